Background: an optimization exercise with open tools, aiming at small area and a short achievable clock period. Do not read the settings as production practice. Only simulation tests tie the RTL to the original design; equivalence was not proved. Order is by start time. A run may have started before the one above it ended, and the first run may already hold edits. Some runs may be left out. An edit can pass the tests and still lose a function that they never use. Power figures rest on the tool's default switching activity, not on a simulated workload.

==> flow/design.v <==
module full_adder (
    input a,
    input b,
    input cin, 
    output sum,
    output cout
); 
assign sum = a ^ b ^ cin;
assign cout = (a&b) | ((a^b) & cin);
endmodule 
module adder (
    input  [31:0] op_a,
    input  [31:0] op_b,
    input         cin ,
    output        cout,
    output [31:0] sum
);
logic [31:0]  cout_tmp; 
full_adder fa_0 (
    .a(op_a[0]), 
    .b(op_b[0]),
    .cin(cin),
    .cout(cout_tmp[0]),
    .sum(sum[0])
); 
genvar i; 
generate 
  for (i = 1; i < 32; i++) begin : fa
    full_adder fa_i (
        .a(op_a[i]), 
        .b(op_b[i]),
        .cin(cout_tmp[i-1]),
        .cout(cout_tmp[i]),
        .sum(sum[i])
    ); 
  end 
endgenerate 
assign cout = cout_tmp[31]; 
endmodule 
module shifter_left (
    input [31:0] a_in,
    input [4:0] shamt,
    output [31:0] a_out
); 
logic [31:0] a_left_1b; 
logic [31:0] a_left_2b; 
logic [31:0] a_left_4b; 
logic [31:0] a_left_8b; 
logic [31:0] a_left_16b;
assign a_left_1b = shamt[0] ? {a_in[30:0], 1'b0} : a_in;
assign a_left_2b = shamt[1] ? {a_left_1b[29:0], 2'b0} : a_left_1b;
assign a_left_4b = shamt[2] ? {a_left_2b[27:0], 4'b0} : a_left_2b;
assign a_left_8b = shamt[3] ? {a_left_4b[23:0], 8'b0} : a_left_4b;
assign a_left_16b = shamt[4] ? {a_left_8b[15:0], 16'b0} : a_left_8b;
assign a_out = a_left_16b;
endmodule 
module shifter_right_arth (
    input [31:0] a_in,
    input [4:0] shamt,
    output [31:0] a_out
); 
logic [31:0] a_right_1b; 
logic [31:0] a_right_2b; 
logic [31:0] a_right_4b; 
logic [31:0] a_right_8b; 
logic [31:0] a_right_16b;
assign a_right_1b = shamt[0] ? {a_in[31],a_in[31:1]} : a_in;
assign a_right_2b = shamt[1] ? {{2{a_right_1b[31]}}, a_right_1b[31:2]} : a_right_1b;
assign a_right_4b = shamt[2] ? {{4{a_right_2b[31]}}, a_right_2b[31:4]} : a_right_2b;
assign a_right_8b = shamt[3] ? {{8{a_right_4b[31]}}, a_right_4b[31:8]} : a_right_4b;
assign a_right_16b = shamt[4] ? {{16{a_right_8b[31]}}, a_right_8b[31:16]} : a_right_8b;
assign a_out = a_right_16b;
endmodule 
module shifter_right_logic (
    input [31:0] a_in,
    input [4:0] shamt,
    output [31:0] a_out
); 
logic [31:0] a_right_1b; 
logic [31:0] a_right_2b; 
logic [31:0] a_right_4b; 
logic [31:0] a_right_8b; 
logic [31:0] a_right_16b;
assign a_right_1b = shamt[0] ? {1'b0,a_in[31:1]} : a_in;
assign a_right_2b = shamt[1] ? {2'b0, a_right_1b[31:2]} : a_right_1b;
assign a_right_4b = shamt[2] ? {4'b0, a_right_2b[31:4]} : a_right_2b;
assign a_right_8b = shamt[3] ? {8'b0, a_right_4b[31:8]} : a_right_4b;
assign a_right_16b = shamt[4] ? {16'b0, a_right_8b[31:16]} : a_right_8b;
assign a_out = a_right_16b;
endmodule 
module alu (
    input  logic [31:0] i_operand_a,  
    input  logic [31:0] i_operand_b,  
    input  logic [3:0]  i_alu_op,     
    output logic [31:0] o_alu_data    
);
localparam logic [3:0] ADD  = 4'b0000;
localparam logic [3:0] SUB  = 4'b0001;
localparam logic [3:0] SLT  = 4'b0010;
localparam logic [3:0] SLTU = 4'b0011;
localparam logic [3:0] XOR  = 4'b0100;
localparam logic [3:0] OR   = 4'b0101;
localparam logic [3:0] AND  = 4'b0110;
localparam logic [3:0] SLL  = 4'b0111;
localparam logic [3:0] SRL  = 4'b1000;
localparam logic [3:0] SRA  = 4'b1001;
logic [31:0] b_path; 
logic  cin_path; 
logic [31:0] b_path_4op; 
logic cin_path_4op; 
logic [31:0] sum_path; 
logic [31:0] shrl_path; 
logic [31:0] shll_path; 
logic [31:0] shra_path; 
logic cout_path; 
logic sel_path; 
logic signA, signB, signDiff, overflow, res;
assign sel_path = (~i_alu_op[3]) & (~i_alu_op[2]) & (i_alu_op[1] | i_alu_op[0]);  
assign b_path     = sel_path ? (~i_operand_b) : i_operand_b; 
assign cin_path   = sel_path; 
adder adder_0 (
    .op_a(i_operand_a),
    .op_b(b_path),
    .cin(cin_path),
    .sum(sum_path),
    .cout(cout_path)
);
shifter_right_logic shrl0 (
    .a_in(i_operand_a),
    .shamt(i_operand_b[4:0]),
    .a_out(shrl_path)
);
shifter_left shll0 (
    .a_in(i_operand_a),
    .shamt(i_operand_b[4:0]),
    .a_out(shll_path)
);
shifter_right_arth shra0 (
    .a_in(i_operand_a),
    .shamt(i_operand_b[4:0]),
    .a_out(shra_path)
);
always_comb begin
    signA =0; 
	 signB=0; 
	 signDiff = 0;
	 overflow = 0; 
	 res = 0;
    case (i_alu_op)
    ADD: begin
        o_alu_data = sum_path[31:0];
    end
    SUB: begin
        o_alu_data = sum_path[31:0];
    end
    SLT: begin
    signA = i_operand_a[31]; 
    signB = i_operand_b[31];
    signDiff = sum_path[31]; 
    overflow = (signA ^ signB) & (signDiff ^ signA);  
    res = signDiff ^ overflow;
    o_alu_data = {31'h0, res};
    end
    SLTU: begin
    o_alu_data = {31'b0, ~cout_path};
    end
    XOR: begin
        o_alu_data = i_operand_a ^ i_operand_b;
    end
    OR: begin
        o_alu_data = i_operand_a | i_operand_b;
    end
    AND: begin
        o_alu_data = i_operand_a & i_operand_b;
    end
    SLL: begin
        o_alu_data = shll_path;
    end
    SRL: begin
        o_alu_data = shrl_path;
    end
    SRA: begin
        o_alu_data = shra_path;
    end
    default: begin
        o_alu_data = sum_path[31:0];
    end
    endcase
end
endmodule
module aludecode(
     input logic [2:0]      i_funct3, 
     input logic            i_funct7,
     input logic  [6:0]     i_opcode, 
     output logic [3:0]     o_alu_op     
);
    localparam logic [3:0] ADD  = 4'b0000;
    localparam logic [3:0] SUB  = 4'b0001;
    localparam logic [3:0] SLT  = 4'b0010;
    localparam logic [3:0] SLTU = 4'b0011;
    localparam logic [3:0] XOR  = 4'b0100;
    localparam logic [3:0] OR   = 4'b0101;
    localparam logic [3:0] AND  = 4'b0110;
    localparam logic [3:0] SLL  = 4'b0111;
    localparam logic [3:0] SRL  = 4'b1000;
    localparam logic [3:0] SRA  = 4'b1001;
    localparam R_TYPE           =   7'b0110011; 
    logic [3:0] sr; 
    assign sr = (i_funct7) ? SRA : SRL; 
    always_comb begin 
        if (i_opcode == R_TYPE) begin 
            o_alu_op = ADD;
            case({i_funct7, i_funct3})
                4'b0000: o_alu_op = ADD;
                4'b1000: o_alu_op = SUB; 
                4'b0001: o_alu_op = SLL; 
                4'b0010: o_alu_op = SLT; 
                4'b0011: o_alu_op = SLTU; 
                4'b0100: o_alu_op = XOR;
                4'b0101: o_alu_op = SRL; 
                4'b1101: o_alu_op = SRA;
                4'b0110: o_alu_op = OR;
                4'b0111: o_alu_op = AND;
                default: o_alu_op = ADD; 
            endcase
        end
        else begin 
            o_alu_op = ADD;
            case(i_funct3) 
                3'b000: o_alu_op = ADD;
                3'b001: o_alu_op = SLL; 
                3'b010: o_alu_op = SLT; 
                3'b011: o_alu_op = SLTU;  
                3'b100: o_alu_op = XOR; 
                3'b101: o_alu_op = sr;  
                3'b110: o_alu_op = OR; 
                3'b111: o_alu_op = AND; 
            endcase
        end
    end
endmodule
module brc (
    input  logic [31:0] i_rs1_data,  
    input  logic [31:0] i_rs2_data,  
    input logic  i_br_un,     
    output logic  o_br_less,    
    output logic  o_br_equal    
);
assign o_br_equal = ~|(i_rs1_data ^ i_rs2_data);
logic cout_path; 
logic [31:0] sum_path; 
logic signA, signB, signDiff, overflow;
adder adder_0 (
    .op_a(i_rs1_data),
    .op_b(~i_rs2_data),
    .cin(1'b1),
    .sum(sum_path),
    .cout(cout_path)
);
always_comb begin
	 signA=0;
	 signB=0;
	 signDiff=0;
	 overflow=0;
    case (i_br_un)
    1'b1: begin 
        signA = i_rs1_data[31]; 
        signB = i_rs2_data[31];
        signDiff = sum_path[31]; 
        overflow = (signA ^ signB) & (signDiff ^ signA);  
        o_br_less = signDiff ^ overflow;
    end
    1'b0: begin 
        o_br_less = ~cout_path;
    end
    default: begin 
        o_br_less = ~cout_path;
    end 
    endcase 
end 
endmodule
module imm_gen(
    input logic     [31:7]  i_inst, 
    input logic     [2:0]   i_imm_sel,
    output logic    [31:0]  o_imm
);
    localparam IMM_I_TYPE       =   3'b000; 
    localparam IMM_S_TYPE       =   3'b001; 
    localparam IMM_B_TYPE       =   3'b010; 
    localparam IMM_J_TYPE       =   3'b011; 
    localparam IMM_U_TYPE       =   3'b100;
    always_comb begin 
        case(i_imm_sel) 
            IMM_I_TYPE: o_imm = {{20{i_inst[31]}}, i_inst[31:20]}; 
            IMM_S_TYPE: o_imm = {{20{i_inst[31]}} ,i_inst[31:25], i_inst[11:7]};
            IMM_B_TYPE: o_imm = {{20{i_inst[31]}} ,i_inst[7], i_inst[30:25], i_inst[11:8], 1'b0};
            IMM_J_TYPE: o_imm = { {11{i_inst[31]}},i_inst[31], i_inst[19:12], i_inst[20], i_inst[30:25], i_inst[24:21], 1'b0};
            IMM_U_TYPE: o_imm = {i_inst[31:12], 12'd0};
            default: o_imm = 32'd0;
        endcase
    end 
endmodule
module controller(
    input            [31:0]    i_inst,
    output logic     [3:0]     o_alu_op, 
    output logic               o_reg_wen,
    output logic     [1:0]     o_alu_a_sel,
    output logic               o_alu_b_sel, 
    output logic     [2:0]     o_imm_sel,  
    output logic     [1:0]     o_wb_sel,
    output logic               o_dmem_we, 
    output logic               o_pc_sel, 
    output logic               o_insn_vld,
    output logic               o_lsu_signed,
    output logic     [1:0]     o_lsu_size   
);
    localparam IMM_I_TYPE       =   3'b000; 
    localparam IMM_S_TYPE       =   3'b001;
    localparam IMM_B_TYPE       =   3'b010; 
    localparam IMM_J_TYPE       =   3'b011; 
    localparam IMM_U_TYPE       =   3'b100;
    localparam  ADD  =   4'b0000;
    typedef enum logic [6:0] { R_TYPE           =   7'b0110011, 
                               R_TYPE_IMM       =   7'b0010011,
                               I_TYPE           =   7'b0000011, 
                               S_TYPE           =   7'b0100011,
                               B_TYPE           =   7'b1100011, 
                               J_TYPE           =   7'b1101111, 
                               JALR_TYPE        =   7'b1100111, 
                               LUI_TYPE         =   7'b0110111, 
                               AUIPC_TYPE       =   7'b0010111} inst_type; 
    inst_type opcode ;
    logic [3:0] alu_op; 
    always_comb begin
        opcode = inst_type'(i_inst[6:0]);
    end
    always_comb begin 
        case(opcode) 
            R_TYPE: begin 
                o_alu_op        =       alu_op;  
                o_reg_wen       =       1'b1;
                o_alu_a_sel     =       2'b00;
                o_alu_b_sel     =       1'b0; 
                o_imm_sel       =       3'b00;
                o_wb_sel        =       2'b01; 
                o_dmem_we       =       1'b0; 
                o_pc_sel        =       1'b0; 
                o_insn_vld      =       1'b1;  
            end 
            R_TYPE_IMM: begin
                 o_alu_op       =       alu_op; 
                 o_reg_wen      =       1'b1;
                 o_alu_a_sel    =       2'b00;
                 o_alu_b_sel    =       1'b1; 
                 o_imm_sel      =       IMM_I_TYPE; 
                 o_wb_sel       =       2'b01; 
                 o_dmem_we      =       1'b0; 
                 o_pc_sel        =      1'b0; 
                 o_insn_vld     =       1'b1;
            end 
            I_TYPE: begin  
                o_alu_op        =       ADD;  
                o_reg_wen       =       1'b1;
                o_alu_a_sel     =       2'b00;
                o_alu_b_sel     =       1'b1; 
                o_imm_sel       =       IMM_I_TYPE;
                o_wb_sel        =       2'b00; 
                o_dmem_we       =       1'b0; 
                o_pc_sel        =       1'b0; 
                o_insn_vld      =       1'b1;  
            end 
            S_TYPE: begin   
                o_alu_op        =       ADD;  
                o_reg_wen       =       1'b0;
                o_alu_a_sel     =       2'b00;
                o_alu_b_sel     =       1'b1; 
                o_imm_sel       =       IMM_S_TYPE;
                o_wb_sel        =       2'b0; 
                o_dmem_we       =       1'b1; 
                o_pc_sel        =       1'b0; 
                o_insn_vld      =       1'b1;  
            end 
            B_TYPE: begin  
                 o_alu_op        =      ADD;
                 o_reg_wen       =      1'b0;
                 o_alu_a_sel     =      2'b01;
                 o_alu_b_sel     =      1'b1;
                 o_imm_sel       =      IMM_B_TYPE;
                 o_wb_sel        =      2'b00;
                 o_dmem_we       =      1'b0;
                 o_pc_sel        =      1'b0; 
                 o_insn_vld      =      1'b1;
            end
            J_TYPE: begin 
                 o_alu_op        =      ADD;
                 o_reg_wen       =      1'b1;
                 o_alu_a_sel     =      2'b01;
                 o_alu_b_sel     =      1'b1;
                 o_imm_sel       =      IMM_J_TYPE;
                 o_wb_sel        =      2'b10;
                 o_dmem_we       =      1'b0;
                 o_pc_sel        =      1'b1; 
                 o_insn_vld      =      1'b1;
            end 
            JALR_TYPE: begin 
                 o_alu_op        =      ADD;
                 o_reg_wen       =      1'b1;
                 o_alu_a_sel     =      2'b00; 
                 o_alu_b_sel     =      1'b1;
                 o_imm_sel       =      IMM_I_TYPE;
                 o_wb_sel        =      2'b10;
                 o_dmem_we       =      1'b0;
                 o_pc_sel        =      1'b1; 
                 o_insn_vld      =      1'b1;
            end 
            LUI_TYPE: begin
                 o_alu_op        =      ADD;
                 o_reg_wen       =      1'b1;
                 o_alu_a_sel     =      2'b10; 
                 o_alu_b_sel     =      1'b1;
                 o_imm_sel       =      IMM_U_TYPE;
                 o_wb_sel        =      2'b01;
                 o_dmem_we       =      1'b0;
                 o_pc_sel        =      1'b0; 
                 o_insn_vld      =      1'b1;
            end
            AUIPC_TYPE: begin 
                 o_alu_op        =      ADD;
                 o_reg_wen       =      1'b1;
                 o_alu_a_sel     =      2'b01; 
                 o_alu_b_sel     =      1'b1;
                 o_imm_sel       =      IMM_U_TYPE;
                 o_wb_sel        =      2'b01;
                 o_dmem_we       =      1'b1;
                 o_pc_sel        =      1'b0; 
                 o_insn_vld      =      1'b1;
            end 
            default: begin 
                o_alu_op        =       4'd0; 
                o_reg_wen       =       1'b0;
                o_alu_a_sel     =       2'b00;
                o_alu_b_sel     =       1'b0; 
                o_imm_sel       =       3'b000; 
                o_wb_sel        =       2'b00; 
                o_dmem_we       =       1'b0; 
                o_pc_sel        =       1'b0; 
                o_insn_vld      =       1'b0; 
            end 
        endcase
    end 
     logic [2:0] funct3; 
     assign  funct3 = i_inst[14:12]; 
    always_comb begin 
        case(opcode)
        S_TYPE: begin
            o_lsu_signed = 1'b0; 
            o_lsu_size   = funct3[1:0]; 
        end 
        I_TYPE: begin 
            o_lsu_signed = funct3[2]; 
            o_lsu_size   = funct3[1:0];
        end
        default: begin
            o_lsu_signed = 1'b0; 
            o_lsu_size   = 2'b0;
        end 
        endcase 
    end 
    aludecode aludecode_inst(
        .i_opcode       (opcode), 
        .i_funct3       (i_inst[14:12]),   
        .i_funct7       (i_inst[30]),   
        .o_alu_op       (alu_op)
    );
endmodule
module regfile (
    input                       i_clk, 
    input                       i_reset,
    input         [4:0]         i_rs1_addr, 
    input         [4:0]         i_rs2_addr, 
    output logic  [31:0]        o_rs1_data, 
    output logic  [31:0]        o_rs2_data, 
    input         [4:0]         i_rd_addr, 
    input         [31:0]        i_rd_data,
    input                       i_rd_wren
);
    logic [31:0]  reg_mem [0:31]; 
    always_ff @(posedge i_clk, posedge i_reset)begin 
        if (i_reset) begin 
            for (int i=0; i<32; i++) begin 
                reg_mem[i] <= 32'd0;
            end
        end 
        else begin 
            if (i_rd_wren) begin 
                reg_mem[i_rd_addr] <= i_rd_data;
            end 
        end 
    end 
     always_comb begin 
        if (i_rd_wren && (i_rs1_addr==i_rd_addr) && (i_rs1_addr!=0)) begin
            o_rs1_data = i_rd_data;
        end 
        else begin 
            o_rs1_data = (i_rs1_addr == 5'd0) ? 32'd0 : reg_mem[i_rs1_addr];
        end 
     end
    always_comb begin 
        if (i_rd_wren && (i_rs2_addr==i_rd_addr) && (i_rs2_addr!=0)) begin
            o_rs2_data = i_rd_data;
        end 
        else begin 
            o_rs2_data = (i_rs2_addr == 5'd0) ? 32'd0 : reg_mem[i_rs2_addr];
        end 
     end
endmodule
module SimpleFIFO #(
    parameter DATA_WIDTH = 32,
    parameter DEPTH      = 2
) (
    input  logic                 clk,
    input  logic                 reset,
    input  logic                 purge,     
    input  logic                 wr_en,
    input  logic                 rd_en,
    input  logic [DATA_WIDTH-1:0] din,
    output logic [DATA_WIDTH-1:0] dout,
    output logic                 full,
    output logic                 empty
);
    localparam PTR_WIDTH = $clog2(DEPTH);
    logic [DATA_WIDTH-1:0] mem [0:DEPTH-1];
    logic [PTR_WIDTH-1:0]  wr_ptr, rd_ptr;
    logic [PTR_WIDTH:0]    count;
    always_ff @(posedge clk or posedge reset) begin
        if (reset) begin
            wr_ptr <= '0;
            rd_ptr <= '0;
            count  <= '0;
        end else if (purge) begin
            wr_ptr <= '0;
            rd_ptr <= '0;
            count  <= '0;
        end else begin
            if (wr_en && !full) begin
                mem[wr_ptr] <= din;
                wr_ptr <= wr_ptr + 1;
            end
            if (rd_en && !empty) begin
                rd_ptr <= rd_ptr + 1;
            end
            count <= count + (wr_en && !full ? 1 : 0) - (rd_en && !empty ? 1 : 0);
        end
    end
    assign dout = mem[rd_ptr];
    assign full  = (count == DEPTH);
    assign empty = (count == 0);
endmodule
module prefetch_buffer #(
    parameter ADDR_WIDTH = 32,
    parameter DATA_WIDTH = 32,
    parameter DEPTH      = 4
) (
    input  logic                   clk,
    input  logic                   reset,
    input  logic [ADDR_WIDTH-1:0]  pc_current,
    input  logic                   pc_stall,
    input  logic                   branch_flush,
    input  logic [ADDR_WIDTH-1:0]  branch_target,
    output logic [ADDR_WIDTH-1:0]  sram_addr,
    output logic                   sram_req,
    input  logic                   sram_valid,
    input  logic [DATA_WIDTH-1:0]  sram_data,
    output logic [DATA_WIDTH-1:0]  inst_out,
    output logic                   inst_valid
);
    typedef enum logic [1:0] {START, PREFILL, STEADY, FLUSH } state_t;
    state_t state, next_state;
    logic [ADDR_WIDTH-1:0] next_addr;
    logic fifo_full, fifo_empty;
    logic fifo_wr_en, fifo_rd_en;
    SimpleFIFO #(
        .DATA_WIDTH(DATA_WIDTH),
        .DEPTH(DEPTH)
    ) fifo_inst (
        .clk   (clk),
        .reset (reset),
        .purge (branch_flush),
        .wr_en (fifo_wr_en),
        .rd_en (fifo_rd_en),
        .din   (sram_data),
        .dout  (inst_out),
        .full  (fifo_full),
        .empty (fifo_empty)
    );
    always_ff @(posedge clk or posedge reset) begin
        if (reset) begin
            state     <= PREFILL;
            next_addr <= 0;
        end else begin
            state <= next_state;
            if (branch_flush) begin
                next_addr <= branch_target;
            end else if (sram_req) begin
                next_addr <= next_addr + 4;
            end
        end
    end
    assign sram_req     = (state == PREFILL) ? (pre_fill_counter <= DEPTH-1) : ((state == STEADY) && !fifo_full);
    assign sram_addr    = next_addr;
    assign inst_valid   = (state == STEADY);
    assign fifo_rd_en   = (state == STEADY) && !fifo_empty && !pc_stall;   
    assign fifo_wr_en   =  (state == PREFILL) ?  pre_fill_counter>=1 : ((state == STEADY) && !fifo_full); 
    logic [2:0] pre_fill_counter; 
    always_ff @(posedge clk or posedge reset) begin
        if (reset) begin
            pre_fill_counter <= 0;
        end 
        else if (state == PREFILL) begin
            pre_fill_counter <= pre_fill_counter + 1;
        end 
        else begin
            pre_fill_counter <= 0;
        end
    end
    always_comb begin
        next_state   = state;
        case (state)
            START: begin
                next_state = PREFILL;
            end
            PREFILL: begin
                if (pre_fill_counter == DEPTH-1) begin
                    next_state = STEADY;
                end
            end
            STEADY: begin
                if (branch_flush) begin
                    next_state = FLUSH;
                end
            end
            FLUSH: begin
                next_state = PREFILL;
            end
            default: next_state = PREFILL;
        endcase
    end
endmodule
module hazard_unit_always_non_taken (
    input  logic       i_clk, i_reset,
    input  logic [6:0] opcodeIF,  
    input  logic [6:0] opcodeEX,
    input  logic [4:0] rs1E, rs2E, 
    input  logic [4:0] rs1D, rs2D,         
    input  logic [4:0] ex_rd, mem_rd, wb_rd,    
    input  logic       ex_regwrite, mem_regwrite, wb_regwrite,
    input  logic [1:0] wb_sel,    
    input  logic       pc_sel_ex,  
    output logic       stallF,
    output logic       stallD,
    output logic       flushD,           
    output logic       flushE,       
    output logic       flushMEM, 
    output logic [1:0] forward_a, forward_b     
);
    always_comb begin
        forward_a = 2'b00;  
        forward_b = 2'b00;
        if (mem_regwrite && (mem_rd != 0) && (mem_rd == rs1E))
            forward_a = 2'b10;
        else if (wb_regwrite && (wb_rd != 0) && (wb_rd == rs1E))
            forward_a = 2'b01;
        if (mem_regwrite && (mem_rd != 0) && (mem_rd == rs2E))
            forward_b = 2'b10;
        else if (wb_regwrite && (wb_rd != 0) && (wb_rd == rs2E))
            forward_b = 2'b01;
    end
    wire lwStall = (wb_sel==2'b00) && ((ex_rd == rs1D) || (ex_rd == rs2D)) && (ex_rd != 0);
    wire branchFlush = pc_sel_ex; 
    assign stallD = lwStall;  
    assign stallF = lwStall;
    assign flushD = branchFlush;
    assign flushE = lwStall | branchFlush;
    assign flushMEM = 0 ;
endmodule
module lsu (
    input logic         i_clk,
    input logic         i_reset,
    input logic [31:0]  i_lsu_addr,
    input logic [31:0]  i_st_data,
    input logic [1:0]   i_lsu_size,   
    input logic         i_lsu_wren,
    input logic         i_lsu_signed,
    output logic [31:0] o_ld_data,
    output logic [31:0] o_io_ledr,
    output logic [31:0] o_io_ledg,
    output logic [6:0]  o_io_hex0, o_io_hex1, o_io_hex2, o_io_hex3,  
    output logic [6:0]  o_io_hex4, o_io_hex5, o_io_hex6, o_io_hex7,  
    output logic [31:0] o_io_lcd,
    input  logic [31:0] i_io_sw,
    output logic [31:0] o_dmem_addr_a,
    output logic [31:0] o_dmem_addr_b,
    output logic [31:0] o_dmem_wdata_a,
    output logic [31:0] o_dmem_wdata_b,
    output logic [3:0]  o_dmem_bmask_a,
    output logic [3:0]  o_dmem_bmask_b,
    output logic        o_dmem_wren_a,
    output logic        o_dmem_wren_b,
    input  logic [31:0] i_dmem_rdata_a,
    input  logic [31:0] i_dmem_rdata_b
);
    logic [31:0] aligned_addr;
    logic [1:0]  byte_offset;
    logic [31:0] mem_addr;
    logic [31:0] mem_addr_a;
    logic [31:0] mem_addr_b;
    logic        misalign; 
    logic [31:0] i_st_data_a; 
    logic [31:0] i_st_data_b; 
    logic [31:0] i_st_data_temp;
    logic        i_lsu_wren_a;
    logic        i_lsu_wren_b; 
    logic [31:0] r_data;
    logic [31:0] r_data_a;
    logic [31:0] r_data_b;
    logic [3:0]  mem_bmask; 
    logic [3:0]  mem_bmask_a;
    logic [3:0]  mem_bmask_b;
    logic [31:0] r_switch; 
    logic [31:0] r_seven_seg_0; 
    logic [31:0] r_seven_seg_1;
    logic [31:0] r_ledr; 
    logic [31:0] r_ledg;
    logic [31:0] r_lcd ; 
    assign o_dmem_addr_a  = mem_addr_a;
    assign o_dmem_addr_b  = mem_addr_b;
    assign o_dmem_wdata_a = i_st_data_a;
    assign o_dmem_wdata_b = i_st_data_b;
    assign o_dmem_bmask_a = mem_bmask_a;
    assign o_dmem_bmask_b = mem_bmask_b;
    assign o_dmem_wren_a  = i_lsu_wren_a;
    assign o_dmem_wren_b  = i_lsu_wren_b;
    assign r_data_a       = i_dmem_rdata_a;
    assign r_data_b       = i_dmem_rdata_b;
    assign misalign = ((i_lsu_size == 2'b10) && (byte_offset != 2'b00)) ? 1'b1 : 
                      ((i_lsu_size == 2'b01) && (byte_offset[0])) ? 1'b1 : 1'b0;
    always_comb begin 
        if (!misalign) begin
            mem_bmask_a = mem_bmask; 
            mem_bmask_b = 4'b0; 
            i_st_data_a = i_st_data_temp;  
            i_st_data_b = 32'b0;
            mem_addr_a = mem_addr; 
            mem_addr_b = 32'b0; 
            r_data = r_data_a; 
            i_lsu_wren_a = i_lsu_wren; 
            i_lsu_wren_b = 1'b0; 
        end else begin  
            mem_addr_a = mem_addr; 
            mem_addr_b = mem_addr + 1'b1;  
            i_lsu_wren_a = i_lsu_wren; 
            i_lsu_wren_b = i_lsu_wren; 
            if (i_lsu_size == 2'b10) begin 
                case (byte_offset)
                2'b01: begin
                    i_st_data_a = {i_st_data[23:0],8'b0};  
                    i_st_data_b = {24'b0,i_st_data[31:24]}; 
                    mem_bmask_a = 4'b1110; 
                    mem_bmask_b = 4'b0001;
                    r_data = {r_data_b[7:0],r_data_a[31:8]};
                end 
                2'b10: begin
                    i_st_data_a = {i_st_data[15:0],16'b0};  
                    i_st_data_b = {16'b0,i_st_data[31:16]}; 
                    mem_bmask_a = 4'b1100; 
                    mem_bmask_b = 4'b0011;
                    r_data = {r_data_b[15:0],r_data_a[31:16]};
                end 
                2'b11: begin 
                    i_st_data_a = {i_st_data[7:0],24'b0};  
                    i_st_data_b = {8'b0,i_st_data[31:8]}; 
                    mem_bmask_a = 4'b1000; 
                    mem_bmask_b = 4'b0111;
                    r_data = {r_data_b[23:0],r_data_a[31:24]};
                end 
                default: begin
                    i_st_data_a = {i_st_data[23:0],8'b0};  
                    i_st_data_b = {24'b0,i_st_data[31:24]}; 
                    mem_bmask_a = 4'b1110; 
                    mem_bmask_b = 4'b0001;
                    r_data = {r_data_b[7:0],r_data_a[31:8]};
                end 
                endcase 
            end else begin
                case(byte_offset)
                2'b01: begin
                    i_st_data_a = {8'b0,i_st_data[15:0],8'b0};  
                    i_st_data_b = 32'b0; 
                    mem_bmask_a = 4'b0110; 
                    mem_bmask_b = 4'b0000;
                    r_data = {16'b0,r_data_a[23:8]};
                end 
                2'b11: begin
                    i_st_data_a = {i_st_data[7:0],24'b0};  
                    i_st_data_b = {24'b0,i_st_data[15:8]}; 
                    i_st_data_a = {i_st_data[23:0],8'b0};  
                    i_st_data_b = {24'b0,i_st_data[31:24]};
                    mem_bmask_a = 4'b1000; 
                    mem_bmask_b = 4'b0001;
                    r_data = {16'b0,r_data_b[7:0],r_data_a[31:24]};
                end 
                default: begin
						  i_st_data_a = {8'b0,i_st_data[15:0],8'b0};  
                    i_st_data_b = 32'b0; 
                    mem_bmask_a = 4'b0110; 
                    mem_bmask_b = 4'b0000;
                    r_data = {16'b0,r_data_a[23:8]};
                end 
                endcase 
            end
        end 
    end 
    assign aligned_addr = {i_lsu_addr[31:2], 2'b00};
    assign byte_offset  = i_lsu_addr[1:0];
     assign mem_addr = {2'b0, i_lsu_addr[31:2]}; 
    always_comb begin 
        if (i_lsu_addr <= 32'h0000_7FFF) begin
            i_st_data_temp = i_st_data;
            case (i_lsu_size)
                2'b00: begin  
                i_st_data_temp = (byte_offset == 2'b00) ? {24'b0,i_st_data[7:0]} : 
                                 (byte_offset == 2'b01) ? {16'b0,i_st_data[7:0],8'b0} : 
                                 (byte_offset == 2'b10) ? {8'b0,i_st_data[7:0],16'b0} :
                                 (byte_offset == 2'b11) ? {i_st_data[7:0],24'b0} : {24'b0,i_st_data[7:0]};
                mem_bmask = (byte_offset == 2'b00) ? (4'b0001) : 
                            (byte_offset == 2'b01) ? (4'b0010) : 
                            (byte_offset == 2'b10) ? (4'b0100) :
                            (byte_offset == 2'b11) ? (4'b1000) : (4'b0001); 
                end
                2'b01: begin  
                mem_bmask = (byte_offset[1] == 1'b0) ? (4'b0011) : 
                            (byte_offset[1] == 1'b1) ? (4'b1100) : (4'b0011);
                i_st_data_temp = (byte_offset[1] == 1'b0) ? {16'b0,i_st_data[15:0]} : 
                                 (byte_offset[1] == 1'b1) ? {i_st_data[15:0], 16'b0} : {16'b0,i_st_data[15:0]};
                end
                default: begin 
                mem_bmask = 4'b1111;
					 i_st_data_temp = i_st_data; 
                end 
            endcase
        end else begin 
            mem_bmask = 4'b0000;
			   i_st_data_temp = i_st_data;	
        end 
    end
  always_ff @(posedge i_clk or posedge i_reset) begin
        if (i_reset) begin
            r_ledr <= 0;
            r_ledg <= 0;
            r_lcd  <= 0;
            r_seven_seg_0 <= 0;
            r_seven_seg_1 <= 0;
        end else begin 
	 if (i_lsu_wren) begin
            case (i_lsu_addr)
                32'h1000_0000: r_ledr <= i_st_data;
                32'h1000_1000: r_ledg <= i_st_data;
                32'h1000_2000: r_seven_seg_0 <= i_st_data;
                32'h1000_3000: r_seven_seg_1 <= i_st_data;
                32'h1000_4000: r_lcd   <= i_st_data;
            endcase
         end
      end 
    end
    assign r_switch = i_io_sw;
    assign o_io_lcd = {r_lcd[31],20'b0,r_lcd[10:0]};
    assign o_io_ledg = {24'b0,r_ledg[7:0]}; 
    assign o_io_ledr = {15'b0,r_ledr[16:0]};
    assign o_io_hex0 = r_seven_seg_0[6:0];
    assign o_io_hex1 = r_seven_seg_0[14:8];
    assign o_io_hex2 = r_seven_seg_0[22:16];
    assign o_io_hex3 = r_seven_seg_0[30:24];
    assign o_io_hex4 = r_seven_seg_1[6:0];
    assign o_io_hex5 = r_seven_seg_1[14:8];
    assign o_io_hex6 = r_seven_seg_1[22:16];
    assign o_io_hex7 = r_seven_seg_1[30:24];
    always_comb begin
        o_ld_data = 32'd0;
          if (i_lsu_addr <= 32'h0000_7FFF) begin
            case (i_lsu_size)
                2'b00: begin  
                    o_ld_data = (byte_offset == 2'b00) ? {{24{i_lsu_signed & r_data[7]}}, r_data[7:0]} :
                                (byte_offset == 2'b01) ? {{24{i_lsu_signed & r_data[15]}}, r_data[15:8]} :
                                (byte_offset == 2'b10) ? {{24{i_lsu_signed & r_data[23]}}, r_data[23:16]} :
                                                         {{24{i_lsu_signed & r_data[31]}}, r_data[31:24]};
                end
                2'b01: begin  
                    o_ld_data = (byte_offset[1] == 1'b1) ? {{16{i_lsu_signed&r_data[31]}},r_data[31:16]} : {{16{i_lsu_signed&r_data[15]}},r_data[15:0]}; 
                end
                2'b10: begin  
                    o_ld_data = r_data;
                end
                default: begin 
                    o_ld_data = r_data;
                end 
            endcase
    end else begin 
            case (i_lsu_addr)
                32'h1000_0000: o_ld_data = r_ledr;
                32'h1000_1000: o_ld_data = r_ledg;
                32'h1000_2000: o_ld_data = r_seven_seg_0;
                32'h1000_3000: o_ld_data = r_seven_seg_1;
                32'h1000_4000: o_ld_data = r_lcd;
                32'h1001_0000: o_ld_data = r_switch;
		default o_ld_data = r_data; 
            endcase
    end  
    end
endmodule
module pipelined(
    input  logic            i_clk, 
    input  logic            i_reset, 
    output logic [31:0]     o_pc_debug,
    output logic            o_ctrl, 
    output logic            o_mispred,
    output logic            o_insn_vld, 
    output logic [31:0]     o_io_ledr, 
    output logic [31:0]     o_io_ledg, 
    output logic [6:0]      o_io_hex0,
    output logic [6:0]      o_io_hex1,
    output logic [6:0]      o_io_hex2,
    output logic [6:0]      o_io_hex3,
    output logic [6:0]      o_io_hex4,
    output logic [6:0]      o_io_hex5,
    output logic [6:0]      o_io_hex6,
    output logic [6:0]      o_io_hex7,
    output logic [31:0]     o_io_lcd, 
    input  logic [31:0]     i_io_sw,
    output logic [31:0]     o_imem_addr,
    output logic            o_imem_req,
    input  logic [31:0]     i_imem_rdata,
    output logic [31:0]     o_dmem_addr_a,
    output logic [31:0]     o_dmem_addr_b,
    output logic [31:0]     o_dmem_wdata_a,
    output logic [31:0]     o_dmem_wdata_b,
    output logic [3:0]      o_dmem_bmask_a,
    output logic [3:0]      o_dmem_bmask_b,
    output logic            o_dmem_wren_a,
    output logic            o_dmem_wren_b,
    input  logic [31:0]     i_dmem_rdata_a,
    input  logic [31:0]     i_dmem_rdata_b
);
    logic [31:0]    pc, pc_next, pc_plus_4; 
    logic [31:0]    inst;
    logic [31:0]    alu_out, write_back_data; 
    logic [31:0]    rs1_data, rs2_data; 
    logic [31:0]    alu_opa, alu_opb;
    logic [31:0]    imm;
    logic [31:0]    dmem_rdata, dmem_wdata; 
    logic [1:0]     alu_a_sel; 
    logic           alu_b_sel; 
    logic [2:0]     imm_sel; 
    logic [3:0]     alu_op; 
    logic           reg_wen;
    logic [1:0]     wb_sel;
    logic           dmem_we; 
    logic           br_un; 
    logic           br_less, br_equal; 
    logic           pc_sel;
    logic           lsu_signed;
    logic [1:0]     lsu_size;
    logic [31:0]    imem_data_out;
    logic [31:0]    inst_if, pc_if; 
    localparam  BEQ        =   3'b000;
    localparam  BNE        =   3'b001;
    localparam  BLT        =   3'b100;
    localparam  BGE        =   3'b101;
    localparam  BLTU       =   3'b110;
    localparam  BGEU       =   3'b111;
    logic     stall_IF;
    logic     stall_ID;
    logic     flush_ID; 
    logic     flush_EX; 
    logic     flush_MEM; 
    typedef enum logic [6:0] { R_TYPE           =   7'b0110011, 
                               R_TYPE_IMM       =   7'b0010011,
                               I_TYPE           =   7'b0000011, 
                               S_TYPE           =   7'b0100011,
                               B_TYPE           =   7'b1100011, 
                               J_TYPE           =   7'b1101111, 
                               JALR_TYPE        =   7'b1100111, 
                               LUI_TYPE         =   7'b0110111, 
                               AUIPC_TYPE       =   7'b0010111} inst_type; 
    assign o_ctrl = 1; 
    assign o_mispred = 1; 
    logic [31:0] sram_addr; 
    logic        sram_addr_valid;
    assign o_imem_addr   = {2'd0, sram_addr[31:2]};
    assign o_imem_req    = sram_addr_valid;
    assign imem_data_out = i_imem_rdata;
    logic pc_sel_if; 
    logic inst_valid_if;
    logic [31:0] pc_if_delay;
    prefetch_buffer #(
        .ADDR_WIDTH(32), 
        .DATA_WIDTH(32),
        .DEPTH(2)
    ) prefetch_buffer_inst (
        .clk               (i_clk),
        .reset             (i_reset),
        .pc_current        (pc_if),
        .pc_stall          (stall_IF),
        .branch_flush      (flush_ID),
        .branch_target     (pc_next),
        .sram_addr         (sram_addr),
        .sram_valid        (1'b1), 
        .sram_req          (sram_addr_valid),
        .sram_data         (imem_data_out),
        .inst_out          (inst_if),
        .inst_valid        (inst_valid_if) 
    );
    always_ff @(posedge i_clk, posedge i_reset) begin 
        if (i_reset) begin 
            pc_if <= 0; 
        end 
        else if (~stall_IF && inst_valid_if) begin 
            pc_if <= pc_next; 
        end 
    end
    assign pc_plus_4 = pc_if + 32'd4;
    assign pc_next = pc_sel_if ? alu_out : pc_plus_4; 
    assign pc_sel_if = pc_sel;
    inst_type opcode_if;
    always_comb begin 
        opcode_if = inst_type'(inst_if[6:0]); 
    end
    typedef struct packed {
        logic [31:0] pc; 
        logic [31:0] inst; 
    } IF_ID_t;
    IF_ID_t reg_IF_ID;
    always_ff @(posedge i_clk, posedge i_reset) begin
        if (i_reset) begin 
            reg_IF_ID <= 0;
        end 
        else if (flush_ID) begin 
            reg_IF_ID <= 0; 
        end 
        else if (~stall_ID && inst_valid_if) begin 
            reg_IF_ID.pc <= pc_if;
            reg_IF_ID.inst <= inst_if; 
        end
    end 
    wire [31:0] inst_id = reg_IF_ID.inst;
    wire [31:0] pc_id   = reg_IF_ID.pc;
    logic [2:0] imm_sel_id; 
    logic       reg_wen_id;
    logic       pc_sel_id;
    logic       dmem_we_id;
    logic [1:0] alu_a_sel_id;
    logic       alu_b_sel_id; 
    logic [3:0]  alu_op_id;
    logic [1:0]  wb_sel_id; 
    logic [1:0]  lsu_size_id;
    logic        insn_vld_id;
    logic        lsu_signed_id;
    regfile regfile_inst(
        .i_clk          (i_clk),                
        .i_reset        (i_reset),              
        .i_rs1_addr     (inst_id[19:15]),           
        .i_rs2_addr     (inst_id[24:20]),           
        .o_rs1_data     (rs1_data),           
        .o_rs2_data     (rs2_data), 
        .i_rd_addr      (inst_wb[11:7]),            
        .i_rd_data      (write_back_data),            
        .i_rd_wren      (reg_wen_wb)      
    );
    imm_gen imm_gen_inst (
         .i_inst         (inst_id[31:7]),                     
         .i_imm_sel      (imm_sel_id),                
         .o_imm          (imm)          
    );
    controller controller_inst(
        .i_inst          (inst_id),
        .o_imm_sel       (imm_sel_id),
        .o_reg_wen       (reg_wen_id),
        .o_alu_op        (alu_op_id),
        .o_alu_a_sel     (alu_a_sel_id), 
        .o_alu_b_sel     (alu_b_sel_id),  
        .o_dmem_we       (dmem_we_id), 
        .o_pc_sel        (pc_sel_id),
        .o_insn_vld      (insn_vld_id),
        .o_lsu_signed    (lsu_signed_id),
        .o_lsu_size      (lsu_size_id),
        .o_wb_sel        (wb_sel_id) 
    );
    inst_type opcode_id;
    always_comb begin 
        opcode_id = inst_type'(inst_id[6:0]); 
    end
    typedef struct packed {
        logic [31:0] pc;
        logic [31:0] rs1_data;
        logic [31:0] rs2_data;
        logic [31:0] imm;
        logic [31:0] inst;
        logic [3:0]  alu_op;
        logic [1:0]  alu_a_sel;
        logic        alu_b_sel;
        logic        dmem_we;
        logic [1:0]  wb_sel;
        logic        lsu_signed;
        logic [1:0]  lsu_size;
        logic        insn_vld;
        logic        reg_wen;
        logic        pc_sel;
    } id_ex_reg_t;
    id_ex_reg_t reg_ID_EX;
    always_ff @(posedge i_clk, posedge i_reset) begin
        if (i_reset) begin 
            reg_ID_EX <= 0;
        end 
        else if (flush_EX) begin
            reg_ID_EX <= 0; 
        end 
        else begin 
            reg_ID_EX.pc <= pc_id;
            reg_ID_EX.rs1_data <= rs1_data;
            reg_ID_EX.rs2_data <= rs2_data;
            reg_ID_EX.imm <= imm;
            reg_ID_EX.inst <= inst_id;
            reg_ID_EX.alu_op <= alu_op_id;
            reg_ID_EX.alu_a_sel <= alu_a_sel_id;
            reg_ID_EX.alu_b_sel <= alu_b_sel_id;
            reg_ID_EX.dmem_we <= dmem_we_id;
            reg_ID_EX.wb_sel <= wb_sel_id;
            reg_ID_EX.lsu_signed <= lsu_signed_id;
            reg_ID_EX.lsu_size <= lsu_size_id;
            reg_ID_EX.insn_vld <= insn_vld_id;
            reg_ID_EX.reg_wen <= reg_wen_id;
            reg_ID_EX.pc_sel <= pc_sel_id;
        end
    end 
    wire [3:0]  alu_op_ex     = reg_ID_EX.alu_op;  
    wire [1:0]  alu_a_sel_ex  = reg_ID_EX.alu_a_sel;  
    wire        alu_b_sel_ex  = reg_ID_EX.alu_b_sel;  
    wire        dmem_we_ex    = reg_ID_EX.dmem_we;
    wire [1:0]  wb_sel_ex     = reg_ID_EX.wb_sel;
    wire        lsu_signed_ex = reg_ID_EX.lsu_signed;
    wire [1:0]  lsu_size_ex   = reg_ID_EX.lsu_size;
    wire        insn_vld_ex   = reg_ID_EX.insn_vld;
    wire        reg_wen_ex    = reg_ID_EX.reg_wen;
    wire        pc_sel_ex_id  = reg_ID_EX.pc_sel;  
    wire [31:0] rs1_data_ex  = reg_ID_EX.rs1_data;
    wire [31:0] rs2_data_ex  = reg_ID_EX.rs2_data;
    wire [31:0] imm_ex       = reg_ID_EX.imm;
    wire [31:0] inst_ex      = reg_ID_EX.inst;
    wire [31:0] pc_ex        = reg_ID_EX.pc;
    logic [2:0] funct3; 
    logic [6:0] opcode; 
    logic       pc_sel_ex;
    logic       reg_wen_wb;
    assign  opcode = inst_ex[6:0];
    assign  funct3 = inst_ex[14:12]; 
    assign pc_sel = (opcode == B_TYPE) ? pc_sel_ex : pc_sel_ex_id;
    always_comb begin   
        case(funct3)
            BEQ: begin 
                pc_sel_ex = br_equal; 
            end 
            BNE: begin 
                pc_sel_ex = ~br_equal; 
            end 
            BLT: begin 
                pc_sel_ex = br_less; 
            end 
            BGE: begin 
                pc_sel_ex = br_equal | ~br_less; 
            end
            BLTU: begin
                pc_sel_ex = br_less; 
            end
            BGEU: begin 
                pc_sel_ex = br_equal | ~br_less; 
            end
            default: begin
                pc_sel_ex = 1'b0;
            end
        endcase
    end 
    always_comb begin   
        case(funct3)
            BEQ: begin 
                br_un = 1'b0; 
            end 
            BNE: begin 
                br_un = 1'b0; 
            end 
            BLT: begin 
                br_un = 1'b1; 
            end 
            BGE: begin 
                br_un = 1'b1;     
            end
            BLTU: begin
                br_un = 1'b0; 
            end
            BGEU: begin 
                br_un = 1'b0; 
            end
            default: begin
                br_un = 1'b0;
            end
        endcase
    end 
    logic [1:0] forward_a, forward_b;
    alu alu_inst (
        .i_operand_a    (alu_opa),
        .i_operand_b    (alu_opb),
        .i_alu_op       (alu_op_ex),   
        .o_alu_data     (alu_out) 
    );
    always_comb begin 
        alu_opa = 0; 
        casez({forward_a, alu_a_sel_ex})
            {2'b00,2'b00}: alu_opa = rs1_data_ex; 
            {2'b00,2'b01}: alu_opa = pc_ex; 
            {2'b00,2'b10}: alu_opa = 0;
            {2'b10,2'b??}: alu_opa = alu_out_mem;
            {2'b01,2'b??}: alu_opa = write_back_data; 
            default: alu_opa = rs1_data_ex; 
        endcase
    end 
    always_comb begin
        alu_opb = 0; 
        casez({forward_b, alu_b_sel_ex})
            {2'b00,1'b0}: alu_opb = rs2_data_ex; 
            {2'b00,1'b1}: alu_opb = imm_ex; 
            {2'b10,1'b?}: alu_opb = alu_out_mem;
            {2'b01,1'b?}: alu_opb = alu_out_wb; 
            default: alu_opb = rs2_data_ex; 
        endcase
    end
    brc brc_inst (
        .i_rs1_data     (rs1_data_ex),
        .i_rs2_data     (rs2_data_ex),
        .i_br_un        (br_un), 
        .o_br_less      (br_less), 
        .o_br_equal     (br_equal)
    );
    inst_type opcode_ex;
    always_comb begin 
        opcode_ex = inst_type'(inst_ex[6:0]); 
    end
    typedef struct packed  {
        logic [31:0] pc;
        logic [31:0] alu_out;
        logic [31:0] rs2_data;
        logic [31:0] inst;
        logic        dmem_we;   
        logic [1:0]  wb_sel;    
        logic        lsu_signed;
        logic [1:0]  lsu_size;  
        logic        insn_vld;  
        logic        reg_wen;   
    } ex_mem_reg_t;
    ex_mem_reg_t reg_EX_MEM;
    always_ff @(posedge i_clk, posedge i_reset) begin
        if (i_reset) begin 
            reg_EX_MEM <= '0;
        end 
        else if (flush_MEM) begin 
            reg_EX_MEM <= '0; 
        end 
        else begin 
            reg_EX_MEM.pc <= pc_ex;
            reg_EX_MEM.alu_out <= alu_out;
            reg_EX_MEM.rs2_data <= rs2_data_ex;
            reg_EX_MEM.inst <= inst_ex;
            reg_EX_MEM.dmem_we <= dmem_we_ex;
            reg_EX_MEM.wb_sel <= wb_sel_ex;
            reg_EX_MEM.lsu_signed <= lsu_signed_ex;
            reg_EX_MEM.lsu_size <= lsu_size_ex;
            reg_EX_MEM.insn_vld <= insn_vld_ex;
            reg_EX_MEM.reg_wen <= reg_wen_ex; 
        end
    end 
    wire [31:0] pc_mem         =       reg_EX_MEM.pc;
    wire [31:0] alu_out_mem    =       reg_EX_MEM.alu_out;
    wire [31:0] rs2_data_mem   =       reg_EX_MEM.rs2_data;
    wire [31:0] inst_mem       =       reg_EX_MEM.inst;
    wire        dmem_we_mem    =       reg_EX_MEM.dmem_we;    
    wire [1:0]  wb_sel_mem     =       reg_EX_MEM.wb_sel;    
    wire        lsu_signed_mem =       reg_EX_MEM.lsu_signed;  
    wire [1:0]  lsu_size_mem   =       reg_EX_MEM.lsu_size;    
    wire        insn_vld_mem   =       reg_EX_MEM.insn_vld;  
    wire        reg_wen_mem    =       reg_EX_MEM.reg_wen;   
    logic [31:0]     io_ledr_mem;
    logic [31:0]     io_ledg_mem;
    logic [31:0]     io_lcd_mem;
    logic [6:0]     io_hex0_mem;
    logic [6:0]     io_hex1_mem;
    logic [6:0]     io_hex2_mem;
    logic [6:0]     io_hex3_mem;
    logic [6:0]     io_hex4_mem;
    logic [6:0]     io_hex5_mem;
    logic [6:0]     io_hex6_mem;
    logic [6:0]     io_hex7_mem;
    lsu lsu_inst (
          .i_clk        (i_clk),
          .i_reset      (i_reset),
          .i_lsu_addr   (alu_out_mem),
          .i_st_data    (dmem_wdata),
          .i_lsu_size    (lsu_size_mem),  
          .i_lsu_signed  (~lsu_signed_mem), 
          .i_lsu_wren   (dmem_we_mem),
          .o_ld_data    (dmem_rdata),
          .o_io_ledr    (io_ledr_mem),
          .o_io_ledg    (io_ledg_mem),
          .o_io_hex0    (io_hex0_mem),
          .o_io_hex1    (io_hex1_mem),
          .o_io_hex2    (io_hex2_mem),
          .o_io_hex3    (io_hex3_mem),
          .o_io_hex4    (io_hex4_mem),
          .o_io_hex5    (io_hex5_mem),
          .o_io_hex6    (io_hex6_mem),
          .o_io_hex7    (io_hex7_mem),
          .o_io_lcd     (io_lcd_mem),
          .i_io_sw      (i_io_sw),
          .o_dmem_addr_a  (o_dmem_addr_a),
          .o_dmem_addr_b  (o_dmem_addr_b),
          .o_dmem_wdata_a (o_dmem_wdata_a),
          .o_dmem_wdata_b (o_dmem_wdata_b),
          .o_dmem_bmask_a (o_dmem_bmask_a),
          .o_dmem_bmask_b (o_dmem_bmask_b),
          .o_dmem_wren_a  (o_dmem_wren_a),
          .o_dmem_wren_b  (o_dmem_wren_b),
          .i_dmem_rdata_a (i_dmem_rdata_a),
          .i_dmem_rdata_b (i_dmem_rdata_b)
    );
    assign dmem_wdata       = rs2_data_mem;
    wire [31:0] pc_plus_4_mem = pc_mem + 32'd4;
    inst_type opcode_mem;
    always_comb begin 
        opcode_mem = inst_type'(inst_mem[6:0]); 
    end
    typedef struct packed {
        logic [31:0]    pc;
        logic [31:0]    pc_plus_4;
        logic [31:0]    alu_out;
        logic [31:0]    dmem_rdata;
        logic [31:0]    inst; 
        logic [31:0]    io_ledr;
        logic [31:0]    io_ledg;
        logic [31:0]    io_lcd;
        logic [6:0]     io_hex0;
        logic [6:0]     io_hex1;
        logic [6:0]     io_hex2;
        logic [6:0]     io_hex3;
        logic [6:0]     io_hex4;
        logic [6:0]     io_hex5;
        logic [6:0]     io_hex6;
        logic [6:0]     io_hex7;
        logic           reg_wen;
        logic [1:0]     wb_sel; 
        logic           insn_vld;
    } mem_wb_reg_t;
    mem_wb_reg_t reg_MEM_WB;
    always_ff @(posedge i_clk, posedge i_reset) begin
        if (i_reset) begin 
            reg_MEM_WB <= 0;
        end 
        else begin 
            reg_MEM_WB.pc <= pc_mem;
            reg_MEM_WB.pc_plus_4 <= pc_plus_4_mem;
            reg_MEM_WB.alu_out <= alu_out_mem;
            reg_MEM_WB.dmem_rdata <= dmem_rdata;
            reg_MEM_WB.inst <= inst_mem;
            reg_MEM_WB.io_ledr <= io_ledr_mem;
            reg_MEM_WB.io_ledg <= io_ledg_mem;
            reg_MEM_WB.io_lcd <= io_lcd_mem;
            reg_MEM_WB.io_hex0 <= io_hex0_mem;
            reg_MEM_WB.io_hex1 <= io_hex1_mem;
            reg_MEM_WB.io_hex2 <= io_hex2_mem;
            reg_MEM_WB.io_hex3 <= io_hex3_mem;
            reg_MEM_WB.io_hex4 <= io_hex4_mem;
            reg_MEM_WB.io_hex5 <= io_hex5_mem;
            reg_MEM_WB.io_hex6 <= io_hex6_mem;
            reg_MEM_WB.io_hex7 <= io_hex7_mem;
            reg_MEM_WB.reg_wen <= reg_wen_mem;
            reg_MEM_WB.wb_sel <= wb_sel_mem;
            reg_MEM_WB.insn_vld <= insn_vld_mem;
        end
    end 
    wire [31:0]    pc_wb = reg_MEM_WB.pc;
    wire [31:0]    pc_plus_4_wb = reg_MEM_WB.pc_plus_4;
    wire [31:0]    alu_out_wb = reg_MEM_WB.alu_out;
    wire [31:0]    inst_wb = reg_MEM_WB.inst; 
    wire [31:0]    io_ledr_wb = reg_MEM_WB.io_ledr;
    wire [31:0]    io_ledg_wb = reg_MEM_WB.io_ledg;
    wire [31:0]    io_lcd_wb = reg_MEM_WB.io_lcd;
    wire [6:0]     io_hex0_wb = reg_MEM_WB.io_hex0;
    wire [6:0]     io_hex1_wb = reg_MEM_WB.io_hex1;
    wire [6:0]     io_hex2_wb = reg_MEM_WB.io_hex2;
    wire [6:0]     io_hex3_wb = reg_MEM_WB.io_hex3;
    wire [6:0]     io_hex4_wb = reg_MEM_WB.io_hex4;
    wire [6:0]     io_hex5_wb = reg_MEM_WB.io_hex5;
    wire [6:0]     io_hex6_wb = reg_MEM_WB.io_hex6;
    wire [6:0]     io_hex7_wb = reg_MEM_WB.io_hex7;
    wire [1:0]     wb_sel_wb = reg_MEM_WB.wb_sel; 
    wire           insn_vld_wb = reg_MEM_WB.insn_vld;
    assign         reg_wen_wb = reg_MEM_WB.reg_wen;
    always_comb begin
        write_back_data = dmem_rdata;
        case(wb_sel_wb)
            2'b00: write_back_data = dmem_rdata; 
            2'b01: write_back_data = alu_out_wb; 
            2'b10: write_back_data = pc_plus_4_wb;
	    default:write_back_data = dmem_rdata; 
        endcase
    end 
    inst_type opcode_wb;
    always_comb begin 
        opcode_wb = inst_type'(inst_wb[6:0]); 
    end
    assign o_io_ledr = io_ledr_wb; 
    assign o_io_ledg = io_ledg_wb; 
    assign o_io_lcd  = io_lcd_wb; 
    assign o_io_hex0 = io_hex0_wb;
    assign o_io_hex1 = io_hex1_wb;
    assign o_io_hex2 = io_hex2_wb;
    assign o_io_hex3 = io_hex3_wb;
    assign o_io_hex4 = io_hex4_wb;
    assign o_io_hex5 = io_hex5_wb;
    assign o_io_hex6 = io_hex6_wb;
    assign o_io_hex7 = io_hex7_wb;
    assign o_insn_vld = insn_vld_wb;
    assign o_pc_debug = pc_wb;
    hazard_unit_always_non_taken hazard_unit_inst (
        .i_clk         (i_clk),
        .i_reset       (i_reset),
        .opcodeIF      (inst_if[6:0]),  
        .opcodeEX      (inst_ex[6:0]),  
        .rs1E          (inst_ex[19:15]),  
        .rs2E          (inst_ex[24:20]),  
        .rs1D          (inst_id[19:15]),  
        .rs2D          (inst_id[24:20]),  
        .ex_rd         (inst_ex[11:7]),   
        .mem_rd        (inst_mem[11:7]),  
        .wb_rd         (inst_wb[11:7]),   
        .ex_regwrite   (reg_wen_ex), 
        .mem_regwrite  (reg_wen_mem), 
        .wb_regwrite   (reg_wen_wb), 
        .wb_sel        (wb_sel_ex), 
        .pc_sel_ex     (pc_sel),
        .stallF        (stall_IF), 
        .stallD        (stall_ID), 
        .flushE        (flush_EX), 
        .flushD        (flush_ID),
        .flushMEM      (flush_MEM),
        .forward_a     (forward_a), 
        .forward_b     (forward_b) 
    );
endmodule 
==> flow/run.sh <==
#!/bin/bash
# synth_recipe.tcl (not shown) runs the flow's synth.tcl, then flattens the netlist and writes it again
# the make line also repeats each setting of config.mk as NAME=value (left out here)
make -C /OpenROAD-flow-scripts/flow DESIGN_CONFIG=/design/flow/config.mk WORK_HOME=/design/flow/orfs CLKGATE_MAP_FILE= SYNTH_SCRIPT=/design/flow/synth_recipe.tcl finish
==> flow/config.mk <==
export PLATFORM = sky130hd
export DESIGN_NAME = pipelined
export DESIGN_NICKNAME = pipelined
export VERILOG_FILES = /design/flow/design.v
export SDC_FILE = /design/flow/constraint.sdc
export NUM_CORES = 4
export LEC_CHECK = 0
export CAP_MARGIN = 20
export CORE_MARGIN = 2
export CORE_UTILIZATION = 30
export SLEW_MARGIN = 20
==> flow/constraint.sdc <==
create_clock -name core_clock -period 18.5 [get_ports {i_clk}]
set_input_delay 3.7000 -clock core_clock [delete_from_list [all_inputs] [get_ports {i_clk}]]
set_output_delay 3.7000 -clock core_clock [all_outputs]
set_load 0.01 [all_outputs]
==> summary.md, run 1 <==
| Metric | Value |
|---|---|
| Result of the run | no timing/DRC/antenna violations |
| Number of H-tree branching levels | 4 |
| TritonCTS clock tree | built |
| Setup Skew | 0.134 ns |
| Maximum number of pins on one net before global-route repair | about 170 |
| Overall track demand over capacity in global routing | 31.4% |
| Type of the worst setup path | input pin to flop |
| Routed WL per cell | approximately 36 um |
| Synthesized instance count | 10,232 |
| Total vias in the final route | ~90,000 |
| Worst Setup Start Kind | input pin |
| Post-DP HPWL | ~350 mm |
| Clock latency on the worst-skew pair | 0.98 ns |
| Most used flip-flop cell after synthesis | sky130_fd_sc_hd__dfrtp_1 |
| Slew at the pin closest to its max-slew limit | around 1.4 ns |
| Root Buffer Master | sky130_fd_sc_hd__clkbuf_16 |
| Share of flip-flops with an asynchronous set or reset | 96.5% |
| Crit path capture type | flop |
| Number of sinks handled by clock tree synthesis | 1,825 |
| Crit share post-route | between 90% and 100% |
| Total of warnings raised by yosys | 13 |
| Vias in the first global route | 85,216 |
| Worst max-slew margin expressed relative to the limit | 6.70% |
| Share of layout cells above drive strength 1 | 13.0% |
| Final setup margin | 0.304 ns |
| Flop and latch count out of synthesis | 1,825 |
| Number of input and output port buffers inserted | 404 |
| Final cell count without fillers | between 10,000 and 15,000 |
| Ratio of total power to cell area | 218 nW/um2 |
| Worst slack at placement | -3.21 ns |
| Max Buffers Root-to-Sink | 4 |
| Layout filler cell count | 32,352 |
| Achievable frequency | 0.0550 GHz |
| Wire length of the first global-routing pass | 718 mm |
| Peak supply drop | 0.162 mV |
| Number of antenna violations at the first check in global routing | 59 |
| Startpoint of the lowest-slack hold path | reg_ID_EX[8] |
| Final GP Congestion | ~1.1 |
| Initial Util | 30.2% |
| Antenna violation net count after detailed routing | 0 |
| Area growth from synthesis to layout | 17.2% |
| Initial DRT Pass Iterations | 14 |
| Cell with the largest stage delay on the worst path | sky130_fd_sc_hd__or4b_2 |
| Launching element of the worst setup path | i_dmem_rdata_a[18] |
| Sequential element share of the synthesized area | 47.9% |
| Average cell area after synthesis | 9.38 um2 |
| Crit path DAT | 18.95 ns |
| Most common cell after layout, fill and taps aside | sky130_fd_sc_hd__dfrtp_1 |
| Yosys cell types | around 120 |
| Post-layout minimum cycle time | 18.20 ns |
| Final hold violation count | 0 |
| Cell Count Post-Placement | ~14,000 |
| Required time of the worst setup path | 19.26 ns |
| Number of top-level pins | approximately 500 |
| Horizontal die dimension | approximately 570 um |
| Largest stage delay on the critical path | 0.64 ns |
| Placement Rows | 207 |
| DIE HEIGHT | 570 um |
| Hold crit path type | flop to flop |
| Post-synthesis instance area | 96,000 um2 |
| NumNets Final | 10,570 |
| Critical register-to-register path startpoint | reg_EX_MEM[3] |
| Detailed router's first-iteration violation count | about 16,000 |
| Most frequent cells in the layout | sky130_fd_sc_hd__dfrtp_1 (1,751), sky130_fd_sc_hd__nand2_1 (1,362), sky130_fd_sc_hd__o21ai_0 (1,204) |
| Worst-case hold slack | 0.350 ns |
| Unrepaired setup endpoints after global routing | no |
| Reported max-cap violation count | 0 |
| Grt ovf | 0 |
| Die footprint | 325,000 um2 |
| Cell mode on critical path | sky130_fd_sc_hd__fa_2 |
| Wirelength, routed | between 500 and 600 mm |
| Clock buffers created by TritonCTS | 203 |
| Number of enable flip-flop cells after synthesis | 64 |
| Clock input transition at the sequential cells of the worst setup and hold paths | around 0.06 ns |
| Via-to-Cell Ratio | 6.29 |
| Final max-slew violation count | 0 |
| Total core area | between 300,000 and 400,000 um2 |
| Peak fanout along the critical path | 3 |
| Drt drc | 0 |
| Total of endpoints with negative setup slack in the final report | 0 |
| Static leakage | between 0.04 and 0.05 uW |
| # hold bufs at CTS | 0 |
## final timing paths
path,end,slack [ns],depth (start not counted)
max in group asynchronous,regfile_inst.reg_mem[13][26],11.54,6
max,pc_if[31],0.30,45
min reg2reg,reg_EX_MEM[7],0.35,0
min,reg_EX_MEM[7],0.35,0
max reg2reg,pc_if[31],2.49,46
min in group asynchronous,reg_IF_ID[1],3.30,2
## where the power goes
part	internal, uW	switching (uW)
logic	4030	9140
clock network	2480	1810
registers	5350	1670
total	11900	12600
## sequential cells by signal, indices dropped and copies added, names as in the netlist, named ones only
| signal | flops |
|---|---|
| regfile_inst.reg_mem | 992 |
| reg_MEM_WB | 196 |
| reg_ID_EX | 169 |
| reg_EX_MEM | 109 |
| prefetch_buffer_inst.fifo_inst.mem | 64 |
| reg_IF_ID | 64 |
| lsu_inst.r_lcd | 32 |
| lsu_inst.r_ledg | 32 |
| lsu_inst.r_ledr | 32 |
| lsu_inst.r_seven_seg_0 | 32 |
| lsu_inst.r_seven_seg_1 | 32 |
| pc_if | 30 |
| prefetch_buffer_inst.next_addr | 30 |
| prefetch_buffer_inst.pre_fill_counter | 3 |
| prefetch_buffer_inst.fifo_inst.count | 2 |
| prefetch_buffer_inst.state | 2 |
| prefetch_buffer_inst.fifo_inst.rd_ptr | 1 |
| prefetch_buffer_inst.fifo_inst.wr_ptr | 1 |
## critical path: cells and delay by family
family / cells / cell delay, ns
compound gates: 9 / 1.88
fa+ha+maj: 30 / 11.88
buf+inv: 3 / 0.54
simple gates: 3 / 0.95
## synthesized netlist by cell type, drive strengths merged (43+ instances only)
cell    number  area (um2)
a211oi     101         768
a21oi      497        2510
a221oi     300        2660
a222oi      77         771
a22o       274        2400
a22oi      402        3020
a31oi       48         388
and3       134         838
buf        400        2530
clkbuf     744        2790
dfrtp     1760       44000
edfxtp      64        1920
ha         111        1390
inv        191         717
mux2       178        2010
mux2i      184        1840
nand2     1388        5220
nand3      211        1060
nand3b      46         358
nand4      171        1070
nor2       518        1950
nor3       208        1070
nor4        43         337
o211ai      59         473
o21ai     1230        6200
o221ai      53         470
o22ai      104         663
xnor2      120        1050
## what timing repair did
action | CTS | global route
endpoints found under the hold margin | 0 | 0
pin swaps | 16 | 27
setup endpoints to repair | 14 | 5
setup buffers | 3 | 0
gates resized for setup | 50 | 8
## per-layer routing
metal / share of wire (%) / global-route usage, %
met1: 37 / 39.3
met2: 42 / 45.7
met5: 0.096 / 0.312
met4: 8.3 / 21.1
met3: 12 / 10.3
## layout make-up
class                           count  area (um2)  share of cell area [%]
Sequential cell                  1825       46000                    40.9
Multi-Input combinational cell   7142       45400                    40.4
Inverter                          194         732                   0.651
Clock buffer                      281        5790                    5.14
Antenna cell                       28        70.1                  0.0623
Tap cell                         4180        5230                    4.65
Clock inverter                     83        1120                    1.00
Timing Repair Buffer              930        8120                    7.22
## kinds of logic (layout without fill, tap and decap cells)
| logic type | count (synthesis) | after routing | share of synthesized area [%] |
|---|---|---|---|
| fa+ha+maj | 145 | 145 | 2.15 |
| simple gates | 2944 | 2944 | 14.1 |
| buf+inv | 1338 | 1488 | 6.30 |
| mux | 363 | 363 | 4.03 |
| other cells | 2 | 103 | 0.00782 |
| flops | 1825 | 1825 | 47.9 |
| xor+xnor | 160 | 160 | 1.46 |
| compound gates | 3455 | 3455 | 24.1 |
## through the flow
stage / setup TNS, ns / power (uW) / cell area (um2) / util, %
2_1_floorplan: - / 12700 / 96300 / -
3_3_place_gp: -36.07 / 19300 / 105000 / 33.0
3_5_place_dp: -34.72 / 19300 / 105000 / 33.0
4_1_cts: 0 / 23700 / 112000 / 35.3
5_1_grt: 0 / 25100 / 112000 / 35.3
6_report: 0 / 24500 / 112000 / 35.3
==> run 2, diff against run 1 <==
==> flow/design.v (replaced) <==
module alu (
    input  logic [31:0] i_operand_a,
    input  logic [31:0] i_operand_b,
    input  logic [3:0]  i_alu_op,
    output logic [31:0] o_alu_data
);
    wire sub = (i_alu_op == 4'd1) | (i_alu_op == 4'd2) | (i_alu_op == 4'd3);
    wire [31:0] bx = i_operand_b ^ {32{sub}};
    wire [33:0] s  = {1'b0, i_operand_a, 1'b1} + {1'b0, bx, sub};
    wire [31:0] sum  = s[32:1];
    wire        cout = s[33];
    wire slt  = (i_operand_a[31] ^ i_operand_b[31]) ? i_operand_a[31] : sum[31];
    wire sltu = ~cout;
    wire        left  = (i_alu_op == 4'd7);
    wire        arith = (i_alu_op == 4'd9);
    logic [31:0] a_rev, sr_rev;
    always_comb for (int i = 0; i < 32; i++) a_rev[i] = i_operand_a[31-i];
    wire [31:0] sh_in = left ? a_rev : i_operand_a;
    wire [63:0] sh_x  = {{32{arith & i_operand_a[31]}}, sh_in};
    wire [63:0] sr    = sh_x >> i_operand_b[4:0];
    always_comb for (int i = 0; i < 32; i++) sr_rev[i] = sr[31-i];
    wire [31:0] shout = left ? sr_rev : sr[31:0];
    always_comb begin
        case (i_alu_op)
            4'd2:    o_alu_data = {31'd0, slt};
            4'd3:    o_alu_data = {31'd0, sltu};
            4'd4:    o_alu_data = i_operand_a ^ i_operand_b;
            4'd5:    o_alu_data = i_operand_a | i_operand_b;
            4'd6:    o_alu_data = i_operand_a & i_operand_b;
            4'd7, 4'd8, 4'd9: o_alu_data = shout;
            default: o_alu_data = sum;
        endcase
    end
endmodule
module regfile (input i_clk, input i_reset, input [4:0] i_rs1_addr, input [4:0] i_rs2_addr,
 output logic [31:0] o_rs1_data, output logic [31:0] o_rs2_data, input [4:0] i_rd_addr, input [31:0] i_rd_data, input i_rd_wren);
    logic [31:0]  reg_mem [0:31];
    logic [31:0]  reg_vld;
    always_ff @(posedge i_clk) if (i_rd_wren && (i_rd_addr != 5'd0)) reg_mem[i_rd_addr] <= i_rd_data;
    always_ff @(posedge i_clk, posedge i_reset) if (i_reset) reg_vld <= '0; else if (i_rd_wren && (i_rd_addr != 5'd0)) reg_vld[i_rd_addr] <= 1'b1;
    logic [31:0] rd1, rd2;
    wire byp1 = i_rd_wren && (i_rs1_addr == i_rd_addr) && (i_rs1_addr != 5'd0);
    wire byp2 = i_rd_wren && (i_rs2_addr == i_rd_addr) && (i_rs2_addr != 5'd0);
    assign o_rs1_data = byp1 ? i_rd_data : rd1;
    assign o_rs2_data = byp2 ? i_rd_data : rd2;
    logic [31:0] s1, s2;
    always_comb begin
      for (int i=0;i<32;i++) begin
        s1[i] = (i_rs1_addr[4:2]==i[4:2]) && (i_rs1_addr[1:0]==i[1:0]) && reg_vld[i] && i!=0;
        s2[i] = (i_rs2_addr[4:2]==i[4:2]) && (i_rs2_addr[1:0]==i[1:0]) && reg_vld[i] && i!=0;
      end
      rd1 = 0; rd2 = 0;
      for (int i=1;i<32;i++) begin rd1 = rd1 | ({32{s1[i]}} & reg_mem[i]); rd2 = rd2 | ({32{s2[i]}} & reg_mem[i]); end
    end
endmodule
module ldfmt #(parameter int LDS_N = 27) (
    input  logic [LDS_N-1:0] s,
    input  logic [31:0]      ra,
    input  logic [31:0]      rb,
    input  logic [31:0]      p,
    input  logic [159:0]     c,       
    input  logic [31:0]      sw,
    output logic [31:0]      y
);
    localparam int LS_RA  = 0;
    localparam int LS_W1  = 1;
    localparam int LS_W2  = 2;
    localparam int LS_W3  = 3;
    localparam int LS_H3  = 4;
    localparam int LS_H1  = 5;
    localparam int LS_B0  = 6;    
    localparam int LS_BS0 = 10;   
    localparam int LS_HL  = 14;
    localparam int LS_HLS = 15;
    localparam int LS_HH  = 16;
    localparam int LS_HHS = 17;
    localparam int LS_HM  = 18;
    localparam int LS_HMS = 19;
    localparam int LS_C0  = 20;   
    localparam int LS_P   = 25;
    localparam int LS_SW  = 26;
    function automatic [31:0] rep(input logic b);
        rep = {32{b}};
    endfunction
    always_comb begin
        y = (rep(s[LS_RA]) & ra)
          | (rep(s[LS_W1]) & {rb[7:0],  ra[31:8]})
          | (rep(s[LS_W2]) & {rb[15:0], ra[31:16]})
          | (rep(s[LS_W3]) & {rb[23:0], ra[31:24]})
          | (rep(s[LS_H3]) & {16'd0, rb[7:0], ra[31:24]})
          | (rep(s[LS_H1]) & {16'd0, ra[23:8]})
          | (rep(s[LS_B0+0]) & {24'd0, ra[7:0]})
          | (rep(s[LS_B0+1]) & {24'd0, ra[15:8]})
          | (rep(s[LS_B0+2]) & {24'd0, ra[23:16]})
          | (rep(s[LS_B0+3]) & {24'd0, ra[31:24]})
          | {{24{s[LS_BS0+0] & ra[7]}},  8'd0}
          | {{24{s[LS_BS0+1] & ra[15]}}, 8'd0}
          | {{24{s[LS_BS0+2] & ra[23]}}, 8'd0}
          | {{24{s[LS_BS0+3] & ra[31]}}, 8'd0}
          | (rep(s[LS_HL]) & {16'd0, ra[15:0]})
          | {{16{s[LS_HLS] & ra[15]}}, 16'd0}
          | (rep(s[LS_HH]) & {16'd0, ra[31:16]})
          | {{16{s[LS_HHS] & ra[31]}}, 16'd0}
          | (rep(s[LS_HM]) & {16'd0, ra[23:8]})
          | {{16{s[LS_HMS] & ra[23]}}, 16'd0}
          | (rep(s[LS_C0+0]) & c[0 +: 32])
          | (rep(s[LS_C0+1]) & c[32 +: 32])
          | (rep(s[LS_C0+2]) & c[64 +: 32])
          | (rep(s[LS_C0+3]) & c[96 +: 32])
          | (rep(s[LS_C0+4]) & c[128 +: 32])
          | (rep(s[LS_P]) & p)
          | (rep(s[LS_SW]) & sw);
    end
endmodule
module lsu #(parameter int LDS_N = 27) (
    input  logic        i_clk,
    input  logic        i_reset,
    input  logic [31:0] i_lsu_addr,
    input  logic [31:0] i_st_data,
    input  logic [1:0]  i_lsu_size,    
    input  logic        i_lsu_wren,
    input  logic        i_lsu_sext,    
    output logic [LDS_N-1:0] o_ld_sel,      
    output logic [31:0] o_io_p,
    output logic [159:0] o_io_r,
    output logic [31:0] o_io_ledr,
    output logic [31:0] o_io_ledg,
    output logic [31:0] o_io_seg0,
    output logic [31:0] o_io_seg1,
    output logic [31:0] o_io_lcd,
    input  logic [31:0] i_io_sw,
    output logic [31:0] o_dmem_addr_a,
    output logic [31:0] o_dmem_addr_b,
    output logic [31:0] o_dmem_wdata_a,
    output logic [31:0] o_dmem_wdata_b,
    output logic [3:0]  o_dmem_bmask_a,
    output logic [3:0]  o_dmem_bmask_b,
    output logic        o_dmem_wren_a,
    output logic        o_dmem_wren_b,
    input  logic [31:0] i_dmem_rdata_a,
    input  logic [31:0] i_dmem_rdata_b
);
    localparam int LS_RA  = 0;
    localparam int LS_W1  = 1;
    localparam int LS_W2  = 2;
    localparam int LS_W3  = 3;
    localparam int LS_H3  = 4;
    localparam int LS_H1  = 5;
    localparam int LS_B0  = 6;    
    localparam int LS_BS0 = 10;   
    localparam int LS_HL  = 14;
    localparam int LS_HLS = 15;
    localparam int LS_HH  = 16;
    localparam int LS_HHS = 17;
    localparam int LS_HM  = 18;
    localparam int LS_HMS = 19;
    localparam int LS_C0  = 20;   
    localparam int LS_P   = 25;
    localparam int LS_SW  = 26;
    wire [1:0]  off    = i_lsu_addr[1:0];
    wire        is_w   = i_lsu_size[1];
    wire        is_h   = (i_lsu_size == 2'b01);
    wire        is_b   = (i_lsu_size == 2'b00);
    wire        mis    = (i_lsu_size == 2'b10 && off != 2'b00) || (is_h && off[0]);
    wire        in_mem = (i_lsu_addr[31:15] == 17'd0);
    wire [29:0] waddr  = i_lsu_addr[31:2];
    assign o_dmem_addr_a = {2'b00, waddr};
    assign o_dmem_addr_b = mis ? {1'b0, {1'b0, waddr} + 31'd1} : 32'd0;
    assign o_dmem_wren_a = i_lsu_wren;
    assign o_dmem_wren_b = i_lsu_wren & mis;
    wire [31:0] st = i_st_data;
    always_comb begin
        o_dmem_wdata_b = 32'd0;
        o_dmem_bmask_b = 4'b0000;
        if (!mis) begin
            if (!in_mem) begin
                o_dmem_bmask_a = 4'b0000;
                o_dmem_wdata_a = st;
            end else if (is_b) begin
                o_dmem_bmask_a = 4'b0001 << off;
                o_dmem_wdata_a = {24'd0, st[7:0]} << {off, 3'b000};
            end else if (is_h) begin
                o_dmem_bmask_a = off[1] ? 4'b1100 : 4'b0011;
                o_dmem_wdata_a = off[1] ? {st[15:0], 16'd0} : {16'd0, st[15:0]};
            end else begin
                o_dmem_bmask_a = 4'b1111;
                o_dmem_wdata_a = st;
            end
        end else if (is_w) begin
            case (off)
                2'b10: begin
                    o_dmem_wdata_a = {st[15:0], 16'd0}; o_dmem_bmask_a = 4'b1100;
                    o_dmem_wdata_b = {16'd0, st[31:16]}; o_dmem_bmask_b = 4'b0011;
                end
                2'b11: begin
                    o_dmem_wdata_a = {st[7:0], 24'd0};  o_dmem_bmask_a = 4'b1000;
                    o_dmem_wdata_b = {8'd0, st[31:8]};  o_dmem_bmask_b = 4'b0111;
                end
                default: begin
                    o_dmem_wdata_a = {st[23:0], 8'd0};  o_dmem_bmask_a = 4'b1110;
                    o_dmem_wdata_b = {24'd0, st[31:24]}; o_dmem_bmask_b = 4'b0001;
                end
            endcase
        end else if (off[1]) begin    
            o_dmem_wdata_a = {st[23:0], 8'd0};  o_dmem_bmask_a = 4'b1000;
            o_dmem_wdata_b = {24'd0, st[31:24]}; o_dmem_bmask_b = 4'b0001;
        end else begin                
            o_dmem_wdata_a = {8'd0, st[15:0], 8'd0}; o_dmem_bmask_a = 4'b0110;
        end
    end
    logic [31:0] io_cledr, io_cledg, io_cseg0, io_cseg1, io_clcd;
    logic [31:0] io_p;
    logic [2:0]  io_pend;    
    wire io_hit = (i_lsu_addr[31:15] == 17'h02000) && (i_lsu_addr[11:0] == 12'd0)
                  && (i_lsu_addr[14:12] <= 3'd4);
    always_ff @(posedge i_clk or posedge i_reset) begin
        if (i_reset) begin
            io_cledr <= 0; io_cledg <= 0; io_cseg0 <= 0; io_cseg1 <= 0; io_clcd <= 0;
            io_pend <= 3'd0;
        end else begin
            if (io_pend == 3'd1) io_cledr <= io_p;
            if (io_pend == 3'd2) io_cledg <= io_p;
            if (io_pend == 3'd3) io_cseg0 <= io_p;
            if (io_pend == 3'd4) io_cseg1 <= io_p;
            if (io_pend == 3'd5) io_clcd  <= io_p;
            io_pend <= (i_lsu_wren && io_hit) ? i_lsu_addr[14:12] + 3'd1 : 3'd0;
        end
    end
    always_ff @(posedge i_clk) io_p <= st;
    assign o_io_ledr = io_cledr;
    assign o_io_ledg = io_cledg;
    assign o_io_seg0 = io_cseg0;
    assign o_io_seg1 = io_cseg1;
    assign o_io_lcd  = io_clcd;
    wire io_rd  = (i_lsu_addr[31:15] == 17'h02000) && (i_lsu_addr[11:0] == 12'd0);
    wire io_any = io_rd && (i_lsu_addr[14:12] <= 3'd4);
    wire sw_sel = (i_lsu_addr == 32'h1001_0000);
    wire dflt   = !in_mem && !io_any && !sw_sel;
    wire sel_r  = (in_mem && is_w) || dflt;
    wire sx     = i_lsu_sext;
    logic [4:0] io_k, pend_k;
    always_comb begin
        for (int k = 0; k < 5; k++) begin
            io_k[k]   = io_rd && (i_lsu_addr[14:12] == k[2:0]);
            pend_k[k] = (io_pend == k[2:0] + 3'd1);
        end
    end
    always_comb begin
        o_ld_sel = '0;
        o_ld_sel[LS_RA] = sel_r && !mis;
        o_ld_sel[LS_W1] = sel_r && mis && is_w && off == 2'b01;
        o_ld_sel[LS_W2] = sel_r && mis && is_w && off == 2'b10;
        o_ld_sel[LS_W3] = sel_r && mis && is_w && off == 2'b11;
        o_ld_sel[LS_H3] = sel_r && mis && !is_w && off[1];
        o_ld_sel[LS_H1] = sel_r && mis && !is_w && !off[1];
        for (int k = 0; k < 4; k++) begin
            o_ld_sel[LS_B0 + k]  = in_mem && is_b && off == k[1:0];
            o_ld_sel[LS_BS0 + k] = in_mem && is_b && off == k[1:0] && sx;
        end
        o_ld_sel[LS_HL]  = in_mem && is_h && off == 2'b00;
        o_ld_sel[LS_HLS] = in_mem && is_h && off == 2'b00 && sx;
        o_ld_sel[LS_HH]  = in_mem && is_h && off == 2'b10;
        o_ld_sel[LS_HHS] = in_mem && is_h && off == 2'b10 && sx;
        o_ld_sel[LS_HM]  = in_mem && is_h && off == 2'b01;
        o_ld_sel[LS_HMS] = in_mem && is_h && off == 2'b01 && sx;
        for (int k = 0; k < 5; k++) o_ld_sel[LS_C0 + k] = io_k[k] && !pend_k[k];
        o_ld_sel[LS_P]  = |(io_k & pend_k);
        o_ld_sel[LS_SW] = sw_sel;
    end
    assign o_io_p    = io_p;
    assign o_io_r[0 +: 32] = io_cledr;
    assign o_io_r[32 +: 32] = io_cledg;
    assign o_io_r[64 +: 32] = io_cseg0;
    assign o_io_r[96 +: 32] = io_cseg1;
    assign o_io_r[128 +: 32] = io_clcd;
endmodule
module pipelined(
    input  logic            i_clk,
    input  logic            i_reset,
    output logic [31:0]     o_pc_debug,
    output logic            o_ctrl,
    output logic            o_mispred,
    output logic            o_insn_vld,
    output logic [31:0]     o_io_ledr,
    output logic [31:0]     o_io_ledg,
    output logic [6:0]      o_io_hex0,
    output logic [6:0]      o_io_hex1,
    output logic [6:0]      o_io_hex2,
    output logic [6:0]      o_io_hex3,
    output logic [6:0]      o_io_hex4,
    output logic [6:0]      o_io_hex5,
    output logic [6:0]      o_io_hex6,
    output logic [6:0]      o_io_hex7,
    output logic [31:0]     o_io_lcd,
    input  logic [31:0]     i_io_sw,
    output logic [31:0]     o_imem_addr,
    output logic            o_imem_req,
    input  logic [31:0]     i_imem_rdata,
    output logic [31:0]     o_dmem_addr_a,
    output logic [31:0]     o_dmem_addr_b,
    output logic [31:0]     o_dmem_wdata_a,
    output logic [31:0]     o_dmem_wdata_b,
    output logic [3:0]      o_dmem_bmask_a,
    output logic [3:0]      o_dmem_bmask_b,
    output logic            o_dmem_wren_a,
    output logic            o_dmem_wren_b,
    input  logic [31:0]     i_dmem_rdata_a,
    input  logic [31:0]     i_dmem_rdata_b
);
    localparam int LDS_N = 27;
    assign o_ctrl    = 1'b1;
    assign o_mispred = 1'b1;
    logic        stall;       
    logic        pc_sel;      
    logic [31:0] alu_out;
    logic [31:0] wb_data;
    logic [1:0]  pf_state;
    logic [31:2] fetch_addr;
    logic [31:0] fifo_mem0, fifo_mem1;
    logic        fifo_wp, fifo_rp;
    logic [1:0]  fifo_cnt;
    wire steady     = (pf_state == 2'd2);
    wire fifo_full  = (fifo_cnt == 2'd2);
    wire fifo_empty = (fifo_cnt == 2'd0);
    wire fetch_req  = (pf_state == 2'd0) | (pf_state == 2'd1) | (steady & ~fifo_full);
    wire fifo_wr    = ((pf_state == 2'd1) | steady) & ~fifo_full;
    wire fifo_rd    = steady & ~fifo_empty & ~stall;
    wire [31:0] inst_if = fifo_rp ? fifo_mem1 : fifo_mem0;
    assign o_imem_addr = {2'b00, fetch_addr};
    assign o_imem_req  = fetch_req;
    always_ff @(posedge i_clk or posedge i_reset) begin
        if (i_reset) begin
            pf_state   <= 2'd0;
            fetch_addr <= '0;
            fifo_wp    <= 1'b0;
            fifo_rp    <= 1'b0;
            fifo_cnt   <= 2'd0;
        end else begin
            case (pf_state)
                2'd0:    pf_state <= 2'd1;
                2'd1:    pf_state <= 2'd2;
                2'd2:    if (pc_sel) pf_state <= 2'd3;
                default: pf_state <= 2'd0;
            endcase
            if (pc_sel)         fetch_addr <= alu_out[31:2];
            else if (fetch_req) fetch_addr <= fetch_addr + 30'd1;
            if (pc_sel) begin
                fifo_wp  <= 1'b0;
                fifo_rp  <= 1'b0;
                fifo_cnt <= 2'd0;
            end else begin
                if (fifo_wr) fifo_wp <= ~fifo_wp;
                if (fifo_rd) fifo_rp <= ~fifo_rp;
                fifo_cnt <= fifo_cnt + {1'b0, fifo_wr} - {1'b0, fifo_rd};
            end
        end
    end
    always_ff @(posedge i_clk) begin
        if (fifo_wr & ~pc_sel & ~fifo_wp) fifo_mem0 <= i_imem_rdata;
        if (fifo_wr & ~pc_sel &  fifo_wp) fifo_mem1 <= i_imem_rdata;
    end
    logic [31:0] pc_if;
    wire if_adv = steady & ~stall;
    always_ff @(posedge i_clk or posedge i_reset) begin
        if (i_reset)     pc_if <= '0;
        else if (if_adv) pc_if <= pc_sel ? alu_out : pc_if + 32'd4;
    end
    logic [31:0] id_pc, id_inst;
    always_ff @(posedge i_clk or posedge i_reset) begin
        if (i_reset) begin
            id_pc <= '0; id_inst <= '0;
        end else if (pc_sel) begin
            id_pc <= '0; id_inst <= '0;
        end else if (if_adv) begin
            id_pc <= pc_if; id_inst <= inst_if;
        end
    end
    wire [6:0] opc = id_inst[6:0];
    wire [2:0] f3  = id_inst[14:12];
    wire [4:0] id_rs1 = id_inst[19:15];
    wire [4:0] id_rs2 = id_inst[24:20];
    wire [4:0] id_rd  = id_inst[11:7];
    wire op_r     = (opc == 7'b0110011);
    wire op_i     = (opc == 7'b0010011);
    wire op_l     = (opc == 7'b0000011);
    wire op_s     = (opc == 7'b0100011);
    wire op_b     = (opc == 7'b1100011);
    wire op_jal   = (opc == 7'b1101111);
    wire op_jalr  = (opc == 7'b1100111);
    wire op_lui   = (opc == 7'b0110111);
    wire op_auipc = (opc == 7'b0010111);
    wire       d_vld     = op_r | op_i | op_l | op_s | op_b | op_jal | op_jalr | op_lui | op_auipc;
    wire       d_reg_wen = op_r | op_i | op_l | op_jal | op_jalr | op_lui | op_auipc;
    wire [1:0] d_a_sel   = (op_b | op_jal | op_auipc) ? 2'b01 : op_lui ? 2'b10 : 2'b00;
    wire       d_b_sel   = d_vld & ~op_r;
    wire [1:0] d_wb_sel  = (op_r | op_i | op_lui | op_auipc) ? 2'b01 : (op_jal | op_jalr) ? 2'b10 : 2'b00;
    wire       d_dmem_we = op_s | op_auipc;
    wire       d_jump    = op_jal | op_jalr;
    wire       d_lsu_signed = op_l & f3[2];
    wire [1:0] d_lsu_size   = (op_l | op_s) ? f3[1:0] : 2'b00;
    logic [3:0] d_alu_op;
    always_comb begin
        d_alu_op = 4'd0;
        if (op_r) begin
            case ({id_inst[30], f3})
                4'b1000: d_alu_op = 4'd1;
                4'b0001: d_alu_op = 4'd7;
                4'b0010: d_alu_op = 4'd2;
                4'b0011: d_alu_op = 4'd3;
                4'b0100: d_alu_op = 4'd4;
                4'b0101: d_alu_op = 4'd8;
                4'b1101: d_alu_op = 4'd9;
                4'b0110: d_alu_op = 4'd5;
                4'b0111: d_alu_op = 4'd6;
                default: d_alu_op = 4'd0;
            endcase
        end else if (op_i) begin
            case (f3)
                3'b001:  d_alu_op = 4'd7;
                3'b010:  d_alu_op = 4'd2;
                3'b011:  d_alu_op = 4'd3;
                3'b100:  d_alu_op = 4'd4;
                3'b101:  d_alu_op = id_inst[30] ? 4'd9 : 4'd8;
                3'b110:  d_alu_op = 4'd5;
                3'b111:  d_alu_op = 4'd6;
                default: d_alu_op = 4'd0;
            endcase
        end
    end
    logic [31:0] d_imm;
    always_comb begin
        if (op_s)
            d_imm = {{20{id_inst[31]}}, id_inst[31:25], id_inst[11:7]};
        else if (op_b)
            d_imm = {{20{id_inst[31]}}, id_inst[7], id_inst[30:25], id_inst[11:8], 1'b0};
        else if (op_jal)
            d_imm = {{12{id_inst[31]}}, id_inst[19:12], id_inst[20], id_inst[30:21], 1'b0};
        else if (op_lui | op_auipc)
            d_imm = {id_inst[31:12], 12'd0};
        else
            d_imm = {{20{id_inst[31]}}, id_inst[31:20]};
    end
    logic        wb_reg_wen;
    logic [4:0]  wb_rd;
    logic [31:0] rs1_data, rs2_data;
    regfile regfile_inst (
        .i_clk      (i_clk),
        .i_reset    (i_reset),
        .i_rs1_addr (id_rs1),
        .i_rs2_addr (id_rs2),
        .o_rs1_data (rs1_data),
        .o_rs2_data (rs2_data),
        .i_rd_addr  (wb_rd),
        .i_rd_data  (wb_data),
        .i_rd_wren  (wb_reg_wen)
    );
    logic [31:0] ex_pc, ex_rs1, ex_rs2, ex_imm;
    logic [4:0]  ex_rd;
    logic [2:0]  ex_f3;
    logic        ex_isb, ex_jump;
    logic [3:0]  ex_alu_op;
    logic [1:0]  ex_a_sel;
    logic        ex_b_sel;
    logic        ex_dmem_we;
    logic [1:0]  ex_wb_sel;
    logic        ex_lsu_signed;
    logic [1:0]  ex_lsu_size;
    logic        ex_vld;
    logic        ex_reg_wen;
    logic [1:0]  ex_fa, ex_fb;    
    logic        mem_reg_wen;
    logic [4:0]  mem_rd;
    assign stall = (ex_wb_sel == 2'b00) && (ex_rd != 5'd0) && ((ex_rd == id_rs1) || (ex_rd == id_rs2));
    wire fa_mem = ex_reg_wen  && (ex_rd  != 5'd0) && (ex_rd  == id_rs1);
    wire fa_wb  = mem_reg_wen && (mem_rd != 5'd0) && (mem_rd == id_rs1);
    wire fb_mem = ex_reg_wen  && (ex_rd  != 5'd0) && (ex_rd  == id_rs2);
    wire fb_wb  = mem_reg_wen && (mem_rd != 5'd0) && (mem_rd == id_rs2);
    always_ff @(posedge i_clk or posedge i_reset) begin
        if (i_reset) begin
            ex_pc <= '0; ex_rs1 <= '0; ex_rs2 <= '0; ex_imm <= '0;
            ex_rd <= '0; ex_f3 <= '0; ex_isb <= 1'b0; ex_jump <= 1'b0;
            ex_alu_op <= '0; ex_a_sel <= '0; ex_b_sel <= 1'b0; ex_dmem_we <= 1'b0;
            ex_wb_sel <= '0; ex_lsu_signed <= 1'b0; ex_lsu_size <= '0; ex_vld <= 1'b0;
            ex_reg_wen <= 1'b0; ex_fa <= '0; ex_fb <= '0;
        end else if (stall | pc_sel) begin
            ex_pc <= '0; ex_rs1 <= '0; ex_rs2 <= '0; ex_imm <= '0;
            ex_rd <= '0; ex_f3 <= '0; ex_isb <= 1'b0; ex_jump <= 1'b0;
            ex_alu_op <= '0; ex_a_sel <= '0; ex_b_sel <= 1'b0; ex_dmem_we <= 1'b0;
            ex_wb_sel <= '0; ex_lsu_signed <= 1'b0; ex_lsu_size <= '0; ex_vld <= 1'b0;
            ex_reg_wen <= 1'b0; ex_fa <= '0; ex_fb <= '0;
        end else begin
            ex_pc <= id_pc; ex_rs1 <= rs1_data; ex_rs2 <= rs2_data; ex_imm <= d_imm;
            ex_rd <= id_rd; ex_f3 <= f3; ex_isb <= op_b; ex_jump <= d_jump;
            ex_alu_op <= d_alu_op; ex_a_sel <= d_a_sel; ex_b_sel <= d_b_sel; ex_dmem_we <= d_dmem_we;
            ex_wb_sel <= d_wb_sel; ex_lsu_signed <= d_lsu_signed; ex_lsu_size <= d_lsu_size; ex_vld <= d_vld;
            ex_reg_wen <= d_reg_wen;
            ex_fa <= {fa_mem, fa_wb & ~fa_mem};
            ex_fb <= {fb_mem, fb_wb & ~fb_mem};
        end
    end
    logic [31:0] mem_alu, wb_alu;
    logic [31:0] wb_pc;
    logic [1:0]  wb_sel;
    logic [LDS_N-1:0] ld_sel;
    logic [31:0] io_p;
    logic [159:0] io_r;
    wire [31:0] wb_pc4   = wb_pc + 32'd4;
    wire        wsel_ld  = (wb_sel == 2'b00) | (wb_sel == 2'b11);
    wire        wsel_alu = (wb_sel == 2'b01);
    wire        wsel_pc4 = (wb_sel == 2'b10);
    logic [31:0] opa, opb;
    logic [31:0] opa_ld, opa_base;
    wire ex_fa_wb = ex_fa[0] & ~ex_fa[1];
    ldfmt ldfmt_opa (
        .s (ld_sel & {LDS_N{wsel_ld & ex_fa_wb}}), .ra (i_dmem_rdata_a), .rb (i_dmem_rdata_b),
        .p (io_p), .c (io_r), .sw (i_io_sw), .y (opa_ld)
    );
    always_comb begin
        if (ex_a_sel == 2'b01)      opa_base = ex_pc;
        else if (ex_a_sel == 2'b10) opa_base = 32'd0;
        else                        opa_base = ex_rs1;
    end
    assign opa = opa_ld
               | ({32{ex_fa_wb & wsel_alu}} & wb_alu)
               | ({32{ex_fa_wb & wsel_pc4}} & wb_pc4)
               | ({32{ex_fa[1]}} & mem_alu)
               | ({32{ex_fa == 2'b00}} & opa_base);
    always_comb begin
        if (ex_fb[1])      opb = mem_alu;
        else if (ex_fb[0]) opb = wb_alu;
        else if (ex_b_sel) opb = ex_imm;
        else               opb = ex_rs2;
    end
    alu alu_inst (
        .i_operand_a (opa),
        .i_operand_b (opb),
        .i_alu_op    (ex_alu_op),
        .o_alu_data  (alu_out)
    );
    wire br_eq  = (ex_rs1 == ex_rs2);
    wire br_ltu = (ex_rs1 < ex_rs2);
    wire br_lt  = (ex_rs1[31] ^ ex_rs2[31]) ? ex_rs1[31] : br_ltu;
    logic br_taken;
    always_comb begin
        case (ex_f3)
            3'b000:  br_taken = br_eq;
            3'b001:  br_taken = ~br_eq;
            3'b100:  br_taken = br_lt;
            3'b101:  br_taken = ~br_lt;
            3'b110:  br_taken = br_ltu;
            3'b111:  br_taken = ~br_ltu;
            default: br_taken = 1'b0;
        endcase
    end
    assign pc_sel = ex_isb ? br_taken : ex_jump;
    logic [31:0] mem_pc, mem_rs2;
    logic        mem_dmem_we;
    logic [1:0]  mem_wb_sel;
    logic        mem_lsu_signed;
    logic [1:0]  mem_lsu_size;
    logic        mem_vld;
    always_ff @(posedge i_clk or posedge i_reset) begin
        if (i_reset) begin
            mem_pc <= '0; mem_alu <= '0; mem_rs2 <= '0; mem_rd <= '0;
            mem_dmem_we <= 1'b0; mem_wb_sel <= '0; mem_lsu_signed <= 1'b0; mem_lsu_size <= '0;
            mem_vld <= 1'b0; mem_reg_wen <= 1'b0;
        end else begin
            mem_pc <= ex_pc; mem_alu <= alu_out; mem_rs2 <= ex_rs2; mem_rd <= ex_rd;
            mem_dmem_we <= ex_dmem_we; mem_wb_sel <= ex_wb_sel; mem_lsu_signed <= ex_lsu_signed;
            mem_lsu_size <= ex_lsu_size; mem_vld <= ex_vld; mem_reg_wen <= ex_reg_wen;
        end
    end
    logic [31:0] io_ledr, io_ledg, io_seg0, io_seg1, io_lcd;
    lsu lsu_inst (
        .i_clk          (i_clk),
        .i_reset        (i_reset),
        .i_lsu_addr     (mem_alu),
        .i_st_data      (mem_rs2),
        .i_lsu_size     (mem_lsu_size),
        .i_lsu_wren     (mem_dmem_we),
        .i_lsu_sext     (~mem_lsu_signed),
        .o_ld_sel       (ld_sel),
        .o_io_p         (io_p),
        .o_io_r         (io_r),
        .o_io_ledr      (io_ledr),
        .o_io_ledg      (io_ledg),
        .o_io_seg0      (io_seg0),
        .o_io_seg1      (io_seg1),
        .o_io_lcd       (io_lcd),
        .i_io_sw        (i_io_sw),
        .o_dmem_addr_a  (o_dmem_addr_a),
        .o_dmem_addr_b  (o_dmem_addr_b),
        .o_dmem_wdata_a (o_dmem_wdata_a),
        .o_dmem_wdata_b (o_dmem_wdata_b),
        .o_dmem_bmask_a (o_dmem_bmask_a),
        .o_dmem_bmask_b (o_dmem_bmask_b),
        .o_dmem_wren_a  (o_dmem_wren_a),
        .o_dmem_wren_b  (o_dmem_wren_b),
        .i_dmem_rdata_a (i_dmem_rdata_a),
        .i_dmem_rdata_b (i_dmem_rdata_b)
    );
    logic        wb_vld;
    always_ff @(posedge i_clk or posedge i_reset) begin
        if (i_reset) begin
            wb_pc <= '0; wb_alu <= '0; wb_rd <= '0; wb_reg_wen <= 1'b0; wb_sel <= '0; wb_vld <= 1'b0;
        end else begin
            wb_pc <= mem_pc; wb_alu <= mem_alu; wb_rd <= mem_rd; wb_reg_wen <= mem_reg_wen;
            wb_sel <= mem_wb_sel; wb_vld <= mem_vld;
        end
    end
    logic [31:0] wb_ld;
    ldfmt ldfmt_wb (
        .s (ld_sel & {LDS_N{wsel_ld}}), .ra (i_dmem_rdata_a), .rb (i_dmem_rdata_b),
        .p (io_p), .c (io_r), .sw (i_io_sw), .y (wb_ld)
    );
    assign wb_data = wb_ld | ({32{wsel_alu}} & wb_alu) | ({32{wsel_pc4}} & wb_pc4);
    assign o_pc_debug = wb_pc;
    assign o_insn_vld = wb_vld;
    assign o_io_ledr  = {15'd0, io_ledr[16:0]};
    assign o_io_ledg  = {24'd0, io_ledg[7:0]};
    assign o_io_lcd   = {io_lcd[31], 20'd0, io_lcd[10:0]};
    assign o_io_hex0  = io_seg0[6:0];
    assign o_io_hex1  = io_seg0[14:8];
    assign o_io_hex2  = io_seg0[22:16];
    assign o_io_hex3  = io_seg0[30:24];
    assign o_io_hex4  = io_seg1[6:0];
    assign o_io_hex5  = io_seg1[14:8];
    assign o_io_hex6  = io_seg1[22:16];
    assign o_io_hex7  = io_seg1[30:24];
endmodule
==> run 2 against run 1 <==
  * Die area shrank 9.1%
  * First-iteration DRC count grew 5.8%
  * Still clean on timing, DRC and antenna
  * Combinational power shrank 52%
  * Cell area shrank 9.4%
  * Synthesized cell count shrank 23%
  * Sequential power shrank 15%
  * Fmax grew 69%
  * Setup slack gained 7.5 ns
==> summary.md, run 2 <==
| Metric | Value |
|---|---|
| Result of the run | no timing/DRC/antenna violations |
| Number of input and output port buffers inserted | 404 (unchanged) |
| Dominant cell type by area after synthesis | sky130_fd_sc_hd__edfxtp_1 |
| Most frequent cells in the layout | sky130_fd_sc_hd__edfxtp_1 (1,056), sky130_fd_sc_hd__nand2_1 (790), sky130_fd_sc_hd__dfrtp_1 (659) |
| Final cell utilization of the core | 35.3% (about the same) |
| P_sw | 7080 uW (-44%) |
| # hold bufs at CTS | 0 (unchanged) |
| Worst slack at placement | 7.40 ns (+10.61 ns) |
| Part of the total power dissipated in the clock network | 24.0% (+6.5 points) |
| Required time of the worst setup path | 19.21 ns (-0.05 ns) |
| Total core area | 289,000 um2 (-9.3%) |
| Unrepaired setup endpoints after global routing | no |
| Clock latency on the worst-skew pair | 0.90 ns (-0.08 ns) |
| Yosys cell types | 107 (-10%) |
| NumNets Final | 8,316 (-21%) |
| Ratio of total power to cell area | 159 nW/um2 (-27%) |
| TritonCTS clock tree | built |
| Leading post-synthesis cells by instance count | sky130_fd_sc_hd__edfxtp_1 (1,056), sky130_fd_sc_hd__nand2_1 (792), sky130_fd_sc_hd__dfrtp_1 (665) |
| Share of total power in combinational logic | 39.0% (-15 points) |
| Final max-slew violation count | 0 (unchanged) |
| Clock buffers created by TritonCTS | 184 (-9.4%) |
| Leading post-synthesis cells by cell area | sky130_fd_sc_hd__edfxtp_1 (36%), sky130_fd_sc_hd__dfrtp_1 (19%), sky130_fd_sc_hd__a221oi_1 (3.5%), sky130_fd_sc_hd__nand2_1 (3.4%), sky130_fd_sc_hd__a22oi_1 (3.3%) |
| Layout filler cell count | 28,299 (-13%) |
| Grt ovf | 0 (unchanged) |
| Horizontal die dimension | 543 um (-4.6%) |
| Via-to-Cell Ratio | 6.54 (+4.0%) |
| Max Buffers Root-to-Sink | 3 (-1) |
| Slew at the pin closest to its max-slew limit | 1.29 ns (-0.102 ns) |
| Largest reg by FF count | regfile_inst.reg_mem |
| Flop and latch count out of synthesis | 1,753 (-3.9%) |
| Fin Setup TNS | 0 ns (unchanged) |
| Most common cell in the synthesized netlist | sky130_fd_sc_hd__edfxtp_1 |
| Switching fraction of total power | 43.6% (-7.9 points) |
| Achievable frequency | 0.0931 GHz (+69%) |
| Wire length of the first global-routing pass | 625 mm (-13%) |
| Total of endpoints with negative setup slack in the final report | 0 (unchanged) |
| Antenna violation net count after detailed routing | 0 (unchanged) |
| Placement Rows | 197 (-4.8%) |
| Area growth from synthesis to layout | 16.8% |
| Number of sinks handled by clock tree synthesis | 1,753 (-3.9%) |
| Worst-case hold slack | 0.345 ns (-0.00531 ns) |
| Hold crit path type | flop to flop |
| Post-layout minimum cycle time | 10.74 ns (-7.45 ns) |
| Post-synthesis instance area | 87,200 um2 (-9.1%) |
| # Post-CTS Setup Buffers | 0 (-3) |
| Post-DP HPWL | 309 mm (-13%) |
| Crit path capture type | flop |
| Setup Skew | 0.0914 ns (-0.0428 ns) |
| Number of cells traversed by the worst register-to-register path | 27 (-41%) |
| Synth top area share | 36.4% (-9.5 points) |
| DIE HEIGHT | 543 um (-4.6%) |
| Initial DRT Pass Iterations | 10 (-4) |
| Static leakage | 0.0376 uW (-22%) |
| Synthesized instance count | 7,898 (-23%) |
| Total of warnings raised by yosys | 5 (-8) |
| Drt drc | 0 (unchanged) |
| Sequential element share of the synthesized area | 56.2% (+8.3 points) |
| Clock input transition at the sequential cells of the worst setup and hold paths | 0.07 ns (about the same) |
| Crit share post-route | 58.1% (-40 points) |
| Most common cell after layout, fill and taps aside | sky130_fd_sc_hd__edfxtp_1 |
| Root Buffer Master | sky130_fd_sc_hd__clkbuf_16 |
| Overall track demand over capacity in global routing | 30.5% (-0.87 points) |
| Share of layout cells above drive strength 1 | 9.89% (-3.1 points) |
| Number of enable flip-flop cells after synthesis | 1,056 (+1600%) |
| Number of antenna violations at the first check in global routing | 48 (-19%) |
| Peak supply drop | 0.134 mV (-17%) |
| Cell area after layout | 102,000 um2 (-9.4%) |
| Worst max-slew margin expressed relative to the limit | 13.4% (+6.7 points) |
| Total vias in the final route | 79,180 (-14%) |
| Share of flip-flops with an asynchronous set or reset | 37.9% (-59 points) |
| Worst Setup Start Kind | input pin |
| Final setup margin | 7.76 ns (+7.45 ns) |
| Hold Crit Depth | 0 (unchanged) |
| Maximum number of pins on one net before global-route repair | 158 (-5.4%) |
| Routed WL per cell | 38.8 um (+7.8%) |
| Final GP Congestion | 1.04 (-1.9%) |
| Power share of the sequential group | 37.0% (+8.3 points) |
| Detailed router's first-iteration violation count | 16,592 (+5.8%) |
| Number of H-tree branching levels | 4 (unchanged) |
| Cell-internal power | 9140 uW (-23%) |
| Vias in the first global route | 73,490 (-14%) |
| Type of the worst setup path | input pin to flop |
| Most used flip-flop cell after synthesis | sky130_fd_sc_hd__edfxtp_1 |
| Peak fanout along the critical path | 12 (+9) |
| Final hold violation count | 0 (unchanged) |
| Initial Util | 30.2% (+0.061 points) |
| Crit path DAT | 11.45 ns (-7.50 ns) |
| Wirelength, routed | 470 mm (-11%) |
| Die footprint | 295,000 um2 (-9.1%) |
| Placed instance area | 95,400 um2 (-9.3%) |
| Post-cts resize count | 0 (-100%) |
| Max FFs per register | 992 (unchanged) |
| Reported max-cap violation count | 0 (unchanged) |
| Number of top-level pins | 488 (unchanged) |
| Average cell area after synthesis | 11.0 um2 (+18%) |
## run 2: cell type report
cell class	count	area, um2	area share, %
clock inverters	107	1300	1.27
flip-flops and latches	1753	49000	48.1
inverters	170	642	0.630
clock buffers	234	5000	4.91
multi-input cells	5253	34900	34.3
diodes	40	100	0.0982
repair buffers	673	6090	5.97
well taps	3880	4850	4.76
## run 2: cells by family after synthesis
logic type	count (synthesis)	share of synthesized area (%)
other	2	0.00861
adder cells (fa/ha/maj)	151	2.17
buffers and inverters	965	5.06
multiplexers	135	1.67
AND/OR/NAND/NOR	2424	13.3
flip-flops	1753	56.2
XOR/XNOR	174	1.75
AO/OA/AOI/OAI	2294	19.9
## run 2: path summary, 6_finish.rpt
path                                    endpoint               start  slack [ns]
max                               fetch_addr[16]  i_dmem_rdata_a[15]        7.76
min                                    wb_pc[22]          mem_pc[22]        0.34
max reg2reg                       fetch_addr[30]          mem_alu[1]        8.80
min reg2reg                            wb_pc[22]          mem_pc[22]        0.34
max in group asynchronous             ex_rs2[27]             i_reset       12.09
min in group asynchronous  lsu_inst.io_cseg0[26]             i_reset        3.28
## run 2: per-layer routing
| metal | global-route usage, % | part of all wire, % | vias to the layer above |
|---|---|---|---|
| met5 | 0.146 | 0.054 | - |
| met1 | 37.0 | 35 | 38708 |
| met4 | 20.8 | 8.5 | 28 |
| met3 | 10.7 | 14 | 2104 |
| met2 | 45.4 | 42 | 7722 |
| li1 | - | - | 30618 |
## run 2: stage by stage
step | power, uW | instances
global route | 16600 | 12092
CTS | 15900 | 12070
detailed placement | 12100 | 11729
floorplan | 8910 | 7971
finish | 16200 | 12110
global placement | 12100 | 11728
## run 2: worst max-delay path, cell delays in order
cell and delay, ns:
sky130_fd_sc_hd__clkdlybuf4s50_1 0.83, sky130_fd_sc_hd__mux2_2 0.50, sky130_fd_sc_hd__nand3_1 0.21, sky130_fd_sc_hd__a211oi_1 0.16, sky130_fd_sc_hd__o21bai_2 0.51, sky130_fd_sc_hd__nand2_1 0.57, sky130_fd_sc_hd__nor4_1 1.14, sky130_fd_sc_hd__nor2_1 0.12
sky130_fd_sc_hd__buf_4 0.22, sky130_fd_sc_hd__o21ai_1 0.59, sky130_fd_sc_hd__a221oi_1 0.30, sky130_fd_sc_hd__a31oi_1 0.83, sky130_fd_sc_hd__a221oi_1 0.23, sky130_fd_sc_hd__a211oi_1 0.99, sky130_fd_sc_hd__nor2_1 0.19, sky130_fd_sc_hd__mux2_2 0.32
## run 2: power groups by stage
stage	combinational, uW	clock, uW	sequential (uW)
final	6330	3890	5990
after global routing	6540	4060	6010
after CTS	6070	3910	5970
after detailed placement	6040	0	6040
after global placement	6020	0	6030
after floorplan	3350	0	5570
==> run 3, diff against run 2 <==
--- a/flow/config.mk
+++ b/flow/config.mk
@@ -9,3 +9,3 @@
 export CORE_MARGIN = 2
-export CORE_UTILIZATION = 30
+export CORE_UTILIZATION = 55
 export SLEW_MARGIN = 20
==> run 3 against run 2 <==
  * Still clean
  * Wire length shrank 8.9%
  * Combinational power decreased by 3%
  * Sequential cell count stayed put
  * Fmax is 2.5% higher
  * Die area is 45% lower
  * Sequential share of layout area up 1.4 points
  * First-iteration DRC count grew 7.8%
  * Core utilization is 27 points higher
  * Critical path type unchanged
  * Largest power group unchanged
==> summary.md, run 3 <==
| Metric | Value |
|---|---|
| Result of the run | no timing/DRC/antenna violations |
| Fin Setup TNS | 0 ns (unchanged) |
| Final max-slew violation count | 0 (unchanged) |
| Placement Rows | 146 (-26%) |
| Critical register-to-register path startpoint | mem_alu[14] |
| Dominant cell type by area after synthesis | sky130_fd_sc_hd__edfxtp_1 |
| Worst-case hold slack | 0.345 ns (+0.000723 ns) |
| TritonCTS clock tree | built |
| # hold bufs at CTS | 0 (unchanged) |
| Final GP Congestion | 1.07 (+3.6%) |
| Crit path capture type | flop |
| Post-synthesis instance area | 87,200 um2 (unchanged) |
| Share of flip-flops with an asynchronous set or reset | 37.9% (unchanged) |
| Most frequent cells in the layout | sky130_fd_sc_hd__edfxtp_1 (1,056), sky130_fd_sc_hd__nand2_1 (790), sky130_fd_sc_hd__dfrtp_1 (660) |
| # Post-CTS Setup Buffers | 0 (unchanged) |
| Average cell area after synthesis | 11.0 um2 (unchanged) |
| Hold Crit Depth | 0 (unchanged) |
| Dominant combinational cell family by area after synthesis | compound AO/OA/AOI/OAI gates |
| DIE HEIGHT | 402 um (-26%) |
| Number of input and output port buffers inserted | 404 (unchanged) |
| Root Buffer Master | sky130_fd_sc_hd__clkbuf_16 |
| Post-synthesis compound-gate area fraction | 19.9% (unchanged) |
| Hold crit path type | flop to flop |
| Number of cells traversed by the worst register-to-register path | 26 (-3.7%) |
| Crit path DAT | 11.14 ns (-0.31 ns) |
| Total of warnings raised by yosys | 5 (unchanged) |
| Leading post-synthesis cells by instance count | sky130_fd_sc_hd__edfxtp_1 (1,056), sky130_fd_sc_hd__nand2_1 (792), sky130_fd_sc_hd__dfrtp_1 (665) |
| Area growth from synthesis to layout | 13.5% |
| Post-DP HPWL | 272 mm (-12%) |
| Arithmetic-cell share of the synthesized area counting full adders, half adders and majority gates | 2.17% (unchanged) |
| Layout filler cell count | 12,627 (-55%) |
| Horizontal die dimension | 402 um (-26%) |
| Final hold violation count | 0 (unchanged) |
| Via-to-Cell Ratio | 7.80 (+19%) |
| Number of top-level pins | 488 (unchanged) |
| Overall track demand over capacity in global routing | 51.5% (+21 points) |
| Setup slack of the most critical reg-to-reg path | 8.82 ns (+0.02 ns) |
| Area share of and/or/nand/nor cells after synthesis | 13.3% (unchanged) |
| Most common cell after layout, fill and taps aside | sky130_fd_sc_hd__edfxtp_1 |
| Static leakage | 0.0376 uW (-0.19%) |
| Worst max-slew margin expressed relative to the limit | 11.4% (-2.0 points) |
| Antenna violation net count after detailed routing | 0 (unchanged) |
| Sequential element share of the synthesized area | 56.2% (unchanged) |
| Clock latency on the worst-skew pair | 0.88 ns (-0.02 ns) |
| Max FFs per register | 992 (unchanged) |
| Peak fanout along the critical path | 11 (-1) |
| Startpoint of the lowest-slack hold path | mem_pc[29] |
| XOR/XNOR share of the synthesized area | 1.75% (unchanged) |
| Type of the worst setup path | input pin to flop |
| Multiplexer fraction of the synthesized cell area | 1.67% (unchanged) |
| Unrepaired setup endpoints after global routing | no |
| Reported max-cap violation count | 0 (unchanged) |
| Setup Skew | 0.0800 ns (-0.0115 ns) |
| Number of antenna violations at the first check in global routing | 22 (-54%) |
| Post-cts resize count | 0 (unchanged) |
| Total vias in the final route | 80,048 (+1.1%) |
| Detailed router's first-iteration violation count | 17,881 (+7.8%) |
| Total of endpoints with negative setup slack in the final report | 0 (unchanged) |
| Worst Setup Start Kind | input pin |
| Clock input transition at the sequential cells of the worst setup and hold paths | 0.06 ns (about the same) |
| Yosys cell types | 107 (unchanged) |
| Die footprint | 162,000 um2 (-45%) |
| Max Buffers Root-to-Sink | 3 (unchanged) |
| Number of enable flip-flop cells after synthesis | 1,056 (unchanged) |
| Clock buffers created by TritonCTS | 179 (-2.7%) |
| Achievable frequency | 0.0954 GHz (+2.5%) |
| Maximum number of pins on one net before global-route repair | 168 (+6.3%) |
| NumNets Final | 8,302 (-0.17%) |
| Ratio of total power to cell area | 160 nW/um2 (+0.82%) |
| Most used flip-flop cell after synthesis | sky130_fd_sc_hd__edfxtp_1 |
| Number of H-tree branching levels | 4 (unchanged) |
| Hold worst-path end | wb_pc[29] |
| Required time of the worst setup path | 19.15 ns (-0.06 ns) |
| Synthesized instance count | 7,898 (unchanged) |
| Flop and latch count out of synthesis | 1,753 (unchanged) |
| Wirelength, routed | 428 mm (-8.9%) |
| Initial DRT Pass Iterations | 13 (+3) |
| Crit share post-route | 56.7% (-1.4 points) |
| Post-layout minimum cycle time | 10.49 ns (-0.258 ns) |
| Grt ovf | 0 (unchanged) |
| Most common cell in the synthesized netlist | sky130_fd_sc_hd__edfxtp_1 |
| Launching element of the worst setup path | i_dmem_rdata_a[7] |
| Slew at the pin closest to its max-slew limit | 1.32 ns (+0.0292 ns) |
| Initial Util | 55.2% (+25 points) |
| Total core area | 158,000 um2 (-45%) |
| Peak supply drop | 0.121 mV (-10%) |
| Wire length of the first global-routing pass | 582 mm (-6.8%) |
| Drt drc | 0 (unchanged) |
| Share of layout cells above drive strength 1 | 9.47% (-0.42 points) |
| Number of sinks handled by clock tree synthesis | 1,753 (unchanged) |
| Crit Reg-Reg Endpoint | pc_if[28] |
| Leading post-synthesis cells by cell area | sky130_fd_sc_hd__edfxtp_1 (36%), sky130_fd_sc_hd__dfrtp_1 (19%), sky130_fd_sc_hd__a221oi_1 (3.5%), sky130_fd_sc_hd__nand2_1 (3.4%), sky130_fd_sc_hd__a22oi_1 (3.3%) |
| Routed WL per cell | 41.7 um (+7.4%) |
| Synth top area share | 36.4% (unchanged) |
| Largest reg by FF count | regfile_inst.reg_mem |
| Vias in the first global route | 73,765 (+0.37%) |
## run 3: cell types whose count changed in the layout (fill, tap and decap cells not counted), sizes merged
cell and delta:
bufinv -5, clkinv -3, buf -9, clkinvlp -2
diode -19, inv -8, clkbuf +9
## run 3: report_power, final
group          internal [uW]  switching, uW  total (uW)
clock network           2110           1640        3760
registers               5150            845        6000
logic                   1780           4360        6140
total                   9040           6850       15900
## run 3: area by class of cell
| class | count | area, um2 | share of cell area (%) |
|---|---|---|---|
| Sequential cell | 1753 | 49000 | 49.5 |
| Multi-Input combinational cell | 5253 | 34600 | 35.0 |
| Timing Repair Buffer | 664 | 6010 | 6.07 |
| Clock buffer | 243 | 5040 | 5.09 |
| Tap cell | 2072 | 2590 | 2.62 |
| Clock inverter | 89 | 1080 | 1.09 |
| Inverter | 170 | 642 | 0.648 |
| Antenna cell | 21 | 52.6 | 0.0531 |
## run 3: worst max path at each step
stage / end / slack, ns
after floorplan: ex_a_sel[0] / 5.71
after global placement: pc_if[28] / 7.74
after detailed placement: pc_if[28] / 7.71
after CTS: pc_if[28] / 8.53
after global routing: fetch_addr[30] / 8.05
final: pc_if[28] / 8.01
## run 3: critical path, cell delays in order
cell	delay (ns)
sky130_fd_sc_hd__clkdlybuf4s50_1	0.58
sky130_fd_sc_hd__mux2_2	0.35
sky130_fd_sc_hd__a32oi_1	0.30
sky130_fd_sc_hd__or3_1	0.15
sky130_fd_sc_hd__a21o_1	0.50
sky130_fd_sc_hd__nand2_1	0.35
sky130_fd_sc_hd__nor3_1	0.88
sky130_fd_sc_hd__nor2_1	0.11
sky130_fd_sc_hd__buf_4	0.23
sky130_fd_sc_hd__ha_1	0.24
sky130_fd_sc_hd__a2111oi_0	0.53
sky130_fd_sc_hd__nand2_1	0.12
sky130_fd_sc_hd__or4_1	0.48
sky130_fd_sc_hd__o21a_1	0.24
sky130_fd_sc_hd__o21ai_0	0.19
sky130_fd_sc_hd__buf_4	0.17
sky130_fd_sc_hd__o211ai_1	0.16
sky130_fd_sc_hd__a31o_2	0.27
sky130_fd_sc_hd__a211oi_1	0.24
sky130_fd_sc_hd__nor3_1	0.09
sky130_fd_sc_hd__nor4bb_1	0.98
sky130_fd_sc_hd__a221oi_1	0.23
## run 3: cells by family (layout without fill, tap and decap cells)
logic type | Yosys count | in the layout
simple gates | 2424 | 2424
flops | 1753 | 1753
fa+ha+maj | 151 | 151
compound gates | 2294 | 2294
mux | 135 | 135
buf+inv | 965 | 1166
other cells | 2 | 96
xor+xnor | 174 | 174
## run 3: per-stage QoR
step	total power (uW)	utilization [%]	instances	area (um2)	worst slack, ns
2_1_floorplan	8910	-	7971	87500	5.71
3_3_place_gp	11700	58.8	9912	92800	7.74
3_5_place_dp	11800	58.8	9912	92800	7.71
4_1_cts	15500	62.6	10244	99000	8.53
5_1_grt	16200	62.6	10247	99000	8.05
6_report	15900	62.7	10265	99000	8.01
## run 3: per-layer routing
layer / vias to the layer above / track usage [%] / share of wire (%)
met3: 2568 / 20.0 / 16
met4: 16 / 38.6 / 10
met2: 8529 / 73.0 / 41
li1: 30570 / - / -
met5: - / 0.268 / 0.030
met1: 38365 / 63.7 / 33
==> run 4, diff against run 3 <==
--- a/flow/design.v
+++ b/flow/design.v
@@ -6,15 +6,26 @@
 );
-    wire sub = (i_alu_op == 4'd1) | (i_alu_op == 4'd2) | (i_alu_op == 4'd3);
+    wire [3:0] op = i_alu_op;
+    wire sub    = (op == 4'd1) | (op == 4'd2) | (op == 4'd3);
+    wire s_sum  = (op == 4'd0) | (op == 4'd1) | (op >= 4'd10);
+    wire s_slt  = (op == 4'd2);
+    wire s_sltu = (op == 4'd3);
+    wire s_xor  = (op == 4'd4);
+    wire s_or   = (op == 4'd5);
+    wire s_and  = (op == 4'd6);
+    wire s_sh   = (op == 4'd7) | (op == 4'd8) | (op == 4'd9);
+    wire [31:0] a  = i_operand_a;
     wire [31:0] bx = i_operand_b ^ {32{sub}};
-    wire [33:0] s  = {1'b0, i_operand_a, 1'b1} + {1'b0, bx, sub};
+    wire [31:0] p  = a ^ bx;
+    wire [31:0] g  = a & bx;
+    wire [33:0] s  = {1'b0, a, 1'b1} + {1'b0, bx, sub};
     wire [31:0] sum  = s[32:1];
     wire        cout = s[33];
-    wire slt  = (i_operand_a[31] ^ i_operand_b[31]) ? i_operand_a[31] : sum[31];
+    wire slt  = (a[31] ^ i_operand_b[31]) ? a[31] : sum[31];
     wire sltu = ~cout;
-    wire        left  = (i_alu_op == 4'd7);
-    wire        arith = (i_alu_op == 4'd9);
+    wire        left  = (op == 4'd7);
+    wire        arith = (op == 4'd9);
     logic [31:0] a_rev, sr_rev;
-    always_comb for (int i = 0; i < 32; i++) a_rev[i] = i_operand_a[31-i];
-    wire [31:0] sh_in = left ? a_rev : i_operand_a;
-    wire [63:0] sh_x  = {{32{arith & i_operand_a[31]}}, sh_in};
+    always_comb for (int i = 0; i < 32; i++) a_rev[i] = a[31-i];
+    wire [31:0] sh_in = left ? a_rev : a;
+    wire [63:0] sh_x  = {{32{arith & a[31]}}, sh_in};
     wire [63:0] sr    = sh_x >> i_operand_b[4:0];
@@ -22,13 +33,8 @@
     wire [31:0] shout = left ? sr_rev : sr[31:0];
-    always_comb begin
-        case (i_alu_op)
-            4'd2:    o_alu_data = {31'd0, slt};
-            4'd3:    o_alu_data = {31'd0, sltu};
-            4'd4:    o_alu_data = i_operand_a ^ i_operand_b;
-            4'd5:    o_alu_data = i_operand_a | i_operand_b;
-            4'd6:    o_alu_data = i_operand_a & i_operand_b;
-            4'd7, 4'd8, 4'd9: o_alu_data = shout;
-            default: o_alu_data = sum;
-        endcase
-    end
+    assign o_alu_data = ({32{s_sum}} & sum)
+                      | {31'd0, (s_slt & slt) | (s_sltu & sltu)}
+                      | ({32{s_xor}} & (a ^ i_operand_b))
+                      | ({32{s_or}} & (a | i_operand_b))
+                      | ({32{s_and}} & (a & i_operand_b))
+                      | ({32{s_sh}}  & shout);
 endmodule
@@ -367,10 +373,13 @@
     end
-    logic [31:0] id_pc, id_inst;
+    logic [31:0] id_inst;
+    logic        id_vld;
+    wire  [31:0] id_pc = pc_if - 32'd4;
     always_ff @(posedge i_clk or posedge i_reset) begin
-        if (i_reset) begin
-            id_pc <= '0; id_inst <= '0;
-        end else if (pc_sel) begin
-            id_pc <= '0; id_inst <= '0;
-        end else if (if_adv) begin
-            id_pc <= pc_if; id_inst <= inst_if;
+        if (i_reset)     id_vld <= 1'b0;
+        else if (pc_sel) id_vld <= 1'b0;
+        else if (if_adv) id_vld <= 1'b1;
+    end
+    always_ff @(posedge i_clk) begin
+        if (if_adv) begin
+            id_inst <= inst_if;
         end
@@ -472,3 +481,3 @@
     logic [4:0]  mem_rd;
-    assign stall = (ex_wb_sel == 2'b00) && (ex_rd != 5'd0) && ((ex_rd == id_rs1) || (ex_rd == id_rs2));
+    assign stall = id_vld && (ex_wb_sel == 2'b00) && (ex_rd != 5'd0) && ((ex_rd == id_rs1) || (ex_rd == id_rs2));
     wire fa_mem = ex_reg_wen  && (ex_rd  != 5'd0) && (ex_rd  == id_rs1);
@@ -477,13 +486,17 @@
     wire fb_wb  = mem_reg_wen && (mem_rd != 5'd0) && (mem_rd == id_rs2);
+    wire ex_bubble = stall | pc_sel | ~id_vld;
+    always_ff @(posedge i_clk) begin
+        ex_rs1 <= rs1_data; ex_rs2 <= rs2_data; ex_imm <= d_imm;
+    end
     always_ff @(posedge i_clk or posedge i_reset) begin
         if (i_reset) begin
-            ex_pc <= '0; ex_rs1 <= '0; ex_rs2 <= '0; ex_imm <= '0;
+            ex_pc <= '0;
             ex_rd <= '0; ex_f3 <= '0; ex_isb <= 1'b0; ex_jump <= 1'b0;
-            ex_alu_op <= '0; ex_a_sel <= '0; ex_b_sel <= 1'b0; ex_dmem_we <= 1'b0;
+            ex_alu_op <= 4'd6; ex_a_sel <= 2'b10; ex_b_sel <= 1'b0; ex_dmem_we <= 1'b0;
             ex_wb_sel <= '0; ex_lsu_signed <= 1'b0; ex_lsu_size <= '0; ex_vld <= 1'b0;
             ex_reg_wen <= 1'b0; ex_fa <= '0; ex_fb <= '0;
-        end else if (stall | pc_sel) begin
-            ex_pc <= '0; ex_rs1 <= '0; ex_rs2 <= '0; ex_imm <= '0;
+        end else if (ex_bubble) begin
+            ex_pc <= '0;
             ex_rd <= '0; ex_f3 <= '0; ex_isb <= 1'b0; ex_jump <= 1'b0;
-            ex_alu_op <= '0; ex_a_sel <= '0; ex_b_sel <= 1'b0; ex_dmem_we <= 1'b0;
+            ex_alu_op <= 4'd6; ex_a_sel <= 2'b10; ex_b_sel <= 1'b0; ex_dmem_we <= 1'b0;
             ex_wb_sel <= '0; ex_lsu_signed <= 1'b0; ex_lsu_size <= '0; ex_vld <= 1'b0;
@@ -491,3 +504,3 @@
         end else begin
-            ex_pc <= id_pc; ex_rs1 <= rs1_data; ex_rs2 <= rs2_data; ex_imm <= d_imm;
+            ex_pc <= id_pc;
             ex_rd <= id_rd; ex_f3 <= f3; ex_isb <= op_b; ex_jump <= d_jump;
@@ -561,5 +574,8 @@
     logic        mem_vld;
+    always_ff @(posedge i_clk) begin
+        mem_rs2 <= ex_rs2; mem_rd <= ex_rd;
+    end
     always_ff @(posedge i_clk or posedge i_reset) begin
         if (i_reset) begin
-            mem_pc <= '0; mem_alu <= '0; mem_rs2 <= '0; mem_rd <= '0;
+            mem_pc <= '0; mem_alu <= '0;
             mem_dmem_we <= 1'b0; mem_wb_sel <= '0; mem_lsu_signed <= 1'b0; mem_lsu_size <= '0;
@@ -567,3 +583,3 @@
         end else begin
-            mem_pc <= ex_pc; mem_alu <= alu_out; mem_rs2 <= ex_rs2; mem_rd <= ex_rd;
+            mem_pc <= ex_pc; mem_alu <= alu_out;
             mem_dmem_we <= ex_dmem_we; mem_wb_sel <= ex_wb_sel; mem_lsu_signed <= ex_lsu_signed;
@@ -602,8 +618,10 @@
     logic        wb_vld;
+    always_ff @(posedge i_clk) begin
+        wb_alu <= mem_alu; wb_rd <= mem_rd;
+    end
     always_ff @(posedge i_clk or posedge i_reset) begin
         if (i_reset) begin
-            wb_pc <= '0; wb_alu <= '0; wb_rd <= '0; wb_reg_wen <= 1'b0; wb_sel <= '0; wb_vld <= 1'b0;
+            wb_pc <= '0; wb_reg_wen <= 1'b0; wb_sel <= '0; wb_vld <= 1'b0;
         end else begin
-            wb_pc <= mem_pc; wb_alu <= mem_alu; wb_rd <= mem_rd; wb_reg_wen <= mem_reg_wen;
-            wb_sel <= mem_wb_sel; wb_vld <= mem_vld;
+            wb_pc <= mem_pc; wb_reg_wen <= mem_reg_wen; wb_sel <= mem_wb_sel; wb_vld <= mem_vld;
         end
==> flow/flow/run.sh (new file) <==
#!/bin/bash
# Layout: the standard flow (standard.sh, unchanged synthesis), with two
# layout knobs the flow settings do not reach:
#  - port buffers are sky130_fd_sc_hd__buf_1 (the default picks a delay cell);
set -euo pipefail
bash standard.sh SETUP_SLACK_MARGIN=10 "BUFFER_PORTS_ARGS=-buffer_cell sky130_fd_sc_hd__buf_1" finish > run_standard.log 2>&1
==> flow/standard.sh (new file) <==
#!/bin/bash
# synth_recipe.tcl (not shown) runs the flow's synth.tcl, then flattens the netlist and writes it again
# the make line also repeats each setting of config.mk as NAME=value (left out here)
make -C /OpenROAD-flow-scripts/flow DESIGN_CONFIG=/design/flow/config.mk WORK_HOME=/design/flow/orfs CLKGATE_MAP_FILE= SYNTH_SCRIPT=/design/flow/synth_recipe.tcl "${@:-finish}"
--- a/flow/config.mk
+++ b/flow/config.mk
@@ -7,2 +7,3 @@
 export LEC_CHECK = 0
+export ABC_AREA = 1
 export CAP_MARGIN = 20
removed: flow/run.sh
==> run 4 against run 3 <==
  * Combinational power shrank 16%
  * Critical path type is now flop to primary output
  * Hold slack got worse by 0.0013 ns
  * Sequential cell count shrank 27
  * Area after synthesis increased by 0.85%
  * Sequential power decreased by 7.2%
  * Synthesized cell count grew 21%
  * Wire length decreased by 0.37%
  * Total power is 9.5% lower
  * Count of clock-buffer cells in the layout decreased by 8
  * Via count is 3.9% higher
  * Setup slack improved by 2.0 ns
  * Critical endpoint is now o_dmem_wdata_b[7]
  * Highest routed layer unchanged
  * Global-route usage shrank 0.59 points
==> summary.md, run 4 <==
| Metric | Value |
|---|---|
| Type of the worst setup path | flop to primary output |
| Number of top-level pins | 488 (unchanged) |
| XOR/XNOR share of the synthesized area | 1.16% (-0.59 points) |
| Most common cell in the synthesized netlist | sky130_fd_sc_hd__nand2_1 |
| Number of antenna violations at the first check in global routing | 56 (+150%) |
| Sequential cell area | 47,600 um2 (-2.8%) |
| Clock input transition at the sequential cells of the worst setup and hold paths | 0.07 ns (about the same) |
| Total core area | 159,000 um2 (+0.35%) |
| Max Buffers Root-to-Sink | 3 (unchanged) |
| Routed WL per cell | 35.3 um (-15%) |
| Max FFs per register | 992 (unchanged) |
| Total vias in the final route | 83,175 (+3.9%) |
| Setup Skew | 0.0761 ns (-0.00384 ns) |
| Number of cells traversed by the worst register-to-register path | 36 (+38%) |
| Ratio of total power to cell area | 147 nW/um2 (-8.6%) |
| Post-DP HPWL | 303 mm (+11%) |
| Number of sinks handled by clock tree synthesis | 1,726 (-1.5%) |
| Static leakage | 0.0384 uW (+2.2%) |
| Number of enable flip-flop cells after synthesis | 1,088 (+3.0%) |
| Result of the run | no timing/DRC/antenna violations |
| Maximum number of pins on one net before global-route repair | 148 (-12%) |
| Achievable frequency | 0.117 GHz (+23%) |
| Layout filler cell count | 13,067 (+3.5%) |
| Hold Crit Depth | 0 (unchanged) |
| Initial Util | 55.5% (+0.28 points) |
| Synthesized instance count | 9,521 (+21%) |
| Peak supply drop | 0.107 mV (-12%) |
| Reported max-cap violation count | 0 (unchanged) |
| Final GP Congestion | 1.10 (+2.3%) |
| Number of input and output port buffers inserted | 404 (unchanged) |
| Vias in the first global route | 76,486 (+3.7%) |
| Hold crit path type | flop to flop |
| Crit path capture type | primary output |
| Slew at the pin closest to its max-slew limit | 1.33 ns (+0.0167 ns) |
| Dominant cell type by area after synthesis | sky130_fd_sc_hd__edfxtp_1 |
| Horizontal die dimension | 404 um (+0.42%) |
| Fin Setup TNS | 0 ns (unchanged) |
| Most frequent cells in the layout | sky130_fd_sc_hd__nand2_1 (1,910), sky130_fd_sc_hd__edfxtp_1 (1,088), sky130_fd_sc_hd__inv_1 (1,017) |
| Total of endpoints with negative setup slack in the final report | 0 (unchanged) |
| Post-synthesis compound-gate area fraction | 14.2% (-5.7 points) |
| Post-layout minimum cycle time | 8.52 ns (-1.96 ns) |
| Detailed router's first-iteration violation count | 15,492 (-13%) |
| Placement Rows | 146 (unchanged) |
| Area growth from synthesis to layout | 11.6% |
| Initial DRT Pass Iterations | 9 (-4) |
| Final max-slew violation count | 0 (unchanged) |
| Unrepaired setup endpoints after global routing | yes |
| Required time of the worst setup path | 14.80 ns (-4.35 ns) |
| Share of layout cells above drive strength 1 | 9.41% (-0.059 points) |
| NumNets Final | 10,106 (+22%) |
| Most common cell after layout, fill and taps aside | sky130_fd_sc_hd__nand2_1 |
| Drt drc | 0 (unchanged) |
| Number of H-tree branching levels | 4 (unchanged) |
| Yosys cell types | 87 (-19%) |
| Area share of and/or/nand/nor cells after synthesis | 19.7% (+6.4 points) |
| Post-synthesis instance area | 88,000 um2 (+0.85%) |
| Post-layout power | 14,400 uW (-9.5%) |
| Wire length of the first global-routing pass | 580 mm (-0.30%) |
| Leading post-synthesis cells by cell area | sky130_fd_sc_hd__edfxtp_1 (37%), sky130_fd_sc_hd__dfrtp_1 (12%), sky130_fd_sc_hd__nand2_1 (8.2%), sky130_fd_sc_hd__dfxtp_1 (4.7%), sky130_fd_sc_hd__inv_1 (4.4%) |
| DIE HEIGHT | 404 um (+0.42%) |
| Clock buffers created by TritonCTS | 175 (-2.2%) |
| Grt ovf | 0 (unchanged) |
| Largest stage delay on the critical path | 0.59 ns (-0.39 ns) |
| TritonCTS clock tree | built |
| Worst Path Buf+Inv | 5 (+2) |
| Die footprint | 163,000 um2 (+0.84%) |
| Critical path's top delay family | buffers and inverters |
| Multiplexer fraction of the synthesized cell area | 0.410% (-1.3 points) |
| Final hold violation count | 0 (unchanged) |
| Average cell area after synthesis | 9.24 um2 (-16%) |
| # hold bufs at CTS | 0 (unchanged) |
| Sequential element share of the synthesized area | 54.1% (-2.0 points) |
| Crit path DAT | 4.82 ns (-6.32 ns) |
| Leading post-synthesis cells by instance count | sky130_fd_sc_hd__nand2_1 (1,919), sky130_fd_sc_hd__edfxtp_1 (1,088), sky130_fd_sc_hd__inv_1 (1,028) |
| Worst max-slew margin expressed relative to the limit | 10.2% (-1.2 points) |
| Arithmetic-cell share of the synthesized area counting full adders, half adders and majority gates | 2.15% (-0.018 points) |
| Worst Setup Start Kind | flop |
| Peak fanout along the critical path | 57 (+46) |
| Overall track demand over capacity in global routing | 50.9% (-0.59 points) |
| Share of flip-flops with an asynchronous set or reset | 25.0% (-13 points) |
| Antenna violation net count after detailed routing | 0 (unchanged) |
| Dominant combinational cell family by area after synthesis | simple AND/OR/NAND/NOR gates |
| Multi-input gate area in the final layout | 34,300 um2 (-0.98%) |
| Total of warnings raised by yosys | 5 (unchanged) |
| Largest reg by FF count | regfile_inst.reg_mem |
| Cell with the largest stage delay on the worst path | sky130_fd_sc_hd__dfrtp_2 |
| Wirelength, routed | 426 mm (-0.37%) |
| Synth top area share | 37.1% (+0.79 points) |
| Crit share post-route | 46.1% (-11 points) |
| Clock latency on the worst-skew pair | 0.87 ns (about the same) |
| Total number of cells along the worst setup path | 9 (-59%) |
| Flop and latch count out of synthesis | 1,726 (-1.5%) |
| Critical path, cell by cell | nor2_2 -> inv_1 -> o21ai_4 -> buf_8 -> inv_4 -> nor2_4 -> clkinvlp_4 -> a221oi_1 -> buf_1 |
| Most used flip-flop cell after synthesis | sky130_fd_sc_hd__edfxtp_1 |
| Root Buffer Master | sky130_fd_sc_hd__clkbuf_16 |
| Via-to-Cell Ratio | 6.89 (-12%) |
[run 4: report_power, final]
part	internal [uW]	switching, uW
sequential	4970	601
combinational	1230	3900
clock	2050	1630
[run 4: kinds of logic after synthesis]
| family | after synthesis |
|---|---|
| compound gates | 1906 |
| xor+xnor | 116 |
| fa+ha+maj | 151 |
| buf+inv | 1692 |
| flops | 1726 |
| mux | 32 |
| other cells | 2 |
| simple gates | 3896 |
[run 4: path summary, 6_finish.rpt]
path,from,endpoint,slack [ns]
worst max-delay path,mem_lsu_size[1],o_dmem_wdata_b[7],9.98
worst min-delay path,mem_pc[25],wb_pc[25],0.34
worst max register to register,mem_alu[10],fetch_addr[20],10.28
worst min register to register,mem_pc[25],wb_pc[25],0.34
max in group asynchronous,i_reset,mem_alu[4],13.79
min in group asynchronous,i_reset,lsu_inst.io_cledg[2],3.06
[run 4: timing repair]
item	4_1_cts	5_1_grt
setup endpoints to repair	51	42
setup buffers	4	13
gates cloned	0	0
pin swaps	2	15
resized for setup	17	44
[run 4: area by class of cell]
class,count,share of cell area [%]
clock buffers,235,5.03
repair buffers,665,3.61
well taps,2072,2.64
diodes,24,0.0612
inverters,1081,4.18
clock inverters,93,1.02
multi-input cells,6176,34.9
flip-flops and latches,1726,48.5
[run 4: metrics by stage]
stage	util [%]	setup WS [ns]	std cells	hold slack [ns]	area (um2)
floorplan	-	8.97	9594	0.331	88200
global placement	57.8	8.81	11698	0.332	91700
detailed placement	57.8	8.76	11700	0.335	91700
CTS	61.6	10.0	12032	0.344	97700
global route	61.8	9.91	12049	0.353	98100
finish	61.9	9.98	12072	0.344	98100
[run 4: worst register-to-register path, delay by kind of cell, from the launching register on]
kind | cells | cell delay (ns)
adders and majority gates | 1 | 0.35
DFF | 1 | 0.63
buffers and inverters | 3 | 0.68
and+or+nand+nor | 24 | 4.67
AOI/OAI and AO/OA | 8 | 1.75
[run 4: per-layer routing]
| metal | share of wire, % | routed length (um) | vias up | global-route usage [%] |
|---|---|---|---|---|
| met3 | 15 | 63000 | 2079 | 18.9 |
| met2 | 41 | 176000 | 7654 | 73.3 |
| li1 | - | - | 33865 | - |
| met5 | 0.11 | 469 | - | 0 |
| met4 | 10 | 44000 | 54 | 40.0 |
| met1 | 33 | 143000 | 39523 | 61.7 |
==> run 5, diff against run 4 <==
==> flow/run.sh (new file) <==
#!/bin/bash
# synth_recipe.tcl (not shown) runs the flow's synth.tcl, then flattens the netlist and writes it again
# the make line also repeats each setting of config.mk as NAME=value (left out here)
make -C /OpenROAD-flow-scripts/flow DESIGN_CONFIG=/design/flow/config.mk WORK_HOME=/design/flow/orfs CLKGATE_MAP_FILE= SYNTH_SCRIPT=/design/flow/synth_recipe.tcl finish
--- a/flow/config.mk
+++ b/flow/config.mk
@@ -11,2 +11,3 @@
 export CORE_UTILIZATION = 55
+export CTS_BUF_LIST = sky130_fd_sc_hd__clkbuf_8
 export SLEW_MARGIN = 20
removed: flow/flow/run.sh
removed: flow/standard.sh
==> run 5 against run 4 <==
  * Sequential power barely moved
  * Cell area rose by 2.0%
  * Die area did not move
  * Critical path type unchanged
  * Core utilization rose by 1.3 points
  * Hold slack got worse by 0.045 ns
==> summary.md, run 5 <==
| Metric | Value |
|---|---|
| Result of the run | no timing/DRC/antenna violations |
| Final max-slew violation count | 0 (unchanged) |
| Most common cell after layout, fill and taps aside | sky130_fd_sc_hd__nand2_1 |
| Layout filler cell count | 12,888 (-1.4%) |
| Total of endpoints with negative setup slack in the final report | 0 (unchanged) |
| Worst-case hold slack | 0.299 ns (-0.0451 ns) |
| Drt drc | 0 (unchanged) |
| Number of sinks handled by clock tree synthesis | 1,726 (unchanged) |
| Slew at the pin closest to its max-slew limit | 1.34 ns (+0.0107 ns) |
| Max Buffers Root-to-Sink | 4 (+1) |
| Sequential element share of the synthesized area | 54.1% (unchanged) |
| Initial Util | 55.5% (unchanged) |
| Post-synthesis instance area | 88,000 um2 (unchanged) |
| Dominant cell type by area after synthesis | sky130_fd_sc_hd__edfxtp_1 |
| Share of layout cells above drive strength 1 | 9.81% (+0.40 points) |
| Clock latency on the worst-skew pair | 1.14 ns (+0.27 ns) |
| Ratio of total power to cell area | 141 nW/um2 (-3.5%) |
| Wirelength, routed | 420 mm (-1.4%) |
| Cell area after layout | 100,000 um2 (+2.0%) |
| Setup Skew | 0.158 ns (+0.0821 ns) |
| Type of the worst setup path | flop to primary output |
| Final setup margin | 8.60 ns (-1.38 ns) |
| Required time of the worst setup path | 14.80 ns (about the same) |
| # hold bufs at CTS | 0 (unchanged) |
| Post-cts resize count | 0 (-17) |
| Synthesized instance count | 9,521 (unchanged) |
| Most used flip-flop cell after synthesis | sky130_fd_sc_hd__edfxtp_1 |
| Fin Setup TNS | 0 ns (unchanged) |
| Maximum number of pins on one net before global-route repair | 93 (-37%) |
| Die footprint | 163,000 um2 (unchanged) |
| Crit path capture type | primary output |
| Routed WL per cell | 34.3 um (-2.7%) |
| Initial DRT Pass Iterations | 11 (+2) |
| Number of top-level pins | 488 (unchanged) |
| Peak fanout along the critical path | 57 (unchanged) |
| Total core area | 159,000 um2 (unchanged) |
| Number of input and output port buffers inserted | 404 (unchanged) |
| Synth top area share | 37.1% (unchanged) |
| DIE HEIGHT | 404 um (unchanged) |
| Largest reg by FF count | regfile_inst.reg_mem |
| Achievable frequency | 0.101 GHz (-14%) |
| Detailed router's first-iteration violation count | 15,178 (-2.0%) |
| Leading post-synthesis cells by instance count | sky130_fd_sc_hd__nand2_1 (1,919), sky130_fd_sc_hd__edfxtp_1 (1,088), sky130_fd_sc_hd__inv_1 (1,028) |
| Placed instance area | 94,300 um2 (+2.8%) |
| Clock input transition at the sequential cells of the worst setup and hold paths | 0.06 ns (about the same) |
| Unrepaired setup endpoints after global routing | no |
| Final hold violation count | 0 (unchanged) |
| Hold crit path type | flop to flop |
| Placement Rows | 146 (unchanged) |
| Worst max-slew margin expressed relative to the limit | 10.2% (+0.054 points) |
| Horizontal die dimension | 404 um (unchanged) |
| Number of H-tree branching levels | 5 (+1) |
| Max FFs per register | 992 (unchanged) |
| Number of antenna violations at the first check in global routing | 46 (-18%) |
| Total of warnings raised by yosys | 5 (unchanged) |
| # Post-CTS Setup Buffers | 0 (-4) |
| Leading post-synthesis cells by cell area | sky130_fd_sc_hd__edfxtp_1 (37%), sky130_fd_sc_hd__dfrtp_1 (12%), sky130_fd_sc_hd__nand2_1 (8.2%), sky130_fd_sc_hd__dfxtp_1 (4.7%), sky130_fd_sc_hd__inv_1 (4.4%) |
| Crit share post-route | 53.5% (+7.5 points) |
| Antenna violation net count after detailed routing | 0 (unchanged) |
| Worst Setup Start Kind | flop |
| Static leakage | 0.0397 uW (+3.4%) |
| Number of enable flip-flop cells after synthesis | 1,088 (unchanged) |
| Flop and latch count out of synthesis | 1,726 (unchanged) |
| NumNets Final | 10,221 (+1.1%) |
| Area growth from synthesis to layout | 13.8% |
| Reported max-cap violation count | 0 (unchanged) |
| Yosys cell types | 87 (unchanged) |
| Peak supply drop | 0.118 mV (+11%) |
| Grt ovf | 0 (unchanged) |
| Average cell area after synthesis | 9.24 um2 (unchanged) |
| Most common cell in the synthesized netlist | sky130_fd_sc_hd__nand2_1 |
| Post-layout minimum cycle time | 9.90 ns (+1.38 ns) |
| Wire length of the first global-routing pass | 575 mm (-0.88%) |
| TritonCTS clock tree | built |
| Share of flip-flops with an asynchronous set or reset | 25.0% (unchanged) |
| Crit path DAT | 6.20 ns (+1.38 ns) |
| Vias in the first global route | 76,817 (+0.43%) |
| Overall track demand over capacity in global routing | 50.4% (-0.55 points) |
| Worst slack at placement | 8.63 ns (-0.129 ns) |
| Post-layout power | 14,200 uW (-1.5%) |
| Clock buffers created by TritonCTS | 298 (+70%) |
| Via-to-Cell Ratio | 6.79 (-1.4%) |
| Final GP Congestion | 1.10 (about the same) |
| Post-DP HPWL | 301 mm (-0.86%) |
| Most frequent cells in the layout | sky130_fd_sc_hd__nand2_1 (1,917), sky130_fd_sc_hd__inv_1 (1,126), sky130_fd_sc_hd__edfxtp_1 (1,088) |
| Root Buffer Master | sky130_fd_sc_hd__clkbuf_8 |
| Total vias in the final route | 83,133 (-0.050%) |
[run 5: cell types whose count changed in the layout (fill, tap and decap cells not counted), sizes merged]
cell / before / now
buf: 664 / 251
bufinv: 11 / 10
clkbuf: 236 / 331
clkdlybuf4s50: 0 / 404
clkinvlp: 16 / 8
diode: 24 / 22
inv: 1052 / 1147
[run 5: stage by stage]
step / cells / utilization (%)
after CTS: 12209 / 62.9
after global routing: 12225 / 63.1
after detailed placement: 11701 / 59.5
after floorplan: 9594 / -
final: 12242 / 63.1
after global placement: 11700 / 59.4
[run 5: routing by layer]
layer / global-route usage, % / share of wire [%]
met1: 60.3 / 33
met2: 72.3 / 41
met3: 19.1 / 15
met4: 41.2 / 10
met5: 0 / 0.051
[run 5: path summary, 6_finish.rpt]
kind	startpoint	endpoint	slack, ns	depth (start not counted)
setup / recovery	mem_lsu_size[1]	o_dmem_wdata_b[7]	8.60	10
hold / removal	ex_rs2[29]	mem_rs2[29]	0.30	0
setup reg to reg	mem_alu[31]	pc_if[24]	9.42	35
hold reg to reg	ex_rs2[29]	mem_rs2[29]	0.30	0
max in group asynchronous	i_reset	pc_if[13]	13.17	4
min in group asynchronous	i_reset	lsu_inst.io_cseg1[1]	3.08	2
[run 5: cell type report]
class / instances / area (um2) / area share, %
multi-input cells: 6176 / 34200 / 34.2
clock inverters: 179 / 1000 / 1.00
clock buffers: 329 / 4530 / 4.52
flip-flops and latches: 1726 / 47600 / 47.6
repair buffers: 657 / 6020 / 6.01
diodes: 22 / 55.1 / 0.0550
well taps: 2072 / 2590 / 2.59
inverters: 1081 / 4090 / 4.08
[run 5: where the power goes]
| group | leakage (uW) | switching (uW) | internal (uW) | total (uW) |
|---|---|---|---|---|
| Clock | 0.00320 | 1610 | 1760 | 3370 |
| Sequential | 0.0171 | 606 | 4970 | 5580 |
| Combinational | 0.0194 | 3860 | 1360 | 5220 |
| Total | 0.0397 | 6070 | 8090 | 14200 |
[run 5: critical path: stages, from the launching register on]
cell	delay (ns)
sky130_fd_sc_hd__dfrtp_1	0.71
sky130_fd_sc_hd__nor2_2	0.59
sky130_fd_sc_hd__inv_1	0.38
sky130_fd_sc_hd__o21ai_4	0.23
sky130_fd_sc_hd__buf_4	0.66
sky130_fd_sc_hd__inv_2	0.19
sky130_fd_sc_hd__buf_4	0.38
sky130_fd_sc_hd__nor2_1	0.33
sky130_fd_sc_hd__clkinv_1	0.36
sky130_fd_sc_hd__a221oi_1	0.54
sky130_fd_sc_hd__clkdlybuf4s50_1	0.69
[run 5: logic make-up after synthesis]
kind of cell               count (synthesis)  share of synthesized area (%)
buffers and inverters                   1692                           8.28
and+or+nand+nor                         3896                           19.7
AOI/OAI and AO/OA                       1906                           14.2
other                                      2                        0.00854
adders and majority gates                151                           2.15
xor gates and xnor gates                 116                           1.16
DFF                                     1726                           54.1
muxes                                     32                          0.410
==> run 6, diff against run 5 <==
--- a/flow/design.v
+++ b/flow/design.v
@@ -4,3 +4,4 @@
     input  logic [3:0]  i_alu_op,
-    output logic [31:0] o_alu_data
+    output logic [31:0] o_alu_data,
+    output logic [31:0] o_sum         
 );
@@ -22,2 +23,3 @@
     wire        cout = s[33];
+    assign o_sum = sum;
     wire slt  = (a[31] ^ i_operand_b[31]) ? a[31] : sum[31];
@@ -128,2 +130,5 @@
     input  logic        i_lsu_sext,    
+    input  logic        i_lsu_mis,     
+    input  logic [4:0]  i_zhi,         
+    input  logic [7:0]  i_ones,        
     output logic [LDS_N-1:0] o_ld_sel,      
@@ -169,3 +174,3 @@
     wire        is_b   = (i_lsu_size == 2'b00);
-    wire        mis    = (i_lsu_size == 2'b10 && off != 2'b00) || (is_h && off[0]);
+    wire        mis    = i_lsu_mis;    
     wire        in_mem = (i_lsu_addr[31:15] == 17'd0);
@@ -173,3 +178,14 @@
     assign o_dmem_addr_a = {2'b00, waddr};
-    assign o_dmem_addr_b = mis ? {1'b0, {1'b0, waddr} + 31'd1} : 32'd0;
+    logic [30:0] waddr_inc;
+    always_comb begin
+        for (int j = 0; j < 30; j++) begin
+            logic c;
+            c = 1'b1;
+            for (int k = 0; k < 8; k++) if (k < j / 4) c = c & i_ones[k];
+            for (int k = 0; k < 30; k++) if (k >= (j / 4) * 4 && k < j) c = c & waddr[k];
+            waddr_inc[j] = waddr[j] ^ c;
+        end
+        waddr_inc[30] = &i_ones;
+    end
+    assign o_dmem_addr_b = mis ? {1'b0, waddr_inc} : 32'd0;
     assign o_dmem_wren_a = i_lsu_wren;
@@ -181,3 +197,3 @@
         if (!mis) begin
-            if (!in_mem) begin
+            if (!(&i_zhi)) begin    
                 o_dmem_bmask_a = 4'b0000;
@@ -321,2 +337,3 @@
     logic [31:0] alu_out;
+    logic [31:0] alu_sum;     
     logic [31:0] wb_data;
@@ -350,3 +367,3 @@
             endcase
-            if (pc_sel)         fetch_addr <= alu_out[31:2];
+            if (pc_sel)         fetch_addr <= alu_sum[31:2];
             else if (fetch_req) fetch_addr <= fetch_addr + 30'd1;
@@ -371,3 +388,3 @@
         if (i_reset)     pc_if <= '0;
-        else if (if_adv) pc_if <= pc_sel ? alu_out : pc_if + 32'd4;
+        else if (if_adv) pc_if <= pc_sel ? alu_sum : pc_if + 32'd4;
     end
@@ -550,3 +567,4 @@
         .i_alu_op    (ex_alu_op),
-        .o_alu_data  (alu_out)
+        .o_alu_data  (alu_out),
+        .o_sum       (alu_sum)
     );
@@ -574,2 +592,14 @@
     logic        mem_vld;
+    logic        mem_mis;
+    logic [7:0]  mem_ones;
+    logic [7:0]  ex_ones;
+    always_comb begin
+        for (int g = 0; g < 7; g++) ex_ones[g] = &alu_sum[4*g+2 +: 4];
+        ex_ones[7] = &alu_sum[31:30];
+    end
+    always_ff @(posedge i_clk) mem_ones <= ex_ones;
+    logic [4:0]  mem_zhi;
+    always_ff @(posedge i_clk)
+        mem_zhi <= {~alu_sum[31], alu_sum[30:27] == 4'd0, alu_sum[26:23] == 4'd0,
+                    alu_sum[22:19] == 4'd0, alu_sum[18:15] == 4'd0};
     always_ff @(posedge i_clk) begin
@@ -581,3 +611,3 @@
             mem_dmem_we <= 1'b0; mem_wb_sel <= '0; mem_lsu_signed <= 1'b0; mem_lsu_size <= '0;
-            mem_vld <= 1'b0; mem_reg_wen <= 1'b0;
+            mem_vld <= 1'b0; mem_reg_wen <= 1'b0; mem_mis <= 1'b0;
         end else begin
@@ -586,2 +616,3 @@
             mem_lsu_size <= ex_lsu_size; mem_vld <= ex_vld; mem_reg_wen <= ex_reg_wen;
+            mem_mis <= (ex_lsu_size == 2'b10 && alu_sum[1:0] != 2'b00) || (ex_lsu_size == 2'b01 && alu_sum[0]);
         end
@@ -597,2 +628,5 @@
         .i_lsu_sext     (~mem_lsu_signed),
+        .i_lsu_mis      (mem_mis),
+        .i_ones         (mem_ones),
+        .i_zhi          (mem_zhi),
         .o_ld_sel       (ld_sel),
==> flow/flow/run.sh (new file) <==
#!/bin/bash
# Layout: the standard flow (standard.sh, unchanged synthesis), with two
# layout knobs the flow settings do not reach:
#  - port buffers are sky130_fd_sc_hd__buf_1 (the default picks a delay cell);
set -euo pipefail
bash standard.sh SETUP_SLACK_MARGIN=11 "BUFFER_PORTS_ARGS=-buffer_cell sky130_fd_sc_hd__buf_1" finish > run_standard.log 2>&1
==> flow/standard.sh (new file) <==
#!/bin/bash
# synth_recipe.tcl (not shown) runs the flow's synth.tcl, then flattens the netlist and writes it again
# the make line also repeats each setting of config.mk as NAME=value (left out here)
make -C /OpenROAD-flow-scripts/flow DESIGN_CONFIG=/design/flow/config.mk WORK_HOME=/design/flow/orfs CLKGATE_MAP_FILE= SYNTH_SCRIPT=/design/flow/synth_recipe.tcl "${@:-finish}"
--- a/flow/config.mk
+++ b/flow/config.mk
@@ -8,6 +8,7 @@
 export ABC_AREA = 1
-export CAP_MARGIN = 20
+export CAP_MARGIN = 30
 export CORE_MARGIN = 2
 export CORE_UTILIZATION = 55
-export CTS_BUF_LIST = sky130_fd_sc_hd__clkbuf_8
-export SLEW_MARGIN = 20
+export CTS_CLUSTER_DIAMETER = 80
+export CTS_CLUSTER_SIZE = 30
+export SLEW_MARGIN = 30
removed: flow/run.sh
==> run 6 against run 5 <==
  * Critical path type is now input pin to flop
  * Total power down 4.3%
  * Cell area down 3.3%
  * Fmax up 33%
  * Still clean
  * Critical endpoint is now mem_alu[29]
  * Clock power down 21%
  * Critical path depth up 13
  * Largest cell class unchanged
==> summary.md, run 6 <==
| Metric | Value |
|---|---|
| Result of the run | no timing/DRC/antenna violations |
| Horizontal die dimension | 405 um (+0.30%) |
| Share of flip-flops with an asynchronous set or reset | 24.9% (-0.14 points) |
| Total of endpoints with negative setup slack in the final report | 0 (unchanged) |
| Die footprint | 164,000 um2 (+0.61%) |
| Number of sinks handled by clock tree synthesis | 1,740 (+0.81%) |
| Yosys cell types | 76 (-13%) |
| Routed WL per cell | 34.8 um (+1.3%) |
| Clock latency on the worst-skew pair | 0.83 ns (-0.31 ns) |
| Detailed router's first-iteration violation count | 14,622 (-3.7%) |
| Most common cell after layout, fill and taps aside | sky130_fd_sc_hd__nand2_1 |
| Number of enable flip-flop cells after synthesis | 1,088 (unchanged) |
| Crit share post-route | 40.2% (-13 points) |
| Setup Skew | 0.0795 ns (-0.0788 ns) |
| Post-layout minimum cycle time | 7.44 ns (-2.46 ns) |
| Drt drc | 0 (unchanged) |
| Layout filler cell count | 13,763 (+6.8%) |
| Hold Crit Depth | 0 (unchanged) |
| Cell mode on critical path | sky130_fd_sc_hd__nand3_1 |
| Leading post-synthesis cells by cell area | sky130_fd_sc_hd__edfxtp_1 (37%), sky130_fd_sc_hd__dfrtp_1 (12%), sky130_fd_sc_hd__nand2_1 (8.0%), sky130_fd_sc_hd__dfxtp_1 (5.0%), sky130_fd_sc_hd__nand3_1 (4.7%) |
| Cell area after layout | 96,800 um2 (-3.3%) |
| Sequential element share of the synthesized area | 54.1% (about the same) |
| Initial DRT Pass Iterations | 11 (unchanged) |
| Crit Reg-Reg Endpoint | mem_alu[28] |
| Wire length on met1 | 140 mm (+0.44%) |
| Ratio of total power to cell area | 140 nW/um2 (-1.0%) |
| Type of the worst setup path | input pin to flop |
| Vias in the first global route | 73,771 (-4.0%) |
| Slew at the pin closest to its max-slew limit | 1.18 ns (-0.166 ns) |
| Total core area | 160,000 um2 (+1.0%) |
| Crit path DAT | 8.11 ns (+1.91 ns) |
| Static leakage | 0.0380 uW (-4.3%) |
| DIE HEIGHT | 405 um (+0.30%) |
| Reported max-cap violation count | 0 (unchanged) |
| Achievable frequency | 0.134 GHz (+33%) |
| Leading post-synthesis cells by instance count | sky130_fd_sc_hd__nand2_1 (1,896), sky130_fd_sc_hd__edfxtp_1 (1,088), sky130_fd_sc_hd__inv_1 (1,084) |
| Largest stage delay on the critical path | 0.44 ns (-0.27 ns) |
| Most common cell in the synthesized netlist | sky130_fd_sc_hd__nand2_1 |
| Worst max-slew margin expressed relative to the limit | 20.7% (+10 points) |
| Total of warnings raised by yosys | 5 (unchanged) |
| Peak fanout along the critical path | 7 (-88%) |
| Met2 WL | 176 mm (+0.98%) |
| Initial Util | 55.2% (-0.23 points) |
| Hold worst-path end | mem_dmem_we |
| Final hold violation count | 0 (unchanged) |
| Overall track demand over capacity in global routing | 50.0% (-0.36 points) |
| Required time of the worst setup path | 19.16 ns (+4.36 ns) |
| Synth top area share | 36.9% (-0.23 points) |
| Number of top-level pins | 488 (unchanged) |
| Peak supply drop | 0.135 mV (+15%) |
| Clock buffers created by TritonCTS | 98 (-67%) |
| Post-synthesis instance area | 88,500 um2 (+0.62%) |
| Fin Setup TNS | 0 ns (unchanged) |
| Maximum number of pins on one net before global-route repair | 159 (+71%) |
| Placement Rows | 147 (+0.68%) |
| Placed instance area | 92,800 um2 (-1.6%) |
| Largest reg by FF count | regfile_inst.reg_mem |
| NumNets Final | 10,108 (-1.1%) |
| Antenna violation net count after detailed routing | 0 (unchanged) |
| Critical register-to-register path startpoint | ex_fa[1] |
| Number of cells traversed by the worst register-to-register path | 30 (-14%) |
| Uppermost signal routing layer after detailed routing | met5 |
| Cell with the largest stage delay on the worst path | sky130_fd_sc_hd__buf_1 |
| Number of input and output port buffers inserted | 404 (unchanged) |
| Synthesized instance count | 9,586 (+0.68%) |
| Multi-input gate area in the final layout | 34,700 um2 (+1.4%) |
| Post-DP HPWL | 308 mm (+2.5%) |
| Crit path capture type | flop |
| Hold crit path type | flop to flop |
| Wire length of the first global-routing pass | 571 mm (-0.83%) |
| Clock input transition at the sequential cells of the worst setup and hold paths | 0.11 ns (+0.05 ns) |
| TritonCTS clock tree | built |
| Critical path, cell by cell | buf_1 -> nand3_1 -> nand2_1 -> nand2_4 -> nand2_4 -> inv_4 -> nor2_1 -> a211oi_2 -> buf_4 -> nand2_1 -> ha_1 -> a21oi_1 -> inv_1 -> a31oi_1 -> o21ai_0 -> a31oi_1 -> nand2_1 -> nand2_1 -> nand3_1 -> nand3_1 -> nand3_1 -> nor2_1 -> nand3_1 |
| Most used flip-flop cell after synthesis | sky130_fd_sc_hd__edfxtp_1 |
| Worst Setup Start Kind | input pin |
| Unrepaired setup endpoints after global routing | yes |
| Average cell area after synthesis | 9.23 um2 (about the same) |
| Sequential cell area | 47,900 um2 (+0.60%) |
| Final max-slew violation count | 0 (unchanged) |
| Dominant cell type by area after synthesis | sky130_fd_sc_hd__edfxtp_1 |
| Via-to-Cell Ratio | 6.74 (-0.70%) |
| Number of antenna violations at the first check in global routing | 48 (+4.3%) |
| Root Buffer Master | sky130_fd_sc_hd__clkbuf_16 |
| Share of layout cells above drive strength 1 | 8.14% (-1.7 points) |
| Total vias in the final route | 81,306 (-2.2%) |
| Most frequent cells in the layout | sky130_fd_sc_hd__nand2_1 (1,889), sky130_fd_sc_hd__edfxtp_1 (1,088), sky130_fd_sc_hd__inv_1 (1,077) |
| Setup slack of the most critical reg-to-reg path | 11.15 ns (+1.73 ns) |
| Max FFs per register | 992 (unchanged) |
| Startpoint of the lowest-slack hold path | ex_dmem_we |
| Max Buffers Root-to-Sink | 3 (-1) |
| Number of H-tree branching levels | 3 (-2) |
| Flop and latch count out of synthesis | 1,740 (+0.81%) |
| Met3 routed wirelength | 58.7 mm (-6.3%) |
| Grt ovf | 0 (unchanged) |
| Wirelength, routed | 419 mm (-0.21%) |
| Final GP Congestion | 1.10 (about the same) |
| Area growth from synthesis to layout | 9.41% |
[run 6: layer usage]
layer  GRT usage, %  up-vias
li1               -    33801
met1           60.5    38832
met2           72.9     6952
met3           16.6     1675
met4           40.6       46
met5              0        -
[run 6: through the flow]
stage | worst slack [ns] | hold WS (ns) | util, % | power [uW] | cells
after floorplan | 8.96 | 0.331 | - | 8220 | 9659
after global placement | 9.65 | 0.332 | 57.7 | 10500 | 11845
after detailed placement | 9.63 | 0.335 | 57.9 | 10600 | 11855
after CTS | 10.98 | 0.354 | 60.2 | 13200 | 12031
after global routing | 10.95 | 0.365 | 60.4 | 13900 | 12042
final | 11.06 | 0.354 | 60.4 | 13600 | 12057
[run 6: kinds of logic (layout without fill, tap and decap cells)]
| family | count (synthesis) | in the layout | share of synthesized area [%] |
|---|---|---|---|
| multiplexers | 35 | 35 | 0.445 |
| flip-flops | 1740 | 1740 | 54.1 |
| other | 2 | 92 | 0.00849 |
| buffers and inverters | 1767 | 1988 | 8.51 |
| AO/OA/AOI/OAI | 1869 | 1869 | 14.0 |
| AND/OR/NAND/NOR | 3856 | 3856 | 19.0 |
| XOR/XNOR | 145 | 145 | 1.45 |
| adder cells (fa/ha/maj) | 172 | 172 | 2.43 |
[run 6: worst max-delay path by stage]
stage                                   from              to  slack (ns)  cells after the start
after global routing              mem_alu[2]     mem_alu[29]       10.95                     31
after floorplan                      i_reset     ex_a_sel[0]        8.96                      1
after detailed placement  i_dmem_rdata_a[23]  fetch_addr[22]        9.63                     22
after global placement    i_dmem_rdata_a[23]     mem_alu[22]        9.65                     24
after CTS                  i_dmem_rdata_a[7]     mem_alu[22]       10.98                     26
final                     i_dmem_rdata_a[31]     mem_alu[29]       11.06                     23
[run 6: repair_timing]
item	4_1_cts	5_1_grt
hold buffers	0	0
buffers inserted	2	1
cloned	0	0
pin swaps	1	1
setup endpoints to repair	34	49
gates resized for setup	8	37
[run 6: final cells by class]
class,count,share of cell area (%)
Sequential cell,1740,49.5
Multi-Input combinational cell,6152,35.8
Clock inverter,70,1.08
Clock buffer,104,2.57
Tap cell,2160,2.79
Inverter,1145,4.45
Antenna cell,17,0.0439
Timing Repair Buffer,669,3.76
[run 6: worst max-delay path: cells and delay by family]
| kind | cells | cell delay [ns] |
|---|---|---|
| simple gates | 13 | 2.23 |
| compound gates | 5 | 0.95 |
| buf+inv | 4 | 0.82 |
| fa+ha+maj | 1 | 0.37 |
[run 6: power by group]
group	total (uW)	switching (uW)	internal [uW]
logic	5250	3970	1280
registers	5660	633	5020
clock network	2660	1550	1110
==> run 7, diff against run 6 <==
--- a/flow/design.v
+++ b/flow/design.v
@@ -133,3 +133,7 @@
     input  logic [7:0]  i_ones,        
-    output logic [LDS_N-1:0] o_ld_sel,      
+    output logic [LDS_N-1:0] o_ld_sel_nx,   
+    input  logic [31:0] i_nx_addr,     
+    input  logic [1:0]  i_nx_size,     
+    input  logic        i_nx_sext,     
+    input  logic        i_nx_mis,      
     output logic [31:0] o_io_p,
@@ -237,2 +241,3 @@
                   && (i_lsu_addr[14:12] <= 3'd4);
+    wire [2:0] io_pend_nx = (i_lsu_wren && io_hit) ? i_lsu_addr[14:12] + 3'd1 : 3'd0;
     always_ff @(posedge i_clk or posedge i_reset) begin
@@ -247,3 +252,3 @@
             if (io_pend == 3'd5) io_clcd  <= io_p;
-            io_pend <= (i_lsu_wren && io_hit) ? i_lsu_addr[14:12] + 3'd1 : 3'd0;
+            io_pend <= io_pend_nx;
         end
@@ -256,13 +261,20 @@
     assign o_io_lcd  = io_clcd;
-    wire io_rd  = (i_lsu_addr[31:15] == 17'h02000) && (i_lsu_addr[11:0] == 12'd0);
-    wire io_any = io_rd && (i_lsu_addr[14:12] <= 3'd4);
-    wire sw_sel = (i_lsu_addr == 32'h1001_0000);
-    wire dflt   = !in_mem && !io_any && !sw_sel;
-    wire sel_r  = (in_mem && is_w) || dflt;
-    wire sx     = i_lsu_sext;
-    logic [4:0] io_k, pend_k;
+    wire [31:0] na       = i_nx_addr;
+    wire [1:0]  noff     = na[1:0];
+    wire        n_is_w   = i_nx_size[1];
+    wire        n_is_h   = (i_nx_size == 2'b01);
+    wire        n_is_b   = (i_nx_size == 2'b00);
+    wire        n_in_mem = (na[31:15] == 17'd0);
+    wire        n_io_rd  = (na[31:15] == 17'h02000) && (na[11:0] == 12'd0);
+    wire        n_io_any = n_io_rd && (na[14:12] <= 3'd4);
+    wire        n_sw     = (na == 32'h1001_0000);
+    wire        n_dflt   = !n_in_mem && !n_io_any && !n_sw;
+    wire        n_sel_r  = (n_in_mem && n_is_w) || n_dflt;
+    wire        nmis     = i_nx_mis;
+    wire        nsx      = i_nx_sext;
+    logic [4:0] n_io_k, n_pend_k;
     always_comb begin
         for (int k = 0; k < 5; k++) begin
-            io_k[k]   = io_rd && (i_lsu_addr[14:12] == k[2:0]);
-            pend_k[k] = (io_pend == k[2:0] + 3'd1);
+            n_io_k[k]   = n_io_rd && (na[14:12] == k[2:0]);
+            n_pend_k[k] = (io_pend_nx == k[2:0] + 3'd1);
         end
@@ -270,22 +282,22 @@
     always_comb begin
-        o_ld_sel = '0;
-        o_ld_sel[LS_RA] = sel_r && !mis;
-        o_ld_sel[LS_W1] = sel_r && mis && is_w && off == 2'b01;
-        o_ld_sel[LS_W2] = sel_r && mis && is_w && off == 2'b10;
-        o_ld_sel[LS_W3] = sel_r && mis && is_w && off == 2'b11;
-        o_ld_sel[LS_H3] = sel_r && mis && !is_w && off[1];
-        o_ld_sel[LS_H1] = sel_r && mis && !is_w && !off[1];
+        o_ld_sel_nx = '0;
+        o_ld_sel_nx[LS_RA] = n_sel_r && !nmis;
+        o_ld_sel_nx[LS_W1] = n_sel_r && nmis && n_is_w && noff == 2'b01;
+        o_ld_sel_nx[LS_W2] = n_sel_r && nmis && n_is_w && noff == 2'b10;
+        o_ld_sel_nx[LS_W3] = n_sel_r && nmis && n_is_w && noff == 2'b11;
+        o_ld_sel_nx[LS_H3] = n_sel_r && nmis && !n_is_w && noff[1];
+        o_ld_sel_nx[LS_H1] = n_sel_r && nmis && !n_is_w && !noff[1];
         for (int k = 0; k < 4; k++) begin
-            o_ld_sel[LS_B0 + k]  = in_mem && is_b && off == k[1:0];
-            o_ld_sel[LS_BS0 + k] = in_mem && is_b && off == k[1:0] && sx;
+            o_ld_sel_nx[LS_B0 + k]  = n_in_mem && n_is_b && noff == k[1:0];
+            o_ld_sel_nx[LS_BS0 + k] = n_in_mem && n_is_b && noff == k[1:0] && nsx;
         end
-        o_ld_sel[LS_HL]  = in_mem && is_h && off == 2'b00;
-        o_ld_sel[LS_HLS] = in_mem && is_h && off == 2'b00 && sx;
-        o_ld_sel[LS_HH]  = in_mem && is_h && off == 2'b10;
-        o_ld_sel[LS_HHS] = in_mem && is_h && off == 2'b10 && sx;
-        o_ld_sel[LS_HM]  = in_mem && is_h && off == 2'b01;
-        o_ld_sel[LS_HMS] = in_mem && is_h && off == 2'b01 && sx;
-        for (int k = 0; k < 5; k++) o_ld_sel[LS_C0 + k] = io_k[k] && !pend_k[k];
-        o_ld_sel[LS_P]  = |(io_k & pend_k);
-        o_ld_sel[LS_SW] = sw_sel;
+        o_ld_sel_nx[LS_HL]  = n_in_mem && n_is_h && noff == 2'b00;
+        o_ld_sel_nx[LS_HLS] = n_in_mem && n_is_h && noff == 2'b00 && nsx;
+        o_ld_sel_nx[LS_HH]  = n_in_mem && n_is_h && noff == 2'b10;
+        o_ld_sel_nx[LS_HHS] = n_in_mem && n_is_h && noff == 2'b10 && nsx;
+        o_ld_sel_nx[LS_HM]  = n_in_mem && n_is_h && noff == 2'b01;
+        o_ld_sel_nx[LS_HMS] = n_in_mem && n_is_h && noff == 2'b01 && nsx;
+        for (int k = 0; k < 5; k++) o_ld_sel_nx[LS_C0 + k] = n_io_k[k] && !n_pend_k[k];
+        o_ld_sel_nx[LS_P]  = |(n_io_k & n_pend_k);
+        o_ld_sel_nx[LS_SW] = n_sw;
     end
@@ -533,3 +545,4 @@
     logic [1:0]  wb_sel;
-    logic [LDS_N-1:0] ld_sel;
+    logic [LDS_N-1:0] ld_sel, ld_sel_nx;
+    always_ff @(posedge i_clk) ld_sel <= ld_sel_nx;
     logic [31:0] io_p;
@@ -593,2 +606,3 @@
     logic        mem_mis;
+    wire         ex_mis = (ex_lsu_size == 2'b10 && alu_sum[1:0] != 2'b00) || (ex_lsu_size == 2'b01 && alu_sum[0]);
     logic [7:0]  mem_ones;
@@ -616,3 +630,3 @@
             mem_lsu_size <= ex_lsu_size; mem_vld <= ex_vld; mem_reg_wen <= ex_reg_wen;
-            mem_mis <= (ex_lsu_size == 2'b10 && alu_sum[1:0] != 2'b00) || (ex_lsu_size == 2'b01 && alu_sum[0]);
+            mem_mis <= ex_mis;
         end
@@ -631,3 +645,7 @@
         .i_zhi          (mem_zhi),
-        .o_ld_sel       (ld_sel),
+        .o_ld_sel_nx    (ld_sel_nx),
+        .i_nx_addr      (alu_out),
+        .i_nx_size      (ex_lsu_size),
+        .i_nx_sext      (~ex_lsu_signed),
+        .i_nx_mis       (ex_mis),
         .o_io_p         (io_p),
==> run 7 against run 6 <==
  * Still clean
  * Sequential share of layout area barely moved
  * Clock power hardly changed
  * Cell area increased by 1.1%
  * Clock skew is 0.020 ns lower
  * Global-route usage fell by 2.8 points
  * Setup slack got worse by 0.13 ns
  * Total power increased by 3.5%
  * Register-to-register slack gained 0.54 ns
  * Hold slack worse by 0.0096 ns
  * Critical path type unchanged
==> summary.md, run 7 <==
| Metric | Value |
|---|---|
| Result of the run | no timing/DRC/antenna violations |
| Total core area | 160,000 um2 (-0.11%) |
| Most used flip-flop cell after synthesis | sky130_fd_sc_hd__edfxtp_1 |
| Grt ovf | 0 (unchanged) |
| Most frequent cells in the layout | sky130_fd_sc_hd__nand2_1 (2,111), sky130_fd_sc_hd__inv_1 (1,126), sky130_fd_sc_hd__edfxtp_1 (1,088) |
| Flop and latch count out of synthesis | 1,766 (+1.5%) |
| Via-to-Cell Ratio | 6.59 (-2.3%) |
| Antenna violation net count after detailed routing | 0 (unchanged) |
| Detailed router's first-iteration violation count | 12,969 (-11%) |
| Number of top-level pins | 488 (unchanged) |
| Total vias in the final route | 79,614 (-2.1%) |
| Number of sinks handled by clock tree synthesis | 1,766 (+1.5%) |
| Slew at the pin closest to its max-slew limit | 1.18 ns (-0.00196 ns) |
| Peak supply drop | 0.127 mV (-6.2%) |
| Final cell count without fillers | 12,084 (+0.22%) |
| Leading post-synthesis cells by cell area | sky130_fd_sc_hd__edfxtp_1 (37%), sky130_fd_sc_hd__dfrtp_1 (12%), sky130_fd_sc_hd__nand2_1 (9.2%), sky130_fd_sc_hd__dfxtp_1 (5.6%), sky130_fd_sc_hd__inv_1 (4.8%) |
| Sequential element share of the synthesized area | 54.8% (+0.67 points) |
| Most common cell in the synthesized netlist | sky130_fd_sc_hd__nand2_1 |
| Placement Rows | 147 (unchanged) |
| NumNets Final | 10,210 (+1.0%) |
| Worst max-slew margin expressed relative to the limit | 19.6% (-1.1 points) |
| Average cell area after synthesis | 9.16 um2 (-0.83%) |
| Die footprint | 164,000 um2 (-0.15%) |
| Synth top area share | 37.0% (+0.057 points) |
| Worst Setup Start Kind | input pin |
| Hold Crit Depth | 0 (unchanged) |
| Root Buffer Master | sky130_fd_sc_hd__clkbuf_16 |
| Overall track demand over capacity in global routing | 47.3% (-2.8 points) |
| Fin Setup TNS | 0 ns (unchanged) |
| Maximum number of pins on one net before global-route repair | 186 (+17%) |
| Synthesized instance count | 9,651 (+0.68%) |
| Cell area after layout | 97,900 um2 (+1.1%) |
| Hold crit path type | flop to flop |
| Yosys cell types | 76 (unchanged) |
| Number of antenna violations at the first check in global routing | 27 (-44%) |
| # hold bufs at CTS | 0 (unchanged) |
| Cell Count Post-Placement | 11,844 (-0.093%) |
| Clock input transition at the sequential cells of the worst setup and hold paths | 0.11 ns (about the same) |
| Routed WL per cell | 32.7 um (-6.0%) |
| Area growth from synthesis to layout | 10.8% |
| TritonCTS clock tree | built |
| Crit path capture type | flop |
| Crit path DAT | 8.25 ns (+0.14 ns) |
| DIE HEIGHT | 405 um (about the same) |
| Final GP Congestion | 1.10 (+0.59%) |
| Peak fanout along the critical path | 6 (-1) |
| Horizontal die dimension | 405 um (about the same) |
| Reported max-cap violation count | 0 (unchanged) |
| Initial DRT Pass Iterations | 6 (-5) |
| Clock buffers created by TritonCTS | 96 (-2.0%) |
| Sequential cell area | 48,400 um2 (+1.1%) |
| Clock latency on the worst-skew pair | 0.82 ns (about the same) |
| Multi-input gate area in the final layout | 35,000 um2 (+0.74%) |
| Unrepaired setup endpoints after global routing | yes |
| Placed instance area | 92,300 um2 (-0.57%) |
| Most common cell after layout, fill and taps aside | sky130_fd_sc_hd__nand2_1 |
| Type of the worst setup path | input pin to flop |
| Layout filler cell count | 13,653 (-0.80%) |
| Post-layout minimum cycle time | 7.57 ns (+0.128 ns) |
| Wire length of the first global-routing pass | 544 mm (-4.6%) |
| Critical register-to-register path startpoint | wb_sel[0] |
| Final cell utilization of the core | 61.2% (+0.72 points) |
| Number of H-tree branching levels | 3 (unchanged) |
| Post-synthesis instance area | 88,400 um2 (-0.15%) |
| Max Buffers Root-to-Sink | 3 (unchanged) |
| Number of input and output port buffers inserted | 404 (unchanged) |
| Ratio of total power to cell area | 143 nW/um2 (+2.4%) |
| Achievable frequency | 0.132 GHz (-1.7%) |
| Number of enable flip-flop cells after synthesis | 1,088 (unchanged) |
| Number of cells traversed by the worst register-to-register path | 33 (+10%) |
| Worst-case hold slack | 0.345 ns (-0.00963 ns) |
| Total of warnings raised by yosys | 5 (unchanged) |
| Share of flip-flops with an asynchronous set or reset | 24.5% (-0.42 points) |
| Vias in the first global route | 73,322 (-0.61%) |
| Launching element of the worst setup path | i_dmem_rdata_a[23] |
| Total of endpoints with negative setup slack in the final report | 0 (unchanged) |
| Wirelength, routed | 395 mm (-5.8%) |
| Max FFs per register | 992 (unchanged) |
| Dominant cell type by area after synthesis | sky130_fd_sc_hd__edfxtp_1 |
| Final hold violation count | 0 (unchanged) |
| Post-DP HPWL | 285 mm (-7.4%) |
| Crit share post-route | 40.9% (+0.69 points) |
| Drt drc | 0 (unchanged) |
| Share of layout cells above drive strength 1 | 9.25% (+1.1 points) |
| Required time of the worst setup path | 19.18 ns (+0.02 ns) |
| Startpoint of the lowest-slack hold path | mem_pc[4] |
| Leading post-synthesis cells by instance count | sky130_fd_sc_hd__nand2_1 (2,155), sky130_fd_sc_hd__inv_1 (1,134), sky130_fd_sc_hd__edfxtp_1 (1,088) |
| Initial Util | 55.2% (about the same) |
| Setup Skew | 0.0590 ns (-0.0205 ns) |
| Largest reg by FF count | regfile_inst.reg_mem |
| Final max-slew violation count | 0 (unchanged) |
| Static leakage | 0.0390 uW (+2.6%) |
-- run 7: critical path, stage by stage --
cell and delay, ns:
sky130_fd_sc_hd__clkbuf_4 0.20, sky130_fd_sc_hd__nand3_1 0.13, sky130_fd_sc_hd__nand2_2 0.12, sky130_fd_sc_hd__nor2_4 0.21, sky130_fd_sc_hd__nand2_4 0.16, sky130_fd_sc_hd__inv_4 0.13, sky130_fd_sc_hd__nand2_1 0.23, sky130_fd_sc_hd__nand2_2 0.17
sky130_fd_sc_hd__nand3_4 0.15, sky130_fd_sc_hd__ha_1 0.39, sky130_fd_sc_hd__nand2_1 0.13, sky130_fd_sc_hd__nor2_2 0.15, sky130_fd_sc_hd__inv_1 0.11, sky130_fd_sc_hd__nor4_2 0.27, sky130_fd_sc_hd__o21ai_0 0.15, sky130_fd_sc_hd__nand3_1 0.22
sky130_fd_sc_hd__nor3_1 0.09, sky130_fd_sc_hd__nor3_2 0.22, sky130_fd_sc_hd__nand4_4 0.19, sky130_fd_sc_hd__nor2_4 0.18, sky130_fd_sc_hd__nand2_1 0.11, sky130_fd_sc_hd__nor2_4 0.20, sky130_fd_sc_hd__nand3_1 0.16, sky130_fd_sc_hd__nand3_2 0.15
sky130_fd_sc_hd__nand2_2 0.11, sky130_fd_sc_hd__nand3_1 0.12, sky130_fd_sc_hd__nor2_1 0.05
-- run 7: logic make-up (layout without fill, tap and decap cells) --
family	Yosys count	after routing	synth area share (%)
AND/OR/NAND/NOR	4022	4023	19.6
buffers and inverters	1785	2048	8.64
flip-flops	1766	1766	54.8
AO/OA/AOI/OAI	1751	1751	13.0
adder cells (fa/ha/maj)	169	169	2.39
XOR/XNOR	124	124	1.23
multiplexers	32	32	0.408
other	2	85	0.00850
-- run 7: final cells by class --
type / instances / area share (%)
Timing Repair Buffer: 690 / 3.88
Tap cell: 2086 / 2.67
Sequential cell: 1766 / 49.5
Antenna cell: 10 / 0.0256
Inverter: 1183 / 4.56
Clock inverter: 69 / 1.14
Clock buffer: 106 / 2.55
Multi-Input combinational cell: 6174 / 35.7
-- run 7: timing repair --
| action | in CTS | in global routing |
|---|---|---|
| gates resized for setup | 126 | 149 |
| pin swaps | 14 | 50 |
| setup buffers | 8 | 40 |
| endpoints found under the setup margin | 52 | 33 |
| gates cloned | 0 | 1 |
| hold endpoints to repair | 0 | 0 |
-- run 7: path summary, 6_finish.rpt --
check,endpoint,slack [ns]
max in group asynchronous,regfile_inst.reg_vld[3],13.00
max,ld_sel[5],10.93
min in group asynchronous,lsu_inst.io_cledg[13],3.16
max reg2reg,ld_sel[4],11.69
min,wb_pc[4],0.34
min reg2reg,wb_pc[4],0.34
-- run 7: through the flow --
stage | power (uW) | worst slack, ns
floorplan | 8400 | 8.97
global placement | 10700 | 8.99
detailed placement | 10800 | 9.03
CTS | 13500 | 11.01
global route | 14500 | 10.86
finish | 14000 | 10.93
-- run 7: layer usage --
layer,wire length [um],global-route usage (%),vias up
met5,94,0,-
met4,43600,41.4,14
met3,48700,12.9,1581
met2,170000,70.2,6182
met1,133000,56.7,38134
li1,-,-,33703
-- run 7: power breakdown --
group | switching (uW) | internal, uW
Combinational | 4220 | 1500
Sequential | 582 | 5060
Clock | 1530 | 1130
==> run 8, diff against run 7 <==
==> flow/design.v: back to that of run 6 <==
--- a/flow/config.mk
+++ b/flow/config.mk
@@ -11,4 +11,4 @@
 export CORE_UTILIZATION = 55
-export CTS_CLUSTER_DIAMETER = 80
-export CTS_CLUSTER_SIZE = 30
+export CTS_CLUSTER_DIAMETER = 60
+export CTS_CLUSTER_SIZE = 20
 export SLEW_MARGIN = 30
==> run 8 against run 7 <==
  * Still clean on timing, DRC and antenna
  * Clock power is 23% higher
  * Area after synthesis up 0.15%
  * Sequential share of layout area decreased by 0.68 points
  * Hold slack better by 0.0049 ns
  * Combinational power is 8.4% lower
  * Register-to-register slack worse by 0.60 ns
  * Synthesized cell count fell by 0.67%
  * Fmax rose by 1.5%
  * First-iteration DRC count rose by 11%
  * Critical path type is now flop to primary output
  * Highest routed layer unchanged
==> summary.md, run 8 <==
| Metric | Value |
|---|---|
| Final GP Congestion | 1.10 (-0.59%) |
| Area growth from synthesis to layout | 10.9% |
| Detailed router's first-iteration violation count | 14,408 (+11%) |
| Largest reg by FF count | regfile_inst.reg_mem |
| Flop and latch count out of synthesis | 1,740 (-1.5%) |
| TritonCTS clock tree | built |
| Root Buffer Master | sky130_fd_sc_hd__clkbuf_16 |
| Number of input and output port buffers inserted | 404 (unchanged) |
| Share of flip-flops with an asynchronous set or reset | 24.9% (+0.42 points) |
| Max FFs per register | 992 (unchanged) |
| Drt drc | 0 (unchanged) |
| Post-synthesis instance area | 88,500 um2 (+0.15%) |
| Worst Setup Start Kind | flop |
| Cell Count Post-Placement | 11,855 (+0.093%) |
| Number of H-tree branching levels | 4 (+1) |
| Hold crit path type | flop to flop |
| Horizontal die dimension | 405 um (about the same) |
| Total core area | 160,000 um2 (+0.11%) |
| Peak supply drop | 0.125 mV (-1.4%) |
| Total of endpoints with negative setup slack in the final report | 0 (unchanged) |
| Number of antenna violations at the first check in global routing | 41 (+52%) |
| Number of top-level pins | 488 (unchanged) |
| Peak fanout along the critical path | 34 (+28) |
| Maximum number of pins on one net before global-route repair | 159 (-15%) |
| Number of enable flip-flop cells after synthesis | 1,088 (unchanged) |
| Clock buffers created by TritonCTS | 145 (+51%) |
| Dominant cell type by area after synthesis | sky130_fd_sc_hd__edfxtp_1 |
| Average cell area after synthesis | 9.23 um2 (+0.83%) |
| NumNets Final | 10,157 (-0.52%) |
| Sequential element share of the synthesized area | 54.1% (-0.67 points) |
| Synthesized instance count | 9,586 (-0.67%) |
| Clock input transition at the sequential cells of the worst setup and hold paths | 0.07 ns (-0.04 ns) |
| Yosys cell types | 76 (unchanged) |
| Initial Util | 55.2% (about the same) |
| Antenna violation net count after detailed routing | 0 (unchanged) |
| Reported max-cap violation count | 0 (unchanged) |
| Worst slack at placement | 9.63 ns (+0.598 ns) |
| Critical register-to-register path startpoint | ex_fa[1] |
| Die footprint | 164,000 um2 (+0.15%) |
| Number of cells traversed by the worst register-to-register path | 28 (-15%) |
| Static leakage | 0.0386 uW (-0.83%) |
| Max Buffers Root-to-Sink | 3 (unchanged) |
| Ratio of total power to cell area | 144 nW/um2 (+0.67%) |
| Worst max-slew margin expressed relative to the limit | 20.8% (+1.2 points) |
| Initial DRT Pass Iterations | 9 (+3) |
| Result of the run | no timing/DRC/antenna violations |
| Setup slack of the most critical reg-to-reg path | 11.09 ns (-0.60 ns) |
| Final setup margin | 11.04 ns (+0.112 ns) |
| Fin Setup TNS | 0 ns (unchanged) |
| Most common cell in the synthesized netlist | sky130_fd_sc_hd__nand2_1 |
| Crit path DAT | 3.76 ns (-4.49 ns) |
| Leading post-synthesis cells by cell area | sky130_fd_sc_hd__edfxtp_1 (37%), sky130_fd_sc_hd__dfrtp_1 (12%), sky130_fd_sc_hd__nand2_1 (8.0%), sky130_fd_sc_hd__dfxtp_1 (5.0%), sky130_fd_sc_hd__nand3_1 (4.7%) |
| Hold worst-path end | wb_pc[21] |
| Startpoint of the lowest-slack hold path | mem_pc[21] |
| Via-to-Cell Ratio | 6.73 (+2.2%) |
| Final cell count without fillers | 12,135 (+0.42%) |
| Post-DP HPWL | 308 mm (+8.0%) |
| Number of sinks handled by clock tree synthesis | 1,740 (-1.5%) |
| Grt ovf | 0 (unchanged) |
| Required time of the worst setup path | 14.80 ns (-4.38 ns) |
| Post-layout minimum cycle time | 7.46 ns (-0.112 ns) |
| Slew at the pin closest to its max-slew limit | 1.19 ns (+0.0125 ns) |
| Final max-slew violation count | 0 (unchanged) |
| Synth top area share | 36.9% (-0.057 points) |
| Wirelength, routed | 422 mm (+6.7%) |
| Final hold violation count | 0 (unchanged) |
| Most common cell after layout, fill and taps aside | sky130_fd_sc_hd__nand2_1 |
| Unrepaired setup endpoints after global routing | yes |
| Type of the worst setup path | flop to primary output |
| Achievable frequency | 0.134 GHz (+1.5%) |
| Vias in the first global route | 74,336 (+1.4%) |
| Wire length of the first global-routing pass | 574 mm (+5.5%) |
| Most used flip-flop cell after synthesis | sky130_fd_sc_hd__edfxtp_1 |
| Clock latency on the worst-skew pair | 0.89 ns (+0.07 ns) |
| Total vias in the final route | 81,705 (+2.6%) |
| Routed WL per cell | 34.8 um (+6.3%) |
| Hold Crit Depth | 0 (unchanged) |
| DIE HEIGHT | 405 um (about the same) |
| Layout filler cell count | 13,608 (-0.33%) |
| Setup Skew | 0.0445 ns (-0.0145 ns) |
| # hold bufs at CTS | 0 (unchanged) |
| Placement Rows | 147 (unchanged) |
| Share of layout cells above drive strength 1 | 8.80% (-0.46 points) |
| Most frequent cells in the layout | sky130_fd_sc_hd__nand2_1 (1,890), sky130_fd_sc_hd__edfxtp_1 (1,088), sky130_fd_sc_hd__inv_1 (1,077) |
| Crit share post-route | 40.3% (-0.60 points) |
| Leading post-synthesis cells by instance count | sky130_fd_sc_hd__nand2_1 (1,896), sky130_fd_sc_hd__edfxtp_1 (1,088), sky130_fd_sc_hd__inv_1 (1,084) |
| Total of warnings raised by yosys | 5 (unchanged) |
| Crit Reg-Reg Endpoint | pc_if[28] |
| Crit path capture type | primary output |
| Overall track demand over capacity in global routing | 50.4% (+3.2 points) |
## run 8: worst max path at each step
stage	startpoint	endpoint	slack [ns]	depth (start not counted)
2_1_floorplan	i_reset	ex_a_sel[0]	8.96	1
3_3_place_gp	i_dmem_rdata_a[23]	mem_alu[22]	9.65	24
3_5_place_dp	i_dmem_rdata_a[23]	fetch_addr[22]	9.63	22
4_1_cts	i_dmem_rdata_a[7]	fetch_addr[30]	11.01	24
5_1_grt	mem_alu[12]	fetch_addr[30]	10.98	36
6_report	mem_mis	o_dmem_wdata_b[12]	11.04	6
## run 8: critical path, cell delays in order, from the launching register on
cell and delay, ns:
sky130_fd_sc_hd__dfrtp_1 0.34, sky130_fd_sc_hd__buf_4 0.42, sky130_fd_sc_hd__nand2_2 0.28, sky130_fd_sc_hd__nor2_1 0.32, sky130_fd_sc_hd__nand2_1 0.41, sky130_fd_sc_hd__o21ai_1 0.88
sky130_fd_sc_hd__buf_1 0.23
## run 8: metal layers
metal / GRT usage (%) / up-vias / share of wire (%)
met2: 73.1 / 6804 / 42
met5: 0 / - / 0.076
met1: 60.5 / 39268 / 34
met4: 40.9 / 42 / 10
li1: - / 33932 / -
met3: 18.0 / 1659 / 14
## run 8: metrics by stage
stage	instance area, um2	hold slack (ns)	utilization [%]	power (uW)
2_1_floorplan	88800	0.331	-	8220
3_3_place_gp	92500	0.332	57.7	10500
3_5_place_dp	92800	0.335	57.9	10600
4_1_cts	97700	0.350	61.0	13800
5_1_grt	98100	0.357	61.3	14500
6_report	98200	0.350	61.3	14200
## run 8: power breakdown
part	switching, uW	leakage, uW	total (uW)	internal, uW
Combinational	3960	0.0192	5240	1270
Sequential	632	0.0171	5660	5020
Clock	1630	0.00237	3270	1640
Total	6230	0.0386	14200	7930
## run 8: logic make-up after synthesis
logic type | count (synthesis) | synth area share, %
AO/OA/AOI/OAI | 1869 | 14.0
XOR/XNOR | 145 | 1.45
adder cells (fa/ha/maj) | 172 | 2.43
buffers and inverters | 1767 | 8.51
flip-flops | 1740 | 54.1
multiplexers | 35 | 0.445
other | 2 | 0.00849
AND/OR/NAND/NOR | 3856 | 19.0
## run 8: timing repair
action,in CTS,in global routing
pin swaps,0,2
resized for setup,9,31
endpoints found under the setup margin,34,56
setup buffers,0,2
## run 8: cell type report
cell class / count / area (um2) / share of cell area (%)
diodes: 15 / 37.5 / 0.0382
inverters: 1145 / 4310 / 4.39
repair buffers: 671 / 3670 / 3.74
well taps: 2160 / 2700 / 2.75
clock inverters: 92 / 1110 / 1.13
clock buffers: 160 / 3790 / 3.86
flip-flops and latches: 1740 / 47900 / 48.8
multi-input cells: 6152 / 34700 / 35.3
==> run 9, diff against run 8 <==
==> flow/flow/run.sh (replaced) <==
#!/bin/bash
# Layout: the standard flow (standard.sh, unchanged synthesis), with two
# layout knobs the flow settings do not reach:
#  - port buffers are sky130_fd_sc_hd__buf_2 (the default picks a delay cell);
set -euo pipefail
bash standard.sh SETUP_SLACK_MARGIN=11 "BUFFER_PORTS_ARGS=-buffer_cell sky130_fd_sc_hd__buf_2" finish > run_standard.log 2>&1
--- a/flow/config.mk
+++ b/flow/config.mk
@@ -8,3 +8,3 @@
 export ABC_AREA = 1
-export CAP_MARGIN = 30
+export CAP_MARGIN = 35
 export CORE_MARGIN = 2
@@ -13,2 +13,2 @@
 export CTS_CLUSTER_SIZE = 20
-export SLEW_MARGIN = 30
+export SLEW_MARGIN = 35
==> run 9 against run 8 <==
  * Combinational power rose by 3%
  * Hold slack got worse by 0.0079 ns
  * Critical path depth did not move
  * Cell area is 0.73% higher
  * Setup slack worse by 0.23 ns
  * Via count increased by 1.7%
  * First-iteration DRC count increased by 11%
  * Still clean on timing, DRC and antenna
  * Sequential share of layout area is 0.36 points lower
==> summary.md, run 9 <==
| Metric | Value |
|---|---|
| Final hold violation count | 0 (unchanged) |
| Final cell count without fillers | 12,155 (+0.16%) |
| Yosys cell types | 76 (unchanged) |
| Critical path, cell by cell | clkinv_1 -> buf_4 -> nor2_1 -> clkinv_1 -> a221oi_2 -> buf_2 |
| Crit Reg-Reg Endpoint | mem_alu[22] |
| Hold Crit Depth | 0 (unchanged) |
| Via-to-Cell Ratio | 6.83 (+1.5%) |
| Clock input transition at the sequential cells of the worst setup and hold paths | 0.08 ns (about the same) |
| Drt drc | 0 (unchanged) |
| Wirelength, routed | 427 mm (+1.3%) |
| Placed instance area | 93,500 um2 (+0.83%) |
| Average cell area after synthesis | 9.23 um2 (unchanged) |
| Global routing usage on met1 | 62.3% (+1.8 points) |
| Wire length of the first global-routing pass | 582 mm (+1.5%) |
| Total of endpoints with negative setup slack in the final report | 0 (unchanged) |
| Clock buffers created by TritonCTS | 142 (-2.1%) |
| Reported max-cap violation count | 0 (unchanged) |
| Number of top-level pins | 488 (unchanged) |
| Number of sinks handled by clock tree synthesis | 1,740 (unchanged) |
| Startpoint of the lowest-slack hold path | mem_pc[13] |
| Vias in the first global route | 75,070 (+0.99%) |
| Cell area after layout | 98,900 um2 (+0.73%) |
| Synthesized instance count | 9,586 (unchanged) |
| Cell Count Post-Placement | 11,868 (+0.11%) |
| Share of flip-flops with an asynchronous set or reset | 24.9% (unchanged) |
| Share of layout cells above drive strength 1 | 13.0% (+4.2 points) |
| Number of antenna violations at the first check in global routing | 60 (+46%) |
| Ratio of total power to cell area | 144 nW/um2 (-0.42%) |
| Most used flip-flop cell after synthesis | sky130_fd_sc_hd__edfxtp_1 |
| Total of warnings raised by yosys | 5 (unchanged) |
| Required time of the worst setup path | 14.80 ns (about the same) |
| Largest reg by FF count | regfile_inst.reg_mem |
| Sequential cell area | 47,900 um2 (about the same) |
| Detailed router's first-iteration violation count | 15,956 (+11%) |
| Root Buffer Master | sky130_fd_sc_hd__clkbuf_16 |
| Peak fanout along the critical path | 33 (-2.9%) |
| Die footprint | 164,000 um2 (unchanged) |
| Max FFs per register | 992 (unchanged) |
| Largest stage delay on the critical path | 0.82 ns (-0.06 ns) |
| Crit share post-route | 41.6% (+1.2 points) |
| Most common cell in the synthesized netlist | sky130_fd_sc_hd__nand2_1 |
| Most frequent cells in the layout | sky130_fd_sc_hd__nand2_1 (1,888), sky130_fd_sc_hd__edfxtp_1 (1,088), sky130_fd_sc_hd__inv_1 (1,076) |
| Post-synthesis instance area | 88,500 um2 (unchanged) |
| Final max-slew violation count | 0 (unchanged) |
| Flop and latch count out of synthesis | 1,740 (unchanged) |
| Fin Setup TNS | 0 ns (unchanged) |
| Number of cells traversed by the worst register-to-register path | 34 (+21%) |
| Area growth from synthesis to layout | 11.7% |
| Number of H-tree branching levels | 4 (unchanged) |
| Initial DRT Pass Iterations | 7 (-2) |
| GR met2 Demand/Resource | 74.1% (+0.98 points) |
| Hold worst-path end | wb_pc[13] |
| Result of the run | no timing/DRC/antenna violations |
| Unrepaired setup endpoints after global routing | yes |
| NumNets Final | 10,162 (+0.049%) |
| Achievable frequency | 0.130 GHz (-3.0%) |
| Number of input and output port buffers inserted | 404 (unchanged) |
| Layout filler cell count | 13,294 (-2.3%) |
| Most common cell after layout, fill and taps aside | sky130_fd_sc_hd__nand2_1 |
| Worst max-slew margin expressed relative to the limit | 22.9% (+2.1 points) |
| Clock latency on the worst-skew pair | 0.85 ns (-0.04 ns) |
| Hold crit path type | flop to flop |
| Slew at the pin closest to its max-slew limit | 1.15 ns (-0.0384 ns) |
| Critical register-to-register path startpoint | mem_alu[2] |
| Sequential element share of the synthesized area | 54.1% (unchanged) |
| Leading post-synthesis cells by cell area | sky130_fd_sc_hd__edfxtp_1 (37%), sky130_fd_sc_hd__dfrtp_1 (12%), sky130_fd_sc_hd__nand2_1 (8.0%), sky130_fd_sc_hd__dfxtp_1 (5.0%), sky130_fd_sc_hd__nand3_1 (4.7%) |
| DIE HEIGHT | 405 um (unchanged) |
| Number of enable flip-flop cells after synthesis | 1,088 (unchanged) |
| GR met3 Demand/Resource | 16.7% (-1.3 points) |
| Overall track demand over capacity in global routing | 51.1% (+0.68 points) |
| Total core area | 160,000 um2 (unchanged) |
| Layer with the highest usage after global routing | met2 |
| Synth top area share | 36.9% (unchanged) |
| Crit path DAT | 3.99 ns (+0.23 ns) |
| Routed WL per cell | 35.1 um (+1.1%) |
| Leading post-synthesis cells by instance count | sky130_fd_sc_hd__nand2_1 (1,896), sky130_fd_sc_hd__edfxtp_1 (1,088), sky130_fd_sc_hd__inv_1 (1,084) |
| Worst Setup Start Kind | flop |
| Crit path capture type | primary output |
| Setup slack of the most critical reg-to-reg path | 11.21 ns (+0.12 ns) |
| Post-layout minimum cycle time | 7.69 ns (+0.231 ns) |
| Peak supply drop | 0.129 mV (+3.1%) |
| Placement Rows | 147 (unchanged) |
| Setup Skew | 0.0847 ns (+0.0402 ns) |
| Max Buffers Root-to-Sink | 3 (unchanged) |
| Critical path's top delay family | buffers and inverters |
| Post-layout power | 14,200 uW (+0.31%) |
| Worst Path Buf+Inv | 4 (+2) |
| TritonCTS clock tree | built |
| Multi-input gate area in the final layout | 34,800 um2 (+0.39%) |
| Post-DP HPWL | 312 mm (+1.3%) |
| Cell mode on critical path | sky130_fd_sc_hd__clkinv_1 |
| Horizontal die dimension | 405 um (unchanged) |
| Dominant cell type by area after synthesis | sky130_fd_sc_hd__edfxtp_1 |
| Total vias in the final route | 83,069 (+1.7%) |
| Initial Util | 55.2% (unchanged) |
| Antenna violation net count after detailed routing | 0 (unchanged) |
| Cell with the largest stage delay on the worst path | sky130_fd_sc_hd__a221oi_2 |
| Static leakage | 0.0401 uW (+3.9%) |
| Final GP Congestion | 1.10 (about the same) |
| Grt ovf | 0 (unchanged) |
| Maximum number of pins on one net before global-route repair | 167 (+5.0%) |
| Type of the worst setup path | flop to primary output |
==> run 9: cell counts after synthesis <==
Identical to the previous run, type by type.
==> run 9: area by class of cell <==
class / count / area share [%]
Inverter: 1145 / 4.36
Clock inverter: 81 / 1.01
Antenna cell: 27 / 0.0683
Multi-Input combinational cell: 6152 / 35.2
Timing Repair Buffer: 679 / 4.35
Sequential cell: 1740 / 48.4
Tap cell: 2160 / 2.73
Clock buffer: 171 / 3.85
==> run 9: worst max path at each step <==
| stage | slack, ns | to | start | cells past startpoint |
|---|---|---|---|---|
| floorplan | 8.96 | ex_a_sel[0] | i_reset | 1 |
| global placement | 9.54 | mem_alu[22] | i_dmem_rdata_a[7] | 24 |
| detailed placement | 9.54 | mem_alu[22] | i_dmem_rdata_a[7] | 24 |
| CTS | 10.95 | mem_alu[22] | i_dmem_rdata_a[7] | 26 |
| global route | 10.82 | o_dmem_wdata_b[0] | mem_mis | 6 |
| finish | 10.81 | o_dmem_wdata_b[3] | mem_mis | 6 |
==> run 9: routing by layer <==
metal / share of wire (%) / vias to the layer above
met4: 10 / 30
met5: 0.059 / -
met1: 33 / 39595
li1: - / 33943
met3: 14 / 1791
met2: 42 / 7710
==> run 9: logic make-up after synthesis <==
| group | after synthesis | share of synthesized area (%) |
|---|---|---|
| mux | 35 | 0.445 |
| buf+inv | 1767 | 8.51 |
| simple gates | 3856 | 19.0 |
| fa+ha+maj | 172 | 2.43 |
| other cells | 2 | 0.00849 |
| compound gates | 1869 | 14.0 |
| xor+xnor | 145 | 1.45 |
| flops | 1740 | 54.1 |
==> run 9: stage by stage <==
step	hold slack (ns)	utilization, %	setup WS [ns]
final	0.342	61.7	10.81
after CTS	0.344	61.4	10.95
after global placement	0.332	58.1	9.54
after global routing	0.357	61.7	10.82
after detailed placement	0.335	58.4	9.54
after floorplan	0.331	-	8.96
==> run 9: what timing repair did <==
action | 4_1_cts | 5_1_grt
gates resized for setup | 14 | 31
hold buffers | 0 | 0
pin swaps | 0 | 1
endpoints found under the setup margin | 54 | 49
setup buffers | 0 | 1
==> run 9: power by group <==
part / leakage (uW) / internal, uW / switching [uW]
logic: 0.0207 / 1330 / 4050
clock network: 0.00233 / 1570 / 1620
registers: 0.0171 / 5020 / 608
==> run 9: worst reg2reg max path: cells and delay by family, from the launching register on <==
kind	cells	cell delay, ns
and+or+nand+nor	18	3.28
buffers and inverters	7	1.61
AOI/OAI and AO/OA	6	1.07
adders and majority gates	2	0.63
DFF	1	0.37
xor gates and xnor gates	1	0.23
==> run 10, diff against run 9 <==
--- a/flow/design.v
+++ b/flow/design.v
@@ -132,2 +132,6 @@
     input  logic [4:0]  i_zhi,         
+    input  logic [31:0] i_wa,          
+    input  logic [3:0]  i_ba,
+    input  logic [31:0] i_wb,          
+    input  logic [3:0]  i_bb,
     input  logic [7:0]  i_ones,        
@@ -192,42 +196,8 @@
     assign o_dmem_wren_b = i_lsu_wren & mis;
+    wire oor = !mis && !(&i_zhi);    
+    assign o_dmem_wdata_a = oor ? i_st_data : i_wa;
+    assign o_dmem_bmask_a = oor ? 4'b0000 : i_ba;
+    assign o_dmem_wdata_b = i_wb;
+    assign o_dmem_bmask_b = i_bb;
     wire [31:0] st = i_st_data;
-    always_comb begin
-        o_dmem_wdata_b = 32'd0;
-        o_dmem_bmask_b = 4'b0000;
-        if (!mis) begin
-            if (!(&i_zhi)) begin    
-                o_dmem_bmask_a = 4'b0000;
-                o_dmem_wdata_a = st;
-            end else if (is_b) begin
-                o_dmem_bmask_a = 4'b0001 << off;
-                o_dmem_wdata_a = {24'd0, st[7:0]} << {off, 3'b000};
-            end else if (is_h) begin
-                o_dmem_bmask_a = off[1] ? 4'b1100 : 4'b0011;
-                o_dmem_wdata_a = off[1] ? {st[15:0], 16'd0} : {16'd0, st[15:0]};
-            end else begin
-                o_dmem_bmask_a = 4'b1111;
-                o_dmem_wdata_a = st;
-            end
-        end else if (is_w) begin
-            case (off)
-                2'b10: begin
-                    o_dmem_wdata_a = {st[15:0], 16'd0}; o_dmem_bmask_a = 4'b1100;
-                    o_dmem_wdata_b = {16'd0, st[31:16]}; o_dmem_bmask_b = 4'b0011;
-                end
-                2'b11: begin
-                    o_dmem_wdata_a = {st[7:0], 24'd0};  o_dmem_bmask_a = 4'b1000;
-                    o_dmem_wdata_b = {8'd0, st[31:8]};  o_dmem_bmask_b = 4'b0111;
-                end
-                default: begin
-                    o_dmem_wdata_a = {st[23:0], 8'd0};  o_dmem_bmask_a = 4'b1110;
-                    o_dmem_wdata_b = {24'd0, st[31:24]}; o_dmem_bmask_b = 4'b0001;
-                end
-            endcase
-        end else if (off[1]) begin    
-            o_dmem_wdata_a = {st[23:0], 8'd0};  o_dmem_bmask_a = 4'b1000;
-            o_dmem_wdata_b = {24'd0, st[31:24]}; o_dmem_bmask_b = 4'b0001;
-        end else begin                
-            o_dmem_wdata_a = {8'd0, st[15:0], 8'd0}; o_dmem_bmask_a = 4'b0110;
-        end
-    end
     logic [31:0] io_cledr, io_cledg, io_cseg0, io_cseg1, io_clcd;
@@ -593,2 +563,3 @@
     logic        mem_mis;
+    wire         ex_mis = (ex_lsu_size == 2'b10 && alu_sum[1:0] != 2'b00) || (ex_lsu_size == 2'b01 && alu_sum[0]);
     logic [7:0]  mem_ones;
@@ -601,2 +572,44 @@
     logic [4:0]  mem_zhi;
+    logic [31:0] mem_wa, mem_wb;
+    logic [3:0]  mem_ba, mem_bb;
+    always_ff @(posedge i_clk) begin
+        logic [31:0] st;
+        logic [1:0]  off;
+        st  = ex_rs2;
+        off = alu_sum[1:0];
+        mem_wb <= 32'd0;
+        mem_bb <= 4'b0000;
+        if (!ex_mis) begin
+            if (ex_lsu_size == 2'b00) begin
+                mem_ba <= 4'b0001 << off;
+                mem_wa <= {24'd0, st[7:0]} << {off, 3'b000};
+            end else if (ex_lsu_size == 2'b01) begin
+                mem_ba <= off[1] ? 4'b1100 : 4'b0011;
+                mem_wa <= off[1] ? {st[15:0], 16'd0} : {16'd0, st[15:0]};
+            end else begin
+                mem_ba <= 4'b1111;
+                mem_wa <= st;
+            end
+        end else if (ex_lsu_size[1]) begin
+            case (off)
+                2'b10: begin
+                    mem_wa <= {st[15:0], 16'd0}; mem_ba <= 4'b1100;
+                    mem_wb <= {16'd0, st[31:16]}; mem_bb <= 4'b0011;
+                end
+                2'b11: begin
+                    mem_wa <= {st[7:0], 24'd0};  mem_ba <= 4'b1000;
+                    mem_wb <= {8'd0, st[31:8]};  mem_bb <= 4'b0111;
+                end
+                default: begin
+                    mem_wa <= {st[23:0], 8'd0};  mem_ba <= 4'b1110;
+                    mem_wb <= {24'd0, st[31:24]}; mem_bb <= 4'b0001;
+                end
+            endcase
+        end else if (off[1]) begin    
+            mem_wa <= {st[23:0], 8'd0};  mem_ba <= 4'b1000;
+            mem_wb <= {24'd0, st[31:24]}; mem_bb <= 4'b0001;
+        end else begin                
+            mem_wa <= {8'd0, st[15:0], 8'd0}; mem_ba <= 4'b0110;
+        end
+    end
     always_ff @(posedge i_clk)
@@ -616,3 +629,3 @@
             mem_lsu_size <= ex_lsu_size; mem_vld <= ex_vld; mem_reg_wen <= ex_reg_wen;
-            mem_mis <= (ex_lsu_size == 2'b10 && alu_sum[1:0] != 2'b00) || (ex_lsu_size == 2'b01 && alu_sum[0]);
+            mem_mis <= ex_mis;
         end
@@ -630,2 +643,6 @@
         .i_ones         (mem_ones),
+        .i_wa           (mem_wa),
+        .i_ba           (mem_ba),
+        .i_wb           (mem_wb),
+        .i_bb           (mem_bb),
         .i_zhi          (mem_zhi),
==> run 10 against run 9 <==
  * Count of clock-buffer cells in the layout rose by 5
  * Clock skew shrank 0.039 ns
  * Clock power is 6% lower
  * Critical path type is now input pin to flop
==> summary.md, run 10 <==
| Metric | Value |
|---|---|
| Result of the run | no timing/DRC/antenna violations |
| Dominant cell type by area after synthesis | sky130_fd_sc_hd__edfxtp_1 |
| Max Buffers Root-to-Sink | 3 (unchanged) |
| Grt ovf | 0 (unchanged) |
| Clock buffers created by TritonCTS | 131 (-7.7%) |
| Fin Setup TNS | 0 ns (unchanged) |
| Total vias in the final route | 85,070 (+2.4%) |
| Sequential element share of the synthesized area | 54.2% (+0.11 points) |
| Final GP Congestion | 1.09 (-0.61%) |
| Achievable frequency | 0.133 GHz (+2.5%) |
| Routed WL per cell | 35.3 um (+0.43%) |
| Final hold violation count | 0 (unchanged) |
| Total of warnings raised by yosys | 5 (unchanged) |
| Peak fanout along the critical path | 6 (-82%) |
| Critical path, cell by cell | buf_2 -> inv_1 -> nor2_1 -> inv_1 -> nor2_4 -> inv_1 -> nand2_1 -> o21ai_0 -> nand4_1 -> nor2_1 -> nand2_1 -> ha_1 -> nand2_1 -> inv_1 -> a21oi_1 -> o21ai_0 -> a221oi_1 -> nand2_1 -> nand3_1 -> nand2_1 -> xor2_1 -> inv_1 -> o21ai_0 -> nand3b_1 |
| Number of enable flip-flop cells after synthesis | 1,088 (unchanged) |
| Share of flip-flops with an asynchronous set or reset | 24.0% (-0.87 points) |
| Ratio of total power to cell area | 144 nW/um2 (+0.30%) |
| Critical path's top delay family | simple AND/OR/NAND/NOR gates |
| Worst Setup Start Kind | input pin |
| Worst max-slew margin expressed relative to the limit | 25.5% (+2.6 points) |
| Clock input transition at the sequential cells of the worst setup and hold paths | 0.08 ns (about the same) |
| Number of input and output port buffers inserted | 404 (unchanged) |
| DIE HEIGHT | 410 um (+1.2%) |
| Clock latency on the worst-skew pair | 0.87 ns (+0.02 ns) |
| Crit path capture type | flop |
| Wirelength, routed | 440 mm (+2.9%) |
| Crit share post-route | 40.5% (-1.0 points) |
| Average cell area after synthesis | 9.17 um2 (-0.72%) |
| Placement Rows | 148 (+0.68%) |
| Most common cell after layout, fill and taps aside | sky130_fd_sc_hd__nand2_1 |
| Drt drc | 0 (unchanged) |
| Largest reg by FF count | regfile_inst.reg_mem |
| Overall track demand over capacity in global routing | 51.1% (about the same) |
| Yosys cell types | 79 (+3.9%) |
| Slew at the pin closest to its max-slew limit | 1.11 ns (-0.0387 ns) |
| Die footprint | 168,000 um2 (+2.4%) |
| Required time of the worst setup path | 19.22 ns (+4.42 ns) |
| Root Buffer Master | sky130_fd_sc_hd__clkbuf_16 |
| Post-layout minimum cycle time | 7.50 ns (-0.188 ns) |
| Wire length of the first global-routing pass | 600 mm (+3.0%) |
| Unrepaired setup endpoints after global routing | no |
| Cell Count Post-Placement | 12,175 (+2.6%) |
| Largest stage delay on the critical path | 0.50 ns (-0.32 ns) |
| Maximum number of pins on one net before global-route repair | 84 (-50%) |
| Horizontal die dimension | 410 um (+1.2%) |
| Final max-slew violation count | 0 (unchanged) |
| Flop and latch count out of synthesis | 1,803 (+3.6%) |
| Synthesized instance count | 9,889 (+3.2%) |
| Detailed router's first-iteration violation count | 16,129 (+1.1%) |
| Share of layout cells above drive strength 1 | 12.1% (-0.88 points) |
| Max FFs per register | 992 (unchanged) |
| Type of the worst setup path | input pin to flop |
| Static leakage | 0.0412 uW (+2.7%) |
| Most common cell in the synthesized netlist | sky130_fd_sc_hd__nand2_1 |
| Post-synthesis instance area | 90,600 um2 (+2.4%) |
| Leading post-synthesis cells by cell area | sky130_fd_sc_hd__edfxtp_1 (36%), sky130_fd_sc_hd__dfrtp_1 (12%), sky130_fd_sc_hd__nand2_1 (8.8%), sky130_fd_sc_hd__dfxtp_1 (6.2%), sky130_fd_sc_hd__nand3_1 (4.6%) |
| Post-DP HPWL | 328 mm (+5.1%) |
| Number of top-level pins | 488 (unchanged) |
| Vias in the first global route | 77,869 (+3.7%) |
| Reported max-cap violation count | 0 (unchanged) |
| Leading post-synthesis cells by instance count | sky130_fd_sc_hd__nand2_1 (2,137), sky130_fd_sc_hd__edfxtp_1 (1,088), sky130_fd_sc_hd__inv_1 (1,002) |
| Final cell count without fillers | 12,455 (+2.5%) |
| Number of sinks handled by clock tree synthesis | 1,803 (+3.6%) |
| NumNets Final | 10,450 (+2.8%) |
| Total of endpoints with negative setup slack in the final report | 0 (unchanged) |
| Setup Skew | 0.0454 ns (-0.0393 ns) |
| Cell with the largest stage delay on the worst path | sky130_fd_sc_hd__ha_1 |
| Number of H-tree branching levels | 4 (unchanged) |
| Initial Util | 55.6% (+0.32 points) |
| Worst Path Buf+Inv | 6 (+2) |
| Area growth from synthesis to layout | 11.1% |
| Crit path DAT | 8.22 ns (+4.23 ns) |
| Number of antenna violations at the first check in global routing | 51 (-15%) |
| Synth top area share | 36.0% (-0.87 points) |
| TritonCTS clock tree | built |
| Most frequent cells in the layout | sky130_fd_sc_hd__nand2_1 (2,117), sky130_fd_sc_hd__edfxtp_1 (1,088), sky130_fd_sc_hd__inv_1 (991) |
| Most used flip-flop cell after synthesis | sky130_fd_sc_hd__edfxtp_1 |
| Hold crit path type | flop to flop |
| Via-to-Cell Ratio | 6.83 (about the same) |
| Initial DRT Pass Iterations | 10 (+3) |
| # hold bufs at CTS | 0 (unchanged) |
| Peak supply drop | 0.117 mV (-9.6%) |
| Antenna violation net count after detailed routing | 0 (unchanged) |
| Total core area | 163,000 um2 (+1.8%) |
-- run 10: cell types whose count changed in the layout (fill, tap and decap cells not counted), sizes merged, moves of 11 or more --
cell,previous run,this run
a211oi,82,69
o221ai,48,22
o21ai,475,520
nand2,1924,2153
nor2,656,712
a21oi,310,321
dfxtp,219,282
inv,1142,1041
-- run 10: path summary, 6_finish.rpt --
| kind | startpoint | endpoint | slack [ns] | depth (start not counted) |
|---|---|---|---|---|
| worst max-delay path | i_dmem_rdata_a[31] | mem_alu[30] | 11.00 | 24 |
| worst min-delay path | mem_pc[15] | wb_pc[15] | 0.35 | 0 |
| worst max register to register | ex_fa[1] | fetch_addr[20] | 11.05 | 27 |
| worst min register to register | mem_pc[15] | wb_pc[15] | 0.35 | 0 |
| max in group asynchronous | i_reset | pc_if[6] | 13.01 | 5 |
| min in group asynchronous | i_reset | lsu_inst.io_cledr[8] | 2.86 | 2 |
-- run 10: worst reg2reg max path, delay by kind of cell, from the launching register on --
family	cells	cell delay, ns
buf+inv	6	2.46
simple gates	13	2.34
compound gates	6	1.18
xor+xnor	1	0.63
fa+ha+maj	1	0.41
flops	1	0.33
-- run 10: cell type report --
| type | count | area (um2) |
|---|---|---|
| Tap cell | 2175 | 2720 |
| Clock buffer | 176 | 3660 |
| Timing Repair Buffer | 680 | 4480 |
| Multi-Input combinational cell | 6474 | 36000 |
| Antenna cell | 31 | 77.6 |
| Fill cell | 13365 | 62400 |
| Inverter | 1058 | 3990 |
| Sequential cell | 1803 | 49200 |
| Clock inverter | 58 | 651 |
-- run 10: through the flow --
stage	utilization [%]	total power, uW	hold slack, ns	cell area, um2	setup slack (ns)
after floorplan	-	8570	0.331	90900	8.96
after global placement	58.3	11000	0.333	95100	9.42
after detailed placement	58.7	11200	0.335	95800	9.43
after CTS	61.4	14100	0.352	100000	10.93
after global routing	61.7	14800	0.358	101000	10.98
final	61.7	14500	0.352	101000	11.00
-- run 10: power by group --
part | leakage (uW) | total, uW | internal [uW] | switching (uW)
Sequential | 0.0176 | 5830 | 5150 | 672
Combinational | 0.0215 | 5680 | 1390 | 4290
Clock | 0.00208 | 3010 | 1460 | 1550
Total | 0.0412 | 14500 | 8000 | 6510
-- run 10: cells by family (layout without fill, tap and decap cells) --
logic type / after synthesis / after routing / share of synthesized area, %
AO/OA/AOI/OAI: 1904 / 1905 / 13.9
XOR/XNOR: 152 / 152 / 1.49
adder cells (fa/ha/maj): 172 / 172 / 2.37
buffers and inverters: 1686 / 1972 / 7.93
flip-flops: 1803 / 1803 / 54.2
multiplexers: 33 / 33 / 0.410
other: 2 / 106 / 0.00829
AND/OR/NAND/NOR: 4137 / 4137 / 19.7
-- run 10: metal layers --
layer	track usage [%]	vias to the layer above	share of wire [%]
met3	16.8	1908	14
met1	62.9	40532	34
li1	-	34940	-
met4	39.4	38	10
met2	74.4	7652	42
met5	0.0862	-	0.056
-- run 10: repair_timing --
| action | in CTS | in global routing |
|---|---|---|
| endpoints found under the hold margin | 0 | 0 |
| endpoints found under the setup margin | 95 | 82 |
| buffers inserted | 0 | 6 |
| pin swaps | 1 | 4 |
| resized for setup | 25 | 40 |
| cloned | 1 | 0 |
==> run 11, diff against run 10 <==
==> flow/design.v: back to that of run 6 <==
--- a/flow/config.mk
+++ b/flow/config.mk
@@ -11,4 +11,4 @@
 export CORE_UTILIZATION = 55
-export CTS_CLUSTER_DIAMETER = 60
-export CTS_CLUSTER_SIZE = 20
+export CTS_CLUSTER_DIAMETER = 80
+export CTS_CLUSTER_SIZE = 30
 export SLEW_MARGIN = 35
==> run 11 against run 10 <==
  * Combinational power is 5.5% lower
  * Global-route usage is 0.40 points lower
  * Largest power group unchanged
  * Critical path type is now flop to primary output
  * Clock power is 11% lower
  * Sequential power is 3.4% lower
  * Wire length is 3.2% lower
  * Cell count is 2.9% lower
  * Sequential share of layout area is 0.14 points higher
  * Core utilization is 0.66 points lower
  * Count of clock-buffer cells in the layout is 71 lower
  * First-iteration DRC count is 5.5% lower
  * Register-to-register slack better by 0.16 ns
  * Critical path depth is 18 lower
==> summary.md, run 11 <==
| Metric | Value |
|---|---|
| Post-DP HPWL | 312 mm (-4.9%) |
| Largest stage delay on the critical path | 0.81 ns (+0.31 ns) |
| Cell Count Post-Placement | 11,868 (-2.5%) |
| Placed instance area | 93,500 um2 (-2.4%) |
| Number of H-tree branching levels | 3 (-1) |
| Fin Setup TNS | 0 ns (unchanged) |
| Share of flip-flops with an asynchronous set or reset | 24.9% (+0.87 points) |
| Initial DRT Pass Iterations | 10 (unchanged) |
| Achievable frequency | 0.129 GHz (-2.9%) |
| Critical path's top delay family | buffers and inverters |
| Final cell utilization of the core | 61.1% (-0.66 points) |
| Wirelength, routed | 425 mm (-3.2%) |
| Leading post-synthesis cells by cell area | sky130_fd_sc_hd__edfxtp_1 (37%), sky130_fd_sc_hd__dfrtp_1 (12%), sky130_fd_sc_hd__nand2_1 (8.0%), sky130_fd_sc_hd__dfxtp_1 (5.0%), sky130_fd_sc_hd__nand3_1 (4.7%) |
| Worst Setup Start Kind | flop |
| Ratio of total power to cell area | 140 nW/um2 (-2.9%) |
| Most common cell after layout, fill and taps aside | sky130_fd_sc_hd__nand2_1 |
| Yosys cell types | 76 (-3.8%) |
| Total vias in the final route | 82,636 (-2.9%) |
| Final cell count without fillers | 12,088 (-2.9%) |
| Horizontal die dimension | 405 um (-1.2%) |
| Die footprint | 164,000 um2 (-2.3%) |
| Antenna violation net count after detailed routing | 0 (unchanged) |
| Result of the run | no timing/DRC/antenna violations |
| Most frequent cells in the layout | sky130_fd_sc_hd__nand2_1 (1,889), sky130_fd_sc_hd__edfxtp_1 (1,088), sky130_fd_sc_hd__inv_1 (1,075) |
| Worst Path Buf+Inv | 4 (-2) |
| Type of the worst setup path | flop to primary output |
| Static leakage | 0.0396 uW (-3.9%) |
| Dominant cell type by area after synthesis | sky130_fd_sc_hd__edfxtp_1 |
| Final hold violation count | 0 (unchanged) |
| Cell mode on critical path | sky130_fd_sc_hd__clkinv_1 |
| Final GP Congestion | 1.10 (+0.62%) |
| Placement Rows | 147 (-0.68%) |
| Number of top-level pins | 488 (unchanged) |
| Share of layout cells above drive strength 1 | 12.6% (+0.45 points) |
| Routed WL per cell | 35.2 um (-0.28%) |
| Vias in the first global route | 74,469 (-4.4%) |
| TritonCTS clock tree | built |
| Synth top area share | 36.9% (+0.87 points) |
| Hold crit path type | flop to flop |
| NumNets Final | 10,120 (-3.2%) |
| Root Buffer Master | sky130_fd_sc_hd__clkbuf_16 |
| Cell-internal power | 7490 uW (-6.4%) |
| Average cell area after synthesis | 9.23 um2 (+0.72%) |
| Grt ovf | 0 (unchanged) |
| Setup Skew | 0.0914 ns (+0.0460 ns) |
| Cell area after layout | 97,800 um2 (-2.9%) |
| Reported max-cap violation count | 0 (unchanged) |
| Peak fanout along the critical path | 33 (+27) |
| Clock input transition at the sequential cells of the worst setup and hold paths | 0.11 ns (+0.03 ns) |
| Max Buffers Root-to-Sink | 3 (unchanged) |
| Share of total power in combinational logic | 39.2% (about the same) |
| # hold bufs at CTS | 0 (unchanged) |
| Overall track demand over capacity in global routing | 50.7% (-0.40 points) |
| Total of warnings raised by yosys | 5 (unchanged) |
| Detailed router's first-iteration violation count | 15,242 (-5.5%) |
| Most used flip-flop cell after synthesis | sky130_fd_sc_hd__edfxtp_1 |
| Max FFs per register | 992 (unchanged) |
| Number of enable flip-flop cells after synthesis | 1,088 (unchanged) |
| Wire length of the first global-routing pass | 578 mm (-3.6%) |
| Initial Util | 55.2% (-0.32 points) |
| Switching fraction of total power | 45.3% (+0.44 points) |
| Total core area | 160,000 um2 (-1.8%) |
| Cell with the largest stage delay on the worst path | sky130_fd_sc_hd__a221oi_2 |
| Post-layout minimum cycle time | 7.73 ns (+0.225 ns) |
| Crit share post-route | 41.8% (+1.2 points) |
| Peak supply drop | 0.106 mV (-9.5%) |
| Number of antenna violations at the first check in global routing | 57 (+12%) |
| Clock latency on the worst-skew pair | 0.86 ns (about the same) |
| Critical path, cell by cell | clkinv_1 -> buf_4 -> nor2_1 -> clkinv_1 -> a221oi_2 -> buf_2 |
| DIE HEIGHT | 405 um (-1.2%) |
| Synthesized instance count | 9,586 (-3.1%) |
| P_sw | 6200 uW (-4.7%) |
| Flop and latch count out of synthesis | 1,740 (-3.5%) |
| Total of endpoints with negative setup slack in the final report | 0 (unchanged) |
| Unrepaired setup endpoints after global routing | yes |
| Leading post-synthesis cells by instance count | sky130_fd_sc_hd__nand2_1 (1,896), sky130_fd_sc_hd__edfxtp_1 (1,088), sky130_fd_sc_hd__inv_1 (1,084) |
| Crit path capture type | primary output |
| Number of input and output port buffers inserted | 404 (unchanged) |
| Largest reg by FF count | regfile_inst.reg_mem |
| Maximum number of pins on one net before global-route repair | 167 (+99%) |
| Via-to-Cell Ratio | 6.84 (about the same) |
| Most common cell in the synthesized netlist | sky130_fd_sc_hd__nand2_1 |
| Worst-case hold slack | 0.347 ns (-0.00434 ns) |
| Clock buffers created by TritonCTS | 98 (-25%) |
| Required time of the worst setup path | 14.80 ns (-4.42 ns) |
| Sequential element share of the synthesized area | 54.1% (-0.11 points) |
| Crit path DAT | 4.03 ns (-4.19 ns) |
| Final max-slew violation count | 0 (unchanged) |
| Power share of the sequential group | 41.1% (+1.0 points) |
| Number of sinks handled by clock tree synthesis | 1,740 (-3.5%) |
| Part of the total power dissipated in the clock network | 19.7% (-1.0 points) |
| Drt drc | 0 (unchanged) |
| Layout filler cell count | 13,423 (+0.43%) |
| Worst max-slew margin expressed relative to the limit | 22.9% (-2.7 points) |
| Post-synthesis instance area | 88,500 um2 (-2.4%) |
| Area growth from synthesis to layout | 10.6% |
| Slew at the pin closest to its max-slew limit | 1.15 ns (+0.0360 ns) |
-- run 11: cell types whose count changed in the layout (fill, tap and decap cells not counted), moves of 19 or more --
cell | before | now
sky130_fd_sc_hd__o21ai_0 | 470 | 443
sky130_fd_sc_hd__dfxtp_1 | 282 | 219
sky130_fd_sc_hd__o221ai_1 | 22 | 48
sky130_fd_sc_hd__nor2_1 | 648 | 586
sky130_fd_sc_hd__inv_1 | 991 | 1075
sky130_fd_sc_hd__clkbuf_1 | 32 | 5
sky130_fd_sc_hd__nand2_1 | 2117 | 1889
sky130_fd_sc_hd__o21ai_1 | 39 | 20
sky130_fd_sc_hd__clkbuf_16 | 139 | 98
-- run 11: final timing paths --
check	startpoint	to	slack, ns	cells after the start
worst min-delay path	ex_rs2[9]	mem_rs2[9]	0.35	0
max in group asynchronous	i_reset	regfile_inst.reg_vld[15]	13.09	6
worst max register to register	ex_fa[1]	mem_alu[30]	11.21	25
worst min register to register	ex_rs2[9]	mem_rs2[9]	0.35	0
worst max-delay path	mem_mis	o_dmem_wdata_b[3]	10.77	6
min in group asynchronous	i_reset	lsu_inst.io_cseg0[20]	3.00	3
-- run 11: per-stage QoR --
stage	setup WS, ns	power (uW)
floorplan	8.96	8220
global placement	9.54	10600
detailed placement	9.54	10700
CTS	10.99	13300
global route	10.84	14000
finish	10.77	13700
-- run 11: power groups by stage --
stage / sequential, uW / combinational [uW] / clock [uW]
final: 5630 / 5370 / 2690
after global routing: 5640 / 5580 / 2800
after CTS: 5590 / 5070 / 2670
after floorplan: 5380 / 2850 / 0
after detailed placement: 5670 / 5030 / 0
after global placement: 5660 / 4890 / 0
-- run 11: cell families (layout without fill, tap and decap cells) --
kind of cell	Yosys count	after routing	share of synthesized area, %
AND/OR/NAND/NOR	3856	3856	19.0
other	2	105	0.00849
adder cells (fa/ha/maj)	172	172	2.43
flip-flops	1740	1740	54.1
multiplexers	35	35	0.445
buffers and inverters	1767	2006	8.51
AO/OA/AOI/OAI	1869	1869	14.0
XOR/XNOR	145	145	1.45
-- run 11: cell type report --
class	count	area (um2)	area share (%)
antenna	30	75.1	0.0767
clock inverter	75	1190	1.21
sequential	1740	47900	49.0
inverter	1145	4320	4.41
tap	2160	2700	2.76
timing repair buffer	681	4330	4.43
clock buffer	105	2500	2.55
multi-input combinational	6152	34800	35.6
-- run 11: metal layers --
metal	global-route usage [%]	wire [um]	part of all wire, %
met5	0.506	238	0.056
met4	40.3	44400	10
met3	16.9	59900	14
met2	74.0	179000	42
met1	61.5	142000	33
-- run 11: timing repair --
| action | 4_1_cts | 5_1_grt |
|---|---|---|
| pin swaps | 0 | 1 |
| endpoints found under the setup margin | 58 | 61 |
| gates resized for setup | 12 | 34 |
| buffers inserted | 0 | 1 |

static timing again, ports no longer ideal:
In the flow no input, the clock included, has a driving cell. The finished layouts below were timed again as built, in two steps. Step 1, drivers: a clkbuf_16 drives i_clk and a buf_2 each remaining input, both assumed. Step 2 moves the port delays by t, midway between the first and last clock arrival at a register: inputs arrive t later, outputs are due t later. That takes back most of the time a late clock gives input paths. a / b / c = ideal / step 1 / step 2; a / b = the first two.
run	shift t [ns]	slack for setup (ns)	hold slack, ns	latest minus earliest clock arrival (ns)
run 1	1.002	0.304 / 0.375 / -0.627	0.350 / 0.350 / 0.350	0.137 / 0.137
run 2	0.945	7.757 / 7.815 / 6.870	0.345 / 0.345 / 0.345	0.093 / 0.094
run 3	0.930	8.015 / 8.077 / 7.147	0.345 / 0.345 / 0.345	0.081 / 0.081
run 4	0.926	9.976 / 9.879 / 9.184	0.344 / 0.344 / 0.344	0.076 / 0.076
run 5	1.151	8.597 / 8.502 / 8.212	0.299 / 0.299 / 0.299	0.160 / 0.161
run 6	0.886	11.059 / 10.982 / 10.162	0.354 / 0.354 / 0.354	0.080 / 0.080
run 7	0.875	10.931 / 10.909 / 10.123	0.345 / 0.345 / 0.345	0.059 / 0.059
run 8	0.964	11.042 / 10.949 / 10.199	0.350 / 0.350 / 0.350	0.044 / 0.044
run 9	0.908	10.811 / 10.714 / 10.356	0.342 / 0.342 / 0.342	0.085 / 0.084
run 10	0.941	10.999 / 11.032 / 10.116	0.352 / 0.352 / 0.352	0.045 / 0.045
run 11	0.920	10.775 / 10.667 / 10.359	0.347 / 0.347 / 0.347	0.094 / 0.095
With both steps, setup timing fails in run 1, where it was met with ideal ports. For run 1, which loses most, drivers alone change the setup slack by +0.071 ns; drivers and shift together by -0.931 ns.
